This is an optimization exercise on Yosys and OpenROAD, whose aim is small area, a short achievable clock period and few clock cycles per item, not a production implementation. At most, simulation tests tie the RTL to the original design; equivalence was not proved. The runs stand in the order in which they began. Some may have run side by side, so a run need not build on the results above it, and the first need not be the original design. Not every run is shown, and edits may drop behaviour that the tests do not exercise. The RTL of runs 2 to 8, 11 and 17 was laid out without a check of its function. No activity file was given, so power comes from the tool's default toggle rates.

<file path="config.mk">
export PLATFORM = sky130hd
export DESIGN_NAME = sort_32_u8
export DESIGN_NICKNAME = sort_32_u8
export VERILOG_FILES = /design/flow/design.v
export SDC_FILE = /design/flow/constraint.sdc
export NUM_CORES = 8
export LEC_CHECK = 0
export CAP_MARGIN = 20
export CORE_MARGIN = 2
export CORE_UTILIZATION = 25
export PLACE_DENSITY = 0.35
export SLEW_MARGIN = 20
</file>
<file path="run.sh">
#!/bin/bash
# synth_recipe.tcl (not shown) runs the flow's synth.tcl, then flattens the netlist and writes it again
# the make line also repeats each setting of config.mk as NAME=value (left out here)
make -C /OpenROAD-flow-scripts/flow DESIGN_CONFIG=/design/flow/config.mk WORK_HOME=/design/flow/orfs CLKGATE_MAP_FILE= SYNTH_SCRIPT=/design/flow/synth_recipe.tcl finish
</file>
<file path="design.v">
module sort_32_u8(
    input   clk,
    input   rst_n,
    input   vld_in,
    input   [7:0]   din_0 ,
    input   [7:0]   din_1 ,
    input   [7:0]   din_2 ,
    input   [7:0]   din_3 ,
    input   [7:0]   din_4 ,
    input   [7:0]   din_5 ,
    input   [7:0]   din_6 ,
    input   [7:0]   din_7 ,
    input   [7:0]   din_8 ,
    input   [7:0]   din_9 ,
    input   [7:0]   din_10,
    input   [7:0]   din_11,
    input   [7:0]   din_12,
    input   [7:0]   din_13,
    input   [7:0]   din_14,
    input   [7:0]   din_15,
    input   [7:0]   din_16,
    input   [7:0]   din_17,
    input   [7:0]   din_18,
    input   [7:0]   din_19,
    input   [7:0]   din_20,
    input   [7:0]   din_21,
    input   [7:0]   din_22,
    input   [7:0]   din_23,
    input   [7:0]   din_24,
    input   [7:0]   din_25,
    input   [7:0]   din_26,
    input   [7:0]   din_27,
    input   [7:0]   din_28,
    input   [7:0]   din_29,
    input   [7:0]   din_30,
    input   [7:0]   din_31,
    output  vld_out,
    output  [7:0]   dout_0 ,
    output  [7:0]   dout_1 ,
    output  [7:0]   dout_2 ,
    output  [7:0]   dout_3 ,
    output  [7:0]   dout_4 ,
    output  [7:0]   dout_5 ,
    output  [7:0]   dout_6 ,
    output  [7:0]   dout_7 ,
    output  [7:0]   dout_8 ,
    output  [7:0]   dout_9 ,
    output  [7:0]   dout_10,
    output  [7:0]   dout_11,
    output  [7:0]   dout_12,
    output  [7:0]   dout_13,
    output  [7:0]   dout_14,
    output  [7:0]   dout_15,
    output  [7:0]   dout_16,
    output  [7:0]   dout_17,
    output  [7:0]   dout_18,
    output  [7:0]   dout_19,
    output  [7:0]   dout_20,
    output  [7:0]   dout_21,
    output  [7:0]   dout_22,
    output  [7:0]   dout_23,
    output  [7:0]   dout_24,
    output  [7:0]   dout_25,
    output  [7:0]   dout_26,
    output  [7:0]   dout_27,
    output  [7:0]   dout_28,
    output  [7:0]   dout_29,
    output  [7:0]   dout_30,
    output  [7:0]   dout_31
);
    reg  [7:0]  a   [16:0];
    reg  [7:0]  b   [16:0];
    reg  [7:0]  a_r [16:0];
    reg  [7:0]  b_r [16:0];
    reg  [7:0]  big [16:0];
    reg  [7:0]  lit [16:0];
    reg         oe;
    reg  [3:0]  state_nxt;
    reg  [3:0]  state_cur;
    always @(*) begin
        if(vld_in) begin
            state_nxt = 0;
        end else if(state_cur == 15) begin
            state_nxt = state_cur;
        end else begin
            state_nxt = state_cur + 1;
        end
    end
    always @(posedge clk or negedge rst_n) begin
        if(!rst_n) begin
            state_cur <= 15;
        end
        else begin
            state_cur <= state_nxt;
        end
    end
    always @(posedge clk or negedge rst_n) begin
        if(!rst_n) begin
            oe <= 1'b0;
        end
        else begin
            if(state_nxt == 14) begin
                oe <= 1'b1;
            end else begin
                oe <= 1'b0;
            end
        end
    end
    genvar i;
    generate
        for(i=0;i<16;i=i+1) begin: gen_comparator
            always @(*) begin
                if(a_r[i] > b_r[i]) begin
                    big[i] = a_r[i];
                    lit[i] = b_r[i];
                end
                else begin
                    big[i] = b_r[i];
                    lit[i] = a_r[i];
                end
            end
            always @(posedge clk) begin
                if(state_nxt != 15) begin
                    a_r[i] <= a[i];
                    b_r[i] <= b[i];
                end
            end
        end
    endgenerate
    assign vld_out = oe;
    assign dout_0  = lit[0];  
    assign dout_1  = big[0];  
    assign dout_2  = lit[1];   
    assign dout_3  = big[1];   
    assign dout_4  = lit[2];   
    assign dout_5  = big[2];   
    assign dout_6  = lit[3];   
    assign dout_7  = big[3];   
    assign dout_8  = lit[4];   
    assign dout_9  = big[4];   
    assign dout_10 = lit[5];   
    assign dout_11 = big[5];   
    assign dout_12 = lit[6];   
    assign dout_13 = big[6];   
    assign dout_14 = lit[7];   
    assign dout_15 = big[7];   
    assign dout_16 = lit[8];
    assign dout_17 = big[8];
    assign dout_18 = lit[9];
    assign dout_19 = big[9];
    assign dout_20 = lit[10];
    assign dout_21 = big[10];
    assign dout_22 = lit[11];
    assign dout_23 = big[11];
    assign dout_24 = lit[12];
    assign dout_25 = big[12];
    assign dout_26 = lit[13];
    assign dout_27 = big[13];
    assign dout_28 = lit[14];
    assign dout_29 = big[14];
    assign dout_30 = lit[15];
    assign dout_31 = big[15];
    integer k;
    always @(*) begin
        for(k=0;k<17;k=k+1) begin
            a[k] = 8'd0;
            b[k] = 8'd0;
        end
        case(state_nxt)
            4'd0: begin 
                a[0 ] = din_0 ;   b[0 ] = din_16;
                a[1 ] = din_1 ;   b[1 ] = din_17;
                a[2 ] = din_2 ;   b[2 ] = din_18;
                a[3 ] = din_3 ;   b[3 ] = din_19;
                a[4 ] = din_4 ;   b[4 ] = din_20;
                a[5 ] = din_5 ;   b[5 ] = din_21;
                a[6 ] = din_6 ;   b[6 ] = din_22;
                a[7 ] = din_7 ;   b[7 ] = din_23;
                a[8 ] = din_8 ;   b[8 ] = din_24;
                a[9 ] = din_9 ;   b[9 ] = din_25;
                a[10] = din_10;   b[10] = din_26;
                a[11] = din_11;   b[11] = din_27;
                a[12] = din_12;   b[12] = din_28;
                a[13] = din_13;   b[13] = din_29;
                a[14] = din_14;   b[14] = din_30;
                a[15] = din_15;   b[15] = din_31;
            end
            4'd1: begin
                a[0 ] = lit[ 0];   b[0 ] = big[ 1];
                a[1 ] = big[ 0];   b[1 ] = lit[ 1];
                a[2 ] = lit[ 2];   b[2 ] = big[ 3];
                a[3 ] = big[ 2];   b[3 ] = lit[ 3];
                a[4 ] = lit[ 4];   b[4 ] = big[ 5];
                a[5 ] = big[ 4];   b[5 ] = lit[ 5];
                a[6 ] = lit[ 6];   b[6 ] = big[ 7];
                a[7 ] = big[ 6];   b[7 ] = lit[ 7];
                a[8 ] = lit[ 8];   b[8 ] = big[ 9];
                a[9 ] = big[ 8];   b[9 ] = lit[ 9];
                a[10] = lit[10];   b[10] = big[11];
                a[11] = big[10];   b[11] = lit[11];
                a[12] = lit[12];   b[12] = big[13];
                a[13] = big[12];   b[13] = lit[13];
                a[14] = lit[14];   b[14] = big[15];
                a[15] = big[14];   b[15] = lit[15];
            end
            4'd2: begin
                a[0 ] = lit[ 0];   b[0 ] = lit[ 1];
                a[1 ] = big[ 0];   b[1 ] = big[ 1];
                a[2 ] = big[ 2];   b[2 ] = big[ 3];
                a[3 ] = lit[ 2];   b[3 ] = lit[ 3];
                a[4 ] = lit[ 4];   b[4 ] = lit[ 5];
                a[5 ] = big[ 4];   b[5 ] = big[ 5];
                a[6 ] = big[ 6];   b[6 ] = big[ 7];
                a[7 ] = lit[ 6];   b[7 ] = lit[ 7];
                a[8 ] = lit[ 8];   b[8 ] = lit[ 9];
                a[9 ] = big[ 8];   b[9 ] = big[ 9];
                a[10] = big[10];   b[10] = big[11];
                a[11] = lit[10];   b[11] = lit[11];
                a[12] = lit[12];   b[12] = lit[13];
                a[13] = big[12];   b[13] = big[13];
                a[14] = big[14];   b[14] = big[15];
                a[15] = lit[14];   b[15] = lit[15];
            end
            4'd3: begin
                a[0 ] = lit[ 0];   b[0 ] = big[ 2];
                a[1 ] = big[ 0];   b[1 ] = lit[ 2];
                a[2 ] = lit[ 1];   b[2 ] = big[ 3];
                a[3 ] = big[ 1];   b[3 ] = lit[ 3];
                a[4 ] = lit[ 4];   b[4 ] = big[ 6];
                a[5 ] = big[ 4];   b[5 ] = lit[ 6];
                a[6 ] = lit[ 5];   b[6 ] = big[ 7];
                a[7 ] = big[ 5];   b[7 ] = lit[ 7];
                a[8 ] = lit[ 8];   b[8 ] = big[10];
                a[9 ] = big[ 8];   b[9 ] = lit[10];
                a[10] = lit[ 9];   b[10] = big[11];
                a[11] = big[ 9];   b[11] = lit[11];
                a[12] = lit[12];   b[12] = big[14];
                a[13] = big[12];   b[13] = lit[14];
                a[14] = lit[13];   b[14] = big[15];
                a[15] = big[13];   b[15] = lit[15];
            end
            4'd4: begin
                a[0 ] = lit[ 0];   b[0 ] = lit[ 2];
                a[1 ] = lit[ 1];   b[1 ] = lit[ 3];
                a[2 ] = big[ 0];   b[2 ] = big[ 2];
                a[3 ] = big[ 1];   b[3 ] = big[ 3];
                a[4 ] = big[ 4];   b[4 ] = big[ 6];
                a[5 ] = big[ 5];   b[5 ] = big[ 7];
                a[6 ] = lit[ 4];   b[6 ] = lit[ 6];
                a[7 ] = lit[ 5];   b[7 ] = lit[ 7];
                a[8 ] = lit[ 8];   b[8 ] = lit[10];
                a[9 ] = lit[ 9];   b[9 ] = lit[11];
                a[10] = big[ 8];   b[10] = big[10];
                a[11] = big[ 9];   b[11] = big[11];
                a[12] = big[12];   b[12] = big[14];
                a[13] = big[13];   b[13] = big[15];
                a[14] = lit[12];   b[14] = lit[14];
                a[15] = lit[13];   b[15] = lit[15];
            end
            4'd5: begin
                a[0 ] = lit[ 0];   b[0 ] = lit[ 1];
                a[1 ] = big[ 0];   b[1 ] = big[ 1];
                a[2 ] = lit[ 2];   b[2 ] = lit[ 3];
                a[3 ] = big[ 2];   b[3 ] = big[ 3];
                a[4 ] = big[ 4];   b[4 ] = big[ 5];
                a[5 ] = lit[ 4];   b[5 ] = lit[ 5];
                a[6 ] = big[ 6];   b[6 ] = big[ 7];
                a[7 ] = lit[ 6];   b[7 ] = lit[ 7];
                a[8 ] = lit[ 8];   b[8 ] = lit[ 9];
                a[9 ] = big[ 8];   b[9 ] = big[ 9];
                a[10] = lit[10];   b[10] = lit[11];
                a[11] = big[10];   b[11] = big[11];
                a[12] = big[12];   b[12] = big[13];
                a[13] = lit[12];   b[13] = lit[13];
                a[14] = big[14];   b[14] = big[15];
                a[15] = lit[14];   b[15] = lit[15];
            end
            4'd6: begin
                a[0 ] = lit[ 0];   b[0 ] = big[ 4];
                a[1 ] = big[ 0];   b[1 ] = lit[ 4];
                a[2 ] = lit[ 1];   b[2 ] = big[ 5];
                a[3 ] = big[ 1];   b[3 ] = lit[ 5];
                a[4 ] = lit[ 2];   b[4 ] = big[ 6];
                a[5 ] = big[ 2];   b[5 ] = lit[ 6];
                a[6 ] = lit[ 3];   b[6 ] = big[ 7];
                a[7 ] = big[ 3];   b[7 ] = lit[ 7];
                a[8 ] = lit[ 8];   b[8 ] = big[12];
                a[9 ] = big[ 8];   b[9 ] = lit[12];
                a[10] = lit[ 9];   b[10] = big[13];
                a[11] = big[ 9];   b[11] = lit[13];
                a[12] = lit[10];   b[12] = big[14];
                a[13] = big[10];   b[13] = lit[14];
                a[14] = lit[11];   b[14] = big[15];
                a[15] = big[11];   b[15] = lit[15];
            end
            4'd7: begin
                a[0 ] = lit[ 0];   b[0 ] = lit[ 4];
                a[1 ] = lit[ 1];   b[1 ] = lit[ 5];
                a[2 ] = lit[ 2];   b[2 ] = lit[ 6];
                a[3 ] = lit[ 3];   b[3 ] = lit[ 7];
                a[4 ] = big[ 0];   b[4 ] = big[ 4];
                a[5 ] = big[ 1];   b[5 ] = big[ 5];
                a[6 ] = big[ 2];   b[6 ] = big[ 6];
                a[7 ] = big[ 3];   b[7 ] = big[ 7];
                a[8 ] = big[ 8];   b[8 ] = big[12];
                a[9 ] = big[ 9];   b[9 ] = big[13];
                a[10] = big[10];   b[10] = big[14];
                a[11] = big[11];   b[11] = big[15];
                a[12] = lit[ 8];   b[12] = lit[12];
                a[13] = lit[ 9];   b[13] = lit[13];
                a[14] = lit[10];   b[14] = lit[14];
                a[15] = lit[11];   b[15] = lit[15];
            end
            4'd8: begin
                a[0 ] = lit[ 0];   b[0 ] = lit[ 2];
                a[1 ] = lit[ 1];   b[1 ] = lit[ 3];
                a[2 ] = big[ 0];   b[2 ] = big[ 2];
                a[3 ] = big[ 1];   b[3 ] = big[ 3];
                a[4 ] = lit[ 4];   b[4 ] = lit[ 6];
                a[5 ] = lit[ 5];   b[5 ] = lit[ 7];
                a[6 ] = big[ 4];   b[6 ] = big[ 6];
                a[7 ] = big[ 5];   b[7 ] = big[ 7];
                a[8 ] = big[ 8];   b[8 ] = big[10];
                a[9 ] = big[ 9];   b[9 ] = big[11];
                a[10] = lit[ 8];   b[10] = lit[10];
                a[11] = lit[ 9];   b[11] = lit[11];
                a[12] = big[12];   b[12] = big[14];
                a[13] = big[13];   b[13] = big[15];
                a[14] = lit[12];   b[14] = lit[14];
                a[15] = lit[13];   b[15] = lit[15];   
            end
            4'd9: begin
                a[0 ] = lit[ 0];   b[0 ] = lit[ 1];
                a[1 ] = big[ 0];   b[1 ] = big[ 1];
                a[2 ] = lit[ 2];   b[2 ] = lit[ 3];
                a[3 ] = big[ 2];   b[3 ] = big[ 3];
                a[4 ] = lit[ 4];   b[4 ] = lit[ 5];
                a[5 ] = big[ 4];   b[5 ] = big[ 5];
                a[6 ] = lit[ 6];   b[6 ] = lit[ 7];
                a[7 ] = big[ 6];   b[7 ] = big[ 7];
                a[8 ] = big[ 8];   b[8 ] = big[ 9];
                a[9 ] = lit[ 8];   b[9 ] = lit[ 9];
                a[10] = big[10];   b[10] = big[11];
                a[11] = lit[10];   b[11] = lit[11];
                a[12] = big[12];   b[12] = big[13];
                a[13] = lit[12];   b[13] = lit[13];
                a[14] = big[14];   b[14] = big[15];
                a[15] = lit[14];   b[15] = lit[15];            
            end
            4'd10: begin
                a[0 ] = lit[ 0];   b[0 ] = big[ 8];
                a[1 ] = big[ 0];   b[1 ] = lit[ 8];
                a[2 ] = lit[ 1];   b[2 ] = big[ 9];
                a[3 ] = big[ 1];   b[3 ] = lit[ 9];
                a[4 ] = lit[ 2];   b[4 ] = big[10];
                a[5 ] = big[ 2];   b[5 ] = lit[10];
                a[6 ] = lit[ 3];   b[6 ] = big[11];
                a[7 ] = big[ 3];   b[7 ] = lit[11];
                a[8 ] = lit[ 4];   b[8 ] = big[12];
                a[9 ] = big[ 4];   b[9 ] = lit[12];
                a[10] = lit[ 5];   b[10] = big[13];
                a[11] = big[ 5];   b[11] = lit[13];
                a[12] = lit[ 6];   b[12] = big[14];
                a[13] = big[ 6];   b[13] = lit[14];
                a[14] = lit[ 7];   b[14] = big[15];
                a[15] = big[ 7];   b[15] = lit[15];                    
            end
            4'd11: begin
                a[0 ] = lit[ 0];   b[0 ] = lit[ 8];
                a[1 ] = lit[ 1];   b[1 ] = lit[ 9];
                a[2 ] = lit[ 2];   b[2 ] = lit[10];
                a[3 ] = lit[ 3];   b[3 ] = lit[11];
                a[4 ] = lit[ 4];   b[4 ] = lit[12];
                a[5 ] = lit[ 5];   b[5 ] = lit[13];
                a[6 ] = lit[ 6];   b[6 ] = lit[14];
                a[7 ] = lit[ 7];   b[7 ] = lit[15];
                a[8 ] = big[ 0];   b[8 ] = big[ 8];
                a[9 ] = big[ 1];   b[9 ] = big[ 9];
                a[10] = big[ 2];   b[10] = big[10];
                a[11] = big[ 3];   b[11] = big[11];
                a[12] = big[ 4];   b[12] = big[12];
                a[13] = big[ 5];   b[13] = big[13];
                a[14] = big[ 6];   b[14] = big[14];
                a[15] = big[ 7];   b[15] = big[15];                
            end
            4'd12: begin
                a[0 ] = lit[ 0];   b[0 ] = lit[ 4];
                a[1 ] = lit[ 1];   b[1 ] = lit[ 5];
                a[2 ] = lit[ 2];   b[2 ] = lit[ 6];
                a[3 ] = lit[ 3];   b[3 ] = lit[ 7];
                a[4 ] = big[ 0];   b[4 ] = big[ 4];
                a[5 ] = big[ 1];   b[5 ] = big[ 5];
                a[6 ] = big[ 2];   b[6 ] = big[ 6];
                a[7 ] = big[ 3];   b[7 ] = big[ 7];
                a[8 ] = lit[ 8];   b[8 ] = lit[12];
                a[9 ] = lit[ 9];   b[9 ] = lit[13];
                a[10] = lit[10];   b[10] = lit[14];
                a[11] = lit[11];   b[11] = lit[15];
                a[12] = big[ 8];   b[12] = big[12];
                a[13] = big[ 9];   b[13] = big[13];
                a[14] = big[10];   b[14] = big[14];
                a[15] = big[11];   b[15] = big[15];                
            end
            4'd13: begin
                a[0 ] = lit[ 0];   b[0 ] = lit[ 2];
                a[1 ] = lit[ 1];   b[1 ] = lit[ 3];
                a[2 ] = big[ 0];   b[2 ] = big[ 2];
                a[3 ] = big[ 1];   b[3 ] = big[ 3];
                a[4 ] = lit[ 4];   b[4 ] = lit[ 6];
                a[5 ] = lit[ 5];   b[5 ] = lit[ 7];
                a[6 ] = big[ 4];   b[6 ] = big[ 6];
                a[7 ] = big[ 5];   b[7 ] = big[ 7];
                a[8 ] = lit[ 8];   b[8 ] = lit[10];
                a[9 ] = lit[ 9];   b[9 ] = lit[11];
                a[10] = big[ 8];   b[10] = big[10];
                a[11] = big[ 9];   b[11] = big[11];
                a[12] = lit[12];   b[12] = lit[14];
                a[13] = lit[13];   b[13] = lit[15];
                a[14] = big[12];   b[14] = big[14];
                a[15] = big[13];   b[15] = big[15];                   
            end
            4'd14: begin
                a[0 ] = lit[ 0];   b[0 ] = lit[ 1];
                a[1 ] = big[ 0];   b[1 ] = big[ 1];
                a[2 ] = lit[ 2];   b[2 ] = lit[ 3];
                a[3 ] = big[ 2];   b[3 ] = big[ 3];
                a[4 ] = lit[ 4];   b[4 ] = lit[ 5];
                a[5 ] = big[ 4];   b[5 ] = big[ 5];
                a[6 ] = lit[ 6];   b[6 ] = lit[ 7];
                a[7 ] = big[ 6];   b[7 ] = big[ 7];
                a[8 ] = lit[ 8];   b[8 ] = lit[ 9];
                a[9 ] = big[ 8];   b[9 ] = big[ 9];
                a[10] = lit[10];   b[10] = lit[11];
                a[11] = big[10];   b[11] = big[11];
                a[12] = lit[12];   b[12] = lit[13];
                a[13] = big[12];   b[13] = big[13];
                a[14] = lit[14];   b[14] = lit[15];
                a[15] = big[14];   b[15] = big[15];                 
            end
        endcase
    end
endmodule
</file>
<file path="constraint.sdc">
create_clock -name core_clock -period 5.5 [get_ports {clk}]
set_input_delay 1.1000 -clock core_clock [delete_from_list [all_inputs] [get_ports {clk}]]
set_output_delay 1.1000 -clock core_clock [all_outputs]
set_load 0.01 [all_outputs]
</file>
==> results of run 1 <==
==> layout make-up <==
class	instances	area (um2)	area share (%)
diodes	8	20.0	0.0580
clock buffers	50	1060	3.07
clock inverters	18	161	0.467
inverters	187	704	2.04
multi-input cells	2294	15900	46.1
flip-flops and latches	261	7820	22.6
well taps	1298	1620	4.70
repair buffers	777	7220	20.9
==> registers in the layout, summed over array words and instances, names as in the netlist <==
register / count
b_r: 128
oe: 1
a_r: 128
state_cur: 4
==> logic make-up (layout without fill, tap and decap cells) <==
kind of cell,count (synthesis),in the layout,synth area share (%)
fa+ha+maj,129,129,6.41
simple gates,880,880,17.2
flops,261,261,31.1
buf+inv,386,1032,6.27
mux,113,113,5.00
other cells,0,8,0
compound gates,1168,1168,34.0
xor+xnor,4,4,0.139
==> worst register-to-register path, stage by stage, from the launching register on <==
cell and delay (ps):
dfstp_2 730, ha_1 550, nor2b_1 120, a311o_2 530, inv_2 200, nor2_1 140
nand2_1 750, nand3_1 550, a222oi_1 700, nand3_1 340
==> Yosys cell counts (32+ instances only) <==
master     count  share of area [%]
a222oi_1     253                 10
o21ai_1       65                1.3
o211ai_1      60                1.8
inv_1        183                2.7
a22oi_1      183                5.5
nand2_1      325                4.8
ha_1         129                6.4
o21ai_0      176                3.5
a221oi_1      34                1.2
nand4_1       83                2.1
nor2_1        59               0.88
and2_1        32               0.80
edfxtp_1     256                 31
clkbuf_1     119                1.8
a21oi_1      216                4.3
buf_2         66                1.3
a2111oi_0     42                1.5
mux2_2        79                3.5
nand3_1      259                5.1
==> through the flow <==
| step | utilization (%) | setup slack (ps) | cells | cell area [um2] |
|---|---|---|---|---|
| 3_3_place_gp | 33.2 | -166 | 4815 | 33200 |
| 2_1_floorplan | - | 1240 | 2941 | 25200 |
| 6_report | 34.5 | 230 | 4893 | 34500 |
| 4_1_cts | 34.5 | 36.0 | 4884 | 34500 |
| 3_5_place_dp | 33.3 | -0.747 | 4816 | 33300 |
| 5_1_grt | 34.5 | 160 | 4885 | 34500 |
==> metal layers <==
layer / GRT usage (%) / share of wire, % / vias to the layer above / wire length [um]
met2: 65.0 / 43 / 3029 / 97500
met1: 51.2 / 37 / 16700 / 84800
met4: 29.7 / 8.7 / 16 / 19700
met5: 0 / 0.045 / - / 102
li1: - / - / 13300 / -
met3: 10.2 / 11 / 788 / 24200
==> worst min path at each step <==
stage                    start    endpoint  slack, ps  depth (start not counted)
global placement    b_r[15][6]  b_r[11][6]        610                          2
floorplan            a_r[3][0]   b_r[2][0]        560                          2
global route        b_r[15][6]  b_r[11][6]        660                          2
finish              b_r[15][6]  b_r[11][6]        630                          2
detailed placement  b_r[15][6]  b_r[11][6]        610                          2
CTS                 b_r[15][6]  b_r[11][6]        620                          2
==> impl_metrics.py, run 1 <==
metrics = {
    "sta": {
        "rsz0062_at_grt": "no",
        "slew_headroom_pct": 19.2,
        "period_minus_slack_ps": 5270,
        "hold_violations": 0,
        "fin_skew_ps": 34.3,
        "slew_violations": 0,
        "tightest_slew_ps": 1200,
        "fmax_mhz": 190,
        "finalSetupViolCount": 0,
        "hold_ws_ps": 634,
        "setup_tns_ps": 0,
        "min_period_over_period_pct": 95.8,
    },
    "critical_path": {
        "r2r_end": "a_r[7][2]",
        "crit_start": "a_r[15][1]",
        "cp_top_family": "compound AO/OA/AOI/OAI gates",
        "critical_path_depth": 8,
        "slowest_stage": "mux2i_1",
        "slowest_delay_ps": 890,
        "crit_chain": "ha_1 > nor2b_1 > o211ai_1 > a21oi_1 > o21ai_2 > mux2i_1 > inv_1 > clkdlybuf4s50_1",
        "path_class": "reg2out",
        "r2r_slack_ps": 540,
        "crit_required_ps": 4400,
        "cp-start-kind": "register",
        "reg2reg_from": "state_cur[0]",
        "worst-r2r-cell-count": 9,
        "cp_num_buf_inv": 2,
        "critPathCapture": "dout_31[4]",
        "arrival_ps": 4170,
        "cp_max_fo": 16,
        "worstSetupEndpointType": "output port",
    },
    "route": {
        "drc": 0,
        "drt_iter0_drc": 6889,
        "viasPerCell": 6.92,
        "wl_um": 226000,
        "ant_nets": 0,
        "vias": 33900,
        "avgRoutedWirePerCell_um": 46.3,
        "dr.pass1.iters": 14,
    },
    "clock_network": {
        "cts_buffers": 39,
        "cts_tree": "built",
        "post_cts_buffers": 0,
        "cts_buffer_depth": 3,
        "clk_pin_slew_worst_paths_ps": 60,
        "cts_resized": 0,
        "clk_root_buffer_cell": "clkbuf_16",
        "cts.sinks": 261,
        "htreeDepth": 2,
        "worstSkewPairLatency_ps": 620,
        "cts_hold_buf": 0,
    },
    "layout": {
        "fin_nets": 3948,
        "final_common_cell": "clkdlybuf4s50_1",
        "fillerInstances": 10500,
        "layout-drive-gt1-share_pct": 13.1,
        "layout_common_cells": "clkdlybuf4s50_1, nand2_1, nand3_1",
        "syn_to_final_growth_pct": 37.2,
    },
    "status": {
        "status": "no timing/DRC/antenna violations",
    },
    "placed_design": {
        "port_buffers": 515,
        "place_congestion": 1.01,
        "hpwl_um": 174000,
    },
    "floorplan": {
        "die_area_um2": 103000,
        "die_h_um": 321,
        "pin_count": 516,
        "die_w_um": 321,
        "rows": 116,
        "core_area_um2": 100000,
        "initial_utilization_pct": 25.2,
    },
    "global_route": {
        "grt_use_total_pct": 42.0,
        "grt_max_degree": 111,
        "grt_pass1_wl_um": 296000,
        "grt_overflow": 0,
        "antenna_found_initial": 24,
        "grt_pass1_vias": 32400,
    },
    "logic_synthesis": {
        "synth_cells": 2941,
        "synth.avg_cell_area_um2": 8.56,
        "synth.cell_area_um2": 25200,
        "synth_edf_count": 256,
        "ys_warn_count": 7,
        "ys_ff_latch": 261,
        "synthArstFlopShare_pct": 1.92,
        "ys.flop_type": "edfxtp_1",
        "synth.distinct_cells": 85,
        "yosysSeqAreaShare_pct": 31.1,
    },
    "run": {
        "drv_cap": 0,
    },
    "worst_hold_path": {
        "worst_hold_path_type": "reg2reg",
    },
}
Testbench counts, summed over its fixed seeds: cycles 14,400, items 960.
Power of run 1 is not shown: the default activity estimate is doubtful for this run.
==> run 2: changes to the inputs <==
==> design.v (replaced) <==
module sort_32_u8(
    input clk,
    input rst_n,
    input vld_in,
    input [7:0] din_0,
    input [7:0] din_1,
    input [7:0] din_2,
    input [7:0] din_3,
    input [7:0] din_4,
    input [7:0] din_5,
    input [7:0] din_6,
    input [7:0] din_7,
    input [7:0] din_8,
    input [7:0] din_9,
    input [7:0] din_10,
    input [7:0] din_11,
    input [7:0] din_12,
    input [7:0] din_13,
    input [7:0] din_14,
    input [7:0] din_15,
    input [7:0] din_16,
    input [7:0] din_17,
    input [7:0] din_18,
    input [7:0] din_19,
    input [7:0] din_20,
    input [7:0] din_21,
    input [7:0] din_22,
    input [7:0] din_23,
    input [7:0] din_24,
    input [7:0] din_25,
    input [7:0] din_26,
    input [7:0] din_27,
    input [7:0] din_28,
    input [7:0] din_29,
    input [7:0] din_30,
    input [7:0] din_31,
    output vld_out,
    output [7:0] dout_0,
    output [7:0] dout_1,
    output [7:0] dout_2,
    output [7:0] dout_3,
    output [7:0] dout_4,
    output [7:0] dout_5,
    output [7:0] dout_6,
    output [7:0] dout_7,
    output [7:0] dout_8,
    output [7:0] dout_9,
    output [7:0] dout_10,
    output [7:0] dout_11,
    output [7:0] dout_12,
    output [7:0] dout_13,
    output [7:0] dout_14,
    output [7:0] dout_15,
    output [7:0] dout_16,
    output [7:0] dout_17,
    output [7:0] dout_18,
    output [7:0] dout_19,
    output [7:0] dout_20,
    output [7:0] dout_21,
    output [7:0] dout_22,
    output [7:0] dout_23,
    output [7:0] dout_24,
    output [7:0] dout_25,
    output [7:0] dout_26,
    output [7:0] dout_27,
    output [7:0] dout_28,
    output [7:0] dout_29,
    output [7:0] dout_30,
    output [7:0] dout_31
);
    reg [3:0] cnt;
    reg busy;
    reg [7:0] r [0:31];
    always @(posedge clk or negedge rst_n) begin
        if (!rst_n) begin
            cnt <= 0;
            busy <= 1'b0;
        end else if (vld_in) begin
            cnt <= 1;
            busy <= 1'b1;
        end else if (busy) begin
            cnt <= cnt + 1'b1;
            if (cnt == 11) busy <= 1'b0;
        end
    end
    assign vld_out = busy && (cnt == 11);
    wire [3:0] cs = vld_in ? 4'd0 : cnt;
    reg [15:0] en0, mn0;
    reg [15:0] en1, mn1;
    always @(*) begin
        en0 = 16'd0; mn0 = 16'd0;
        case (cnt)
            4'd1: begin en0 = 16'hffff; mn0 = 16'h00ff; end
            4'd3: begin en0 = 16'hffff; mn0 = 16'h00ff; end
            4'd5: begin en0 = 16'hffff; mn0 = 16'h00ff; end
            4'd6: begin en0 = 16'hffff; mn0 = 16'h3333; end
            4'd7: begin en0 = 16'hffff; mn0 = 16'h00ff; end
            4'd8: begin en0 = 16'hffff; mn0 = 16'h3333; end
            4'd9: begin en0 = 16'hffff; mn0 = 16'hffff; end
            4'd10: begin en0 = 16'hffff; mn0 = 16'hffff; end
            4'd11: begin en0 = 16'hffff; mn0 = 16'hffff; end
            default: ;
        endcase
    end
    always @(*) begin
        en1 = 16'd0; mn1 = 16'd0;
        case (cnt)
            4'd3: begin en1 = 16'hffff; mn1 = 16'h00ff; end
            4'd5: begin en1 = 16'hffff; mn1 = 16'h00ff; end
            4'd7: begin en1 = 16'hffff; mn1 = 16'h00ff; end
            4'd8: begin en1 = 16'hffff; mn1 = 16'h3333; end
            4'd9: begin en1 = 16'hffff; mn1 = 16'hffff; end
            4'd10: begin en1 = 16'hffff; mn1 = 16'hffff; end
            default: ;
        endcase
    end
    wire [7:0] din [0:31];
    assign din[0] = din_0;
    assign din[1] = din_1;
    assign din[2] = din_2;
    assign din[3] = din_3;
    assign din[4] = din_4;
    assign din[5] = din_5;
    assign din[6] = din_6;
    assign din[7] = din_7;
    assign din[8] = din_8;
    assign din[9] = din_9;
    assign din[10] = din_10;
    assign din[11] = din_11;
    assign din[12] = din_12;
    assign din[13] = din_13;
    assign din[14] = din_14;
    assign din[15] = din_15;
    assign din[16] = din_16;
    assign din[17] = din_17;
    assign din[18] = din_18;
    assign din[19] = din_19;
    assign din[20] = din_20;
    assign din[21] = din_21;
    assign din[22] = din_22;
    assign din[23] = din_23;
    assign din[24] = din_24;
    assign din[25] = din_25;
    assign din[26] = din_26;
    assign din[27] = din_27;
    assign din[28] = din_28;
    assign din[29] = din_29;
    assign din[30] = din_30;
    assign din[31] = din_31;
    wire [7:0] v0 [0:31];
    wire [7:0] v1 [0:31];
    wire [7:0] v2 [0:31];
    wire [7:0] w0 [0:31];
    wire [7:0] w1 [0:31];
    genvar i;
    generate for (i = 0; i < 32; i = i + 1) begin : g_in
        assign v0[i] = r[i];
    end endgenerate
    assign w0[0] = v0[0];
    assign w0[1] = v0[4];
    assign w0[2] = v0[8];
    assign w0[3] = v0[12];
    assign w0[4] = v0[16];
    assign w0[5] = v0[20];
    assign w0[6] = v0[24];
    assign w0[7] = v0[28];
    assign w0[8] = v0[2];
    assign w0[9] = v0[6];
    assign w0[10] = v0[10];
    assign w0[11] = v0[14];
    assign w0[12] = v0[18];
    assign w0[13] = v0[22];
    assign w0[14] = v0[26];
    assign w0[15] = v0[30];
    assign w0[16] = v0[1];
    assign w0[17] = v0[5];
    assign w0[18] = v0[9];
    assign w0[19] = v0[13];
    assign w0[20] = v0[17];
    assign w0[21] = v0[21];
    assign w0[22] = v0[25];
    assign w0[23] = v0[29];
    assign w0[24] = v0[3];
    assign w0[25] = v0[7];
    assign w0[26] = v0[11];
    assign w0[27] = v0[15];
    assign w0[28] = v0[19];
    assign w0[29] = v0[23];
    assign w0[30] = v0[27];
    assign w0[31] = v0[31];
    generate for (i = 0; i < 16; i = i + 1) begin : g_ce0
        wire [7:0] a = w0[2*i];
        wire [7:0] b = w0[2*i+1];
        wire sw = en0[i] & ((a > b) ~^ mn0[i]);
        wire [7:0] lo = sw ? b : a;
        wire [7:0] hi = sw ? a : b;
        assign v1[2*i]   = lo;
        assign v1[2*i+1] = hi;
    end endgenerate
    assign w1[0] = v1[0];
    assign w1[1] = v1[2];
    assign w1[2] = v1[1];
    assign w1[3] = v1[3];
    assign w1[4] = v1[4];
    assign w1[5] = v1[6];
    assign w1[6] = v1[5];
    assign w1[7] = v1[7];
    assign w1[8] = v1[8];
    assign w1[9] = v1[10];
    assign w1[10] = v1[9];
    assign w1[11] = v1[11];
    assign w1[12] = v1[12];
    assign w1[13] = v1[14];
    assign w1[14] = v1[13];
    assign w1[15] = v1[15];
    assign w1[16] = v1[16];
    assign w1[17] = v1[18];
    assign w1[18] = v1[17];
    assign w1[19] = v1[19];
    assign w1[20] = v1[20];
    assign w1[21] = v1[22];
    assign w1[22] = v1[21];
    assign w1[23] = v1[23];
    assign w1[24] = v1[24];
    assign w1[25] = v1[26];
    assign w1[26] = v1[25];
    assign w1[27] = v1[27];
    assign w1[28] = v1[28];
    assign w1[29] = v1[30];
    assign w1[30] = v1[29];
    assign w1[31] = v1[31];
    generate for (i = 0; i < 16; i = i + 1) begin : g_ce1
        wire [7:0] a = w1[2*i];
        wire [7:0] b = w1[2*i+1];
        wire sw = en1[i] & ((a > b) ~^ mn1[i]);
        wire [7:0] lo = sw ? b : a;
        wire [7:0] hi = sw ? a : b;
        assign v2[2*i]   = lo;
        assign v2[2*i+1] = hi;
    end endgenerate
    integer k;
    always @(posedge clk) begin
        for (k = 0; k < 32; k = k + 1)
            r[k] <= vld_in ? din[k] : v2[k];
    end
    assign dout_0 = v1[0];
    assign dout_1 = v1[1];
    assign dout_2 = v1[16];
    assign dout_3 = v1[17];
    assign dout_4 = v1[8];
    assign dout_5 = v1[9];
    assign dout_6 = v1[24];
    assign dout_7 = v1[25];
    assign dout_8 = v1[4];
    assign dout_9 = v1[5];
    assign dout_10 = v1[20];
    assign dout_11 = v1[21];
    assign dout_12 = v1[12];
    assign dout_13 = v1[13];
    assign dout_14 = v1[28];
    assign dout_15 = v1[29];
    assign dout_16 = v1[2];
    assign dout_17 = v1[3];
    assign dout_18 = v1[18];
    assign dout_19 = v1[19];
    assign dout_20 = v1[10];
    assign dout_21 = v1[11];
    assign dout_22 = v1[26];
    assign dout_23 = v1[27];
    assign dout_24 = v1[6];
    assign dout_25 = v1[7];
    assign dout_26 = v1[22];
    assign dout_27 = v1[23];
    assign dout_28 = v1[14];
    assign dout_29 = v1[15];
    assign dout_30 = v1[30];
    assign dout_31 = v1[31];
endmodule
==> run 2 against run 1 <==
  * Still clean on timing, DRC and antenna
  * Area after synthesis shrank 21%
  * Global-route usage shrank 16 points
  * Critical path depth grew 1
  * Critical path type unchanged
  * Hold slack lost 22 ps
==> impl_metrics.py, run 2 <==
metrics = {
    "status": {
        "status": "no timing/DRC/antenna violations",
    },
    "clock_network": {
        "worstSkewPairLatency_ps": 560,
        "cts.sinks": 261,
        "clk_root_buffer_cell": "clkbuf_16",
        "cts_hold_buf": 0,
        "cts_buffer_depth": 3,
        "htreeDepth": 2,
        "clk_pin_slew_worst_paths_ps": 60,
        "cts_tree": "built",
        "cts_buffers": 36,
    },
    "logic_synthesis": {
        "synth_cells": 2276,
        "yosys-top-cells-count": "inv_1, ha_1, dfxtp_1",
        "ys_warn_count": 2,
        "synth.avg_cell_area_um2": 8.68,
        "synth_top_area_cell": "dfxtp_1",
        "yosysSeqAreaShare_pct": 26.6,
        "ys.flop_type": "dfxtp_1",
        "synth.cell_area_um2": 19800,
        "synth.distinct_cells": 67,
        "yosysTopAreaCellShare_pct": 25.9,
        "synth_edf_count": 0,
        "ys_top_cells_by_area": "dfxtp_1, ha_1, mux2i_1, inv_1, a222oi_1",
        "synthArstFlopShare_pct": 1.92,
        "yosysMostFrequentCell": "inv_1",
        "ys_ff_latch": 261,
    },
    "placed_design": {
        "port_buffers": 515,
        "place_congestion": 0.939,
        "hpwl_um": 92600,
    },
    "global_route": {
        "grt_pass1_vias": 20700,
        "grt_pass1_wl_um": 150000,
        "use_met1_pct": 33.4,
        "grt_use_total_pct": 25.6,
        "grt_max_degree": 99,
        "grt_overflow": 0,
        "antenna_found_initial": 5,
        "top_usage_layer": "met2",
        "grtUsageMet3_pct": 3.86,
        "met2_usage_pct": 43.1,
    },
    "route": {
        "drt_iter0_drc": 2251,
        "viasPerCell": 5.05,
        "vias": 20300,
        "drc": 0,
        "dr.pass1.iters": 10,
        "wl_um": 108000,
        "avgRoutedWirePerCell_um": 26.9,
        "ant_nets": 0,
    },
    "layout": {
        "top_regs": "r: 256 flops, cnt: 4 flops, busy: 1 flops",
        "largest_register_ffs": 256,
        "fin_nets": 3461,
        "seq_area_um2": 5250,
        "fillerInstances": 8201,
        "layout-drive-gt1-share_pct": 11.1,
        "largest-register": "r",
        "final_common_cell": "inv_1",
        "syn_to_final_growth_pct": 45.7,
        "multi_input_area_um2": 12200,
        "layout_common_cells": "inv_1, clkdlybuf4s50_1, ha_1",
    },
    "worst_hold_path": {
        "worst_hold_path_type": "reg2reg",
    },
    "critical_path": {
        "cp-start-kind": "register",
        "crit_required_ps": 4400,
        "arrival_ps": 4330,
        "crit_chain": "inv_1 > ha_1 > nor2b_4 > a2bb2oi_4 > a211o_4 > mux2i_4 > mux2i_1 > inv_1 > clkdlybuf4s50_1",
        "path_class": "reg2out",
        "cp_num_buf_inv": 3,
        "worstSetupEndpointType": "output port",
        "slowest_delay_ps": 840,
        "cp_max_fo": 9,
        "crit_top_cell": "inv_1",
        "cp_top_family": "multiplexers",
        "slowest_stage": "mux2i_1",
    },
    "floorplan": {
        "core_area_um2": 78600,
        "die_w_um": 285,
        "pin_count": 516,
        "die_area_um2": 81300,
        "initial_utilization_pct": 25.1,
        "die_h_um": 285,
        "rows": 103,
    },
    "sta": {
        "slew_violations": 0,
        "fmax_mhz": 184,
        "slew_headroom_pct": 30.5,
        "fin_skew_ps": 28.3,
        "min_period_over_period_pct": 98.8,
        "tightest_slew_ps": 1040,
        "finalSetupViolCount": 0,
        "rsz0062_at_grt": "yes",
        "period_minus_slack_ps": 5430,
        "hold_violations": 0,
        "setup_tns_ps": 0,
    },
    "run": {
        "drv_cap": 0,
    },
}
run 2: cell types whose count changed after synthesis, moves of 68 or more:
cell	delta
a222oi_1	-114
nand3_1	-240
o21ai_0	-134
a22oi_1	-182
a221oi_1	+83
ha_1	+131
nand2_1	-285
dfxtp_1	+256
edfxtp_1	-256
mux2i_1	+223
a21oi_1	-99
inv_1	+351
mux2_2	-68
nor2b_1	+128
run 2: kinds of logic (layout without fill, tap and decap cells):
family          after synthesis  count (layout)  share of synthesized area, %
fa+ha+maj                   260             260                          16.5
compound gates              508             508                          20.3
simple gates                343             343                          9.98
other cells                   0               5                             0
buf+inv                     626            1318                          12.2
xor+xnor                      7               7                         0.310
flops                       261             261                          26.6
mux                         271             271                          14.2
run 2: what timing repair did:
| action | in CTS | in global routing |
|---|---|---|
| hold endpoints to repair | 0 | 0 |
| gates resized for setup | 7 | 11 |
| setup endpoints to repair | 34 | 36 |
| pin swaps | 3 | 1 |
| buffers inserted | 1 | 6 |
run 2: worst paths after layout:
kind	startpoint	end	slack (ps)	cells after the start
max	cnt[0]	dout_18[0]	70	9
min	busy	cnt[0]	610	2
max reg2reg	cnt[0]	r[17][7]	160	16
min reg2reg	busy	cnt[0]	610	2
max in group asynchronous	rst_n	cnt[2]	4490	1
min in group asynchronous	rst_n	cnt[0]	780	1
run 2: routing by layer:
| layer | vias up | routed length (um) |
|---|---|---|
| met3 | 135 | 5770 |
| met1 | 9910 | 47500 |
| met4 | 2 | 3680 |
| met5 | - | 13 |
| met2 | 721 | 51100 |
| li1 | 9560 | - |
run 2: metrics by stage:
step           utilization (%)  hold slack [ps]  instances  setup WS, ps  cell area (um2)
2_1_floorplan                -              555       2276          1270            19800
3_3_place_gp              34.8              603       3947          -275            27300
3_5_place_dp              34.8              607       3947          -252            27300
4_1_cts                   36.5              615       4012          95.8            28700
5_1_grt                   36.6              645       4019         -34.6            28800
6_report                  36.6              612       4023          68.6            28800
run 2: layout make-up:
cell class	instances	share of cell area [%]
inverter	535	6.98
sequential	261	18.2
tap	1050	4.56
antenna	5	0.0435
multi-input combinational	1389	42.3
clock buffer	51	3.68
timing repair buffer	719	23.4
clock inverter	13	0.804
run 2: worst reg2reg max path, stage by stage (launching register included):
cell and delay, ps:
dfrtp_1 540, inv_1 110, ha_1 370, nor2b_4 250, a2bb2oi_4 80, a211o_4 360
nand3_2 100, and2_2 270, buf_4 250, mux2i_1 500, inv_1 180, ha_1 340
a21oi_1 140, o21ai_0 110, o22ai_2 300, mux2_2 540, a222oi_1 730
Power of run 2 is not shown: default switching activity piles up to over one toggle a cycle in this logic, so the estimate is an artifact.
==> run 3: changes to the inputs <==
==> design.v (replaced) <==
module sort_32_u8(
    input clk,
    input rst_n,
    input vld_in,
    input [7:0] din_0,
    input [7:0] din_1,
    input [7:0] din_2,
    input [7:0] din_3,
    input [7:0] din_4,
    input [7:0] din_5,
    input [7:0] din_6,
    input [7:0] din_7,
    input [7:0] din_8,
    input [7:0] din_9,
    input [7:0] din_10,
    input [7:0] din_11,
    input [7:0] din_12,
    input [7:0] din_13,
    input [7:0] din_14,
    input [7:0] din_15,
    input [7:0] din_16,
    input [7:0] din_17,
    input [7:0] din_18,
    input [7:0] din_19,
    input [7:0] din_20,
    input [7:0] din_21,
    input [7:0] din_22,
    input [7:0] din_23,
    input [7:0] din_24,
    input [7:0] din_25,
    input [7:0] din_26,
    input [7:0] din_27,
    input [7:0] din_28,
    input [7:0] din_29,
    input [7:0] din_30,
    input [7:0] din_31,
    output vld_out,
    output [7:0] dout_0,
    output [7:0] dout_1,
    output [7:0] dout_2,
    output [7:0] dout_3,
    output [7:0] dout_4,
    output [7:0] dout_5,
    output [7:0] dout_6,
    output [7:0] dout_7,
    output [7:0] dout_8,
    output [7:0] dout_9,
    output [7:0] dout_10,
    output [7:0] dout_11,
    output [7:0] dout_12,
    output [7:0] dout_13,
    output [7:0] dout_14,
    output [7:0] dout_15,
    output [7:0] dout_16,
    output [7:0] dout_17,
    output [7:0] dout_18,
    output [7:0] dout_19,
    output [7:0] dout_20,
    output [7:0] dout_21,
    output [7:0] dout_22,
    output [7:0] dout_23,
    output [7:0] dout_24,
    output [7:0] dout_25,
    output [7:0] dout_26,
    output [7:0] dout_27,
    output [7:0] dout_28,
    output [7:0] dout_29,
    output [7:0] dout_30,
    output [7:0] dout_31
);
    function gt8(input [7:0] a, input [7:0] b);
        reg [7:0] g1, e1; reg [3:0] g2, e2; reg [1:0] g3, e3; integer i;
        begin
            g1 = a & ~b; e1 = ~(a ^ b);
            for (i = 0; i < 4; i = i + 1) begin
                g2[i] = g1[2*i+1] | (e1[2*i+1] & g1[2*i]);
                e2[i] = e1[2*i+1] & e1[2*i];
            end
            for (i = 0; i < 2; i = i + 1) begin
                g3[i] = g2[2*i+1] | (e2[2*i+1] & g2[2*i]);
                e3[i] = e2[2*i+1] & e2[2*i];
            end
            gt8 = g3[1] | (e3[1] & g3[0]);
        end
    endfunction
    reg [2:0] cnt;
    reg busy;
    reg [7:0] r [0:31];
    always @(posedge clk or negedge rst_n) begin
        if (!rst_n) begin
            cnt <= 0;
            busy <= 1'b0;
        end else if (vld_in) begin
            cnt <= 1;
            busy <= 1'b1;
        end else if (busy) begin
            cnt <= cnt + 1'b1;
            if (cnt == 5) busy <= 1'b0;
        end
    end
    assign vld_out = busy && (cnt == 5);
    wire [2:0] cs = vld_in ? 3'd0 : cnt;
    reg [15:0] en0, mn0;
    reg [15:0] en1, mn1;
    reg [15:0] en2, mn2;
    reg [15:0] en3, mn3;
    reg [15:0] en4, mn4;
    always @(*) begin
        en0 = 16'd0; mn0 = 16'd0;
        case (cnt)
            3'd4: begin en0 = 16'hffff; mn0 = 16'hffff; end
            default: ;
        endcase
    end
    always @(*) begin
        en1 = 16'd0; mn1 = 16'd0;
        case (cnt)
            3'd3: begin en1 = 16'hffff; mn1 = 16'h00ff; end
            3'd4: begin en1 = 16'hffff; mn1 = 16'hffff; end
            default: ;
        endcase
    end
    always @(*) begin
        en2 = 16'd0; mn2 = 16'd0;
        case (cnt)
            3'd2: begin en2 = 16'hffff; mn2 = 16'h0f0f; end
            3'd3: begin en2 = 16'hffff; mn2 = 16'h00ff; end
            3'd4: begin en2 = 16'hffff; mn2 = 16'hffff; end
            default: ;
        endcase
    end
    always @(*) begin
        en3 = 16'd0; mn3 = 16'd0;
        case (cnt)
            3'd1: begin en3 = 16'hffff; mn3 = 16'h3333; end
            3'd2: begin en3 = 16'hffff; mn3 = 16'h0f0f; end
            3'd3: begin en3 = 16'hffff; mn3 = 16'h00ff; end
            3'd4: begin en3 = 16'hffff; mn3 = 16'hffff; end
            default: ;
        endcase
    end
    always @(*) begin
        en4 = 16'd0; mn4 = 16'd0;
        case (cs)
            3'd0: begin en4 = 16'hffff; mn4 = 16'h5555; end
            3'd1: begin en4 = 16'hffff; mn4 = 16'h3333; end
            3'd2: begin en4 = 16'hffff; mn4 = 16'h0f0f; end
            3'd3: begin en4 = 16'hffff; mn4 = 16'h00ff; end
            3'd4: begin en4 = 16'hffff; mn4 = 16'hffff; end
            default: ;
        endcase
    end
    wire [7:0] din [0:31];
    assign din[0] = din_0;
    assign din[1] = din_1;
    assign din[2] = din_2;
    assign din[3] = din_3;
    assign din[4] = din_4;
    assign din[5] = din_5;
    assign din[6] = din_6;
    assign din[7] = din_7;
    assign din[8] = din_8;
    assign din[9] = din_9;
    assign din[10] = din_10;
    assign din[11] = din_11;
    assign din[12] = din_12;
    assign din[13] = din_13;
    assign din[14] = din_14;
    assign din[15] = din_15;
    assign din[16] = din_16;
    assign din[17] = din_17;
    assign din[18] = din_18;
    assign din[19] = din_19;
    assign din[20] = din_20;
    assign din[21] = din_21;
    assign din[22] = din_22;
    assign din[23] = din_23;
    assign din[24] = din_24;
    assign din[25] = din_25;
    assign din[26] = din_26;
    assign din[27] = din_27;
    assign din[28] = din_28;
    assign din[29] = din_29;
    assign din[30] = din_30;
    assign din[31] = din_31;
    wire [7:0] v0 [0:31];
    wire [7:0] v1 [0:31];
    wire [7:0] v2 [0:31];
    wire [7:0] v3 [0:31];
    wire [7:0] v4 [0:31];
    wire [7:0] v5 [0:31];
    genvar i;
    generate for (i = 0; i < 32; i = i + 1) begin : g_in
        assign v0[i] = r[i];
    end endgenerate
    generate for (i = 0; i < 16; i = i + 1) begin : g_ce0
        localparam integer X0 = ((i >> 4) << 5) | (i & 15);
        localparam integer X1 = X0 + 16;
        wire [7:0] a = v0[X0];
        wire [7:0] b = v0[X1];
        wire sw = en0[i] & (gt8(a, b) ~^ mn0[i]);
        assign v1[X0] = sw ? b : a;
        assign v1[X1] = sw ? a : b;
    end endgenerate
    generate for (i = 0; i < 16; i = i + 1) begin : g_ce1
        localparam integer X0 = ((i >> 3) << 4) | (i & 7);
        localparam integer X1 = X0 + 8;
        wire [7:0] a = v1[X0];
        wire [7:0] b = v1[X1];
        wire sw = en1[i] & (gt8(a, b) ~^ mn1[i]);
        assign v2[X0] = sw ? b : a;
        assign v2[X1] = sw ? a : b;
    end endgenerate
    generate for (i = 0; i < 16; i = i + 1) begin : g_ce2
        localparam integer X0 = ((i >> 2) << 3) | (i & 3);
        localparam integer X1 = X0 + 4;
        wire [7:0] a = v2[X0];
        wire [7:0] b = v2[X1];
        wire sw = en2[i] & (gt8(a, b) ~^ mn2[i]);
        assign v3[X0] = sw ? b : a;
        assign v3[X1] = sw ? a : b;
    end endgenerate
    generate for (i = 0; i < 16; i = i + 1) begin : g_ce3
        localparam integer X0 = ((i >> 1) << 2) | (i & 1);
        localparam integer X1 = X0 + 2;
        wire [7:0] a = v3[X0];
        wire [7:0] b = v3[X1];
        wire sw = en3[i] & (gt8(a, b) ~^ mn3[i]);
        assign v4[X0] = vld_in ? din[X0] : (sw ? b : a);
        assign v4[X1] = vld_in ? din[X1] : (sw ? a : b);
    end endgenerate
    generate for (i = 0; i < 16; i = i + 1) begin : g_ce4
        localparam integer X0 = ((i >> 0) << 1) | (i & 0);
        localparam integer X1 = X0 + 1;
        wire [7:0] a = v4[X0];
        wire [7:0] b = v4[X1];
        wire sw = en4[i] & (gt8(a, b) ~^ mn4[i]);
        assign v5[X0] = sw ? b : a;
        assign v5[X1] = sw ? a : b;
    end endgenerate
    always @(posedge clk) begin
        r[0] <= v5[0];
        r[1] <= v5[1];
        r[2] <= v5[2];
        r[3] <= v5[3];
        r[4] <= v5[4];
        r[5] <= v5[5];
        r[6] <= v5[6];
        r[7] <= v5[7];
        r[8] <= v5[8];
        r[9] <= v5[9];
        r[10] <= v5[10];
        r[11] <= v5[11];
        r[12] <= v5[12];
        r[13] <= v5[13];
        r[14] <= v5[14];
        r[15] <= v5[15];
        r[16] <= v5[16];
        r[17] <= v5[17];
        r[18] <= v5[18];
        r[19] <= v5[19];
        r[20] <= v5[20];
        r[21] <= v5[21];
        r[22] <= v5[22];
        r[23] <= v5[23];
        r[24] <= v5[24];
        r[25] <= v5[25];
        r[26] <= v5[26];
        r[27] <= v5[27];
        r[28] <= v5[28];
        r[29] <= v5[29];
        r[30] <= v5[30];
        r[31] <= v5[31];
    end
    assign dout_0 = r[0];
    assign dout_1 = r[1];
    assign dout_2 = r[2];
    assign dout_3 = r[3];
    assign dout_4 = r[4];
    assign dout_5 = r[5];
    assign dout_6 = r[6];
    assign dout_7 = r[7];
    assign dout_8 = r[8];
    assign dout_9 = r[9];
    assign dout_10 = r[10];
    assign dout_11 = r[11];
    assign dout_12 = r[12];
    assign dout_13 = r[13];
    assign dout_14 = r[14];
    assign dout_15 = r[15];
    assign dout_16 = r[16];
    assign dout_17 = r[17];
    assign dout_18 = r[18];
    assign dout_19 = r[19];
    assign dout_20 = r[20];
    assign dout_21 = r[21];
    assign dout_22 = r[22];
    assign dout_23 = r[23];
    assign dout_24 = r[24];
    assign dout_25 = r[25];
    assign dout_26 = r[26];
    assign dout_27 = r[27];
    assign dout_28 = r[28];
    assign dout_29 = r[29];
    assign dout_30 = r[30];
    assign dout_31 = r[31];
endmodule
--- a/config.mk
+++ b/config.mk
@@ -7,6 +7,6 @@
 export LEC_CHECK = 0
 export CAP_MARGIN = 20
 export CORE_MARGIN = 2
-export CORE_UTILIZATION = 25
-export PLACE_DENSITY = 0.35
+export CORE_UTILIZATION = 50
+export PLACE_DENSITY = 0.6
 export SLEW_MARGIN = 20
==> run 3 against run 2 <==
  * The run now fails in global routing
  * Synthesized cell count grew 130%
  * Area after synthesis grew 100%
==> impl_metrics.py, run 3 <==
metrics = {
    "placed_design": {
        "place_area_um2": 63700,
        "place_congestion": 1.20,
        "hpwl_um": 204000,
        "port_buffers": 515,
    },
    "logic_synthesis": {
        "synth.cell_area_um2": 39500,
        "yosysMostFrequentCell": "mux2i_1",
        "synth_edf_count": 0,
        "ys.flop_type": "dfxtp_1",
        "yosysTopAreaCellShare_pct": 19.2,
        "yosysSeqAreaShare_pct": 13.2,
        "synthArstFlopShare_pct": 1.54,
        "synth.avg_cell_area_um2": 7.64,
        "synth_top_area_cell": "mux2i_1",
        "ys_ff_latch": 260,
        "synth_cells": 5172,
        "synth.distinct_cells": 114,
        "ys_top_cells_by_area": "mux2i_1, ha_1, dfxtp_1, mux2_2, inv_1",
        "yosys-top-cells-count": "mux2i_1, inv_1, ha_1",
        "ys_warn_count": 2,
    },
    "floorplan": {
        "die_h_um": 285,
        "pin_count": 516,
        "die_w_um": 285,
        "initial_utilization_pct": 50.3,
        "rows": 103,
    },
    "status": {
        "status": "aborted with a tool error",
        "haltStage": "global routing",
        "error": "[ERROR GRT-0116] Global routing finished with congestion. Check the congestion regions in the DRC Viewer.",
    },
    "clock_network": {
        "cts_buffer_depth": 3,
        "cts.sinks": 260,
        "cts_hold_buf": 0,
        "cts_buffers": 35,
        "clk_root_buffer_cell": "clkbuf_16",
        "htreeDepth": 2,
    },
    "global_route": {
        "grt_pass1_vias": 76700,
        "grt_use_total_pct": 87.8,
        "grt_pass1_wl_um": 553000,
        "grt_overflow": 1282,
        "grt_max_degree": 82,
    },
}
## run 3: worst min path at each step
stage / to / cells past startpoint / slack, ps
3_3_place_gp: busy / 2 / 560
4_1_cts: busy / 2 / 590
2_1_floorplan: busy / 2 / 530
3_5_place_dp: busy / 2 / 580
## run 3: cells by family after synthesis
family	after synthesis	synth area share [%]
AOI/OAI and AO/OA	1370	22.0
and+or+nand+nor	1198	13.6
muxes	992	26.0
buffers and inverters	804	7.97
adders and majority gates	539	17.0
DFF	260	13.2
xor gates and xnor gates	9	0.199
## run 3: layer usage
metal	GRT usage, %	overflow
met4	91.0	437
met2	101	790
met5	49.4	2
met3	77.2	29
met1	85.3	24
## run 3: stage by stage
step	utilization (%)	setup slack, ps	hold slack (ps)	cells
floorplan	-	-4590	533	5172
global placement	81.0	-5890	563	8827
detailed placement	81.0	-6180	579	8827
CTS	92.9	-4540	592	9259
## run 3: what timing repair did
item,CTS
cloned,17
buffers inserted,369
gates resized for setup,1145
endpoints found under the setup margin,256
pin swaps,251
==> run 4: changes to the inputs <==
==> design.v (replaced) <==
module sort_32_u8(
    input clk,
    input rst_n,
    input vld_in,
    input [7:0] din_0,
    input [7:0] din_1,
    input [7:0] din_2,
    input [7:0] din_3,
    input [7:0] din_4,
    input [7:0] din_5,
    input [7:0] din_6,
    input [7:0] din_7,
    input [7:0] din_8,
    input [7:0] din_9,
    input [7:0] din_10,
    input [7:0] din_11,
    input [7:0] din_12,
    input [7:0] din_13,
    input [7:0] din_14,
    input [7:0] din_15,
    input [7:0] din_16,
    input [7:0] din_17,
    input [7:0] din_18,
    input [7:0] din_19,
    input [7:0] din_20,
    input [7:0] din_21,
    input [7:0] din_22,
    input [7:0] din_23,
    input [7:0] din_24,
    input [7:0] din_25,
    input [7:0] din_26,
    input [7:0] din_27,
    input [7:0] din_28,
    input [7:0] din_29,
    input [7:0] din_30,
    input [7:0] din_31,
    output vld_out,
    output [7:0] dout_0,
    output [7:0] dout_1,
    output [7:0] dout_2,
    output [7:0] dout_3,
    output [7:0] dout_4,
    output [7:0] dout_5,
    output [7:0] dout_6,
    output [7:0] dout_7,
    output [7:0] dout_8,
    output [7:0] dout_9,
    output [7:0] dout_10,
    output [7:0] dout_11,
    output [7:0] dout_12,
    output [7:0] dout_13,
    output [7:0] dout_14,
    output [7:0] dout_15,
    output [7:0] dout_16,
    output [7:0] dout_17,
    output [7:0] dout_18,
    output [7:0] dout_19,
    output [7:0] dout_20,
    output [7:0] dout_21,
    output [7:0] dout_22,
    output [7:0] dout_23,
    output [7:0] dout_24,
    output [7:0] dout_25,
    output [7:0] dout_26,
    output [7:0] dout_27,
    output [7:0] dout_28,
    output [7:0] dout_29,
    output [7:0] dout_30,
    output [7:0] dout_31
);
    function gt8(input [7:0] a, input [7:0] b);
        reg [7:0] g1, e1; reg [3:0] g2, e2; reg [1:0] g3, e3; integer i;
        begin
            g1 = a & ~b; e1 = ~(a ^ b);
            for (i = 0; i < 4; i = i + 1) begin
                g2[i] = g1[2*i+1] | (e1[2*i+1] & g1[2*i]);
                e2[i] = e1[2*i+1] & e1[2*i];
            end
            for (i = 0; i < 2; i = i + 1) begin
                g3[i] = g2[2*i+1] | (e2[2*i+1] & g2[2*i]);
                e3[i] = e2[2*i+1] & e2[2*i];
            end
            gt8 = g3[1] | (e3[1] & g3[0]);
        end
    endfunction
    reg [3:0] cnt;
    reg busy, vld_r;
    wire [3:0] cnt_nx = vld_in ? 4'd1 : cnt + 1'b1;
    wire busy_nx = vld_in | (busy & (cnt != 11));
    always @(posedge clk or negedge rst_n) begin
        if (!rst_n) begin
            cnt <= 0;
            busy <= 1'b0;
            vld_r <= 1'b0;
        end else begin
            if (vld_in | busy) cnt <= cnt_nx;
            busy <= busy_nx;
            vld_r <= busy_nx & (cnt_nx == 11);
        end
    end
    assign vld_out = vld_r;
    reg en0_r; reg [4:0] ds0_r;
    reg en0_t; reg [4:0] ds0_t;
    always @(*) begin
        en0_t = 1'b0; ds0_t = 5'd0;
        case (cnt_nx)
            4'd3: begin en0_t = 1'b1; ds0_t = 5'd4; end
            4'd5: begin en0_t = 1'b1; ds0_t = 5'd4; end
            4'd7: begin en0_t = 1'b1; ds0_t = 5'd4; end
            4'd8: begin en0_t = 1'b1; ds0_t = 5'd1; end
            4'd9: begin en0_t = 1'b1; ds0_t = 5'd0; end
            4'd10: begin en0_t = 1'b1; ds0_t = 5'd0; end
            default: ;
        endcase
    end
    always @(posedge clk) begin
        en0_r <= en0_t;
        ds0_r <= ds0_t;
    end
    wire en0 = en0_r;
    wire [4:0] ds0 = ds0_r;
    reg en1_r; reg [4:0] ds1_r;
    reg en1_t; reg [4:0] ds1_t;
    always @(*) begin
        en1_t = 1'b0; ds1_t = 5'd0;
        case (cnt_nx)
            4'd2: begin en1_t = 1'b1; ds1_t = 5'd2; end
            4'd4: begin en1_t = 1'b1; ds1_t = 5'd2; end
            4'd5: begin en1_t = 1'b1; ds1_t = 5'd4; end
            4'd6: begin en1_t = 1'b1; ds1_t = 5'd2; end
            4'd7: begin en1_t = 1'b1; ds1_t = 5'd4; end
            4'd8: begin en1_t = 1'b1; ds1_t = 5'd0; end
            4'd9: begin en1_t = 1'b1; ds1_t = 5'd0; end
            4'd10: begin en1_t = 1'b1; ds1_t = 5'd0; end
            default: ;
        endcase
    end
    always @(posedge clk) begin
        en1_r <= en1_t;
        ds1_r <= ds1_t;
    end
    wire en1 = vld_in ? 1'b1 : en1_r;
    wire [4:0] ds1 = vld_in ? 5'd2 : ds1_r;
    wire [7:0] din [0:31];
    assign din[0] = din_0;
    assign din[1] = din_1;
    assign din[2] = din_2;
    assign din[3] = din_3;
    assign din[4] = din_4;
    assign din[5] = din_5;
    assign din[6] = din_6;
    assign din[7] = din_7;
    assign din[8] = din_8;
    assign din[9] = din_9;
    assign din[10] = din_10;
    assign din[11] = din_11;
    assign din[12] = din_12;
    assign din[13] = din_13;
    assign din[14] = din_14;
    assign din[15] = din_15;
    assign din[16] = din_16;
    assign din[17] = din_17;
    assign din[18] = din_18;
    assign din[19] = din_19;
    assign din[20] = din_20;
    assign din[21] = din_21;
    assign din[22] = din_22;
    assign din[23] = din_23;
    assign din[24] = din_24;
    assign din[25] = din_25;
    assign din[26] = din_26;
    assign din[27] = din_27;
    assign din[28] = din_28;
    assign din[29] = din_29;
    assign din[30] = din_30;
    assign din[31] = din_31;
    wire [7:0] v0 [0:31];
    wire [7:0] v1 [0:31];
    wire [7:0] v2 [0:31];
    genvar i;
    generate for (i = 0; i < 32; i = i + 1) begin : g_in
        assign v0[i] = r[i];
    end endgenerate
    generate for (i = 0; i < 16; i = i + 1) begin : g_ce0
        localparam [4:0] X0 = ((i >> 1) << 2) | (i & 1);
        localparam [4:0] X1 = X0 + 2;
        wire [7:0] a = v0[X0];
        wire [7:0] b = v0[X1];
        wire desc = |(ds0 & X0);
        wire sw = en0 & (gt8(a, b) ^ desc);
        assign v1[X0] = vld_in ? din[X0] : (sw ? b : a);
        assign v1[X1] = vld_in ? din[X1] : (sw ? a : b);
    end endgenerate
    generate for (i = 0; i < 16; i = i + 1) begin : g_ce1
        localparam [4:0] X0 = ((i >> 0) << 1) | (i & 0);
        localparam [4:0] X1 = X0 + 1;
        wire [7:0] a = v1[X0];
        wire [7:0] b = v1[X1];
        wire desc = |(ds1 & X0);
        wire sw = en1 & (gt8(a, b) ^ desc);
        assign v2[X0] = sw ? b : a;
        assign v2[X1] = sw ? a : b;
    end endgenerate
    reg [7:0] r [0:31];
    always @(posedge clk) begin
        r[0] <= v2[0];
        r[1] <= v2[4];
        r[2] <= v2[8];
        r[3] <= v2[12];
        r[4] <= v2[2];
        r[5] <= v2[6];
        r[6] <= v2[10];
        r[7] <= v2[14];
        r[8] <= v2[16];
        r[9] <= v2[20];
        r[10] <= v2[24];
        r[11] <= v2[28];
        r[12] <= v2[18];
        r[13] <= v2[22];
        r[14] <= v2[26];
        r[15] <= v2[30];
        r[16] <= v2[1];
        r[17] <= v2[5];
        r[18] <= v2[9];
        r[19] <= v2[13];
        r[20] <= v2[3];
        r[21] <= v2[7];
        r[22] <= v2[11];
        r[23] <= v2[15];
        r[24] <= v2[17];
        r[25] <= v2[21];
        r[26] <= v2[25];
        r[27] <= v2[29];
        r[28] <= v2[19];
        r[29] <= v2[23];
        r[30] <= v2[27];
        r[31] <= v2[31];
    end
    assign dout_0 = r[0];
    assign dout_1 = r[16];
    assign dout_2 = r[4];
    assign dout_3 = r[20];
    assign dout_4 = r[8];
    assign dout_5 = r[24];
    assign dout_6 = r[12];
    assign dout_7 = r[28];
    assign dout_8 = r[1];
    assign dout_9 = r[17];
    assign dout_10 = r[5];
    assign dout_11 = r[21];
    assign dout_12 = r[9];
    assign dout_13 = r[25];
    assign dout_14 = r[13];
    assign dout_15 = r[29];
    assign dout_16 = r[2];
    assign dout_17 = r[18];
    assign dout_18 = r[6];
    assign dout_19 = r[22];
    assign dout_20 = r[10];
    assign dout_21 = r[26];
    assign dout_22 = r[14];
    assign dout_23 = r[30];
    assign dout_24 = r[3];
    assign dout_25 = r[19];
    assign dout_26 = r[7];
    assign dout_27 = r[23];
    assign dout_28 = r[11];
    assign dout_29 = r[27];
    assign dout_30 = r[15];
    assign dout_31 = r[31];
endmodule
--- a/config.mk
+++ b/config.mk
@@ -7,6 +7,6 @@
 export LEC_CHECK = 0
 export CAP_MARGIN = 20
 export CORE_MARGIN = 2
-export CORE_UTILIZATION = 50
-export PLACE_DENSITY = 0.6
+export CORE_UTILIZATION = 45
+export PLACE_DENSITY = 0.55
 export SLEW_MARGIN = 20
==> run 4 against run 3 <==
  * Now clean on timing, DRC and antenna
  * Synthesized cell count is 51% lower
  * Area after synthesis fell by 48%
==> impl_metrics.py, run 4 <==
metrics = {
    "status": {
        "status": "no timing/DRC/antenna violations",
    },
    "floorplan": {
        "die_area_um2": 47700,
        "die_w_um": 218,
        "pin_count": 516,
        "die_h_um": 218,
        "core_area_um2": 45400,
        "rows": 78,
        "initial_utilization_pct": 45.6,
    },
    "logic_synthesis": {
        "synth.avg_cell_area_um2": 8.24,
        "ys.flop_type": "dfxtp_1",
        "synth.distinct_cells": 82,
        "synth.cell_area_um2": 20700,
        "synth_edf_count": 0,
        "yosys-top-cells-count": "nand2_1, dfxtp_1, o21ai_0",
        "ys_warn_count": 2,
        "yosysMostFrequentCell": "nand2_1",
        "ys_top_cells_by_area": "dfxtp_1, ha_1, mux2i_1, mux2_2, o21ai_0",
        "synth_top_area_cell": "dfxtp_1",
        "synthArstFlopShare_pct": 2.24,
        "ys_ff_latch": 268,
        "yosysTopAreaCellShare_pct": 25.4,
        "yosysSeqAreaShare_pct": 26.1,
        "synth_cells": 2511,
    },
    "clock_network": {
        "cts_tree": "built",
        "clk_pin_slew_worst_paths_ps": 60,
        "clk_root_buffer_cell": "clkbuf_16",
        "htreeDepth": 2,
        "cts_hold_buf": 0,
        "worstSkewPairLatency_ps": 560,
        "cts.sinks": 268,
        "cts_buffers": 34,
        "cts_buffer_depth": 3,
    },
    "critical_path": {
        "cp_max_fo": 14,
        "slowest_delay_ps": 730,
        "crit_start": "en0_r",
        "reg2reg_from": "en0_r",
        "crit_chain": "inv_1 > nor4_1 > a31oi_1 > nand3_1 > mux2i_1 > o21ai_0 > inv_1 > ha_1 > nand3_1 > nor2_1 > inv_1 > a2111oi_0 > a211oi_2 > nor2_1 > buf_4 > mux2_2",
        "worst-r2r-cell-count": 16,
        "crit_required_ps": 5920,
        "r2r_slack_ps": 290,
        "cp_top_family": "compound AO/OA/AOI/OAI gates",
        "slowest_stage": "inv_1",
        "path_class": "reg2reg",
        "arrival_ps": 5630,
        "r2r_end": "r[14][6]",
        "cp_num_buf_inv": 4,
        "critical_path_depth": 16,
        "crit_top_cell": "inv_1",
        "worstSetupEndpointType": "register",
        "critPathCapture": "r[14][6]",
        "cp-start-kind": "register",
    },
    "worst_hold_path": {
        "worst_hold_path_type": "reg2reg",
        "hold_depth": 2,
    },
    "sta": {
        "setup_tns_ps": 0,
        "slew_headroom_pct": 32.6,
        "hold_violations": 0,
        "rsz0062_at_grt": "no",
        "tightest_slew_ps": 1010,
        "min_period_over_period_pct": 94.8,
        "finalSetupViolCount": 0,
        "fin_skew_ps": 20.5,
        "period_minus_slack_ps": 5210,
        "slew_violations": 0,
        "fmax_mhz": 192,
    },
    "route": {
        "dr.pass1.iters": 6,
        "drt_iter0_drc": 1988,
        "avgRoutedWirePerCell_um": 25.0,
        "wl_um": 91400,
        "ant_nets": 0,
        "viasPerCell": 5.76,
        "vias": 21100,
        "drc": 0,
    },
    "global_route": {
        "grt_pass1_wl_um": 130000,
        "grt_use_total_pct": 36.9,
        "grt_overflow": 0,
        "grt_pass1_vias": 20400,
        "antenna_found_initial": 4,
        "grt_max_degree": 129,
    },
    "placed_design": {
        "hpwl_um": 75000,
        "place_congestion": 1.01,
        "port_buffers": 515,
    },
    "layout": {
        "top_regs": "r: 256 flops, cnt: 4 flops",
        "final_common_cell": "clkdlybuf4s50_1",
        "seq_area_um2": 5400,
        "layout-drive-gt1-share_pct": 11.9,
        "largest-register": "r",
        "fillerInstances": 4027,
        "largest_register_ffs": 256,
        "layout_common_cells": "clkdlybuf4s50_1, nand2_1, dfxtp_1",
        "multi_input_area_um2": 13800,
        "syn_to_final_growth_pct": 35.6,
        "antenna_cells": 0,
        "fin_nets": 3519,
    },
    "power_and_ir_drop": {
        "power_density_nw_per_um2": 617,
        "power.static_leakage_nw": 12.7,
        "ir_worst_vdd_mv": 0.361,
        "power_mw": 17.3,
    },
    "run": {
        "drv_cap": 0,
    },
}
run 4: changes by cell type after synthesis, moves of 53 or more:
cell / delta
clkbuf_1: -53
o21ai_0: -137
mux2i_1: -527
nor2_1: -222
nand2_1: -173
ha_1: -311
a21o_1: -78
inv_1: -333
a211oi_1: -53
a21oi_1: -276
run 4: area by class of cell:
class	count	share of cell area [%]
Inverter	251	3.36
Clock inverter	13	0.540
Sequential cell	268	19.2
Tap cell	600	2.68
Clock buffer	48	3.77
Timing Repair Buffer	607	21.0
Multi-Input combinational cell	1873	49.4
run 4: metrics by stage:
step                      setup slack (ps)  cells  utilization [%]  hold slack (ps)  instance area, um2
after floorplan                       85.0   2511                -              551               20700
after global placement                 342   3595             59.0              587               26800
after detailed placement               130   3595             59.0              599               26800
after CTS                              104   3656             61.7              626               28000
after global routing                  46.7   3660             61.8              657               28000
final                                  287   3660             61.8              623               28000
run 4: timing repair:
| action | CTS | global route |
|---|---|---|
| resized for setup | 0 | 4 |
| buffers inserted | 0 | 4 |
| setup endpoints to repair | 0 | 29 |
run 4: worst min-delay path by stage:
stage                     startpoint     end  slack, ps
after detailed placement        busy    busy        600
final                           busy    busy        620
after global placement          busy    busy        590
after floorplan                 busy    busy        550
after CTS                       busy    busy        630
after global routing            busy  cnt[0]        660
run 4: cell families (layout without fill, tap and decap cells):
| group | count (synthesis) | count (layout) | share of synthesized area (%) |
|---|---|---|---|
| compound gates | 580 | 580 | 16.6 |
| mux | 435 | 435 | 22.4 |
| simple gates | 623 | 623 | 13.8 |
| fa+ha+maj | 225 | 225 | 13.6 |
| buf+inv | 370 | 919 | 7.06 |
| xor+xnor | 10 | 10 | 0.424 |
| flops | 268 | 268 | 26.1 |
run 4: per-layer routing:
layer / up-vias / GRT usage (%) / share of wire [%]
li1: 9926 / - / -
met1: 9937 / 48.5 / 42
met2: 997 / 59.8 / 45
met3: 200 / 6.15 / 8.1
met4: 6 / 15.5 / 4.4
met5: - / 0 / 0.048
run 4: where the power goes:
| group | switching [mW] | internal (mW) |
|---|---|---|
| Combinational | 5.32 | 4.96 |
| Sequential | 1.65 | 2.95 |
| Clock | 0.952 | 1.48 |
| Total | 7.92 | 9.39 |
run 4: tightest hold or removal path, delay by kind of cell, from the launching register on:
family        cells  cell delay, ps
flops             1             430
simple gates      2             150
==> run 5: changes to the inputs <==
--- a/design.v
+++ b/design.v
@@ -68,21 +68,6 @@
     output [7:0] dout_30,
     output [7:0] dout_31
 );
-    function gt8(input [7:0] a, input [7:0] b);
-        reg [7:0] g1, e1; reg [3:0] g2, e2; reg [1:0] g3, e3; integer i;
-        begin
-            g1 = a & ~b; e1 = ~(a ^ b);
-            for (i = 0; i < 4; i = i + 1) begin
-                g2[i] = g1[2*i+1] | (e1[2*i+1] & g1[2*i]);
-                e2[i] = e1[2*i+1] & e1[2*i];
-            end
-            for (i = 0; i < 2; i = i + 1) begin
-                g3[i] = g2[2*i+1] | (e2[2*i+1] & g2[2*i]);
-                e3[i] = e2[2*i+1] & e2[2*i];
-            end
-            gt8 = g3[1] | (e3[1] & g3[0]);
-        end
-    endfunction
     reg [3:0] cnt;
     reg busy, vld_r;
     wire [3:0] cnt_nx = vld_in ? 4'd1 : cnt + 1'b1;
@@ -99,47 +84,51 @@
         end
     end
     assign vld_out = vld_r;
-    reg en0_r; reg [4:0] ds0_r;
-    reg en0_t; reg [4:0] ds0_t;
+    reg en0_r, fl0_r; reg [4:0] ds0_r;
+    reg en0_t, fl0_t; reg [4:0] ds0_t;
     always @(*) begin
-        en0_t = 1'b0; ds0_t = 5'd0;
+        en0_t = 1'b0; fl0_t = 1'b0; ds0_t = 5'd0;
         case (cnt_nx)
-            4'd3: begin en0_t = 1'b1; ds0_t = 5'd4; end
-            4'd5: begin en0_t = 1'b1; ds0_t = 5'd4; end
-            4'd7: begin en0_t = 1'b1; ds0_t = 5'd4; end
-            4'd8: begin en0_t = 1'b1; ds0_t = 5'd1; end
-            4'd9: begin en0_t = 1'b1; ds0_t = 5'd0; end
-            4'd10: begin en0_t = 1'b1; ds0_t = 5'd0; end
+            4'd3: begin en0_t = 1'b1; fl0_t = 1'b0; ds0_t = 5'd4; end
+            4'd5: begin en0_t = 1'b1; fl0_t = 1'b0; ds0_t = 5'd4; end
+            4'd7: begin en0_t = 1'b1; fl0_t = 1'b0; ds0_t = 5'd4; end
+            4'd8: begin en0_t = 1'b1; fl0_t = 1'b0; ds0_t = 5'd1; end
+            4'd9: begin en0_t = 1'b1; fl0_t = 1'b0; ds0_t = 5'd0; end
+            4'd10: begin en0_t = 1'b1; fl0_t = 1'b0; ds0_t = 5'd0; end
             default: ;
         endcase
     end
     always @(posedge clk) begin
         en0_r <= en0_t;
+        fl0_r <= fl0_t;
         ds0_r <= ds0_t;
     end
     wire en0 = en0_r;
+    wire fl0 = fl0_r;
     wire [4:0] ds0 = ds0_r;
-    reg en1_r; reg [4:0] ds1_r;
-    reg en1_t; reg [4:0] ds1_t;
+    reg en1_r, fl1_r; reg [4:0] ds1_r;
+    reg en1_t, fl1_t; reg [4:0] ds1_t;
     always @(*) begin
-        en1_t = 1'b0; ds1_t = 5'd0;
+        en1_t = 1'b0; fl1_t = 1'b0; ds1_t = 5'd0;
         case (cnt_nx)
-            4'd2: begin en1_t = 1'b1; ds1_t = 5'd2; end
-            4'd4: begin en1_t = 1'b1; ds1_t = 5'd2; end
-            4'd5: begin en1_t = 1'b1; ds1_t = 5'd4; end
-            4'd6: begin en1_t = 1'b1; ds1_t = 5'd2; end
-            4'd7: begin en1_t = 1'b1; ds1_t = 5'd4; end
-            4'd8: begin en1_t = 1'b1; ds1_t = 5'd0; end
-            4'd9: begin en1_t = 1'b1; ds1_t = 5'd0; end
-            4'd10: begin en1_t = 1'b1; ds1_t = 5'd0; end
+            4'd2: begin en1_t = 1'b1; fl1_t = 1'b1; ds1_t = 5'd2; end
+            4'd4: begin en1_t = 1'b1; fl1_t = 1'b1; ds1_t = 5'd2; end
+            4'd5: begin en1_t = 1'b1; fl1_t = 1'b1; ds1_t = 5'd4; end
+            4'd6: begin en1_t = 1'b1; fl1_t = 1'b1; ds1_t = 5'd2; end
+            4'd7: begin en1_t = 1'b1; fl1_t = 1'b1; ds1_t = 5'd4; end
+            4'd8: begin en1_t = 1'b1; fl1_t = 1'b1; ds1_t = 5'd0; end
+            4'd9: begin en1_t = 1'b1; fl1_t = 1'b1; ds1_t = 5'd0; end
+            4'd10: begin en1_t = 1'b1; fl1_t = 1'b1; ds1_t = 5'd0; end
             default: ;
         endcase
     end
     always @(posedge clk) begin
         en1_r <= en1_t;
+        fl1_r <= fl1_t;
         ds1_r <= ds1_t;
     end
     wire en1 = vld_in ? 1'b1 : en1_r;
+    wire fl1 = vld_in ? 1'b1 : fl1_r;
     wire [4:0] ds1 = vld_in ? 5'd2 : ds1_r;
     wire [7:0] din [0:31];
     assign din[0] = din_0;
@@ -177,6 +166,7 @@
     wire [7:0] v0 [0:31];
     wire [7:0] v1 [0:31];
     wire [7:0] v2 [0:31];
+    reg [7:0] r [0:31];
     genvar i;
     generate for (i = 0; i < 32; i = i + 1) begin : g_in
         assign v0[i] = r[i];
@@ -184,24 +174,25 @@
     generate for (i = 0; i < 16; i = i + 1) begin : g_ce0
         localparam [4:0] X0 = ((i >> 1) << 2) | (i & 1);
         localparam [4:0] X1 = X0 + 2;
-        wire [7:0] a = v0[X0];
-        wire [7:0] b = v0[X1];
-        wire desc = |(ds0 & X0);
-        wire sw = en0 & (gt8(a, b) ^ desc);
-        assign v1[X0] = vld_in ? din[X0] : (sw ? b : a);
-        assign v1[X1] = vld_in ? din[X1] : (sw ? a : b);
+        wire desc = fl0 ^ (|(ds0 & X0));
+        wire s1, s0;
+        ce_ctl3 u_c (.a(v0[X0]), .b(v0[X1]), .en(en0), .desc(desc), .ld(vld_in), .s1(s1), .s0(s0));
+        genvar j;
+        for (j = 0; j < 8; j = j + 1) begin : g_b
+            ce_sel3 u_s (.a(v0[X0][j]), .b(v0[X1][j]), .d0(din[X0][j]), .d1(din[X1][j]), .ld(vld_in), .s1(s1), .s0(s0), .y0(v1[X0][j]), .y1(v1[X1][j]));
+        end
     end endgenerate
     generate for (i = 0; i < 16; i = i + 1) begin : g_ce1
         localparam [4:0] X0 = ((i >> 0) << 1) | (i & 0);
         localparam [4:0] X1 = X0 + 1;
-        wire [7:0] a = v1[X0];
-        wire [7:0] b = v1[X1];
-        wire desc = |(ds1 & X0);
-        wire sw = en1 & (gt8(a, b) ^ desc);
-        assign v2[X0] = sw ? b : a;
-        assign v2[X1] = sw ? a : b;
+        wire desc = fl1 ^ (|(ds1 & X0));
+        wire s1, s0;
+        ce_ctl2 u_c (.a(v1[X0]), .b(v1[X1]), .en(en1), .desc(desc), .s1(s1), .s0(s0));
+        genvar j;
+        for (j = 0; j < 8; j = j + 1) begin : g_b
+            ce_sel2 u_s (.a(v1[X0][j]), .b(v1[X1][j]), .s1(s1), .s0(s0), .y0(v2[X0][j]), .y1(v2[X1][j]));
+        end
     end endgenerate
-    reg [7:0] r [0:31];
     always @(posedge clk) begin
         r[0] <= v2[0];
         r[1] <= v2[4];
@@ -269,3 +260,46 @@
     assign dout_30 = r[15];
     assign dout_31 = r[31];
 endmodule
+module ce_ctl2(input [7:0] a, input [7:0] b, input en, input desc, output s1, output s0);
+    reg [7:0] g1, e1; reg [3:0] g2, e2; reg [1:0] g3, e3; reg gt; integer i;
+    always @(*) begin
+        g1 = a & ~b; e1 = ~(a ^ b);
+        for (i = 0; i < 4; i = i + 1) begin
+            g2[i] = g1[2*i+1] | (e1[2*i+1] & g1[2*i]);
+            e2[i] = e1[2*i+1] & e1[2*i];
+        end
+        for (i = 0; i < 2; i = i + 1) begin
+            g3[i] = g2[2*i+1] | (e2[2*i+1] & g2[2*i]);
+            e3[i] = e2[2*i+1] & e2[2*i];
+        end
+        gt = g3[1] | (e3[1] & g3[0]);
+    end
+    assign s1 = en & (gt ^ desc);
+    assign s0 = ~s1;
+endmodule
+module ce_ctl3(input [7:0] a, input [7:0] b, input en, input desc, input ld, output s1, output s0);
+    reg [7:0] g1, e1; reg [3:0] g2, e2; reg [1:0] g3, e3; reg gt; integer i;
+    always @(*) begin
+        g1 = a & ~b; e1 = ~(a ^ b);
+        for (i = 0; i < 4; i = i + 1) begin
+            g2[i] = g1[2*i+1] | (e1[2*i+1] & g1[2*i]);
+            e2[i] = e1[2*i+1] & e1[2*i];
+        end
+        for (i = 0; i < 2; i = i + 1) begin
+            g3[i] = g2[2*i+1] | (e2[2*i+1] & g2[2*i]);
+            e3[i] = e2[2*i+1] & e2[2*i];
+        end
+        gt = g3[1] | (e3[1] & g3[0]);
+    end
+    wire sw = en & (gt ^ desc);
+    assign s1 = ~ld & sw;
+    assign s0 = ~ld & ~sw;
+endmodule
+module ce_sel2(input a, input b, input s1, input s0, output y0, output y1);
+    assign y0 = ~((s1 & b) | (s0 & a));
+    assign y1 = ~((s1 & a) | (s0 & b));
+endmodule
+module ce_sel3(input a, input b, input d0, input d1, input ld, input s1, input s0, output y0, output y1);
+    assign y0 = ~((ld & d0) | (s1 & b) | (s0 & a));
+    assign y1 = ~((ld & d1) | (s1 & a) | (s0 & b));
+endmodule
--- a/config.mk
+++ b/config.mk
@@ -7,6 +7,8 @@
 export LEC_CHECK = 0
 export CAP_MARGIN = 20
 export CORE_MARGIN = 2
-export CORE_UTILIZATION = 45
-export PLACE_DENSITY = 0.55
+export CORE_UTILIZATION = 40
+export PLACE_DENSITY = 0.5
 export SLEW_MARGIN = 20
+export SYNTH_HIERARCHICAL = 1
+export SYNTH_MINIMUM_KEEP_SIZE = 0
==> run 5 against run 4 <==
  * Still clean
  * Combinational power up 9.7%
  * Clock skew up 12 ps
  * Flip-flop and latch count unchanged
  * Setup slack better by 12 ps
==> impl_metrics.py, run 5 <==
metrics = {
    "route": {
        "viasPerCell": 6.58,
        "ant_nets": 0,
        "dr.pass1.iters": 14,
        "drt_iter0_drc": 3468,
        "drc": 0,
        "avgRoutedWirePerCell_um": 27.6,
        "wl_um": 88300,
        "vias": 21100,
    },
    "sta": {
        "fmax_mhz": 192,
        "slew_headroom_pct": 26.6,
        "setup_tns_ps": 0,
        "rsz0062_at_grt": "no",
        "hold_ws_ps": 638,
        "min_period_over_period_pct": 94.6,
        "tightest_slew_ps": 1100,
        "slew_violations": 0,
        "period_minus_slack_ps": 5200,
        "hold_violations": 0,
        "fin_skew_ps": 32.9,
        "setup_slack_ps": 299,
        "finalSetupViolCount": 0,
    },
    "global_route": {
        "grt_pass1_vias": 19700,
        "antenna_found_initial": 5,
        "grt_overflow": 0,
        "grt_pass1_wl_um": 126000,
        "grt_max_degree": 82,
        "grt_use_total_pct": 34.7,
    },
    "layout": {
        "design_area_um2": 26300,
        "largest-register": "r",
        "layout_common_cells": "clkdlybuf4s50_1, dfxtp_1, inv_1",
        "final_util_pct": 56.9,
        "fin_nets": 3056,
        "top_regs": "r: 256 flops, cnt: 4 flops",
        "largest_register_ffs": 256,
        "syn_to_final_growth_pct": 41.1,
        "layout.cells.non_filler": 3205,
        "final_common_cell": "clkdlybuf4s50_1",
        "layout-drive-gt1-share_pct": 8.82,
    },
    "critical_path": {
        "cp_max_fo": 16,
        "worstSetupEndpointType": "register",
        "cp-start-kind": "register",
        "path_class": "reg2reg",
        "crit_chain": "inv_1 > ha_1 > or3_4 > o221a_1 > or3b_1 > a211oi_2 > a222oi_1 > buf_4 > inv_1 > ha_1 > a211oi_2 > o21ai_0 > mux2i_1 > or2_1 > a22oi_1",
        "arrival_ps": 5580,
        "slowest_stage": "a211oi_2",
        "crit_required_ps": 5880,
        "slowest_delay_ps": 840,
    },
    "power_and_ir_drop": {
        "power.static_leakage_nw": 11.3,
        "power_density_nw_per_um2": 697,
        "ir_worst_vdd_mv": 0.373,
        "power_mw": 18.3,
    },
    "clock_network": {
        "cts_buffer_depth": 3,
        "cts.sinks": 268,
        "cts_buffers": 29,
        "htreeDepth": 1,
        "clk_pin_slew_worst_paths_ps": 70,
        "cts_tree": "built",
        "clk_root_buffer_cell": "clkbuf_16",
        "worstSkewPairLatency_ps": 590,
        "cts_hold_buf": 0,
    },
    "floorplan": {
        "die_h_um": 220,
        "die_w_um": 220,
        "rows": 79,
        "initial_utilization_pct": 40.3,
        "die_area_um2": 48400,
        "core_area_um2": 46300,
        "pin_count": 516,
    },
    "placed_design": {
        "place_congestion": 0.963,
        "pre_cts_ws_ps": 132,
        "dp.cells": 3147,
        "place_area_um2": 25300,
        "hpwl_um": 70900,
        "port_buffers": 515,
    },
    "logic_synthesis": {
        "ys.flop_type": "dfxtp_1",
        "yosysMostFrequentCell": "dfxtp_1",
        "synth_cells": 1925,
        "synth.cell_area_um2": 18700,
        "synth.distinct_cells": 51,
        "ys_ff_latch": 268,
        "synthArstFlopShare_pct": 2.24,
        "yosysSeqAreaShare_pct": 28.9,
        "synth.avg_cell_area_um2": 9.69,
        "ys_warn_count": 13,
        "synth_edf_count": 0,
        "yosys-top-cells-count": "dfxtp_1, inv_1, a222oi_1, a22oi_1, ha_1",
        "ys_top_cells_by_area": "dfxtp_1, ha_1, a222oi_1, a22oi_1, inv_1",
        "yosysTopAreaCellShare_pct": 28.1,
        "synth_top_area_cell": "dfxtp_1",
    },
    "run": {
        "drv_cap": 0,
    },
    "status": {
        "status": "no timing/DRC/antenna violations",
    },
    "worst_hold_path": {
        "worst_hold_path_type": "reg2reg",
    },
}
==> run 5: area by class of cell <==
class / count / area [um2]
inverters: 257 / 965
multi-input cells: 1419 / 12400
well taps: 607 / 759
repair buffers: 597 / 5800
diodes: 3 / 7.51
clock buffers: 36 / 792
fillers: 4136 / 19900
flip-flops and latches: 268 / 5400
clock inverters: 18 / 205
==> run 5: per-module statistics from Yosys (local to each module, per instance) <==
module      cells inside  flip-flops and latches  area [um2]  copies in the design
sort_32_u8           325                     268        5790                     1
ce_sel2                2                       0        15.0                   128
ce_ctl2               33                       0         250                    16
ce_sel3                2                       0        20.0                   128
ce_ctl3               35                       0         274                    16
==> run 5: worst paths after layout <==
kind	cells past startpoint	end	slack, ps	start
worst max-delay path	15	r[25][0]	300	r[23][1]
worst min-delay path	2	cnt[0]	640	busy
worst max register to register	15	r[25][0]	300	r[23][1]
worst min register to register	2	cnt[0]	640	busy
max in group asynchronous	1	cnt[1]	4530	rst_n
min in group asynchronous	1	vld_r	770	rst_n
==> run 5: timing repair <==
item                       4_1_cts  5_1_grt
setup buffers                    0        0
resized for setup                0        5
setup endpoints to repair        0       37
==> run 5: critical path, delay by kind of cell (launching register included) <==
family / cells / cell delay (ps)
AND/OR/NAND/NOR: 3 / 1250
adder cells (fa/ha/maj): 2 / 440
buffers and inverters: 3 / 400
flip-flops: 1 / 480
multiplexers: 1 / 240
AO/OA/AOI/OAI: 6 / 2160
==> run 5: layer usage <==
layer / up-vias / wire (um) / track usage, %
met4: 6 / 3830 / 14.0
met5: - / 34 / 0
met1: 10100 / 35100 / 45.0
met2: 1315 / 41100 / 57.4
li1: 9410 / - / -
met3: 204 / 8350 / 5.20
==> run 5: cell families (layout without fill, tap and decap cells) <==
group / Yosys count / in the layout / synth area share, %
muxes: 49 / 49 / 2.63
adders and majority gates: 225 / 225 / 15.1
buffers and inverters: 261 / 908 / 5.32
DFF: 268 / 268 / 28.9
xor gates and xnor gates: 8 / 8 / 0.376
AOI/OAI and AO/OA: 762 / 762 / 34.9
and+or+nand+nor: 351 / 351 / 12.8
other: 1 / 27 / 0.0201
==> run 5: power breakdown <==
part	switching, mW	internal, mW
Sequential	1.96	3.07
Clock	0.882	1.17
Combinational	6.09	5.17
==> run 6: changes to the inputs <==
--- a/config.mk
+++ b/config.mk
@@ -5,10 +5,12 @@
 export SDC_FILE = /design/flow/constraint.sdc
 export NUM_CORES = 8
 export LEC_CHECK = 0
+export ABC_CLOCK_PERIOD_IN_PS = 3000
 export CAP_MARGIN = 20
 export CORE_MARGIN = 2
 export CORE_UTILIZATION = 40
 export PLACE_DENSITY = 0.5
+export SETUP_SLACK_MARGIN = 2.5
 export SLEW_MARGIN = 20
 export SYNTH_HIERARCHICAL = 1
 export SYNTH_MINIMUM_KEEP_SIZE = 0
==> run 6 against run 5 <==
  * Via count grew 23%
  * Clock-buffer cell count is 6 higher
  * Clock skew fell by 5.8 ps
  * Final cell count up 20%
  * First-iteration DRC count rose by 44%
  * Die area unchanged
  * Hold slack worse by 18 ps
  * Design area increased by 41%
  * Synthesized cell count did not move
  * Utilization increased by 23 points
  * Highest routed layer unchanged
==> impl_metrics.py, run 6 <==
metrics = {
    "sta": {
        "fmax_mhz": 243,
        "min_period_over_period_pct": 74.8,
        "finalSetupViolCount": 0,
        "period_minus_slack_ps": 4110,
        "setup_slack_ps": 1390,
        "rsz0062_at_grt": "yes",
        "fin_skew_ps": 27.1,
        "tightest_slew_ps": 1090,
        "hold_ws_ps": 619,
        "hold_violations": 0,
        "setup_tns_ps": 0,
        "slew_headroom_pct": 27.6,
        "slew_violations": 0,
    },
    "floorplan": {
        "initial_utilization_pct": 40.3,
        "die_w_um": 220,
        "die_h_um": 220,
        "rows": 79,
        "pin_count": 516,
        "core_area_um2": 46300,
        "die_area_um2": 48400,
    },
    "worst_hold_path": {
        "worst_hold_path_type": "reg2reg",
        "hold_depth": 2,
    },
    "clock_network": {
        "clk_root_buffer_cell": "clkbuf_16",
        "htreeDepth": 1,
        "cts_buffer_depth": 3,
        "cts_buffers": 31,
        "cts_hold_buf": 0,
        "cts_tree": "built",
        "clk_pin_slew_worst_paths_ps": 60,
        "cts.sinks": 268,
        "worstSkewPairLatency_ps": 620,
    },
    "logic_synthesis": {
        "ys_ff_latch": 268,
        "ys.flop_type": "dfxtp_1",
        "synth.avg_cell_area_um2": 9.69,
        "synthAdderAreaFrac_pct": 15.1,
        "synthArstFlopShare_pct": 2.24,
        "yosysMostFrequentCell": "dfxtp_1",
        "synth_top_area_cell": "dfxtp_1",
        "synth_cells": 1925,
        "synth.distinct_cells": 51,
        "synth_edf_count": 0,
        "ys_warn_count": 13,
        "synthSimpleGateAreaFrac_pct": 12.8,
        "yosys-top-cells-count": "dfxtp_1, inv_1, a222oi_1, a22oi_1, ha_1",
        "synth_top_family_by_area": "compound AO/OA/AOI/OAI gates",
        "synth_xor_area_share_pct": 0.376,
        "synth.cell_area_um2": 18700,
        "yosysTopAreaCellShare_pct": 28.1,
        "synth_compound_area_share_pct": 34.9,
        "synth_mux_area_share_pct": 2.63,
        "ys_top_cells_by_area": "dfxtp_1, ha_1, a222oi_1, a22oi_1, inv_1",
        "yosysSeqAreaShare_pct": 28.9,
    },
    "placed_design": {
        "port_buffers": 515,
        "pre_cts_ws_ps": 503,
        "place_congestion": 0.984,
        "hpwl_um": 71300,
    },
    "global_route": {
        "met2_usage_pct": 68.5,
        "antenna_found_initial": 16,
        "use_met1_pct": 52.0,
        "grt_overflow": 0,
        "grtUsageMet3_pct": 11.5,
        "top_usage_layer": "met2",
        "grt_pass1_wl_um": 155000,
        "grt_max_degree": 51,
        "grt_use_total_pct": 42.5,
        "grt_pass1_vias": 25000,
    },
    "route": {
        "drc": 0,
        "drt_iter0_drc": 4999,
        "vias": 25900,
        "ant_nets": 0,
        "avgRoutedWirePerCell_um": 29.6,
        "viasPerCell": 6.75,
        "dr.pass1.iters": 14,
        "wl_um": 114000,
    },
    "layout": {
        "layout_common_cells": "buf_4, clkdlybuf4s50_1, a222oi_1",
        "fillerInstances": 2780,
        "layout-drive-gt1-share_pct": 51.9,
        "syn_to_final_growth_pct": 98.8,
        "largest-register": "r",
        "largest_register_ffs": 256,
        "fin_nets": 3689,
        "top_regs": "r: 256 flops, cnt: 4 flops",
        "final_common_cell": "buf_4",
        "final_util_pct": 80.2,
    },
    "critical_path": {
        "path_class": "reg2reg",
        "worstSetupEndpointType": "register",
        "r2r_slack_ps": 1390,
        "cp_max_fo": 26,
        "crit_required_ps": 5950,
        "cp-start-kind": "register",
        "worst-r2r-cell-count": 13,
        "arrival_ps": 4560,
    },
    "status": {
        "status": "no timing/DRC/antenna violations",
    },
    "run": {
        "drv_cap": 0,
    },
}
run 6: cell counts after synthesis:
No cell type changed its count.
run 6: worst paths after layout:
kind / startpoint / to
hold reg to reg: busy / cnt[0]
max in group asynchronous: rst_n / cnt[2]
setup reg to reg: ds0[2] / r[1][0]
hold / removal: busy / cnt[0]
min in group asynchronous: rst_n / busy
setup / recovery: ds0[2] / r[1][0]
run 6: layout make-up:
type,instances,area [um2],area share (%)
Antenna cell,7,17.5,0.0472
Timing Repair Buffer,1191,11100,29.9
Sequential cell,268,5840,15.7
Clock inverter,15,149,0.401
Tap cell,607,759,2.05
Clock buffer,42,890,2.40
Inverter,257,976,2.63
Multi-Input combinational cell,1456,17400,46.8
run 6: kinds of logic after synthesis:
| group | Yosys count |
|---|---|
| AOI/OAI and AO/OA | 762 |
| and+or+nand+nor | 351 |
| DFF | 268 |
| adders and majority gates | 225 |
| other | 1 |
| buffers and inverters | 261 |
| muxes | 49 |
| xor gates and xnor gates | 8 |
run 6: per-module statistics from Yosys, one instance, submodules excluded:
module | area [um2] | cells | times used
ce_sel2 | 15.0 | 2 | 128
ce_sel3 | 20.0 | 2 | 128
sort_32_u8 | 5790 | 325 | 1
ce_ctl3 | 274 | 35 | 16
ce_ctl2 | 250 | 33 | 16
run 6: what timing repair did:
action / 4_1_cts / 5_1_grt
setup buffers: 519 / 112
setup endpoints to repair: 256 / 256
pin swaps: 450 / 282
cloned: 52 / 4
resized for setup: 744 / 268
hold endpoints to repair: 0 / 0
run 6: per-layer routing:
layer,routed length (um),up-vias
li1,-,10700
met1,40900,12600
met2,50900,2045
met3,13900,539
met4,7850,12
met5,77,-
run 6: critical path, stage by stage, from the launching register on:
cell and delay, ps:
dfxtp_1 330, buf_12 160, or2_4 350, or3_4 420
mux2i_4 180, a211oi_4 110, a222oi_1 720, inv_1 200
ha_4 330, nand4_1 110, or3b_4 420, mux2i_4 230
or2_4 250, a22oi_2 120
run 6: per-stage QoR:
stage	instances	instance area, um2
floorplan	1948	19500
global placement	3092	25700
detailed placement	3092	25700
CTS	3720	34700
global route	3840	37100
finish	3843	37100
Power of run 6 is not shown: the default activity estimate is doubtful for this run.
==> run 7: changes to the inputs <==
--- a/design.v
+++ b/design.v
@@ -175,22 +175,36 @@
         localparam [4:0] X0 = ((i >> 1) << 2) | (i & 1);
         localparam [4:0] X1 = X0 + 2;
         wire desc = fl0 ^ (|(ds0 & X0));
-        wire s1, s0;
-        ce_ctl3 u_c (.a(v0[X0]), .b(v0[X1]), .en(en0), .desc(desc), .ld(vld_in), .s1(s1), .s0(s0));
+        wire pa = en0 & ~desc;    
+        wire pb = en0 & desc;     
+        wire ca1 = ~(pa & ~vld_in), cb1 = ~(pb & ~vld_in);
+        wire ca0 = vld_in | pa, cb0 = vld_in | pb;
+        wire ngt, s1, s0;
+        cmp8 u_c (.a(v0[X0]), .b(v0[X1]), .ngt(ngt));
+        cell_mux2i u_m1 (.s(ngt), .a0(ca1), .a1(cb1), .y(s1));
+        cell_mux2i u_m0 (.s(ngt), .a0(ca0), .a1(cb0), .y(s0));
         genvar j;
         for (j = 0; j < 8; j = j + 1) begin : g_b
-            ce_sel3 u_s (.a(v0[X0][j]), .b(v0[X1][j]), .d0(din[X0][j]), .d1(din[X1][j]), .ld(vld_in), .s1(s1), .s0(s0), .y0(v1[X0][j]), .y1(v1[X1][j]));
+            cell_a222oi u_y0 (.a1(vld_in), .a2(din[X0][j]), .b1(s1), .b2(v0[X1][j]), .c1(s0), .c2(v0[X0][j]), .y(v1[X0][j]));
+            cell_a222oi u_y1 (.a1(vld_in), .a2(din[X1][j]), .b1(s1), .b2(v0[X0][j]), .c1(s0), .c2(v0[X1][j]), .y(v1[X1][j]));
         end
     end endgenerate
     generate for (i = 0; i < 16; i = i + 1) begin : g_ce1
         localparam [4:0] X0 = ((i >> 0) << 1) | (i & 0);
         localparam [4:0] X1 = X0 + 1;
         wire desc = fl1 ^ (|(ds1 & X0));
-        wire s1, s0;
-        ce_ctl2 u_c (.a(v1[X0]), .b(v1[X1]), .en(en1), .desc(desc), .s1(s1), .s0(s0));
+        wire pa = en1 & ~desc;    
+        wire pb = en1 & desc;     
+        wire ca1 = ~pa, cb1 = ~pb;
+        wire ca0 = pa, cb0 = pb;
+        wire ngt, s1, s0;
+        cmp8 u_c (.a(v1[X0]), .b(v1[X1]), .ngt(ngt));
+        cell_mux2i u_m1 (.s(ngt), .a0(ca1), .a1(cb1), .y(s1));
+        cell_mux2i u_m0 (.s(ngt), .a0(ca0), .a1(cb0), .y(s0));
         genvar j;
         for (j = 0; j < 8; j = j + 1) begin : g_b
-            ce_sel2 u_s (.a(v1[X0][j]), .b(v1[X1][j]), .s1(s1), .s0(s0), .y0(v2[X0][j]), .y1(v2[X1][j]));
+            cell_a22oi u_y0 (.a1(s1), .a2(v1[X1][j]), .b1(s0), .b2(v1[X0][j]), .y(v2[X0][j]));
+            cell_a22oi u_y1 (.a1(s1), .a2(v1[X0][j]), .b1(s0), .b2(v1[X1][j]), .y(v2[X1][j]));
         end
     end endgenerate
     always @(posedge clk) begin
@@ -260,46 +274,29 @@
     assign dout_30 = r[15];
     assign dout_31 = r[31];
 endmodule
-module ce_ctl2(input [7:0] a, input [7:0] b, input en, input desc, output s1, output s0);
-    reg [7:0] g1, e1; reg [3:0] g2, e2; reg [1:0] g3, e3; reg gt; integer i;
-    always @(*) begin
-        g1 = a & ~b; e1 = ~(a ^ b);
-        for (i = 0; i < 4; i = i + 1) begin
-            g2[i] = g1[2*i+1] | (e1[2*i+1] & g1[2*i]);
-            e2[i] = e1[2*i+1] & e1[2*i];
-        end
-        for (i = 0; i < 2; i = i + 1) begin
-            g3[i] = g2[2*i+1] | (e2[2*i+1] & g2[2*i]);
-            e3[i] = e2[2*i+1] & e2[2*i];
-        end
-        gt = g3[1] | (e3[1] & g3[0]);
-    end
-    assign s1 = en & (gt ^ desc);
-    assign s0 = ~s1;
-endmodule
-module ce_ctl3(input [7:0] a, input [7:0] b, input en, input desc, input ld, output s1, output s0);
-    reg [7:0] g1, e1; reg [3:0] g2, e2; reg [1:0] g3, e3; reg gt; integer i;
-    always @(*) begin
-        g1 = a & ~b; e1 = ~(a ^ b);
-        for (i = 0; i < 4; i = i + 1) begin
-            g2[i] = g1[2*i+1] | (e1[2*i+1] & g1[2*i]);
-            e2[i] = e1[2*i+1] & e1[2*i];
-        end
-        for (i = 0; i < 2; i = i + 1) begin
-            g3[i] = g2[2*i+1] | (e2[2*i+1] & g2[2*i]);
-            e3[i] = e2[2*i+1] & e2[2*i];
-        end
-        gt = g3[1] | (e3[1] & g3[0]);
-    end
-    wire sw = en & (gt ^ desc);
-    assign s1 = ~ld & sw;
-    assign s0 = ~ld & ~sw;
-endmodule
-module ce_sel2(input a, input b, input s1, input s0, output y0, output y1);
-    assign y0 = ~((s1 & b) | (s0 & a));
-    assign y1 = ~((s1 & a) | (s0 & b));
-endmodule
-module ce_sel3(input a, input b, input d0, input d1, input ld, input s1, input s0, output y0, output y1);
-    assign y0 = ~((ld & d0) | (s1 & b) | (s0 & a));
-    assign y1 = ~((ld & d1) | (s1 & a) | (s0 & b));
+module cmp8(input [7:0] a, input [7:0] b, output ngt);
+    wire [7:0] g, nl;
+    wire [3:0] ng1, l1;
+    wire [1:0] g2, nl2;
+    genvar i;
+    generate for (i = 0; i < 8; i = i + 1) begin : g_b
+        cell_nor2b u_g (.a(b[i]), .bn(a[i]), .y(g[i]));
+        cell_nand2b u_l (.an(a[i]), .b(b[i]), .y(nl[i]));
+    end endgenerate
+    generate for (i = 0; i < 4; i = i + 1) begin : g_1
+        cell_a21oi u_g (.a1(nl[2*i+1]), .a2(g[2*i]), .b1(g[2*i+1]), .y(ng1[i]));
+        cell_o21ai u_l (.a1(g[2*i+1]), .a2(nl[2*i]), .b1(nl[2*i+1]), .y(l1[i]));
+    end endgenerate
+    generate for (i = 0; i < 2; i = i + 1) begin : g_2
+        cell_o21ai u_g (.a1(l1[2*i+1]), .a2(ng1[2*i]), .b1(ng1[2*i+1]), .y(g2[i]));
+        cell_a21oi u_l (.a1(ng1[2*i+1]), .a2(l1[2*i]), .b1(l1[2*i+1]), .y(nl2[i]));
+    end endgenerate
+    cell_a21oi u_3 (.a1(nl2[1]), .a2(g2[0]), .b1(g2[1]), .y(ngt));
 endmodule
+module cell_nor2b(input a, input bn, output y); assign y = ~a & bn; endmodule
+module cell_nand2b(input an, input b, output y); assign y = ~(~an & b); endmodule
+module cell_a21oi(input a1, input a2, input b1, output y); assign y = ~((a1 & a2) | b1); endmodule
+module cell_o21ai(input a1, input a2, input b1, output y); assign y = ~((a1 | a2) & b1); endmodule
+module cell_mux2i(input s, input a0, input a1, output y); assign y = ~(s ? a1 : a0); endmodule
+module cell_a22oi(input a1, input a2, input b1, input b2, output y); assign y = ~((a1 & a2) | (b1 & b2)); endmodule
+module cell_a222oi(input a1, input a2, input b1, input b2, input c1, input c2, output y); assign y = ~((a1 & a2) | (b1 & b2) | (c1 & c2)); endmodule
==> config.mk (replaced) <==
export PLATFORM = sky130hd
export DESIGN_NAME = sort_32_u8
export DESIGN_NICKNAME = sort_32_u8
export VERILOG_FILES = /design/flow/design.v
export SDC_FILE = /design/flow/constraint.sdc
export NUM_CORES = 8
export LEC_CHECK = 0
export CAP_MARGIN = 20
export CORE_MARGIN = 2
export CORE_UTILIZATION = 30
export PLACE_DENSITY = 0.45
export SLEW_MARGIN = 20
export SYNTH_HIERARCHICAL = 1
export SYNTH_MINIMUM_KEEP_SIZE = 0
==> run 7 against run 6 <==
  * Non-clock buffer count shrank 478
  * Clock-buffer cell count is 2 lower
  * Area after synthesis increased by 6.1%
  * Still clean on timing, DRC and antenna
  * Final cell count shrank 11%
  * Flip-flop and latch count did not move
  * Utilization decreased by 36 points
  * First-iteration DRC count down 38%
  * Via count shrank 24%
  * Design area is 22% lower
  * Hold slack better by 5.2 ps
  * Routed wire length decreased by 12%
==> impl_metrics.py, run 7 <==
metrics = {
    "status": {
        "status": "no timing/DRC/antenna violations",
    },
    "logic_synthesis": {
        "ys_warn_count": 11,
        "synth_edf_count": 0,
        "synth.cell_area_um2": 19800,
        "yosysMostFrequentCell": "dfxtp_1",
        "yosysTopAreaCellShare_pct": 26.5,
        "ys_ff_latch": 268,
        "yosys-top-cells-count": "dfxtp_1, a222oi_1, a22oi_2, nor2b_4, nand2b_1",
        "synthArstFlopShare_pct": 2.24,
        "synth.distinct_cells": 46,
        "ys.flop_type": "dfxtp_1",
        "ys_top_cells_by_area": "dfxtp_1, nor2b_4, a22oi_2, a222oi_1, a21oi_2",
        "synth_cells": 1770,
        "synth_top_area_cell": "dfxtp_1",
        "yosysSeqAreaShare_pct": 27.3,
        "synth.avg_cell_area_um2": 11.2,
    },
    "clock_network": {
        "post_cts_buffers": 0,
        "cts_buffer_depth": 3,
        "htreeDepth": 2,
        "cts.sinks": 268,
        "cts_resized": 0,
        "clk_pin_slew_worst_paths_ps": 60,
        "cts_tree": "built",
        "clk_root_buffer_cell": "clkbuf_16",
        "cts_hold_buf": 0,
        "cts_buffers": 36,
        "worstSkewPairLatency_ps": 560,
    },
    "global_route": {
        "grt_max_degree": 91,
        "grt_pass1_wl_um": 140000,
        "grt_overflow": 0,
        "grt_pass1_vias": 19300,
        "grt_use_total_pct": 28.1,
        "antenna_found_initial": 12,
    },
    "route": {
        "wl_um": 100000,
        "top_layer": "met5",
        "routed-wl-met3_um": 6230,
        "viasPerCell": 5.76,
        "dr_wl_met2_um": 48900,
        "ant_nets": 0,
        "vias": 19700,
        "drt_iter0_drc": 3097,
        "dr.pass1.iters": 9,
        "drc": 0,
        "avgRoutedWirePerCell_um": 29.3,
        "met1Wirelength_um": 43000,
    },
    "floorplan": {
        "die_w_um": 261,
        "initial_utilization_pct": 30.2,
        "die_area_um2": 68000,
        "die_h_um": 261,
        "core_area_um2": 65500,
        "rows": 94,
        "pin_count": 516,
    },
    "sta": {
        "slew_headroom_pct": 21.4,
        "finalSetupViolCount": 0,
        "setup_tns_ps": 0,
        "hold_violations": 0,
        "rsz0062_at_grt": "no",
        "min_period_over_period_pct": 83.2,
        "tightest_slew_ps": 1180,
        "fmax_mhz": 218,
        "period_minus_slack_ps": 4580,
        "slew_violations": 0,
        "fin_skew_ps": 24.2,
    },
    "layout": {
        "fillerInstances": 6174,
        "layout-drive-gt1-share_pct": 39.7,
        "largest_register_ffs": 256,
        "top_regs": "r: 256 flops, cnt: 4 flops",
        "seq_area_um2": 5400,
        "layout_common_cells": "clkdlybuf4s50_1, dfxtp_1, a222oi_1, nor2b_4, a22oi_2",
        "multi_input_area_um2": 14500,
        "final_common_cell": "clkdlybuf4s50_1",
        "largest-register": "r",
        "fin_nets": 2784,
        "syn_to_final_growth_pct": 46.5,
    },
    "critical_path": {
        "cp_top_family": "compound AO/OA/AOI/OAI gates",
        "worstSetupEndpointType": "register",
        "crit_chain": "nand2b_1 > o21ai_1 > o21ai_1 > a21oi_2 > mux2i_1 > buf_4 > a222oi_1 > nand2b_1 > a21oi_2 > o21ai_1 > a21oi_2 > mux2i_2 > buf_4 > a22oi_2",
        "worst-r2r-cell-count": 14,
        "arrival_ps": 4940,
        "cp_max_fo": 16,
        "cp-start-kind": "register",
        "slowest_stage": "a222oi_1",
        "cp_num_buf_inv": 2,
        "crit_required_ps": 5870,
        "slowest_delay_ps": 950,
        "path_class": "reg2reg",
        "critical_path_depth": 14,
    },
    "placed_design": {
        "port_buffers": 515,
        "hpwl_um": 80800,
        "place_congestion": 0.891,
    },
    "worst_hold_path": {
        "hold_depth": 2,
        "worst_hold_path_type": "reg2reg",
    },
    "run": {
        "drv_cap": 0,
    },
}
==> run 7: cell count changes after synthesis, sizes merged, moves of 80 or more <==
cell    previous run  this run
nand2b             4       225
ha               225         1
inv              257        17
o21ai             65       164
nor2b              2       260
a211oi            82         2
a21oi              2       196
==> run 7: final cells by class <==
type,count,share of cell area (%)
antenna,8,0.0690
timing repair buffer,713,23.2
sequential,268,18.6
clock buffer,40,3.30
tap,864,3.73
inverter,17,0.220
multi-input combinational,1488,50.0
clock inverter,26,0.880
==> run 7: cells by family after synthesis <==
group,count (synthesis),share of synthesized area (%)
XOR/XNOR,4,0.177
multiplexers,65,3.29
AO/OA/AOI/OAI,893,42.8
buffers and inverters,24,0.575
AND/OR/NAND/NOR,513,25.8
other,2,0.0379
flip-flops,268,27.3
adder cells (fa/ha/maj),1,0.0632
==> run 7: worst paths after layout <==
path | startpoint | endpoint | slack, ps
setup / recovery | r[25][6] | r[14][1] | 920
hold / removal | busy | cnt[0] | 620
setup reg to reg | r[25][6] | r[14][1] | 920
hold reg to reg | busy | cnt[0] | 620
max in group asynchronous | rst_n | cnt[2] | 4430
min in group asynchronous | rst_n | vld_r | 810
==> run 7: through the flow <==
stage	area, um2	hold WS (ps)	utilization (%)	setup slack (ps)	instances
finish	29000	624	44.3	923	3424
global route	29000	672	44.3	793	3424
floorplan	19800	560	-	591	1780
CTS	29000	632	44.2	912	3412
detailed placement	27700	615	42.3	597	3346
global placement	27700	604	42.3	438	3346
==> run 7: per-layer routing <==
metal	GRT usage, %	vias up
li1	-	8879
met1	37.4	9871
met2	47.8	872
met3	4.15	97
met4	6.44	4
met5	0	-
==> run 7: worst reg2reg max path: cells and delay by family (launching register included) <==
kind | cells | cell delay (ps)
simple gates | 2 | 420
buf+inv | 2 | 590
compound gates | 8 | 2410
mux | 2 | 550
flops | 1 | 420
==> run 7: modules after synthesis (local to each module, per instance), a selection <==
module	cell area, um2	copies in the design	cells
cell_mux2i	10.0	64	1
cell_nor2b	13.8	256	1
sort_32_u8	5980	1	362
cell_o21ai	5.00	160	1
cell_a22oi	12.5	256	1
cell_nand2b	6.26	224	1
cell_a222oi	10.0	256	1
cell_a21oi	8.76	192	1
Power of run 7 is not shown: the default activity estimate is doubtful for this run.
==> run 8: changes to the inputs <==
==> flow/run.sh (new file) <==
#!/bin/bash
# Own layout flow: the standard ORFS flow (standard.sh) with two changes:
#  - ABC maps each module for a light output load (ABC_LOAD_IN_FF), so the
#    small cell modules of the design keep their smallest drive strength;
#    timing repair later upsizes what the clock period needs.
#  - the port buffers are sky130_fd_sc_hd__buf_1 instead of the cell that
#    buffer_ports picks by default. Every input and output port still gets
#    its own buffer.
# make's full output goes to standard_flow.log; ORFS keeps each step's log
# under orfs/logs/.
set -euo pipefail
cd "$(dirname "$0")/.."
bash standard.sh ABC_LOAD_IN_FF=0.5 'BUFFER_PORTS_ARGS=-buffer_cell sky130_fd_sc_hd__buf_1' finish > standard_flow.log 2>&1 || { tail -50 standard_flow.log; exit 1; }
tail -5 standard_flow.log
==> standard.sh (new file) <==
#!/bin/bash
# synth_recipe.tcl (not shown) runs the flow's synth.tcl, then flattens the netlist and writes it again
# the make line also repeats each setting of config.mk as NAME=value (left out here)
make -C /OpenROAD-flow-scripts/flow DESIGN_CONFIG=/design/flow/config.mk WORK_HOME=/design/flow/orfs CLKGATE_MAP_FILE= SYNTH_SCRIPT=/design/flow/synth_recipe.tcl "${@:-finish}"
--- a/config.mk
+++ b/config.mk
@@ -9,6 +9,7 @@
 export CORE_MARGIN = 2
 export CORE_UTILIZATION = 30
 export PLACE_DENSITY = 0.45
+export SETUP_SLACK_MARGIN = 2.0
 export SLEW_MARGIN = 20
 export SYNTH_HIERARCHICAL = 1
 export SYNTH_MINIMUM_KEEP_SIZE = 0
removed: run.sh
==> run 8 against run 7 <==
  * Still clean on timing, DRC and antenna
  * Hold slack worse by 180 ps
  * Utilization is 8.6 points higher
  * Clock skew is 1.1 ps lower
  * Non-clock buffer count is 361 higher
  * Area after synthesis is 20% lower
  * Sequential share of layout area is 2.0 points higher
  * Routed wire length is 1.1% higher
  * Setup slack better by 1000 ps
  * Global-route usage is 5.4 points higher
  * Maximum frequency is 30% higher
  * Flip-flop and latch count stayed put
  * Critical endpoint is now r[30][0]
==> impl_metrics.py, run 8 <==
metrics = {
    "logic_synthesis": {
        "synthAdderAreaFrac_pct": 0.0789,
        "yosysSeqAreaShare_pct": 34.0,
        "yosysMostFrequentCell": "dfxtp_1",
        "synth.distinct_cells": 45,
        "synth_mux_area_share_pct": 4.10,
        "synth.cell_area_um2": 15900,
        "synth_xor_area_share_pct": 0.221,
        "synthSimpleGateAreaFrac_pct": 20.1,
        "synth_edf_count": 0,
        "synth_compound_area_share_pct": 40.7,
        "ys.flop_type": "dfxtp_1",
        "synth_top_area_cell": "dfxtp_1",
        "synth_top_family_by_area": "compound AO/OA/AOI/OAI gates",
        "synth_cells": 1770,
        "ys_ff_latch": 268,
        "yosys-top-cells-count": "dfxtp_1, nor2b_1, a222oi_1, a22oi_1, nand2b_1",
        "synthArstFlopShare_pct": 2.24,
        "ys_warn_count": 11,
        "ys_top_cells_by_area": "dfxtp_1, a222oi_1, a22oi_1, nor2b_1, nand2b_1",
        "yosysTopAreaCellShare_pct": 33.1,
        "synth.avg_cell_area_um2": 8.96,
    },
    "sta": {
        "rsz0062_at_grt": "yes",
        "tightest_slew_ps": 853,
        "fmax_mhz": 283,
        "finalSetupViolCount": 0,
        "min_period_over_period_pct": 64.2,
        "hold_violations": 0,
        "setup_tns_ps": 0,
        "slew_headroom_pct": 43.0,
        "period_minus_slack_ps": 3530,
        "slew_violations": 0,
        "fin_skew_ps": 23.1,
    },
    "clock_network": {
        "cts_buffer_depth": 3,
        "htreeDepth": 2,
        "clk_root_buffer_cell": "clkbuf_16",
        "cts.sinks": 268,
        "clk_pin_slew_worst_paths_ps": 70,
        "worstSkewPairLatency_ps": 550,
        "cts_hold_buf": 0,
        "cts_tree": "built",
        "cts_buffers": 35,
    },
    "route": {
        "vias": 22200,
        "drt_iter0_drc": 3511,
        "avgRoutedWirePerCell_um": 28.0,
        "dr.pass1.iters": 12,
        "drc": 0,
        "viasPerCell": 6.14,
        "wl_um": 101000,
        "ant_nets": 0,
    },
    "floorplan": {
        "core_area_um2": 52400,
        "die_h_um": 234,
        "rows": 84,
        "initial_utilization_pct": 30.2,
        "die_area_um2": 54700,
        "die_w_um": 234,
        "pin_count": 516,
    },
    "worst_hold_path": {
        "worst_hold_path_type": "in2async",
    },
    "layout": {
        "layout_common_cells": "buf_1, buf_4, a222oi_1",
        "top_regs": "r: 256 flops, cnt: 4 flops",
        "syn_to_final_growth_pct": 74.9,
        "largest_register_ffs": 256,
        "largest-register": "r",
        "layout-drive-gt1-share_pct": 39.6,
        "fin_nets": 3158,
        "final_common_cell": "buf_1",
    },
    "critical_path": {
        "r2r_end": "r[30][0]",
        "r2r_slack_ps": 2000,
        "crit_required_ps": 5920,
        "cp-start-kind": "input port",
        "worstSetupEndpointType": "register",
        "path_class": "in2reg",
        "reg2reg_from": "en0_r",
        "cp_max_fo": 8,
        "arrival_ps": 3950,
        "crit_start": "vld_in",
        "worst-r2r-cell-count": 15,
    },
    "placed_design": {
        "hpwl_um": 71700,
        "place_congestion": 0.973,
        "port_buffers": 515,
    },
    "global_route": {
        "grt_use_total_pct": 33.5,
        "antenna_found_initial": 14,
        "grt_pass1_vias": 19700,
        "grt_overflow": 0,
        "grt_pass1_wl_um": 134000,
        "grt_max_degree": 83,
    },
    "status": {
        "status": "no timing/DRC/antenna violations",
    },
    "run": {
        "drv_cap": 0,
    },
}
-- run 8: timing repair --
action / 4_1_cts / 5_1_grt
pin swaps: 185 / 147
endpoints found under the setup margin: 256 / 256
buffers inserted: 369 / 127
gates cloned: 12 / 12
gates resized for setup: 93 / 468
hold endpoints to repair: 0 / 0
-- run 8: how the worst max path moves through the flow --
stage / to / slack [ps]
finish: r[30][0] / 1970
global route: r[30][4] / 1880
floorplan: r[16][1] / 1980
detailed placement: r[30][0] / 620
global placement: r[30][0] / 650
CTS: r[4][0] / 1990
-- run 8: cell type report --
type	count	area (um2)
Fill cell	4992	24700
Clock inverter	16	246
Multi-Input combinational cell	1502	12800
Sequential cell	268	5730
Inverter	17	67.6
Antenna cell	10	25.0
Timing Repair Buffer	1074	6980
Clock buffer	45	986
Tap cell	688	861
-- run 8: logic make-up (layout without fill, tap and decap cells) --
family	after synthesis	count (layout)
AO/OA/AOI/OAI	893	893
XOR/XNOR	4	4
adder cells (fa/ha/maj)	1	1
buffers and inverters	24	1152
flip-flops	268	268
multiplexers	65	79
other	2	22
AND/OR/NAND/NOR	513	513
-- run 8: per-module statistics from Yosys, one instance, submodules excluded, a selection --
module,times used,flip-flops and latches,cells,area [um2]
cell_a21oi,192,0,1,5.00
cell_a222oi,256,0,1,10.0
cell_a22oi,256,0,1,7.51
cell_mux2i,64,0,1,10.0
cell_nand2b,224,0,1,6.26
cell_nor2b,256,0,1,6.26
cell_o21ai,160,0,1,5.00
sort_32_u8,1,268,362,5970
-- run 8: worst max-delay path: stages --
cell        delay, ps
clkbuf_16         150
nor2b_4           180
buf_6             140
clkinvlp_4         80
buf_8             150
mux2i_4           280
buf_12            170
a222oi_1           80
buf_4             190
nand2b_1          170
o21ai_2           200
o21ai_2            90
a21oi_4           240
mux2i_4           400
buf_12            180
a22oi_2           110
-- run 8: metrics by stage --
stage                     hold slack, ps  instance area (um2)  worst slack [ps]  std cells  utilization, %
after global routing                 470                27700              1880       3615            52.8
after floorplan                      560                16700              1980       1780               -
final                                443                27700              1970       3620            52.9
after CTS                            433                24900              1990       3471            47.5
after detailed placement             599                19900               616       3029            37.9
after global placement               592                19900               650       3029            37.9
-- run 8: per-layer routing --
| metal | track usage, % | routed length (um) | vias up |
|---|---|---|---|
| met5 | 0 | 67 | - |
| met4 | 13.5 | 4090 | 10 |
| met3 | 5.45 | 8960 | 222 |
| met2 | 54.7 | 47500 | 1288 |
| met1 | 44.0 | 40700 | 11000 |
| li1 | - | - | 9660 |
Power of run 8 is not shown: the default activity estimate is doubtful for this run.
==> run 9: changes to the inputs <==
--- a/design.v
+++ b/design.v
@@ -68,10 +68,10 @@
     output [7:0] dout_30,
     output [7:0] dout_31
 );
-    reg [3:0] cnt;
+    reg [4:0] cnt;
     reg busy, vld_r;
-    wire [3:0] cnt_nx = vld_in ? 4'd1 : cnt + 1'b1;
-    wire busy_nx = vld_in | (busy & (cnt != 11));
+    wire [4:0] cnt_nx = vld_in ? 5'd1 : cnt + 1'b1;
+    wire busy_nx = vld_in | (busy & (cnt != 22));
     always @(posedge clk or negedge rst_n) begin
         if (!rst_n) begin
             cnt <= 0;
@@ -80,7 +80,7 @@
         end else begin
             if (vld_in | busy) cnt <= cnt_nx;
             busy <= busy_nx;
-            vld_r <= busy_nx & (cnt_nx == 11);
+            vld_r <= busy_nx & (cnt_nx == 22);
         end
     end
     assign vld_out = vld_r;
@@ -89,12 +89,21 @@
     always @(*) begin
         en0_t = 1'b0; fl0_t = 1'b0; ds0_t = 5'd0;
         case (cnt_nx)
-            4'd3: begin en0_t = 1'b1; fl0_t = 1'b0; ds0_t = 5'd4; end
-            4'd5: begin en0_t = 1'b1; fl0_t = 1'b0; ds0_t = 5'd4; end
-            4'd7: begin en0_t = 1'b1; fl0_t = 1'b0; ds0_t = 5'd4; end
-            4'd8: begin en0_t = 1'b1; fl0_t = 1'b0; ds0_t = 5'd1; end
-            4'd9: begin en0_t = 1'b1; fl0_t = 1'b0; ds0_t = 5'd0; end
-            4'd10: begin en0_t = 1'b1; fl0_t = 1'b0; ds0_t = 5'd0; end
+            5'd1: begin en0_t = 1'b1; fl0_t = 1'b1; ds0_t = 5'd16; end
+            5'd5: begin en0_t = 1'b1; fl0_t = 1'b1; ds0_t = 5'd16; end
+            5'd6: begin en0_t = 1'b1; fl0_t = 1'b0; ds0_t = 5'd8; end
+            5'd9: begin en0_t = 1'b1; fl0_t = 1'b1; ds0_t = 5'd16; end
+            5'd10: begin en0_t = 1'b1; fl0_t = 1'b0; ds0_t = 5'd8; end
+            5'd11: begin en0_t = 1'b1; fl0_t = 1'b1; ds0_t = 5'd4; end
+            5'd13: begin en0_t = 1'b1; fl0_t = 1'b1; ds0_t = 5'd16; end
+            5'd14: begin en0_t = 1'b1; fl0_t = 1'b0; ds0_t = 5'd8; end
+            5'd15: begin en0_t = 1'b1; fl0_t = 1'b1; ds0_t = 5'd4; end
+            5'd16: begin en0_t = 1'b1; fl0_t = 1'b0; ds0_t = 5'd2; end
+            5'd17: begin en0_t = 1'b1; fl0_t = 1'b1; ds0_t = 5'd0; end
+            5'd18: begin en0_t = 1'b1; fl0_t = 1'b0; ds0_t = 5'd0; end
+            5'd19: begin en0_t = 1'b1; fl0_t = 1'b1; ds0_t = 5'd0; end
+            5'd20: begin en0_t = 1'b1; fl0_t = 1'b0; ds0_t = 5'd0; end
+            5'd21: begin en0_t = 1'b1; fl0_t = 1'b1; ds0_t = 5'd0; end
             default: ;
         endcase
     end
@@ -106,30 +115,6 @@
     wire en0 = en0_r;
     wire fl0 = fl0_r;
     wire [4:0] ds0 = ds0_r;
-    reg en1_r, fl1_r; reg [4:0] ds1_r;
-    reg en1_t, fl1_t; reg [4:0] ds1_t;
-    always @(*) begin
-        en1_t = 1'b0; fl1_t = 1'b0; ds1_t = 5'd0;
-        case (cnt_nx)
-            4'd2: begin en1_t = 1'b1; fl1_t = 1'b1; ds1_t = 5'd2; end
-            4'd4: begin en1_t = 1'b1; fl1_t = 1'b1; ds1_t = 5'd2; end
-            4'd5: begin en1_t = 1'b1; fl1_t = 1'b1; ds1_t = 5'd4; end
-            4'd6: begin en1_t = 1'b1; fl1_t = 1'b1; ds1_t = 5'd2; end
-            4'd7: begin en1_t = 1'b1; fl1_t = 1'b1; ds1_t = 5'd4; end
-            4'd8: begin en1_t = 1'b1; fl1_t = 1'b1; ds1_t = 5'd0; end
-            4'd9: begin en1_t = 1'b1; fl1_t = 1'b1; ds1_t = 5'd0; end
-            4'd10: begin en1_t = 1'b1; fl1_t = 1'b1; ds1_t = 5'd0; end
-            default: ;
-        endcase
-    end
-    always @(posedge clk) begin
-        en1_r <= en1_t;
-        fl1_r <= fl1_t;
-        ds1_r <= ds1_t;
-    end
-    wire en1 = vld_in ? 1'b1 : en1_r;
-    wire fl1 = vld_in ? 1'b1 : fl1_r;
-    wire [4:0] ds1 = vld_in ? 5'd2 : ds1_r;
     wire [7:0] din [0:31];
     assign din[0] = din_0;
     assign din[1] = din_1;
@@ -165,15 +150,14 @@
     assign din[31] = din_31;
     wire [7:0] v0 [0:31];
     wire [7:0] v1 [0:31];
-    wire [7:0] v2 [0:31];
     reg [7:0] r [0:31];
     genvar i;
     generate for (i = 0; i < 32; i = i + 1) begin : g_in
         assign v0[i] = r[i];
     end endgenerate
     generate for (i = 0; i < 16; i = i + 1) begin : g_ce0
-        localparam [4:0] X0 = ((i >> 1) << 2) | (i & 1);
-        localparam [4:0] X1 = X0 + 2;
+        localparam [4:0] X0 = ((i >> 0) << 1) | (i & 0);
+        localparam [4:0] X1 = X0 + 1;
         wire desc = fl0 ^ (|(ds0 & X0));
         wire pa = en0 & ~desc;    
         wire pb = en0 & desc;     
@@ -189,88 +173,70 @@
             cell_a222oi u_y1 (.a1(vld_in), .a2(din[X1][j]), .b1(s1), .b2(v0[X0][j]), .c1(s0), .c2(v0[X1][j]), .y(v1[X1][j]));
         end
     end endgenerate
-    generate for (i = 0; i < 16; i = i + 1) begin : g_ce1
-        localparam [4:0] X0 = ((i >> 0) << 1) | (i & 0);
-        localparam [4:0] X1 = X0 + 1;
-        wire desc = fl1 ^ (|(ds1 & X0));
-        wire pa = en1 & ~desc;    
-        wire pb = en1 & desc;     
-        wire ca1 = ~pa, cb1 = ~pb;
-        wire ca0 = pa, cb0 = pb;
-        wire ngt, s1, s0;
-        cmp8 u_c (.a(v1[X0]), .b(v1[X1]), .ngt(ngt));
-        cell_mux2i u_m1 (.s(ngt), .a0(ca1), .a1(cb1), .y(s1));
-        cell_mux2i u_m0 (.s(ngt), .a0(ca0), .a1(cb0), .y(s0));
-        genvar j;
-        for (j = 0; j < 8; j = j + 1) begin : g_b
-            cell_a22oi u_y0 (.a1(s1), .a2(v1[X1][j]), .b1(s0), .b2(v1[X0][j]), .y(v2[X0][j]));
-            cell_a22oi u_y1 (.a1(s1), .a2(v1[X0][j]), .b1(s0), .b2(v1[X1][j]), .y(v2[X1][j]));
-        end
-    end endgenerate
     always @(posedge clk) begin
-        r[0] <= v2[0];
-        r[1] <= v2[4];
-        r[2] <= v2[8];
-        r[3] <= v2[12];
-        r[4] <= v2[2];
-        r[5] <= v2[6];
-        r[6] <= v2[10];
-        r[7] <= v2[14];
-        r[8] <= v2[16];
-        r[9] <= v2[20];
-        r[10] <= v2[24];
-        r[11] <= v2[28];
-        r[12] <= v2[18];
-        r[13] <= v2[22];
-        r[14] <= v2[26];
-        r[15] <= v2[30];
-        r[16] <= v2[1];
-        r[17] <= v2[5];
-        r[18] <= v2[9];
-        r[19] <= v2[13];
-        r[20] <= v2[3];
-        r[21] <= v2[7];
-        r[22] <= v2[11];
-        r[23] <= v2[15];
-        r[24] <= v2[17];
-        r[25] <= v2[21];
-        r[26] <= v2[25];
-        r[27] <= v2[29];
-        r[28] <= v2[19];
-        r[29] <= v2[23];
-        r[30] <= v2[27];
-        r[31] <= v2[31];
+        r[0] <= v1[0];
+        r[1] <= v1[2];
+        r[2] <= v1[4];
+        r[3] <= v1[6];
+        r[4] <= v1[8];
+        r[5] <= v1[10];
+        r[6] <= v1[12];
+        r[7] <= v1[14];
+        r[8] <= v1[16];
+        r[9] <= v1[18];
+        r[10] <= v1[20];
+        r[11] <= v1[22];
+        r[12] <= v1[24];
+        r[13] <= v1[26];
+        r[14] <= v1[28];
+        r[15] <= v1[30];
+        r[16] <= v1[1];
+        r[17] <= v1[3];
+        r[18] <= v1[5];
+        r[19] <= v1[7];
+        r[20] <= v1[9];
+        r[21] <= v1[11];
+        r[22] <= v1[13];
+        r[23] <= v1[15];
+        r[24] <= v1[17];
+        r[25] <= v1[19];
+        r[26] <= v1[21];
+        r[27] <= v1[23];
+        r[28] <= v1[25];
+        r[29] <= v1[27];
+        r[30] <= v1[29];
+        r[31] <= v1[31];
     end
     assign dout_0 = r[0];
     assign dout_1 = r[16];
-    assign dout_2 = r[4];
-    assign dout_3 = r[20];
-    assign dout_4 = r[8];
-    assign dout_5 = r[24];
+    assign dout_2 = r[8];
+    assign dout_3 = r[24];
+    assign dout_4 = r[4];
+    assign dout_5 = r[20];
     assign dout_6 = r[12];
     assign dout_7 = r[28];
-    assign dout_8 = r[1];
-    assign dout_9 = r[17];
-    assign dout_10 = r[5];
-    assign dout_11 = r[21];
-    assign dout_12 = r[9];
-    assign dout_13 = r[25];
-    assign dout_14 = r[13];
-    assign dout_15 = r[29];
-    assign dout_16 = r[2];
-    assign dout_17 = r[18];
-    assign dout_18 = r[6];
-    assign dout_19 = r[22];
-    assign dout_20 = r[10];
-    assign dout_21 = r[26];
-    assign dout_22 = r[14];
-    assign dout_23 = r[30];
+    assign dout_8 = r[2];
+    assign dout_9 = r[18];
+    assign dout_10 = r[10];
+    assign dout_11 = r[26];
+    assign dout_12 = r[6];
+    assign dout_13 = r[22];
+    assign dout_14 = r[14];
+    assign dout_15 = r[30];
+    assign dout_16 = r[1];
+    assign dout_17 = r[17];
+    assign dout_18 = r[9];
+    assign dout_19 = r[25];
+    assign dout_20 = r[5];
+    assign dout_21 = r[21];
+    assign dout_22 = r[13];
+    assign dout_23 = r[29];
     assign dout_24 = r[3];
     assign dout_25 = r[19];
-    assign dout_26 = r[7];
-    assign dout_27 = r[23];
-    assign dout_28 = r[11];
-    assign dout_29 = r[27];
+    assign dout_26 = r[11];
+    assign dout_27 = r[27];
+    assign dout_28 = r[7];
+    assign dout_29 = r[23];
     assign dout_30 = r[15];
     assign dout_31 = r[31];
 endmodule
--- a/config.mk
+++ b/config.mk
@@ -9,7 +9,7 @@
 export CORE_MARGIN = 2
 export CORE_UTILIZATION = 30
 export PLACE_DENSITY = 0.45
-export SETUP_SLACK_MARGIN = 2.0
+export SETUP_SLACK_MARGIN = 3.0
 export SLEW_MARGIN = 20
 export SYNTH_HIERARCHICAL = 1
 export SYNTH_MINIMUM_KEEP_SIZE = 0
==> run 9 against run 8 <==
  * Hold slack worse by 17 ps
  * Global-route usage down 5.0 points
  * Clock-buffer cell count up 5
  * Flip-flop and latch count up 1
  * Still clean
  * Die area down 25%
  * Register-to-register slack better by 1000 ps
==> impl_metrics.py, run 9 <==
metrics = {
    "power_and_ir_drop": {
        "power.static_leakage_nw": 5.68,
        "ir_worst_vdd_mv": 0.312,
        "power_mw": 13.5,
        "power_density_nw_per_um2": 819,
    },
    "critical_path": {
        "r2r_end": "r[16][0]",
        "worstSetupEndpointType": "register",
        "crit_chain": "nand2b_1 > a21oi_1 > a21oi_1 > a21oi_1 > mux2i_1 > buf_4 > a222oi_1",
        "path_class": "reg2reg",
        "r2r_slack_ps": 3040,
        "worst-r2r-cell-count": 7,
        "crit_required_ps": 5910,
        "cp-start-kind": "register",
        "cp_max_fo": 16,
        "arrival_ps": 2870,
        "reg2reg_from": "r[1][7]",
        "slowest_stage": "a21oi_1",
        "cp_top_family": "compound AO/OA/AOI/OAI gates",
        "slowest_delay_ps": 520,
        "cp_num_buf_inv": 1,
        "crit_top_cell": "a21oi_1",
    },
    "clock_network": {
        "worstSkewPairLatency_ps": 580,
        "cts_hold_buf": 0,
        "cts_buffer_depth": 3,
        "clk_root_buffer_cell": "clkbuf_16",
        "cts.sinks": 269,
        "clk_pin_slew_worst_paths_ps": 60,
        "htreeDepth": 1,
        "cts_tree": "built",
        "cts_buffers": 31,
    },
    "logic_synthesis": {
        "yosysSeqAreaShare_pct": 45.6,
        "synth.avg_cell_area_um2": 10.3,
        "yosysTopAreaCellShare_pct": 44.1,
        "synth_edf_count": 0,
        "synth.distinct_cells": 38,
        "synth_top_area_cell": "dfxtp_1",
        "ys_ff_latch": 269,
        "ys.flop_type": "dfxtp_1",
        "ys_top_cells_by_area": "dfxtp_1, a222oi_1, nor2b_1, nand2b_1, a21oi_1",
        "synthArstFlopShare_pct": 2.60,
        "synth_cells": 1158,
        "yosys-top-cells-count": "dfxtp_1, a222oi_1, nor2b_1",
        "synth.cell_area_um2": 11900,
        "ys_warn_count": 9,
        "yosysMostFrequentCell": "dfxtp_1",
    },
    "floorplan": {
        "die_h_um": 203,
        "initial_utilization_pct": 30.5,
        "die_area_um2": 41200,
        "pin_count": 516,
        "die_w_um": 203,
        "core_area_um2": 38900,
        "rows": 72,
    },
    "layout": {
        "final_common_cell": "buf_1",
        "syn_to_final_growth_pct": 38.8,
        "layout_common_cells": "buf_1, a222oi_1, dfxtp_1",
        "top_regs": "r: 256 flops, cnt: 5 flops, ds0_r: 4 flops",
        "layout-drive-gt1-share_pct": 8.02,
        "fin_nets": 1991,
        "largest-register": "r",
        "largest_register_ffs": 256,
    },
    "route": {
        "avgRoutedWirePerCell_um": 27.1,
        "drt_iter0_drc": 2172,
        "ant_nets": 0,
        "vias": 13300,
        "dr.pass1.iters": 10,
        "wl_um": 61500,
        "viasPerCell": 5.84,
        "drc": 0,
    },
    "sta": {
        "setup_tns_ps": 0,
        "slew_headroom_pct": 54.3,
        "fin_skew_ps": 9.66,
        "rsz0062_at_grt": "yes",
        "finalSetupViolCount": 0,
        "fmax_mhz": 407,
        "slew_violations": 0,
        "tightest_slew_ps": 686,
        "hold_violations": 0,
        "hold_ws_ps": 426,
        "min_period_over_period_pct": 44.6,
        "period_minus_slack_ps": 2460,
    },
    "global_route": {
        "antenna_found_initial": 14,
        "grt_max_degree": 137,
        "grt_pass1_vias": 12900,
        "grt_use_total_pct": 28.5,
        "grt_overflow": 0,
        "grt_pass1_wl_um": 87000,
    },
    "placed_design": {
        "port_buffers": 515,
        "hpwl_um": 47000,
        "place_congestion": 0.910,
    },
    "status": {
        "status": "no timing/DRC/antenna violations",
    },
    "run": {
        "drv_cap": 0,
    },
    "worst_hold_path": {
        "worst_hold_path_type": "in2async",
    },
}
run 9: worst max path at each step:
| stage | slack, ps | endpoint | depth (start not counted) | start |
|---|---|---|---|---|
| floorplan | 3000 | r[0][0] | 6 | vld_in |
| global placement | 2010 | r[11][1] | 5 | vld_in |
| detailed placement | 1950 | r[11][1] | 5 | vld_in |
| CTS | 3010 | dout_25[4] | 1 | r[19][4] |
| global route | 2910 | r[16][0] | 7 | r[1][7] |
| finish | 3040 | r[16][0] | 7 | r[1][7] |
run 9: worst reg2reg max path, stage by stage (launching register included):
cell	delay, ps
dfxtp_1	420
nand2b_1	110
a21oi_1	230
a21oi_1	100
a21oi_1	520
mux2i_1	190
buf_4	240
a222oi_1	470
run 9: final cells by class:
cell class                 count  area, um2
clock inverter                 3       15.0
fill                        3971      22400
inverter                       5       18.8
tap                          518        648
timing repair buffer         557       2660
clock buffer                  50        957
sequential                   269       5430
multi-input combinational    862       6750
antenna                        6       15.0
run 9: metrics by stage:
| stage | area (um2) | setup slack [ps] | util [%] | std cells |
|---|---|---|---|---|
| final | 16500 | 3040 | 42.4 | 2270 |
| after global routing | 16500 | 2910 | 42.4 | 2269 |
| after CTS | 16200 | 3010 | 41.7 | 2251 |
| after detailed placement | 14800 | 1950 | 37.9 | 2176 |
| after global placement | 14800 | 2010 | 37.9 | 2176 |
| after floorplan | 12200 | 3000 | - | 1158 |
run 9: per-module statistics from Yosys (local to each module, per instance), a selection:
module	flip-flops and latches	cell area, um2	cells
cell_nor2b	0	6.26	1
cell_a21oi	0	5.00	1
sort_32_u8	269	6620	454
cell_o21ai	0	5.00	1
cell_mux2i	0	10.0	1
cell_nand2b	0	6.26	1
cell_a222oi	0	10.0	1
run 9: report_power, final:
| group | total, mW | internal [mW] | switching, mW |
|---|---|---|---|
| Combinational | 6.68 | 3.01 | 3.67 |
| Clock | 2.01 | 1.17 | 0.844 |
| Sequential | 4.82 | 3.02 | 1.81 |
| Total | 13.5 | 7.19 | 6.32 |
run 9: logic make-up after synthesis:
family / synth area share, %
and+or+nand+nor: 15.7
muxes: 3.14
AOI/OAI and AO/OA: 31.4
buffers and inverters: 1.00
DFF: 45.6
adders and majority gates: 0.632
xor gates and xnor gates: 2.51
run 9: routing by layer:
layer	wire (um)	global-route usage, %
met5	94	0
met4	2440	11.1
met3	6420	8.19
met2	28800	46.8
met1	23800	35.2
run 9: what timing repair did:
item | in CTS | in global routing
hold endpoints to repair | 0 | 0
pin swaps | 0 | 1
setup buffers | 22 | 13
gates resized for setup | 14 | 11
setup endpoints to repair | 259 | 163
Testbench counts for the RTL of run 9, summed over its fixed seeds: cycles 21,120, items 960.
==> run 10: changes to the inputs <==
--- a/design.v
+++ b/design.v
@@ -84,37 +84,7 @@
         end
     end
     assign vld_out = vld_r;
-    reg en0_r, fl0_r; reg [4:0] ds0_r;
-    reg en0_t, fl0_t; reg [4:0] ds0_t;
-    always @(*) begin
-        en0_t = 1'b0; fl0_t = 1'b0; ds0_t = 5'd0;
-        case (cnt_nx)
-            5'd1: begin en0_t = 1'b1; fl0_t = 1'b1; ds0_t = 5'd16; end
-            5'd5: begin en0_t = 1'b1; fl0_t = 1'b1; ds0_t = 5'd16; end
-            5'd6: begin en0_t = 1'b1; fl0_t = 1'b0; ds0_t = 5'd8; end
-            5'd9: begin en0_t = 1'b1; fl0_t = 1'b1; ds0_t = 5'd16; end
-            5'd10: begin en0_t = 1'b1; fl0_t = 1'b0; ds0_t = 5'd8; end
-            5'd11: begin en0_t = 1'b1; fl0_t = 1'b1; ds0_t = 5'd4; end
-            5'd13: begin en0_t = 1'b1; fl0_t = 1'b1; ds0_t = 5'd16; end
-            5'd14: begin en0_t = 1'b1; fl0_t = 1'b0; ds0_t = 5'd8; end
-            5'd15: begin en0_t = 1'b1; fl0_t = 1'b1; ds0_t = 5'd4; end
-            5'd16: begin en0_t = 1'b1; fl0_t = 1'b0; ds0_t = 5'd2; end
-            5'd17: begin en0_t = 1'b1; fl0_t = 1'b1; ds0_t = 5'd0; end
-            5'd18: begin en0_t = 1'b1; fl0_t = 1'b0; ds0_t = 5'd0; end
-            5'd19: begin en0_t = 1'b1; fl0_t = 1'b1; ds0_t = 5'd0; end
-            5'd20: begin en0_t = 1'b1; fl0_t = 1'b0; ds0_t = 5'd0; end
-            5'd21: begin en0_t = 1'b1; fl0_t = 1'b1; ds0_t = 5'd0; end
-            default: ;
-        endcase
-    end
-    always @(posedge clk) begin
-        en0_r <= en0_t;
-        fl0_r <= fl0_t;
-        ds0_r <= ds0_t;
-    end
-    wire en0 = en0_r;
-    wire fl0 = fl0_r;
-    wire [4:0] ds0 = ds0_r;
+    wire ld = vld_in;
     wire [7:0] din [0:31];
     assign din[0] = din_0;
     assign din[1] = din_1;
@@ -151,26 +121,74 @@
     wire [7:0] v0 [0:31];
     wire [7:0] v1 [0:31];
     reg [7:0] r [0:31];
-    genvar i;
+    genvar i, j;
     generate for (i = 0; i < 32; i = i + 1) begin : g_in
         assign v0[i] = r[i];
     end endgenerate
+    reg en0_r, fl0_r; reg [4:0] ds0_r;
+    reg en0_t, fl0_t; reg [4:0] ds0_t;
+    always @(*) begin
+        en0_t = 1'b0; fl0_t = 1'b0; ds0_t = 5'd0;
+        case (cnt_nx)
+            5'd1: begin en0_t = 1'b1; fl0_t = 1'b1; ds0_t = 5'd16; end
+            5'd5: begin en0_t = 1'b1; fl0_t = 1'b1; ds0_t = 5'd16; end
+            5'd6: begin en0_t = 1'b1; fl0_t = 1'b0; ds0_t = 5'd8; end
+            5'd9: begin en0_t = 1'b1; fl0_t = 1'b1; ds0_t = 5'd16; end
+            5'd10: begin en0_t = 1'b1; fl0_t = 1'b0; ds0_t = 5'd8; end
+            5'd11: begin en0_t = 1'b1; fl0_t = 1'b1; ds0_t = 5'd4; end
+            5'd13: begin en0_t = 1'b1; fl0_t = 1'b1; ds0_t = 5'd16; end
+            5'd14: begin en0_t = 1'b1; fl0_t = 1'b0; ds0_t = 5'd8; end
+            5'd15: begin en0_t = 1'b1; fl0_t = 1'b1; ds0_t = 5'd4; end
+            5'd16: begin en0_t = 1'b1; fl0_t = 1'b0; ds0_t = 5'd2; end
+            5'd17: begin en0_t = 1'b1; fl0_t = 1'b1; ds0_t = 5'd0; end
+            5'd18: begin en0_t = 1'b1; fl0_t = 1'b0; ds0_t = 5'd0; end
+            5'd19: begin en0_t = 1'b1; fl0_t = 1'b1; ds0_t = 5'd0; end
+            5'd20: begin en0_t = 1'b1; fl0_t = 1'b0; ds0_t = 5'd0; end
+            5'd21: begin en0_t = 1'b1; fl0_t = 1'b1; ds0_t = 5'd0; end
+            default: ;
+        endcase
+    end
+    always @(posedge clk) begin
+        en0_r <= en0_t;
+        fl0_r <= fl0_t;
+        ds0_r <= ds0_t;
+    end
+    wire en0 = en0_r;
+    wire fl0 = fl0_r;
+    wire [4:0] ds0 = ds0_r;
+    wire [15:0] pa0, pb0;
+    generate for (i = 0; i < 16; i = i + 1) begin : g_ct0
+        localparam [4:0] X0 = ((i >> 0) << 1) | (i & 0);
+        wire desc = fl0 ^ (|(ds0 & X0));
+        assign pa0[i] = en0 & ~desc;
+        assign pb0[i] = en0 & desc;
+    end endgenerate
+    wire [15:0] ca1_0, cb1_0, ca0_0, cb0_0;
+    assign ca1_0 = ~(pa0 & {16{~ld}}), cb1_0 = ~(pb0 & {16{~ld}});
+    assign ca0_0 = pa0 | {16{ld}}, cb0_0 = pb0 | {16{ld}};
     generate for (i = 0; i < 16; i = i + 1) begin : g_ce0
         localparam [4:0] X0 = ((i >> 0) << 1) | (i & 0);
         localparam [4:0] X1 = X0 + 1;
-        wire desc = fl0 ^ (|(ds0 & X0));
-        wire pa = en0 & ~desc;    
-        wire pb = en0 & desc;     
-        wire ca1 = ~(pa & ~vld_in), cb1 = ~(pb & ~vld_in);
-        wire ca0 = vld_in | pa, cb0 = vld_in | pb;
-        wire ngt, s1, s0;
-        cmp8 u_c (.a(v0[X0]), .b(v0[X1]), .ngt(ngt));
-        cell_mux2i u_m1 (.s(ngt), .a0(ca1), .a1(cb1), .y(s1));
-        cell_mux2i u_m0 (.s(ngt), .a0(ca0), .a1(cb0), .y(s0));
-        genvar j;
+        wire ngt, g74, ng76, ng72;
+        cmp8 u_c (.a(v0[X0]), .b(v0[X1]), .ngt(ngt), .g74(g74), .ng76(ng76), .ng72(ng72));
+        wire [7:0] S1, S0;
+        wire s1_0, s0_0;
+        cell_mux2i u_m1_0 (.s(ngt), .a0(ca1_0[i]), .a1(cb1_0[i]), .y(s1_0));
+        cell_mux2i u_m0_0 (.s(ngt), .a0(ca0_0[i]), .a1(cb0_0[i]), .y(s0_0));
+        assign S1[0] = s1_0; assign S0[0] = s0_0;
+        assign S1[1] = s1_0; assign S0[1] = s0_0;
+        assign S1[2] = s1_0; assign S0[2] = s0_0;
+        assign S1[3] = s1_0; assign S0[3] = s0_0;
+        wire s1_1, s0_1;
+        cell_mux2i u_m1_1 (.s(g74), .a0(cb1_0[i]), .a1(ca1_0[i]), .y(s1_1));
+        cell_mux2i u_m0_1 (.s(g74), .a0(cb0_0[i]), .a1(ca0_0[i]), .y(s0_1));
+        assign S1[4] = s1_1; assign S0[4] = s0_1;
+        assign S1[5] = s1_1; assign S0[5] = s0_1;
+        assign S1[6] = s1_1; assign S0[6] = s0_1;
+        assign S1[7] = s1_1; assign S0[7] = s0_1;
         for (j = 0; j < 8; j = j + 1) begin : g_b
-            cell_a222oi u_y0 (.a1(vld_in), .a2(din[X0][j]), .b1(s1), .b2(v0[X1][j]), .c1(s0), .c2(v0[X0][j]), .y(v1[X0][j]));
-            cell_a222oi u_y1 (.a1(vld_in), .a2(din[X1][j]), .b1(s1), .b2(v0[X0][j]), .c1(s0), .c2(v0[X1][j]), .y(v1[X1][j]));
+            cell_a222oi u_y0 (.a1(ld), .a2(din[X0][j]), .b1(S1[j]), .b2(v0[X1][j]), .c1(S0[j]), .c2(v0[X0][j]), .y(v1[X0][j]));
+            cell_a222oi u_y1 (.a1(ld), .a2(din[X1][j]), .b1(S1[j]), .b2(v0[X0][j]), .c1(S0[j]), .c2(v0[X1][j]), .y(v1[X1][j]));
         end
     end endgenerate
     always @(posedge clk) begin
@@ -240,7 +258,7 @@
     assign dout_30 = r[15];
     assign dout_31 = r[31];
 endmodule
-module cmp8(input [7:0] a, input [7:0] b, output ngt);
+module cmp8(input [7:0] a, input [7:0] b, output ngt, output g74, output ng76, output ng72);
     wire [7:0] g, nl;
     wire [3:0] ng1, l1;
     wire [1:0] g2, nl2;
@@ -258,7 +276,14 @@
         cell_a21oi u_l (.a1(ng1[2*i+1]), .a2(l1[2*i]), .b1(l1[2*i+1]), .y(nl2[i]));
     end endgenerate
     cell_a21oi u_3 (.a1(nl2[1]), .a2(g2[0]), .b1(g2[1]), .y(ngt));
+    assign g74 = g2[1];
+    assign ng76 = ng1[3];
+    wire g32;
+    cell_inv u_i32 (.a(ng1[1]), .y(g32));
+    cell_a21oi u_72 (.a1(nl2[1]), .a2(g32), .b1(g2[1]), .y(ng72));
 endmodule
+module cell_inv(input a, output y); assign y = ~a; endmodule
+module cell_nand2(input a, input b, output y); assign y = ~(a & b); endmodule
 module cell_nor2b(input a, input bn, output y); assign y = ~a & bn; endmodule
 module cell_nand2b(input an, input b, output y); assign y = ~(~an & b); endmodule
 module cell_a21oi(input a1, input a2, input b1, output y); assign y = ~((a1 & a2) | b1); endmodule
--- a/config.mk
+++ b/config.mk
@@ -7,9 +7,9 @@
 export LEC_CHECK = 0
 export CAP_MARGIN = 20
 export CORE_MARGIN = 2
-export CORE_UTILIZATION = 30
-export PLACE_DENSITY = 0.45
-export SETUP_SLACK_MARGIN = 3.0
+export CORE_UTILIZATION = 35
+export PLACE_DENSITY = 0.5
+export SETUP_SLACK_MARGIN = 3.2
 export SLEW_MARGIN = 20
 export SYNTH_HIERARCHICAL = 1
 export SYNTH_MINIMUM_KEEP_SIZE = 0
==> run 10 against run 9 <==
  * Still clean
  * Total power fell by 2.7%
  * Combinational power fell by 3.9%
  * Flip-flop and latch count did not move
  * Largest cell class unchanged
==> impl_metrics.py, run 10 <==
metrics = {
    "critical_path": {
        "cp-start-kind": "register",
        "slowest_delay_ps": 440,
        "crit_chain": "buf_1",
        "cp_num_buf_inv": 1,
        "cp_top_family": "flip-flops",
        "crit_required_ps": 4400,
        "slowest_stage": "dfxtp_2",
        "arrival_ps": 1170,
        "worstSetupEndpointType": "output port",
        "path_class": "reg2out",
        "cp_max_fo": 5,
    },
    "logic_synthesis": {
        "ys_warn_count": 9,
        "synth_cells": 1194,
        "synth.cell_area_um2": 12200,
        "synth.avg_cell_area_um2": 10.2,
    },
    "sta": {
        "setup_slack_ps": 3230,
        "slew_violations": 0,
        "fin_skew_ps": 10.8,
        "hold_ws_ps": 466,
        "setup_tns_ps": 0,
        "min_period_over_period_pct": 41.3,
        "rsz0062_at_grt": "yes",
        "slew_headroom_pct": 48.0,
        "period_minus_slack_ps": 2270,
        "finalSetupViolCount": 0,
        "hold_violations": 0,
        "tightest_slew_ps": 758,
        "fmax_mhz": 440,
    },
    "power_and_ir_drop": {
        "power_mw": 13.2,
        "power_density_nw_per_um2": 787,
        "ir_worst_vdd_mv": 0.314,
        "power.static_leakage_nw": 5.75,
    },
    "route": {
        "avgRoutedWirePerCell_um": 24.3,
        "viasPerCell": 5.95,
        "vias": 13100,
        "drc": 0,
        "ant_nets": 0,
        "dr.pass1.iters": 10,
        "drt_iter0_drc": 1999,
        "wl_um": 53700,
    },
    "placed_design": {
        "hpwl_um": 40500,
        "port_buffers": 515,
        "place_area_um2": 15000,
        "dp.cells": 2148,
        "pre_cts_ws_ps": 2170,
        "place_congestion": 0.915,
    },
    "layout": {
        "fillerInstances": 3405,
        "design_area_um2": 16700,
        "final_util_pct": 48.5,
        "final_common_cell": "buf_1",
        "syn_to_final_growth_pct": 36.9,
        "layout.cells.non_filler": 2209,
        "largest-register": "r",
        "layout-drive-gt1-share_pct": 19.7,
        "multi_input_area_um2": 7350,
        "fin_nets": 1999,
        "largest_register_ffs": 256,
        "top_regs": "r: 256 flops, cnt: 5 flops, ds0_r: 4 flops",
        "layout_common_cells": "buf_1, a222oi_1, dfxtp_2",
        "seq_area_um2": 5620,
    },
    "floorplan": {
        "core_area_um2": 34500,
        "die_w_um": 191,
        "die_h_um": 191,
        "initial_utilization_pct": 35.5,
        "pin_count": 516,
        "rows": 68,
        "die_area_um2": 36400,
    },
    "global_route": {
        "grt_use_total_pct": 27.6,
        "antenna_found_initial": 3,
        "grt_overflow": 0,
        "grt_pass1_wl_um": 77200,
        "grt_max_degree": 89,
        "grt_pass1_vias": 12700,
    },
    "clock_network": {
        "worstSkewPairLatency_ps": 560,
        "clk_pin_slew_worst_paths_ps": 60,
        "cts.sinks": 269,
        "cts_buffer_depth": 3,
        "cts_buffers": 31,
        "clk_root_buffer_cell": "clkbuf_16",
        "cts_tree": "built",
        "htreeDepth": 1,
        "cts_hold_buf": 0,
    },
    "worst_hold_path": {
        "worst_hold_path_type": "in2async",
    },
    "run": {
        "drv_cap": 0,
    },
    "status": {
        "status": "no timing/DRC/antenna violations",
    },
}
==> run 10: final cells by class <==
type / count / area share, %
sequential: 269 / 33.6
multi-input combinational: 896 / 44.0
tap: 455 / 3.41
inverter: 7 / 0.187
clock buffer: 44 / 5.42
clock inverter: 9 / 0.299
timing repair buffer: 528 / 13.1
antenna: 1 / 0.0150
==> run 10: report_power, final <==
group          switching (mW)  total (mW)  internal [mW]
Combinational            3.61        6.42           2.81
Sequential               1.62        4.77           3.15
Clock                   0.831        1.96           1.13
Total                    6.06        13.2           7.09
==> run 10: what timing repair did <==
item                                   in CTS  in global routing
cloned                                      2                  0
setup endpoints to repair                 349                243
gates resized for setup                   122                141
pin swaps                                   0                  0
setup buffers                               1                  4
endpoints found under the hold margin       0                  0
==> run 10: final timing paths <==
path                       slack (ps)  cells past startpoint    endpoint     start
max in group asynchronous        4720                      1      cnt[4]     rst_n
max                              3230                      1  dout_26[4]  r[11][4]
min reg2reg                       480                      1    r[31][4]  r[30][4]
max reg2reg                      3290                      6    r[20][2]   r[8][7]
min                               470                      1        busy     rst_n
min in group core_clock           480                      1    r[31][4]  r[30][4]
==> run 10: metal layers <==
layer	global-route usage, %	wire, um	up-vias
li1	-	-	6024
met1	33.4	21100	6367
met2	47.9	26600	634
met3	5.37	4120	106
met4	11.2	1940	2
met5	0	13	-
Testbench counts for the RTL of run 10, summed over its fixed seeds: cycles 21,120, items 960.
==> run 11: changes to the inputs <==
--- a/design.v
+++ b/design.v
@@ -179,13 +179,10 @@
         assign S1[1] = s1_0; assign S0[1] = s0_0;
         assign S1[2] = s1_0; assign S0[2] = s0_0;
         assign S1[3] = s1_0; assign S0[3] = s0_0;
-        wire s1_1, s0_1;
-        cell_mux2i u_m1_1 (.s(g74), .a0(cb1_0[i]), .a1(ca1_0[i]), .y(s1_1));
-        cell_mux2i u_m0_1 (.s(g74), .a0(cb0_0[i]), .a1(ca0_0[i]), .y(s0_1));
-        assign S1[4] = s1_1; assign S0[4] = s0_1;
-        assign S1[5] = s1_1; assign S0[5] = s0_1;
-        assign S1[6] = s1_1; assign S0[6] = s0_1;
-        assign S1[7] = s1_1; assign S0[7] = s0_1;
+        assign S1[4] = s1_0; assign S0[4] = s0_0;
+        assign S1[5] = s1_0; assign S0[5] = s0_0;
+        assign S1[6] = s1_0; assign S0[6] = s0_0;
+        assign S1[7] = s1_0; assign S0[7] = s0_0;
         for (j = 0; j < 8; j = j + 1) begin : g_b
             cell_a222oi u_y0 (.a1(ld), .a2(din[X0][j]), .b1(S1[j]), .b2(v0[X1][j]), .c1(S0[j]), .c2(v0[X0][j]), .y(v1[X0][j]));
             cell_a222oi u_y1 (.a1(ld), .a2(din[X1][j]), .b1(S1[j]), .b2(v0[X0][j]), .c1(S0[j]), .c2(v0[X1][j]), .y(v1[X1][j]));
==> run 11 against run 10 <==
  * Routed wire length rose by 8.4%
  * Critical endpoint is now dout_27[0]
  * Combinational power rose by 3.3%
  * Non-clock buffer count rose by 31
  * Total power up 3.9%
  * First-iteration DRC count grew 20%
  * Design area increased by 0.86%
  * Critical path type unchanged
  * Still clean
==> impl_metrics.py, run 11 <==
metrics = {
    "layout": {
        "layout_common_cells": "buf_1, a222oi_1, dfxtp_2",
        "largest-register": "r",
        "syn_to_final_growth_pct": 41.7,
        "final_common_cell": "buf_1",
        "layout-drive-gt1-share_pct": 19.0,
        "largest_register_ffs": 256,
        "fillerInstances": 3305,
        "top_regs": "r: 256 flops, cnt: 5 flops, ds0_r: 4 flops",
        "fin_nets": 1998,
    },
    "worst_hold_path": {
        "worst_hold_path_type": "in2async",
    },
    "route": {
        "ant_nets": 0,
        "drc": 0,
        "viasPerCell": 6.04,
        "dr.pass1.iters": 9,
        "vias": 13300,
        "avgRoutedWirePerCell_um": 26.4,
        "wl_um": 58200,
        "drt_iter0_drc": 2403,
    },
    "floorplan": {
        "pin_count": 516,
        "die_area_um2": 35500,
        "die_w_um": 188,
        "die_h_um": 188,
        "initial_utilization_pct": 35.5,
        "rows": 67,
        "core_area_um2": 33500,
    },
    "clock_network": {
        "cts_buffers": 31,
        "clk_pin_slew_worst_paths_ps": 60,
        "cts.sinks": 269,
        "clk_root_buffer_cell": "clkbuf_16",
        "cts_tree": "built",
        "cts_buffer_depth": 3,
        "htreeDepth": 1,
        "worstSkewPairLatency_ps": 560,
        "cts_hold_buf": 0,
    },
    "critical_path": {
        "worstSetupEndpointType": "output port",
        "crit_start": "r[27][0]",
        "crit_required_ps": 4400,
        "path_class": "reg2out",
        "reg2reg_from": "r[14][7]",
        "crit_chain": "buf_1",
        "arrival_ps": 1170,
        "cp_top_family": "flip-flops",
        "slowest_delay_ps": 430,
        "cp_num_buf_inv": 1,
        "cp-start-kind": "register",
        "cp_max_fo": 4,
        "slowest_stage": "dfxtp_1",
    },
    "global_route": {
        "grt_max_degree": 103,
        "grt_pass1_vias": 12700,
        "met2_usage_pct": 54.0,
        "grt_pass1_wl_um": 82700,
        "grtUsageMet3_pct": 6.02,
        "use_met1_pct": 39.1,
        "grt_use_total_pct": 30.9,
        "grt_overflow": 0,
        "top_usage_layer": "met2",
        "antenna_found_initial": 8,
    },
    "sta": {
        "setup_tns_ps": 0,
        "fmax_mhz": 440,
        "slew_headroom_pct": 41.9,
        "tightest_slew_ps": 871,
        "period_minus_slack_ps": 2270,
        "setup_slack_ps": 3230,
        "finalSetupViolCount": 0,
        "hold_violations": 0,
        "min_period_over_period_pct": 41.3,
        "hold_ws_ps": 437,
        "rsz0062_at_grt": "no",
        "slew_violations": 0,
        "fin_skew_ps": 14.8,
    },
    "status": {
        "status": "no timing/DRC/antenna violations",
    },
    "placed_design": {
        "hpwl_um": 43100,
        "pre_cts_ws_ps": 2150,
        "place_congestion": 0.919,
        "port_buffers": 515,
    },
    "logic_synthesis": {
        "synth_cells": 1162,
        "synth.avg_cell_area_um2": 10.2,
        "synth.cell_area_um2": 11900,
        "ys_warn_count": 9,
    },
    "power_and_ir_drop": {
        "power_mw": 13.7,
        "power.static_leakage_nw": 5.87,
        "ir_worst_vdd_mv": 0.307,
        "power_density_nw_per_um2": 810,
    },
    "run": {
        "drv_cap": 0,
    },
}
[run 11: area by class of cell]
class                   count  area [um2]  area share (%)
diodes                      4        10.0          0.0594
clock buffers              47         886            5.25
clock inverters             5         100           0.594
inverters                   7        31.3           0.186
multi-input cells         864        6810            40.4
flip-flops and latches    269        5660            33.6
well taps                 448         561            3.32
repair buffers            559        2810            16.6
[run 11: what timing repair did]
item | 4_1_cts | 5_1_grt
setup buffers | 30 | 6
pin swaps | 0 | 1
setup endpoints to repair | 388 | 156
gates cloned | 2 | 1
gates resized for setup | 154 | 76
[run 11: routing by layer]
layer,up-vias,share of wire (%)
li1,5966,-
met1,6509,39
met2,749,49
met3,76,8.8
met4,8,2.5
met5,-,0.098
[run 11: final timing paths]
check	slack, ps	end	depth (start not counted)
max	3230	dout_27[0]	1
min	440	cnt[4]	1
min reg2reg	480	r[18][5]	1
max in group asynchronous	4780	cnt[1]	1
min in group core_clock	480	r[18][5]	1
max reg2reg	3280	r[23][3]	7
[run 11: report_power, final]
| part | switching [mW] | internal, mW | total (mW) | leakage, nW |
|---|---|---|---|---|
| Clock | 0.820 | 1.23 | 2.05 | 0.481 |
| Sequential | 1.78 | 3.19 | 4.97 | 2.30 |
| Combinational | 3.53 | 3.10 | 6.63 | 3.09 |
[run 11: through the flow]
step	instance area [um2]	utilization, %	instances
3_5_place_dp	14800	44.0	2108
4_1_cts	16600	49.5	2192
5_1_grt	16900	50.3	2203
6_report	16900	50.3	2203
2_1_floorplan	12400	-	1162
3_3_place_gp	14800	44.0	2108
==> run 12: changes to the inputs <==
--- a/design.v
+++ b/design.v
@@ -179,10 +179,13 @@
         assign S1[1] = s1_0; assign S0[1] = s0_0;
         assign S1[2] = s1_0; assign S0[2] = s0_0;
         assign S1[3] = s1_0; assign S0[3] = s0_0;
-        assign S1[4] = s1_0; assign S0[4] = s0_0;
-        assign S1[5] = s1_0; assign S0[5] = s0_0;
-        assign S1[6] = s1_0; assign S0[6] = s0_0;
-        assign S1[7] = s1_0; assign S0[7] = s0_0;
+        wire s1_1, s0_1;
+        cell_mux2i u_m1_1 (.s(g74), .a0(cb1_0[i]), .a1(ca1_0[i]), .y(s1_1));
+        cell_mux2i u_m0_1 (.s(g74), .a0(cb0_0[i]), .a1(ca0_0[i]), .y(s0_1));
+        assign S1[4] = s1_1; assign S0[4] = s0_1;
+        assign S1[5] = s1_1; assign S0[5] = s0_1;
+        assign S1[6] = s1_1; assign S0[6] = s0_1;
+        assign S1[7] = s1_1; assign S0[7] = s0_1;
         for (j = 0; j < 8; j = j + 1) begin : g_b
             cell_a222oi u_y0 (.a1(ld), .a2(din[X0][j]), .b1(S1[j]), .b2(v0[X1][j]), .c1(S0[j]), .c2(v0[X0][j]), .y(v1[X0][j]));
             cell_a222oi u_y1 (.a1(ld), .a2(din[X1][j]), .b1(S1[j]), .b2(v0[X0][j]), .c1(S0[j]), .c2(v0[X1][j]), .y(v1[X1][j]));
--- a/config.mk
+++ b/config.mk
@@ -7,8 +7,10 @@
 export LEC_CHECK = 0
 export CAP_MARGIN = 20
 export CORE_MARGIN = 2
-export CORE_UTILIZATION = 35
-export PLACE_DENSITY = 0.5
+export CORE_UTILIZATION = 30
+export CTS_CLUSTER_DIAMETER = 100
+export CTS_CLUSTER_SIZE = 20
+export PLACE_DENSITY = 0.45
 export SETUP_SLACK_MARGIN = 3.2
 export SLEW_MARGIN = 20
 export SYNTH_HIERARCHICAL = 1
==> run 12 against run 11 <==
  * Sequential power is 5.8% lower
  * Synthesized cell count grew 2.8%
  * Critical path type unchanged
  * Register-to-register slack barely moved
  * Design area decreased by 4.4%
  * Combinational power is 3% lower
  * Final cell count grew 2.0%
  * Hold slack improved by 47 ps
  * Clock-buffer cell count shrank 28
  * Highest routed layer unchanged
  * Clock skew shrank 2.0 ps
  * Via count is 2.4% lower
  * Critical endpoint is now dout_20[5]
  * Die area up 19%
  * Still clean on timing, DRC and antenna
  * Global-route usage fell by 6.5 points
==> impl_metrics.py, run 12 <==
metrics = {
    "status": {
        "status": "no timing/DRC/antenna violations",
    },
    "floorplan": {
        "die_w_um": 206,
        "die_h_um": 206,
        "core_area_um2": 40000,
        "die_area_um2": 42300,
        "initial_utilization_pct": 30.5,
        "rows": 73,
        "pin_count": 516,
    },
    "run": {
        "drv_cap": 0,
    },
    "critical_path": {
        "cp_top_family": "flip-flops",
        "arrival_ps": 1170,
        "slowest_stage": "dfxtp_1",
        "worstSetupEndpointType": "output port",
        "cp_max_fo": 5,
        "crit_chain": "buf_1",
        "crit_required_ps": 4400,
        "r2r_slack_ps": 3290,
        "cp-start-kind": "register",
        "r2r_end": "r[5][4]",
        "worst-r2r-cell-count": 5,
        "cp_num_buf_inv": 1,
        "reg2reg_from": "r[10][7]",
        "slowest_delay_ps": 480,
        "path_class": "reg2out",
    },
    "power_and_ir_drop": {
        "power_mw": 12.4,
        "power.static_leakage_nw": 5.39,
        "power_density_nw_per_um2": 767,
        "ir_worst_vdd_mv": 0.312,
    },
    "sta": {
        "hold_violations": 0,
        "fmax_mhz": 441,
        "rsz0062_at_grt": "yes",
        "tightest_slew_ps": 861,
        "finalSetupViolCount": 0,
        "period_minus_slack_ps": 2270,
        "slew_headroom_pct": 42.6,
        "min_period_over_period_pct": 41.2,
        "setup_tns_ps": 0,
        "fin_skew_ps": 12.8,
        "slew_violations": 0,
    },
    "placed_design": {
        "place_area_um2": 15100,
        "hpwl_um": 43500,
        "port_buffers": 515,
        "place_congestion": 0.861,
    },
    "clock_network": {
        "cts_hold_buf": 0,
        "cts_buffer_depth": 3,
        "cts_tree": "built",
        "cts.sinks": 269,
        "clk_pin_slew_worst_paths_ps": 90,
        "clk_root_buffer_cell": "clkbuf_16",
        "htreeDepth": 1,
        "cts_buffers": 17,
        "worstSkewPairLatency_ps": 510,
    },
    "layout": {
        "largest-register": "r",
        "final_common_cell": "buf_1",
        "layout-drive-gt1-share_pct": 12.3,
        "syn_to_final_growth_pct": 32.0,
        "fin_nets": 1981,
        "layout_common_cells": "buf_1, a222oi_1, dfxtp_1",
        "final_util_pct": 40.3,
        "largest_register_ffs": 256,
        "design_area_um2": 16100,
        "top_regs": "r: 256 flops, cnt: 5 flops, ds0_r: 4 flops",
    },
    "global_route": {
        "grt_max_degree": 82,
        "antenna_found_initial": 7,
        "grt_pass1_wl_um": 78300,
        "grt_use_total_pct": 24.4,
        "grt_pass1_vias": 12400,
        "grt_overflow": 0,
    },
    "route": {
        "viasPerCell": 5.78,
        "avgRoutedWirePerCell_um": 24.8,
        "ant_nets": 0,
        "wl_um": 55700,
        "dr.pass1.iters": 11,
        "drc": 0,
        "vias": 13000,
        "drt_iter0_drc": 2064,
    },
    "logic_synthesis": {
        "ys_warn_count": 9,
        "synth.cell_area_um2": 12200,
        "synth.avg_cell_area_um2": 10.2,
        "synth_cells": 1194,
    },
    "worst_hold_path": {
        "worst_hold_path_type": "in2async",
    },
}
[run 12: changes by cell type in the layout (fill, tap and decap cells not counted), sizes merged]
| cell | before | now |
|---|---|---|
| buf | 543 | 517 |
| bufbuf | 2 | 1 |
| bufinv | 3 | 0 |
| clkbuf | 61 | 25 |
| clkinv | 3 | 2 |
| inv | 6 | 7 |
| mux2i | 36 | 68 |
[run 12: per-stage QoR]
step	hold WS, ps	std cells	setup WS, ps
after floorplan	521	1194	3130
after global placement	491	2219	1930
after detailed placement	492	2219	1960
after CTS	476	2242	3150
after global routing	506	2245	3190
final	484	2246	3230
[run 12: final cells by class]
class                      count  area (um2)
multi-input combinational    896        7370
clock buffer                  19         433
clock inverter                 2        13.8
sequential                   269        5520
fill                        4145       23900
timing repair buffer         524        2100
inverter                       7        27.5
tap                          525         657
antenna                        4        10.0
[run 12: how the worst max path moves through the flow]
stage	cells past startpoint	from	to	slack [ps]
2_1_floorplan	7	vld_in	en0_r	3130
3_3_place_gp	8	vld_in	en0_r	1930
3_5_place_dp	8	vld_in	en0_r	1960
4_1_cts	8	vld_in	en0_r	3150
5_1_grt	5	ds0_r[2]	r[7][5]	3190
6_report	1	r[5][5]	dout_20[5]	3230
[run 12: timing repair]
action | CTS | global route
resized for setup | 87 | 75
pin swaps | 0 | 1
gates cloned | 1 | 0
endpoints found under the setup margin | 306 | 184
setup buffers | 1 | 0
[run 12: report_power, final]
group	switching [mW]	internal, mW
clock network	0.691	0.565
logic	3.65	2.78
registers	1.61	3.07
[run 12: layer usage]
layer / vias to the layer above / part of all wire [%] / GRT usage (%)
met5: - / 0.095 / 0
met2: 538 / 51 / 44.2
met4: 8 / 2.0 / 6.28
li1: 5981 / - / -
met1: 6404 / 40 / 29.8
met3: 62 / 7.0 / 4.15
Testbench counts for the RTL of run 12, summed over its fixed seeds: cycles 21,120, items 960.
==> run 13: changes to the inputs <==
--- a/config.mk
+++ b/config.mk
@@ -10,7 +10,7 @@
 export CORE_UTILIZATION = 30
 export CTS_CLUSTER_DIAMETER = 100
 export CTS_CLUSTER_SIZE = 20
-export PLACE_DENSITY = 0.45
+export PLACE_DENSITY = 0.6
 export SETUP_SLACK_MARGIN = 3.2
 export SLEW_MARGIN = 20
 export SYNTH_HIERARCHICAL = 1
==> run 13 against run 12 <==
  * Area after synthesis unchanged
  * Register-to-register slack got worse by 20 ps
  * Flip-flop and latch count unchanged
  * Non-clock buffer count unchanged
  * Sequential power barely moved
  * Via count rose by 2.8%
  * Total power rose by 1.8%
  * First-iteration DRC count rose by 20%
  * Synthesized cell count is the same
  * Hold slack gained 12 ps
  * Critical path type unchanged
  * Largest power group unchanged
==> impl_metrics.py, run 13 <==
metrics = {
    "status": {
        "status": "no timing/DRC/antenna violations",
    },
    "critical_path": {
        "crit_chain": "buf_1",
        "cp_num_buf_inv": 1,
        "path_class": "reg2out",
        "slowest_stage": "dfxtp_1",
        "worstSetupEndpointType": "output port",
        "slowest_delay_ps": 480,
        "cp_max_fo": 5,
        "cp_top_family": "flip-flops",
        "arrival_ps": 1190,
        "crit_required_ps": 4400,
        "cp-start-kind": "register",
    },
    "layout": {
        "seq_area_um2": 5520,
        "fillerInstances": 4026,
        "largest-register": "r",
        "multi_input_area_um2": 7480,
        "layout_common_cells": "buf_1, a222oi_1, dfxtp_1",
        "fin_nets": 1982,
        "layout-drive-gt1-share_pct": 12.6,
        "final_common_cell": "buf_1",
        "syn_to_final_growth_pct": 33.1,
        "design_area_um2": 16300,
        "largest_register_ffs": 256,
        "top_regs": "r: 256 flops, cnt: 5 flops, ds0_r: 4 flops",
    },
    "clock_network": {
        "worstSkewPairLatency_ps": 530,
        "cts_tree": "built",
        "htreeDepth": 1,
        "cts_buffers": 17,
        "clk_pin_slew_worst_paths_ps": 90,
        "cts.sinks": 269,
        "cts_buffer_depth": 3,
        "cts_hold_buf": 0,
        "clk_root_buffer_cell": "clkbuf_16",
    },
    "worst_hold_path": {
        "worst_hold_path_type": "in2async",
    },
    "logic_synthesis": {
        "synth.avg_cell_area_um2": 10.2,
        "synth_cells": 1194,
        "ys_warn_count": 9,
        "synth.cell_area_um2": 12200,
    },
    "sta": {
        "fmax_mhz": 438,
        "slew_headroom_pct": 33.2,
        "min_period_over_period_pct": 41.5,
        "hold_violations": 0,
        "tightest_slew_ps": 1000,
        "slew_violations": 0,
        "period_minus_slack_ps": 2290,
        "setup_tns_ps": 0,
        "fin_skew_ps": 33.5,
        "finalSetupViolCount": 0,
        "rsz0062_at_grt": "yes",
    },
    "run": {
        "drv_cap": 0,
    },
    "global_route": {
        "grt_overflow": 0,
        "antenna_found_initial": 3,
        "grt_use_total_pct": 23.8,
        "grt_pass1_vias": 12200,
        "grt_max_degree": 97,
        "top_usage_layer": "met2",
        "grt_pass1_wl_um": 76400,
        "grtUsageMet3_pct": 3.37,
        "use_met1_pct": 29.7,
        "met2_usage_pct": 43.2,
    },
    "route": {
        "drc": 0,
        "dr.pass1.iters": 12,
        "viasPerCell": 5.94,
        "drt_iter0_drc": 2469,
        "wl_um": 54900,
        "avgRoutedWirePerCell_um": 24.5,
        "ant_nets": 0,
        "vias": 13400,
    },
    "floorplan": {
        "rows": 73,
        "initial_utilization_pct": 30.5,
        "die_w_um": 206,
        "die_h_um": 206,
        "pin_count": 516,
        "core_area_um2": 40000,
        "die_area_um2": 42300,
    },
    "power_and_ir_drop": {
        "power_density_nw_per_um2": 774,
        "ir_worst_vdd_mv": 0.278,
        "power.static_leakage_nw": 5.42,
    },
    "placed_design": {
        "hpwl_um": 42600,
        "port_buffers": 515,
        "place_congestion": 0.890,
        "place_area_um2": 15100,
    },
}
==> run 13: stage by stage <==
| stage | hold slack, ps | setup slack [ps] | util [%] | instances | power [mW] |
|---|---|---|---|---|---|
| 3_3_place_gp | 482 | 1870 | 37.8 | 2218 | 10.5 |
| 3_5_place_dp | 495 | 1850 | 37.8 | 2218 | 10.6 |
| 2_1_floorplan | 521 | 3130 | - | 1194 | 8.03 |
| 5_1_grt | 516 | 3140 | 40.6 | 2245 | 13.3 |
| 4_1_cts | 486 | 3140 | 39.8 | 2241 | 12.3 |
| 6_report | 497 | 3220 | 40.6 | 2246 | 12.6 |
==> run 13: final cells by class <==
type                       count  share of cell area (%)
timing repair buffer         524                    12.9
sequential                   269                    33.9
antenna                        3                  0.0462
multi-input combinational    897                    46.0
clock inverter                 2                   0.123
inverter                       7                   0.192
tap                          525                    4.04
clock buffer                  19                    2.72
==> run 13: worst paths after layout <==
kind	from	endpoint	slack, ps	cells past startpoint
worst max register to register	r[5][7]	r[2][0]	3270	6
worst min-delay path	rst_n	cnt[4]	500	1
min in group core_clock	r[29][1]	r[14][1]	500	1
max in group asynchronous	rst_n	cnt[2]	4700	1
worst max-delay path	r[20][2]	dout_5[2]	3220	1
worst min register to register	r[29][1]	r[14][1]	500	1
==> run 13: per-layer routing <==
layer  vias up  routed length [um]
li1       5992                   -
met3        68                4650
met5         -                  17
met2       784               27800
met1      6505               21300
met4         2                1230
==> run 13: power by group <==
group | internal [mW] | leakage [nW] | switching [mW]
Sequential | 3.07 | 2.29 | 1.62
Clock | 0.580 | 0.228 | 0.698
Combinational | 2.85 | 2.90 | 3.77
Total | 6.50 | 5.42 | 6.09
==> run 13: repair_timing <==
action                                  CTS  global route
resized for setup                       102            76
pin swaps                                 0             1
gates cloned                              2             0
buffers inserted                          0             2
endpoints found under the setup margin  317           210
==> run 14: changes to the inputs <==
--- a/config.mk
+++ b/config.mk
@@ -10,7 +10,8 @@
 export CORE_UTILIZATION = 30
 export CTS_CLUSTER_DIAMETER = 100
 export CTS_CLUSTER_SIZE = 20
-export PLACE_DENSITY = 0.6
+export GPL_ROUTABILITY_DRIVEN = 0
+export PLACE_DENSITY = 0.45
 export SETUP_SLACK_MARGIN = 3.2
 export SLEW_MARGIN = 20
 export SYNTH_HIERARCHICAL = 1
==> run 14 against run 13 <==
  * Sequential power about the same
  * Hold slack got worse by 12 ps
  * Flip-flop and latch count is the same
  * Critical path depth did not move
  * Non-clock buffer count unchanged
  * Die area unchanged
  * Register-to-register slack improved by 20 ps
  * First-iteration DRC count shrank 16%
  * Total power shrank 1.7%
  * Synthesized cell count stayed put
  * Final cell count unchanged
  * Critical path type unchanged
  * Largest cell class unchanged
==> impl_metrics.py, run 14 <==
metrics = {
    "power_and_ir_drop": {
        "power_density_nw_per_um2": 767,
        "ir_worst_vdd_mv": 0.312,
        "comb_power_share_pct": 52.0,
        "switching_power_mw": 5.95,
        "power_mw": 12.4,
        "seqPwrFrac_pct": 37.9,
        "power.static_leakage_nw": 5.39,
        "p_clk_share_pct": 10.2,
        "cellInternalPower_mw": 6.42,
        "switching_share_pct": 48.1,
    },
    "sta": {
        "slew_headroom_pct": 42.6,
        "period_minus_slack_ps": 2270,
        "setup_tns_ps": 0,
        "rsz0062_at_grt": "yes",
        "min_period_over_period_pct": 41.2,
        "slew_violations": 0,
        "finalSetupViolCount": 0,
        "hold_violations": 0,
        "fmax_mhz": 441,
        "tightest_slew_ps": 861,
        "fin_skew_ps": 12.8,
        "setup_slack_ps": 3230,
    },
    "critical_path": {
        "r2r_end": "r[5][4]",
        "cp_max_fo": 5,
        "slowest_delay_ps": 480,
        "crit_required_ps": 4400,
        "worst-r2r-cell-count": 5,
        "path_class": "reg2out",
        "cp-start-kind": "register",
        "cp_top_family": "flip-flops",
        "worstSetupEndpointType": "output port",
        "cp_num_buf_inv": 1,
        "reg2reg_from": "r[10][7]",
        "r2r_slack_ps": 3290,
        "crit_chain": "buf_1",
        "slowest_stage": "dfxtp_1",
        "arrival_ps": 1170,
    },
    "logic_synthesis": {
        "ys_warn_count": 9,
        "synth.cell_area_um2": 12200,
        "synth.avg_cell_area_um2": 10.2,
        "synth_cells": 1194,
    },
    "layout": {
        "layout.cells.non_filler": 2246,
        "largest_register_ffs": 256,
        "final_common_cell": "buf_1",
        "top_regs": "r: 256 flops, cnt: 5 flops, ds0_r: 4 flops",
        "fin_nets": 1981,
        "design_area_um2": 16100,
        "syn_to_final_growth_pct": 32.0,
        "fillerInstances": 4145,
        "largest-register": "r",
        "layout-drive-gt1-share_pct": 12.3,
        "layout_common_cells": "buf_1, a222oi_1, dfxtp_1",
    },
    "floorplan": {
        "core_area_um2": 40000,
        "initial_utilization_pct": 30.5,
        "die_area_um2": 42300,
        "die_w_um": 206,
        "rows": 73,
        "die_h_um": 206,
        "pin_count": 516,
    },
    "route": {
        "avgRoutedWirePerCell_um": 24.8,
        "viasPerCell": 5.78,
        "drc": 0,
        "vias": 13000,
        "wl_um": 55700,
        "drt_iter0_drc": 2064,
        "ant_nets": 0,
        "dr.pass1.iters": 11,
    },
    "clock_network": {
        "worstSkewPairLatency_ps": 510,
        "cts_tree": "built",
        "cts_buffers": 17,
        "clk_root_buffer_cell": "clkbuf_16",
        "cts_buffer_depth": 3,
        "cts.sinks": 269,
        "htreeDepth": 1,
        "clk_pin_slew_worst_paths_ps": 90,
        "cts_hold_buf": 0,
    },
    "global_route": {
        "grt_pass1_wl_um": 78300,
        "grt_pass1_vias": 12400,
        "top_usage_layer": "met2",
        "grtUsageMet3_pct": 4.15,
        "met2_usage_pct": 44.2,
        "use_met1_pct": 29.8,
        "grt_max_degree": 82,
        "grt_overflow": 0,
        "antenna_found_initial": 7,
        "grt_use_total_pct": 24.4,
    },
    "placed_design": {
        "dp.cells": 2219,
        "port_buffers": 515,
        "place_area_um2": 15100,
        "pre_cts_ws_ps": 1960,
        "hpwl_um": 43500,
    },
    "worst_hold_path": {
        "worst_hold_path_type": "in2async",
    },
    "status": {
        "status": "no timing/DRC/antenna violations",
    },
    "run": {
        "drv_cap": 0,
    },
}
[run 14: worst max-delay path by stage]
stage                         from  cells past startpoint  slack, ps    endpoint
after floorplan             vld_in                      7       3130       en0_r
after global placement      vld_in                      8       1930       en0_r
after detailed placement    vld_in                      8       1960       en0_r
after CTS                   vld_in                      8       3150       en0_r
after global routing      ds0_r[2]                      5       3190     r[7][5]
final                      r[5][5]                      1       3230  dout_20[5]
[run 14: through the flow]
step	utilization (%)	hold slack, ps
finish	40.3	484
global route	40.3	506
CTS	39.8	476
detailed placement	37.8	492
global placement	37.8	491
floorplan	-	521
[run 14: power by group through the flow]
stage	clock network, mW	registers [mW]	logic, mW
5_1_grt	1.38	4.84	6.95
3_5_place_dp	0	4.61	5.95
4_1_cts	1.30	4.62	6.30
2_1_floorplan	0	4.43	3.60
6_report	1.26	4.68	6.43
3_3_place_gp	0	4.64	5.90
[run 14: layout make-up]
cell class | instances | area (um2) | share of cell area [%]
well taps | 525 | 657 | 4.07
clock buffers | 19 | 433 | 2.69
inverters | 7 | 27.5 | 0.171
diodes | 4 | 10.0 | 0.0621
repair buffers | 524 | 2100 | 13.0
flip-flops and latches | 269 | 5520 | 34.2
clock inverters | 2 | 13.8 | 0.0854
multi-input cells | 896 | 7370 | 45.7
[run 14: metal layers]
layer	up-vias	share of wire [%]
met4	8	2.0
li1	5981	-
met1	6404	40
met5	-	0.095
met3	62	7.0
met2	538	51
[run 14: what timing repair did]
action | 4_1_cts | 5_1_grt
cloned | 1 | 0
pin swaps | 0 | 1
resized for setup | 87 | 75
buffers inserted | 1 | 0
endpoints found under the setup margin | 306 | 184
==> run 15: changes to the inputs <==
--- a/config.mk
+++ b/config.mk
@@ -10,9 +10,8 @@
 export CORE_UTILIZATION = 30
 export CTS_CLUSTER_DIAMETER = 100
 export CTS_CLUSTER_SIZE = 20
-export GPL_ROUTABILITY_DRIVEN = 0
 export PLACE_DENSITY = 0.45
-export SETUP_SLACK_MARGIN = 3.2
+export SETUP_SLACK_MARGIN = 3.15
 export SLEW_MARGIN = 20
 export SYNTH_HIERARCHICAL = 1
 export SYNTH_MINIMUM_KEEP_SIZE = 0
==> run 15 against run 14 <==
  * Still clean on timing, DRC and antenna
  * Setup slack worse by 51 ps
  * Register-to-register slack worse by 80 ps
  * Clock skew is 1.2 ps lower
  * Utilization is 0.69 points lower
  * Flip-flop and latch count is the same
  * Area after synthesis did not move
  * Total power down 2.0%
  * Synthesized cell count is the same
  * Largest cell class unchanged
==> impl_metrics.py, run 15 <==
metrics = {
    "logic_synthesis": {
        "synth.cell_area_um2": 12200,
        "synth_cells": 1194,
        "synth.avg_cell_area_um2": 10.2,
        "ys_warn_count": 9,
    },
    "floorplan": {
        "die_w_um": 206,
        "pin_count": 516,
        "rows": 73,
        "core_area_um2": 40000,
        "die_area_um2": 42300,
        "die_h_um": 206,
        "initial_utilization_pct": 30.5,
    },
    "route": {
        "drt_iter0_drc": 2060,
        "vias": 13200,
        "drc": 0,
        "wl_um": 58600,
        "dr.pass1.iters": 8,
        "viasPerCell": 5.87,
        "avgRoutedWirePerCell_um": 26.1,
        "ant_nets": 0,
    },
    "clock_network": {
        "cts_buffers": 17,
        "htreeDepth": 1,
        "cts_tree": "built",
        "cts_hold_buf": 0,
        "cts_buffer_depth": 3,
        "clk_root_buffer_cell": "clkbuf_16",
        "clk_pin_slew_worst_paths_ps": 90,
        "cts.sinks": 269,
        "worstSkewPairLatency_ps": 520,
    },
    "sta": {
        "slew_headroom_pct": 52.0,
        "period_minus_slack_ps": 2320,
        "fin_skew_ps": 11.6,
        "tightest_slew_ps": 700,
        "hold_violations": 0,
        "rsz0062_at_grt": "yes",
        "min_period_over_period_pct": 42.1,
        "slew_violations": 0,
        "finalSetupViolCount": 0,
        "setup_tns_ps": 0,
        "fmax_mhz": 431,
    },
    "layout": {
        "design_area_um2": 15800,
        "layout-drive-gt1-share_pct": 9.29,
        "largest_register_ffs": 256,
        "largest-register": "r",
        "syn_to_final_growth_pct": 29.7,
        "top_regs": "r: 256 flops, cnt: 5 flops, ds0_r: 4 flops",
        "fillerInstances": 4107,
        "layout_common_cells": "buf_1, a222oi_1, dfxtp_1",
        "layout.cells.non_filler": 2249,
        "final_common_cell": "buf_1",
        "fin_nets": 1986,
    },
    "global_route": {
        "grt_use_total_pct": 25.8,
        "antenna_found_initial": 6,
        "grt_max_degree": 83,
        "grt_overflow": 0,
        "grt_pass1_wl_um": 81400,
        "grt_pass1_vias": 12400,
    },
    "status": {
        "status": "no timing/DRC/antenna violations",
    },
    "critical_path": {
        "cp-start-kind": "register",
        "r2r_slack_ps": 3210,
        "path_class": "reg2out",
        "crit_required_ps": 4400,
        "arrival_ps": 1220,
        "slowest_delay_ps": 510,
        "slowest_stage": "dfxtp_1",
        "cp_top_family": "flip-flops",
        "cp_num_buf_inv": 1,
        "crit_chain": "buf_1",
        "cp_max_fo": 5,
        "worstSetupEndpointType": "output port",
    },
    "run": {
        "drv_cap": 0,
    },
    "placed_design": {
        "place_area_um2": 14900,
        "port_buffers": 515,
        "dp.cells": 2217,
        "place_congestion": 0.874,
        "hpwl_um": 44400,
    },
    "power_and_ir_drop": {
        "power.static_leakage_nw": 5.39,
        "ir_worst_vdd_mv": 0.349,
        "power_density_nw_per_um2": 764,
    },
    "worst_hold_path": {
        "worst_hold_path_type": "in2async",
    },
}
run 15: per-stage QoR:
step,total power [mW],utilization (%),hold WS [ps],worst slack (ps)
4_1_cts,11.9,38.9,450,3080
6_report,12.1,39.6,471,3180
5_1_grt,12.9,39.6,471,3090
3_3_place_gp,10.4,37.3,497,2010
2_1_floorplan,7.86,-,521,3070
3_5_place_dp,10.4,37.3,498,2270
run 15: metal layers:
metal / GRT usage (%) / wire length [um]
met1: 32.0 / 23600
met2: 44.9 / 28800
met3: 5.89 / 4840
met4: 6.40 / 1300
met5: 0 / 43
run 15: layout make-up:
class | instances | area, um2 | share of cell area [%]
multi-input combinational | 897 | 7060 | 44.6
sequential | 269 | 5470 | 34.5
timing repair buffer | 528 | 2180 | 13.7
tap | 525 | 657 | 4.14
clock buffer | 19 | 433 | 2.73
inverter | 7 | 31.3 | 0.197
clock inverter | 2 | 13.8 | 0.0868
antenna | 2 | 5.00 | 0.0316
run 15: report_power, final:
group	total [mW]	internal (mW)	switching (mW)
sequential	4.69	3.04	1.66
combinational	6.14	2.61	3.52
clock	1.29	0.566	0.720
run 15: timing repair:
| action | in CTS | in global routing |
|---|---|---|
| gates cloned | 3 | 1 |
| setup endpoints to repair | 283 | 170 |
| resized for setup | 38 | 56 |
| pin swaps | 1 | 5 |
| buffers inserted | 0 | 5 |
run 15: worst paths after layout:
kind / cells past startpoint / startpoint / to
hold reg to reg: 1 / r[0][1] / r[16][1]
min in group core_clock: 1 / r[0][1] / r[16][1]
setup / recovery: 1 / r[5][1] / dout_20[1]
hold / removal: 1 / rst_n / cnt[1]
setup reg to reg: 6 / r[11][6] / r[21][0]
max in group asynchronous: 1 / rst_n / cnt[4]
run 15: worst register-to-register path: stages, from the launching register on:
cell	delay, ps
dfxtp_1	490
nor2b_1	90
a21oi_1	190
o21ai_1	210
a21oi_1	350
mux2i_2	620
a222oi_1	200
==> run 16: changes to the inputs <==
--- a/config.mk
+++ b/config.mk
@@ -11,7 +11,7 @@
 export CTS_CLUSTER_DIAMETER = 100
 export CTS_CLUSTER_SIZE = 20
 export PLACE_DENSITY = 0.45
-export SETUP_SLACK_MARGIN = 3.15
+export SETUP_SLACK_MARGIN = 3.25
 export SLEW_MARGIN = 20
 export SYNTH_HIERARCHICAL = 1
 export SYNTH_MINIMUM_KEEP_SIZE = 0
==> run 16 against run 15 <==
  * Still clean
  * Maximum frequency grew 1.6%
  * Sequential power grew 2%
  * Design area grew 5.0%
  * Non-clock buffer count grew 1
  * First-iteration DRC count grew 8.1%
  * Setup slack gained 36 ps
  * Critical path type is now reg2reg
  * Highest routed layer is now met4
==> impl_metrics.py, run 16 <==
metrics = {
    "status": {
        "status": "no timing/DRC/antenna violations",
    },
    "global_route": {
        "grt_pass1_vias": 12300,
        "grt_pass1_wl_um": 78300,
        "grt_overflow": 0,
        "antenna_found_initial": 7,
        "grt_max_degree": 72,
        "grt_use_total_pct": 24.6,
    },
    "clock_network": {
        "cts_tree": "built",
        "clk_root_buffer_cell": "clkbuf_16",
        "worstSkewPairLatency_ps": 520,
        "cts_buffers": 17,
        "clk_pin_slew_worst_paths_ps": 90,
        "cts_hold_buf": 0,
        "cts.sinks": 269,
        "cts_buffer_depth": 3,
        "htreeDepth": 1,
    },
    "layout": {
        "syn_to_final_growth_pct": 36.2,
        "largest_register_ffs": 256,
        "final_util_pct": 41.6,
        "top_regs": "r: 256 flops, cnt: 5 flops, ds0_r: 4 flops",
        "multi_input_area_um2": 7550,
        "largest-register": "r",
        "layout.cells.non_filler": 2255,
        "fillerInstances": 4085,
        "layout_common_cells": "buf_1, a222oi_1, dfxtp_2",
        "fin_nets": 1986,
        "seq_area_um2": 5690,
        "layout-drive-gt1-share_pct": 22.9,
        "design_area_um2": 16600,
        "final_common_cell": "buf_1",
    },
    "power_and_ir_drop": {
        "cellInternalPower_mw": 6.73,
        "switching_share_pct": 47.5,
        "seqPwrFrac_pct": 37.4,
        "p_clk_share_pct": 9.9,
        "power_mw": 12.8,
        "switching_power_mw": 6.09,
        "power.static_leakage_nw": 5.58,
        "comb_power_share_pct": 52.7,
        "ir_worst_vdd_mv": 0.258,
        "power_density_nw_per_um2": 770,
    },
    "route": {
        "avgRoutedWirePerCell_um": 24.9,
        "drc": 0,
        "viasPerCell": 5.76,
        "vias": 13000,
        "drt_iter0_drc": 2226,
        "dr.pass1.iters": 10,
        "wl_um": 56200,
        "ant_nets": 0,
    },
    "sta": {
        "tightest_slew_ps": 814,
        "hold_ws_ps": 468,
        "setup_slack_ps": 3220,
        "hold_violations": 0,
        "min_period_over_period_pct": 41.5,
        "fmax_mhz": 438,
        "rsz0062_at_grt": "yes",
        "slew_headroom_pct": 45.7,
        "slew_violations": 0,
        "period_minus_slack_ps": 2280,
        "finalSetupViolCount": 0,
        "setup_tns_ps": 0,
        "fin_skew_ps": 20.9,
    },
    "floorplan": {
        "die_h_um": 206,
        "rows": 73,
        "die_area_um2": 42300,
        "initial_utilization_pct": 30.5,
        "pin_count": 516,
        "die_w_um": 206,
        "core_area_um2": 40000,
    },
    "critical_path": {
        "cp_max_fo": 8,
        "arrival_ps": 2600,
        "worstSetupEndpointType": "register",
        "crit_required_ps": 5820,
        "cp-start-kind": "register",
        "path_class": "reg2reg",
    },
    "logic_synthesis": {
        "synth_cells": 1194,
        "synth.avg_cell_area_um2": 10.2,
        "synth.cell_area_um2": 12200,
        "ys_warn_count": 9,
    },
    "placed_design": {
        "hpwl_um": 42800,
        "place_area_um2": 15400,
        "pre_cts_ws_ps": 2110,
        "dp.cells": 2218,
        "place_congestion": 0.878,
        "port_buffers": 515,
    },
    "run": {
        "drv_cap": 0,
    },
    "worst_hold_path": {
        "worst_hold_path_type": "reg2reg",
    },
}
==> run 16: cell count changes in the layout (fill, tap and decap cells not counted), sizes merged <==
cell / previous run / this run
clkinvlp: 0 / 1
diode: 2 / 9
inv: 7 / 6
nor2b: 130 / 129
buf: 520 / 504
clkbuf: 25 / 41
==> run 16: metal layers <==
layer | part of all wire (%) | wire length (um) | GRT usage [%]
met2 | 52 | 29000 | 44.5
met3 | 5.9 | 3290 | 3.50
met5 | 0 | 0 | 0
met4 | 2.7 | 1520 | 7.81
met1 | 40 | 22400 | 29.9
==> run 16: worst max-delay path, stage by stage, from the launching register on <==
cell and delay (ps):
dfxtp_2 350, nand2b_1 150, a21oi_1 340, o21ai_4 190, mux2i_4 280, a222oi_1 750
==> run 16: timing repair <==
action	in CTS	in global routing
buffers inserted	2	4
gates resized for setup	203	121
pin swaps	2	2
setup endpoints to repair	409	193
gates cloned	2	0
==> run 16: path summary, 6_finish.rpt <==
kind	start	slack, ps	cells after the start	to
min in group asynchronous	rst_n	490	1	cnt[3]
max in group asynchronous	rst_n	4700	1	vld_r
hold / removal	r[22][3]	470	1	r[27][3]
setup reg to reg	r[6][7]	3220	5	r[3][5]
hold reg to reg	r[22][3]	470	1	r[27][3]
setup / recovery	r[6][7]	3220	5	r[3][5]
==> run 16: final cells by class <==
class / count / share of cell area [%]
inverters: 7 / 0.233
repair buffers: 529 / 13.4
clock inverters: 2 / 0.0977
multi-input cells: 896 / 45.4
well taps: 525 / 3.95
diodes: 9 / 0.135
clock buffers: 18 / 2.58
flip-flops and latches: 269 / 34.2
==> run 16: power groups by stage <==
stage	clock (mW)	combinational, mW	sequential [mW]
floorplan	0	3.94	4.43
global placement	0	6.28	4.61
detailed placement	0	6.32	4.59
CTS	1.31	6.63	4.69
global route	1.37	7.29	4.96
finish	1.26	6.75	4.80
==> run 17: changes to the inputs <==
--- a/design.v
+++ b/design.v
@@ -125,47 +125,41 @@
     generate for (i = 0; i < 32; i = i + 1) begin : g_in
         assign v0[i] = r[i];
     end endgenerate
-    reg en0_r, fl0_r; reg [4:0] ds0_r;
-    reg en0_t, fl0_t; reg [4:0] ds0_t;
+    reg [15:0] dc0_r, dc0_t;
     always @(*) begin
-        en0_t = 1'b0; fl0_t = 1'b0; ds0_t = 5'd0;
+        dc0_t = 16'd0;
         case (cnt_nx)
-            5'd1: begin en0_t = 1'b1; fl0_t = 1'b1; ds0_t = 5'd16; end
-            5'd5: begin en0_t = 1'b1; fl0_t = 1'b1; ds0_t = 5'd16; end
-            5'd6: begin en0_t = 1'b1; fl0_t = 1'b0; ds0_t = 5'd8; end
-            5'd9: begin en0_t = 1'b1; fl0_t = 1'b1; ds0_t = 5'd16; end
-            5'd10: begin en0_t = 1'b1; fl0_t = 1'b0; ds0_t = 5'd8; end
-            5'd11: begin en0_t = 1'b1; fl0_t = 1'b1; ds0_t = 5'd4; end
-            5'd13: begin en0_t = 1'b1; fl0_t = 1'b1; ds0_t = 5'd16; end
-            5'd14: begin en0_t = 1'b1; fl0_t = 1'b0; ds0_t = 5'd8; end
-            5'd15: begin en0_t = 1'b1; fl0_t = 1'b1; ds0_t = 5'd4; end
-            5'd16: begin en0_t = 1'b1; fl0_t = 1'b0; ds0_t = 5'd2; end
-            5'd17: begin en0_t = 1'b1; fl0_t = 1'b1; ds0_t = 5'd0; end
-            5'd18: begin en0_t = 1'b1; fl0_t = 1'b0; ds0_t = 5'd0; end
-            5'd19: begin en0_t = 1'b1; fl0_t = 1'b1; ds0_t = 5'd0; end
-            5'd20: begin en0_t = 1'b1; fl0_t = 1'b0; ds0_t = 5'd0; end
-            5'd21: begin en0_t = 1'b1; fl0_t = 1'b1; ds0_t = 5'd0; end
+            5'd1: dc0_t = 16'h00ff;
+            5'd2: dc0_t = 16'h0000;
+            5'd3: dc0_t = 16'hffff;
+            5'd4: dc0_t = 16'h0000;
+            5'd5: dc0_t = 16'h00ff;
+            5'd6: dc0_t = 16'hf0f0;
+            5'd7: dc0_t = 16'hffff;
+            5'd8: dc0_t = 16'h0000;
+            5'd9: dc0_t = 16'h00ff;
+            5'd10: dc0_t = 16'hf0f0;
+            5'd11: dc0_t = 16'h3333;
+            5'd12: dc0_t = 16'h0000;
+            5'd13: dc0_t = 16'h00ff;
+            5'd14: dc0_t = 16'hf0f0;
+            5'd15: dc0_t = 16'h3333;
+            5'd16: dc0_t = 16'haaaa;
+            5'd17: dc0_t = 16'hffff;
+            5'd18: dc0_t = 16'h0000;
+            5'd19: dc0_t = 16'hffff;
+            5'd20: dc0_t = 16'h0000;
+            5'd21: dc0_t = 16'hffff;
             default: ;
         endcase
     end
     always @(posedge clk) begin
-        en0_r <= en0_t;
-        fl0_r <= fl0_t;
-        ds0_r <= ds0_t;
-    end
-    wire en0 = en0_r;
-    wire fl0 = fl0_r;
-    wire [4:0] ds0 = ds0_r;
-    wire [15:0] pa0, pb0;
-    generate for (i = 0; i < 16; i = i + 1) begin : g_ct0
-        localparam [4:0] X0 = ((i >> 0) << 1) | (i & 0);
-        wire desc = fl0 ^ (|(ds0 & X0));
-        assign pa0[i] = en0 & ~desc;
-        assign pb0[i] = en0 & desc;
-    end endgenerate
+        dc0_r <= dc0_t;
+    end
+    wire [15:0] dc0 = dc0_r;
     wire [15:0] ca1_0, cb1_0, ca0_0, cb0_0;
-    assign ca1_0 = ~(pa0 & {16{~ld}}), cb1_0 = ~(pb0 & {16{~ld}});
-    assign ca0_0 = pa0 | {16{ld}}, cb0_0 = pb0 | {16{ld}};
+    assign ca1_0 = dc0 | {16{ld}}, cb1_0 = ~dc0 | {16{ld}};
+    assign ca0_0 = cb1_0, cb0_0 = ca1_0;
     generate for (i = 0; i < 16; i = i + 1) begin : g_ce0
         localparam [4:0] X0 = ((i >> 0) << 1) | (i & 0);
         localparam [4:0] X1 = X0 + 1;
--- a/config.mk
+++ b/config.mk
@@ -11,7 +11,7 @@
 export CTS_CLUSTER_DIAMETER = 100
 export CTS_CLUSTER_SIZE = 20
 export PLACE_DENSITY = 0.45
-export SETUP_SLACK_MARGIN = 3.25
+export SETUP_SLACK_MARGIN = 3.2
 export SLEW_MARGIN = 20
 export SYNTH_HIERARCHICAL = 1
 export SYNTH_MINIMUM_KEEP_SIZE = 0
==> run 17 against run 16 <==
  * Die area is 1.6% lower
  * Routed wire length shrank 4.3%
  * Global-route usage decreased by 0.36 points
  * Total power shrank 2.0%
  * Critical path type is now reg2out
==> impl_metrics.py, run 17 <==
metrics = {
    "critical_path": {
        "r2r_slack_ps": 3340,
        "slowest_stage": "dfxtp_2",
        "worstSetupEndpointType": "output port",
        "slowest_delay_ps": 460,
        "cp_max_fo": 5,
        "path_class": "reg2out",
        "crit_chain": "buf_1",
        "crit_start": "r[11][5]",
        "arrival_ps": 1160,
        "crit_required_ps": 4400,
        "cp-start-kind": "register",
        "cp_top_family": "flip-flops",
        "reg2reg_from": "r[8][7]",
        "cp_num_buf_inv": 1,
    },
    "global_route": {
        "grt_pass1_vias": 12100,
        "grt_use_total_pct": 24.2,
        "grt_overflow": 0,
        "grt_max_degree": 67,
        "grt_pass1_wl_um": 76600,
        "antenna_found_initial": 5,
    },
    "sta": {
        "tightest_slew_ps": 626,
        "min_period_over_period_pct": 41.1,
        "rsz0062_at_grt": "no",
        "setup_tns_ps": 0,
        "fmax_mhz": 442,
        "hold_violations": 0,
        "finalSetupViolCount": 0,
        "period_minus_slack_ps": 2260,
        "fin_skew_ps": 20.6,
        "slew_violations": 0,
        "slew_headroom_pct": 57.4,
    },
    "layout": {
        "top_regs": "r: 256 flops, dc0_r: 16 flops, cnt: 5 flops",
        "layout_common_cells": "buf_1, a222oi_1, dfxtp_1",
        "fillerInstances": 4079,
        "syn_to_final_growth_pct": 35.3,
        "seq_area_um2": 5760,
        "layout-drive-gt1-share_pct": 17.6,
        "layout.cells.non_filler": 2214,
        "multi_input_area_um2": 7200,
        "largest-register": "r",
        "fin_nets": 1947,
        "final_common_cell": "buf_1",
        "largest_register_ffs": 256,
    },
    "clock_network": {
        "cts_tree": "built",
        "clk_root_buffer_cell": "clkbuf_16",
        "htreeDepth": 1,
        "clk_pin_slew_worst_paths_ps": 90,
        "cts_buffers": 18,
        "worstSkewPairLatency_ps": 530,
        "cts_buffer_depth": 3,
        "cts.sinks": 279,
    },
    "power_and_ir_drop": {
        "ir_worst_vdd_mv": 0.283,
        "power.static_leakage_nw": 5.50,
        "power_density_nw_per_um2": 773,
    },
    "floorplan": {
        "die_area_um2": 41700,
        "die_w_um": 204,
        "core_area_um2": 39600,
        "initial_utilization_pct": 30.3,
        "die_h_um": 204,
        "rows": 73,
        "pin_count": 516,
    },
    "route": {
        "avgRoutedWirePerCell_um": 24.3,
        "ant_nets": 0,
        "wl_um": 53800,
        "drc": 0,
        "drt_iter0_drc": 1941,
        "viasPerCell": 5.70,
        "dr.pass1.iters": 7,
        "vias": 12600,
    },
    "placed_design": {
        "hpwl_um": 42500,
        "dp.cells": 2186,
        "place_congestion": 0.896,
        "port_buffers": 515,
    },
    "logic_synthesis": {
        "synth.cell_area_um2": 12000,
        "ys_warn_count": 9,
        "synth.avg_cell_area_um2": 10.5,
        "synth_cells": 1148,
    },
    "worst_hold_path": {
        "min_from": "r[12][7]",
        "worst_hold_path_type": "reg2reg",
    },
    "status": {
        "status": "no timing/DRC/antenna violations",
    },
    "run": {
        "drv_cap": 0,
    },
}
run 17: repair_timing:
item                                    CTS  global route
buffers inserted                          0             0
endpoints found under the setup margin  263           161
hold buffers                              0             0
resized for setup                        78           100
run 17: metrics by stage:
step / total power, mW / hold WS (ps) / cell area (um2) / util, % / worst slack [ps]
final: 12.6 / 494 / 16300 / 41.0 / 3240
after floorplan: 8.34 / 521 / 12800 / - / 3200
after detailed placement: 10.8 / 494 / 15300 / 38.7 / 2280
after global placement: 10.8 / 494 / 15300 / 38.7 / 2300
after global routing: 13.4 / 518 / 16300 / 41.0 / 3180
after CTS: 12.4 / 500 / 16000 / 40.4 / 3200
run 17: report_power, final:
part,internal [mW],switching [mW]
Sequential,3.19,1.58
Clock,0.690,0.742
Combinational,2.77,3.58
run 17: cell type report:
| cell class | count | share of cell area (%) |
|---|---|---|
| Sequential cell | 279 | 35.5 |
| Timing Repair Buffer | 521 | 12.6 |
| Inverter | 6 | 0.216 |
| Tap cell | 525 | 4.04 |
| Clock buffer | 21 | 3.03 |
| Clock inverter | 2 | 0.285 |
| Multi-Input combinational cell | 855 | 44.3 |
| Antenna cell | 5 | 0.0770 |
run 17: layer usage:
metal / vias up / global-route usage [%] / wire length, um
li1: 5863 / - / -
met1: 6149 / 29.4 / 21200
met2: 544 / 43.8 / 27600
met3: 59 / 4.40 / 3750
met4: 2 / 6.26 / 1180
met5: - / 0 / 13
run 17: path summary, 6_finish.rpt:
kind,endpoint,depth (start not counted)
worst max-delay path,dout_26[5],1
worst min-delay path,r[22][7],1
worst max register to register,r[20][1],6
worst min register to register,r[22][7],1
max in group asynchronous,vld_r,1
min in group asynchronous,cnt[2],1

re-timing with driven ports:
The flow's constraints put no driver on any port. The routed layouts listed below were extracted and timed again, unchanged, in two steps.
Step 1, drivers: a clkbuf_16 drives clk and a buf_2 each remaining input, both assumed.
Step 2 also shifts input and output timing later by t, the mid clock arrival at the registers, as if the neighbouring blocks saw the same clock.
Three values: no drivers, after step 1, after step 2; two values: the first two.
run | t, ns | setup slack, ns | slew at the worst register clock pin (ns)
run 1 | 0.673 | 0.230 / 0.155 / -0.200 | 0.07 / 0.07
run 2 | 0.617 | 0.069 / 0.001 / 0.156 | 0.06 / 0.06
run 4 | 0.610 | 0.287 / 0.287 / 0.287 | 0.07 / 0.07
run 5 | 0.631 | 0.299 / 0.299 / -0.129 | 0.07 / 0.07
run 6 | 0.667 | 1.387 / 1.387 / 0.851 | 0.07 / 0.07
run 7 | 0.611 | 0.923 / 0.923 / 0.492 | 0.07 / 0.07
run 8 | 0.603 | 1.968 / 1.894 / 1.291 | 0.07 / 0.07
run 9 | 0.627 | 3.044 / 2.993 / 2.377 | 0.06 / 0.06
run 10 | 0.609 | 3.229 / 3.175 / 2.692 | 0.06 / 0.06
run 11 | 0.603 | 3.229 / 3.176 / 2.722 | 0.06 / 0.06
run 12 | 0.557 | 3.233 / 3.180 / 2.729 | 0.09 / 0.09
run 13 | 0.562 | 3.215 / 3.164 / 2.655 | 0.09 / 0.09
run 14 | 0.557 | 3.233 / 3.180 / 2.729 | 0.09 / 0.09
run 15 | 0.572 | 3.182 / 3.127 / 2.648 | 0.10 / 0.10
run 16 | 0.569 | 3.218 / 3.214 / 2.690 | 0.09 / 0.09
run 17 | 0.571 | 3.237 / 3.182 / 2.719 | 0.09 / 0.09
With both steps, setup timing fails in run 1 and run 5, where it was met with ideal ports. The setup slack of run 8, which loses most, moves by -0.074 ns with the drivers and by -0.677 ns with both steps.
